From an optimization exercise on the open Yosys and OpenROAD flow, aimed at small area and a short achievable clock period; shortcuts taken in it are not production practice.
Where RTL was checked, it was by simulation tests only, not by an equivalence proof against the original.
Order is by start time. A run may have started before the one above it ended, and the first run may already hold edits.
Some runs may be left out. An edit can pass the tests and still lose a function that they never use.
The RTL of runs 3 and 4 was laid out without a check of its function.
In run 13 the design's own scripts or RTL, not TritonCTS, make the clock network.
No driver is modelled on the clock port, so clock power and skew are understated where the tree is cut down; a real chip needs a root buffer or a tree.
Power figures rest on the tool's default switching activity, not on a simulated workload.

### flow/config.mk
export PLATFORM = sky130hd
export DESIGN_NAME = lab9
export DESIGN_NICKNAME = lab9
export VERILOG_FILES = /design/flow/design.v
export SDC_FILE = /design/flow/constraint.sdc
export NUM_CORES = 4
export LEC_CHECK = 0
export CAP_MARGIN = 20
export CORE_MARGIN = 2
export CORE_UTILIZATION = 40
export PLACE_DENSITY = 0.6
export SLEW_MARGIN = 20
### flow/constraint.sdc
create_clock -name core_clock -period 120.0 [get_ports {clk}]
set_input_delay 24.0000 -clock core_clock [delete_from_list [all_inputs] [get_ports {clk}]]
set_output_delay 24.0000 -clock core_clock [all_outputs]
set_load 0.01 [all_outputs]
### flow/design.v
module lab9(input clk,
            input reset,
            input give_valid,
            input [13:0]Intake,
            output reg [13:0]UpPrime,
            output reg [13:0]LowPrime,
            output out_valid);
wire [7:0] uproot;
wire [7:0] lowroot;
reg updone;
reg lowdone;
reg flag;
reg upflag;
reg lowflag;
reg [13:0]uptmp;
reg [13:0]lowtmp;
reg [13:0]upnumber;
reg [13:0]lownumber;
reg [7:0]cnt_i;
reg [7:0]cnt_j;
reg [3:0]upstate;
reg [3:0]lowstate;
assign out_valid = lowdone & updone;
sqrt sqrt0(.in(upnumber),.out(uproot));
sqrt sqrt1(.in(lownumber),.out(lowroot));
always@(posedge clk or posedge reset)
begin
    if(reset)
    begin
		upflag<=0;
		upnumber<=0;
		cnt_i<=2;
		upstate<=3;
    end
	 else if(give_valid)
	 begin
		upnumber<=Intake;
		upflag<=0;
		upstate<=0;
	 end
    else
    begin
		case(upstate)
			4'd0:begin
				upnumber<=upnumber+1;
				cnt_i<=2;
				upstate<=1;
			end
			4'd1:begin
				if(out_valid) upstate<=2;
				else
				begin
					if(cnt_i>uproot)
					begin
						upflag<=1;
					end
					else
					begin
						if(upnumber%cnt_i==0) upstate<=0;
						else cnt_i<=cnt_i+1;
					end
				end
			end
			4'd2:begin
				upstate<=3;
				upflag<=0;
				upnumber<=0;
				cnt_i<=2;
			end
		endcase
    end
end
always@(posedge clk or posedge reset)
begin
    if(reset)
    begin
		lowflag<=0;
		lownumber<=0;
		cnt_j<=2;
		lowstate<=3;
    end
	 else if(give_valid)
	 begin
		lownumber<=Intake;
		lowflag<=0;
		lowstate<=0;
	 end
    else
    begin
		case(lowstate)
			4'd0:begin
				lownumber<=lownumber-1;
				cnt_j<=2;
				lowstate<=1;
			end
			4'd1:begin
				if(out_valid) lowstate<=2;
				else
				begin
					if(cnt_j>lowroot)
					begin
						lowflag<=1;
					end
					else
					begin
						if(lownumber%cnt_j==0) lowstate<=0;
						else cnt_j<=cnt_j+1;
					end
				end
			end
			4'd2:begin
				lowflag<=0;
				lowstate<=3;
				lownumber<=0;
				cnt_j<=2;
			end
		endcase
    end
end
always@(posedge clk or posedge reset)
begin
    if(reset)
    begin
        updone<=0;
		  lowdone<=0;
		  UpPrime<=0;
		  LowPrime<=0;
    end
	 else if(give_valid)
	 begin
		updone<=0;
		UpPrime<=0;
		lowdone<=0;
		LowPrime<=0;
	 end
	 else if(upflag && lowflag)
	 begin
		updone<=1;
		UpPrime<=upnumber;
		lowdone<=1;
		LowPrime<=lownumber;
	 end
	 else
	 begin
		updone<=0;
		UpPrime<=0;
		lowdone<=0;
		LowPrime<=0;
	 end
end
endmodule
module sqrt(
input [13:0]in,
output reg [7:0]out);
always@(*)
begin
	if ( in >= 9409 ) out <=  97 ;
	 else if ( in >= 7921 ) out <=  89 ;
	 else if ( in >= 6889 ) out <=  83 ;
	 else if ( in >= 6241 ) out <=  79 ;
	 else if ( in >= 5329 ) out <=  73 ;
	 else if ( in >= 5041 ) out <=  71 ;
	 else if ( in >= 4489 ) out <=  67 ;
	 else if ( in >= 3721 ) out <=  61 ;
	 else if ( in >= 3481 ) out <=  59 ;
	 else if ( in >= 2809 ) out <=  53 ;
	 else if ( in >= 2209 ) out <=  47 ;
	 else if ( in >= 1849 ) out <=  43 ;
	 else if ( in >= 1681 ) out <=  41 ;
	 else if ( in >= 1369 ) out <=  37 ;
	 else if ( in >= 961 ) out <=  31 ;
	 else if ( in >= 841 ) out <=  29 ;
	 else if ( in >= 529 ) out <=  23 ;
	 else if ( in >= 361 ) out <=  19 ;
	 else if ( in >= 289 ) out <=  17 ;
	 else if ( in >= 169 ) out <=  13 ;
	 else if ( in >= 121 ) out <=  11 ;
	 else if ( in >= 49 ) out <=  7 ;
	 else if ( in >= 25 ) out <=  5 ;
	 else if ( in >= 9 ) out <=  3 ;
	 else if ( in >= 4 ) out <=  2 ;
	 else out <= 1 ;
end
endmodule 
### flow/run.sh
#!/bin/bash
# synth_recipe.tcl (not shown) runs the flow's synth.tcl, then flattens the netlist and writes it again
# the make line also repeats each setting of config.mk as NAME=value (left out here)
make -C /OpenROAD-flow-scripts/flow DESIGN_CONFIG=/design/flow/config.mk WORK_HOME=/design/flow/orfs CLKGATE_MAP_FILE= SYNTH_SCRIPT=/design/flow/synth_recipe.tcl finish
==> impl_metrics.env, run 1 <==
export IMPL_io_pins=46
export IMPL_syn_avg_cell_area_sq_um=6.84
export IMPL_slew_limit_headroom=0.261
export IMPL_place_gp_congestion=0.944
export IMPL_synth_distinct_cells=141
export IMPL_grt_start_max_net_pins=60
export IMPL_worst_hold_path_type="register to register"
export IMPL_rows=121
export IMPL_cpPeakStageDelay_ns=0.79
export IMPL_dominantRegCellSynth="dfrtp_1"
export IMPL_final_report_hold_violation_count=0
export IMPL_place_port_buffers=45
export IMPL_clk_root_buffer_cell="clkbuf_16"
export IMPL_layout_commonest_cell="nor2_1"
export IMPL_cts_buf_count=9
export IMPL_grt_pass1_wl_um=234000
export IMPL_ys_warnings_count=2
export IMPL_finalWirelength_um=144000
export IMPL_core_region_area_sq_um=109000
export IMPL_max_slew_worst_pin_slew_ns=1.10
export IMPL_drt_pass1_iterations=6
export IMPL_number_of_enable_type_register_cells_in_the_synthesized_netlist=0
export IMPL_post_route_setup_tns_ns=0
export IMPL_post_synth_instance_area_sq_um=44200
export IMPL_die_area_sq_um=113000
export IMPL_postSynth_asyncResetShare=1.00
export IMPL_grt_usage=0.244
export IMPL_antenna_violating_nets_left=0
export IMPL_post_cts_buffers=0
export IMPL_critPathMostFrequentCell="o21a_1"
export IMPL_routedWlPerCell_um=18.3
export IMPL_cts_tree="done"
export IMPL_synthToLayoutAreaGrowth_pct=5.03
export IMPL_flip_flop_and_latch_count_after_synthesis=79
export IMPL_timing_final_max_slew_violations=0
export IMPL_clock_fmax_ghz=0.0104
export IMPL_antenna_found_initial=3
export IMPL_drive_gt1_frac=0.0632
export IMPL_finalSetupViolations=0
export IMPL_routed_via_count=49800
export IMPL_outcome="timing/DRC/antenna clean"
export IMPL_rrSetupSlack_ns=23.56
export IMPL_post_cts_resized=0
export IMPL_clkSlewWorstSetupHoldPaths_ns=0.07
export IMPL_clk_insertion_delay_late_ns=0.38
export IMPL_worst_endpoint_required_ns=120.28
export IMPL_grt_ovfl_total=0
export IMPL_worstSetupStartpointType="register"
export IMPL_cts_sinks=79
export IMPL_seq_area_frac_synth=0.0449
export IMPL_grt_pass1_vias=45400
export IMPL_routed_via_density=6.33
export IMPL_num_nets_final=6896
export IMPL_cpMaxStageDelayCell="a2111oi_1"
export IMPL_dieHeight_um=336
export IMPL_timing_clock_skew_ns=0.0112
export IMPL_syn_instance_count=6459
export IMPL_critPathCaptureType="register"
export IMPL_finalCritPeriodShare=0.804
export IMPL_cts_htree_levels=3
export IMPL_crit_arrival_ns=96.72
export IMPL_fp_dieW_um=336
export IMPL_detailed_place_hpwl_um=115000
export IMPL_floorplan_initialDensity=0.405
export IMPL_cts_buffer_depth=2
export IMPL_criticalPathCategory="register to register"
export IMPL_drv_cap=0
export IMPL_detail_route_drc_violations=0
export IMPL_grt_setup_unrepaired="no"
export IMPL_mostFrequentLayoutCells="nor2_1, nand2_1, ha_1, nor3_1, a21oi_1"
export IMPL_postCtsHoldBufs=0
export IMPL_fin_crit_ns=96.44
export IMPL_worst_path_max_fanout=27
export IMPL_drt_initial_drc_count=4185
==> registers in the layout, summed over array words and instances (netlist names) <==
signal     count
upnumber      14
lownumber     14
upstate        2
LowPrime      14
cnt_j          8
upflag         1
lowdone        1
lowflag        1
lowstate       2
cnt_i          8
UpPrime       14
==> worst paths after layout <==
check | from | to | cells after the start
setup / recovery | cnt_j[7] | cnt_j[7] | 394
hold / removal | lowstate[0] | lowstate[0] | 2
setup reg to reg | cnt_j[7] | cnt_j[7] | 394
hold reg to reg | lowstate[0] | lowstate[0] | 2
max in group asynchronous | reset | UpPrime[0] | 3
min in group asynchronous | reset | UpPrime[10] | 2
==> critical path: cells and delay by family, from the launching register on <==
| kind | cells | cell delay (ns) |
|---|---|---|
| compound gates | 212 | 48.27 |
| simple gates | 122 | 33.09 |
| fa+ha+maj | 31 | 9.25 |
| buf+inv | 21 | 2.60 |
| mux | 8 | 2.49 |
| flops | 1 | 0.51 |
==> synth_stat cells (18+ instances only) <==
master       n  area, sq um
nand3_1    189          946
or3_1      102          638
nor2b_1     50          313
xor2_1     124         1090
nor4b_1     18          158
a41oi_1     23          201
clkbuf_1   134          503
a31oi_1     87          544
mux2i_1     88          881
o2111ai_1   32          280
inv_1      171          642
o21ai_1     33          165
nor3_1     453         2270
ha_1       489         6120
o211ai_1    95          713
a21o_1     117          878
nand2b_1    84          526
or2_2       87          544
a211oi_1    64          480
and3_1      79          494
or4_1       32          240
a211o_1     36          315
a21boi_0    30          225
dfrtp_1     73         1830
buf_2       51          255
mux2_2      94         1060
a31o_2      27          236
o31a_1      21          184
o22ai_1     45          282
xnor2_1    181         1590
nor4_1      63          394
and2_1     111          694
a21oi_1    400         2000
nand2_1    604         2270
and4_1      40          350
nand4_1    116          726
o31ai_1    164         1230
o211a_1     28          280
o21bai_1    32          240
o21ai_0    307         1540
o21a_1     329         2470
nor2_1     665         2500
==> final cells by class <==
class,instances,area [sq um]
fill,11400,62700
inverter,175,659
clock inverter,6,68.8
timing repair buffer,98,843
multi-input combinational,6025,40800
clock buffer,10,229
antenna,2,5.00
sequential,79,1980
tap,1476,1850
==> cell families (layout without fill, tap and decap cells) <==
| group | Yosys count | count (layout) | share of synthesized area |
|---|---|---|---|
| buffers and inverters | 388 | 289 | 0.0353 |
| xor gates and xnor gates | 306 | 306 | 0.0608 |
| other | 1 | 36 | 0.0000848 |
| adders and majority gates | 495 | 495 | 0.140 |
| muxes | 188 | 188 | 0.0459 |
| and+or+nand+nor | 2817 | 2817 | 0.323 |
| DFF | 79 | 79 | 0.0449 |
| AOI/OAI and AO/OA | 2185 | 2185 | 0.350 |
==> per-layer routing <==
| layer | vias to the layer above | track usage | part of all wire |
|---|---|---|---|
| li1 | 24700 | - | - |
| met1 | 23500 | 0.342 | 0.48 |
| met2 | 1456 | 0.406 | 0.45 |
| met3 | 178 | 0.0213 | 0.055 |
| met4 | 0 | 0.0452 | 0.016 |
| met5 | - | 0 | 0 |
==> stage by stage <==
| step | instances | area [sq um] | hold WS, ns | utilization | worst slack, ns |
|---|---|---|---|---|---|
| after detailed placement | 7853 | 46100 | 0.500 | 0.422 | 25.02 |
| final | 7871 | 46400 | 0.519 | 0.425 | 23.56 |
| after floorplan | 6492 | 44300 | 0.470 | - | 36.04 |
| after global routing | 7869 | 46400 | 0.536 | 0.425 | 14.76 |
| after global placement | 7853 | 46100 | 0.490 | 0.422 | 27.77 |
| after CTS | 7869 | 46400 | 0.515 | 0.425 | 24.66 |
Power of run 1 is left out: the tool's default activity adds up to more than one toggle a clock period on the data nets, which glitch-free logic cannot reach.
==> run 2, diff against run 1 <==
==> flow/design.v (replaced) <==
module lab9(input clk,
            input reset,
            input give_valid,
            input [13:0]Intake,
            output [13:0]UpPrime,
            output [13:0]LowPrime,
            output out_valid);
localparam INIT = 2'd0, STEP = 2'd1, TEST = 2'd2, DIV = 2'd3;
reg        busy;
reg        done;
reg        dir;         
reg [1:0]  phase;
reg [13:0] up;
reg [13:0] dn;
reg [1:0]  m3;          
reg [2:0]  k;           
reg [4:0]  idx;         
reg [6:0]  r;           
reg        qf;          
assign out_valid = done;
assign UpPrime   = up;
assign LowPrime  = dn;
reg [6:0] p;
always @(*) begin
    case (idx)
        5'd0:  p = 7'd5;
        5'd1:  p = 7'd7;
        5'd2:  p = 7'd11;
        5'd3:  p = 7'd13;
        5'd4:  p = 7'd17;
        5'd5:  p = 7'd19;
        5'd6:  p = 7'd23;
        5'd7:  p = 7'd29;
        5'd8:  p = 7'd31;
        5'd9:  p = 7'd37;
        5'd10: p = 7'd41;
        5'd11: p = 7'd43;
        5'd12: p = 7'd47;
        5'd13: p = 7'd53;
        5'd14: p = 7'd59;
        5'd15: p = 7'd61;
        5'd16: p = 7'd67;
        5'd17: p = 7'd71;
        5'd18: p = 7'd73;
        5'd19: p = 7'd79;
        5'd20: p = 7'd83;
        5'd21: p = 7'd89;
        default: p = 7'd97;
    endcase
end
wire [13:0] c = dir ? dn : up;
reg [1:0] pair;
always @(*) begin
    case (k)
        3'd0: pair = c[1:0];
        3'd1: pair = c[3:2];
        3'd2: pair = c[5:4];
        3'd3: pair = c[7:6];
        3'd4: pair = c[9:8];
        3'd5: pair = c[11:10];
        default: pair = c[13:12];
    endcase
end
wire [8:0] t   = {r, pair};
wire [9:0] s1  = {1'b0, t} - {2'b0, p, 1'b0};
wire       ge2 = ~s1[9];
wire [7:0] t1  = ge2 ? s1[7:0] : t[7:0];
wire [8:0] s2  = {1'b0, t1} - {2'b0, p};
wire       ge1 = ~s2[8];
wire [6:0] rn  = ge1 ? s2[6:0] : t1[6:0];
wire last_div  = (idx == 5'd22);
wire composite = (rn == 7'd0) & (qf | ge2);
wire c_is3  = (c == 14'd3);
wire reject = ~c[0] | ((m3 == 2'd0) & ~c_is3);
wire [1:0] m3_step = dir ? ((m3 == 2'd0) ? 2'd2 : m3 - 2'd1)
                         : ((m3 == 2'd2) ? 2'd0 : m3 + 2'd1);
wire [2:0] m3_sum  = {1'b0, m3} + {1'b0, pair};
wire [1:0] m3_pass = (m3_sum >= 3'd3) ? m3_sum[1:0] - 2'd3 : m3_sum[1:0];
reg advance;
always @(*) begin
    advance = 1'b0;
    case (phase)
        STEP:    advance = 1'b1;
        TEST:    advance = reject;
        DIV:     advance = (k == 3'd0) & composite;
        default: advance = 1'b0;
    endcase
end
wire prime_found = (phase == DIV) & (k == 3'd0) & ~composite & last_div;
always @(posedge clk or posedge reset) begin
    if (reset) begin
        busy <= 1'b0;
        done <= 1'b0;
    end else if (give_valid) begin
        busy <= 1'b1;
        done <= 1'b0;
    end else if (busy & prime_found & dir) begin
        busy <= 1'b0;
        done <= 1'b1;
    end
end
always @(posedge clk) begin
    if (give_valid) begin
        up <= Intake;
        dn <= Intake;
    end else if (busy & advance) begin
        if (dir) dn <= dn - 14'd1;
        else     up <= up + 14'd1;
    end
end
always @(posedge clk) begin
    if (give_valid) begin
        dir   <= 1'b0;
        phase <= INIT;
        k     <= 3'd6;
        m3    <= 2'd0;
    end else if (busy) begin
        case (phase)
            INIT: begin
                m3 <= m3_pass;
                k  <= k - 3'd1;
                if (k == 3'd0) phase <= STEP;
            end
            STEP: begin
                m3    <= m3_step;
                phase <= TEST;
            end
            TEST: begin
                if (reject) begin
                    m3 <= m3_step;
                end else begin
                    phase <= DIV;
                    idx   <= 5'd0;
                    qf    <= 1'b0;
                    r     <= {5'd0, c[13:12]};
                    k     <= 3'd5;
                end
            end
            DIV: begin
                if (k != 3'd0) begin
                    r  <= rn;
                    qf <= qf | ge1 | ge2;
                    k  <= k - 3'd1;
                end else if (composite) begin
                    m3    <= m3_step;
                    phase <= TEST;
                end else if (last_div) begin
                    dir   <= 1'b1;
                    phase <= INIT;
                    k     <= 3'd6;
                    m3    <= 2'd0;
                end else begin
                    idx <= idx + 5'd1;
                    qf  <= 1'b0;
                    if (idx < 5'd3) begin
                        r <= {5'd0, c[13:12]};
                        k <= 3'd5;
                    end else begin
                        r <= {3'd0, c[13:10]};
                        k <= 3'd4;
                    end
                end
            end
        endcase
    end
end
endmodule
==> run 2 against run 1 <==
- routed wire length shrank 91%
- area after synthesis shrank 89%
- first-iteration DRC count shrank 95%
- highest routed layer unchanged
- synthesized cell count shrank 92%
- non-clock buffer count shrank 50
- critical path type is now input port to register
==> impl_metrics.env, run 2 <==
export IMPL_grt_usage=0.203
export IMPL_criticalPathCategory="input port to register"
export IMPL_worst_hold_path_type="register to register"
export IMPL_ys_warnings_count=1
export IMPL_timing_final_max_slew_violations=0
export IMPL_layout_commonest_cell="nor2_1"
export IMPL_switching_share=0.371
export IMPL_hold_path_endpoint="done"
export IMPL_rows=40
export IMPL_post_route_setup_tns_ns=0
export IMPL_place_worst_setup_slack_ns=92.71
export IMPL_floorplan_initialDensity=0.412
export IMPL_drt_initial_drc_count=203
export IMPL_hold_ws_ns=0.505
export IMPL_final_report_hold_violation_count=0
export IMPL_critPathCaptureType="register"
export IMPL_drive_gt1_frac=0.116
export IMPL_vdd_ir_drop_max_v=0.0000120
export IMPL_syn_avg_cell_area_sq_um=9.26
export IMPL_clk_insertion_delay_late_ns=0.34
export IMPL_timing_rr_start="dir"
export IMPL_grt_start_max_net_pins=39
export IMPL_grt_pass1_wl_um=21400
export IMPL_grt_setup_unrepaired="no"
export IMPL_post_synth_instance_area_sq_um=4990
export IMPL_clkSlewWorstSetupHoldPaths_ns=0.05
export IMPL_finalSetupViolations=0
export IMPL_critPathMostFrequentCell="inv_1"
export IMPL_synth_distinct_cells=88
export IMPL_cts_buf_count=9
export IMPL_antenna_violating_nets_left=0
export IMPL_dominantRegCellSynth="edfxtp_1"
export IMPL_die_area_sq_um=13400
export IMPL_slew_limit_headroom=0.338
export IMPL_clk_root_buffer_cell="clkbuf_16"
export IMPL_synth_largest_area_cell="edfxtp_1"
export IMPL_post_cts_buffers=0
export IMPL_detailed_place_hpwl_um=9590
export IMPL_clock_fmax_ghz=0.0370
export IMPL_ys_top_cells_by_area="edfxtp_1, ha_1, dfxtp_1"
export IMPL_io_pins=46
export IMPL_crit_start="give_valid"
export IMPL_timing_hold_worst_path_depth=2
export IMPL_grt_pass1_vias=4246
export IMPL_antenna_found_initial=0
export IMPL_fp_dieW_um=116
export IMPL_routed_via_density=5.68
export IMPL_worstSetupStartpointType="input port"
export IMPL_worstRegToRegCells=23
export IMPL_cellInternalPower_uw=65.5
export IMPL_fin_crit_ns=27.01
export IMPL_place_gp_congestion=0.862
export IMPL_dieHeight_um=116
export IMPL_routed_via_count=4278
export IMPL_flip_flop_and_latch_count_after_synthesis=57
export IMPL_p_comb_frac=0.445
export IMPL_core_region_area_sq_um=12100
export IMPL_cts_htree_levels=3
export IMPL_worst_path_buf_inv=3
export IMPL_final_util=0.488
export IMPL_synthToLayoutAreaGrowth_pct=18.4
export IMPL_postSynth_asyncResetShare=0.0351
export IMPL_largest_registers="dn x14, up x14, r x7"
export IMPL_number_of_enable_type_register_cells_in_the_synthesized_netlist=41
export IMPL_timing_final_ws_setup_ns=92.99
export IMPL_cp_top_family="compound AO/OA/AOI/OAI gates"
export IMPL_drv_cap=0
export IMPL_synthDominantCellAreaShare=0.247
export IMPL_rrSetupSlack_ns=112.60
export IMPL_cts_tree="done"
export IMPL_mostFrequentLayoutCells="nor2_1, clkdlybuf4s50_1, nand2_1, a21oi_1, edfxtp_1"
export IMPL_crit_path_cell_chain="clkdlybuf4s50_1 > inv_1 > o211ai_1 > a21oi_1 > nand2_2 > and2_1 > a311oi_1 > inv_1 > ha_1 > a2111oi_0 > a211o_1 > a32o_1"
export IMPL_worst_path_max_fanout=16
export IMPL_power_leakage_uw=0.00219
export IMPL_synth_top_cells_by_count="nor2_1, nand2_1, a21oi_1, edfxtp_1, ha_1"
export IMPL_outcome="timing/DRC/antenna clean"
export IMPL_place_port_buffers=45
export IMPL_drt_pass1_iterations=5
export IMPL_power_switching_uw=38.7
export IMPL_max_slew_worst_pin_slew_ns=0.968
export IMPL_grt_ovfl_total=0
export IMPL_timing_clock_skew_ns=0.00693
export IMPL_post_cts_resized=0
export IMPL_power_density_nw_per_um2=17.6
export IMPL_detail_route_drc_violations=0
export IMPL_finalCritPeriodShare=0.225
export IMPL_capture_point_of_the_worst_reg_to_reg_path="p[2]"
export IMPL_cpPeakStageDelay_ns=0.68
export IMPL_cts_sinks=57
export IMPL_share_seq_of_total_power=0.271
export IMPL_num_nets_final=637
export IMPL_hold_path_startpoint="done"
export IMPL_worst_endpoint_required_ns=120.29
export IMPL_finalWirelength_um=12700
export IMPL_seq_area_frac_synth=0.313
export IMPL_cts_buffer_depth=2
export IMPL_antenna_cells_inserted=0
export IMPL_power_clock_fraction=0.284
export IMPL_cpMaxStageDelayCell="clkdlybuf4s50_1"
export IMPL_syn_instance_count=539
export IMPL_crit_arrival_ns=27.29
export IMPL_routedWlPerCell_um=16.9
export IMPL_postCtsHoldBufs=0
export IMPL_cell_with_the_most_instances_after_synthesis="nor2_1"
[run 2: logic make-up (layout without fill, tap and decap cells)]
logic type | after synthesis | in the layout | share of synthesized area
AND/OR/NAND/NOR | 173 | 173 | 0.172
AO/OA/AOI/OAI | 156 | 156 | 0.244
adder cells (fa/ha/maj) | 40 | 40 | 0.105
buffers and inverters | 53 | 99 | 0.0464
flip-flops | 57 | 57 | 0.313
multiplexers | 26 | 26 | 0.0609
XOR/XNOR | 34 | 34 | 0.0596
[run 2: how the worst max path moves through the flow]
stage / to / cells after the start
after floorplan: p[2] / 11
after global placement: p[2] / 12
after detailed placement: p[2] / 12
after CTS: p[2] / 12
after global routing: p[2] / 12
final: p[2] / 12
[run 2: worst register-to-register path, cell delays in order (launching register included)]
cell	delay [ns]
dfxtp_1	0.30
buf_4	0.31
mux2i_1	0.55
and3_1	0.29
a41oi_2	0.11
fa_1	0.53
a211oi_2	0.32
o211ai_1	0.23
nand2_2	0.22
mux2_2	0.39
ha_1	0.40
a211oi_2	0.25
nor2_1	0.11
o31a_4	0.33
or3_4	0.44
mux2i_1	0.31
o2111a_2	0.39
a2111oi_0	0.15
a311oi_1	0.62
inv_1	0.19
ha_1	0.26
a2111oi_0	0.33
a211o_1	0.16
a32o_1	0.15
[run 2: power groups by stage]
| stage | sequential (uW) | combinational [uW] | clock, uW |
|---|---|---|---|
| CTS | 28.2 | 46.5 | 29.8 |
| finish | 28.2 | 46.3 | 29.6 |
| detailed placement | 28.6 | 45.9 | 0 |
| floorplan | 27.8 | 34.9 | 0 |
| global route | 28.8 | 52.1 | 30.7 |
| global placement | 28.5 | 45.1 | 0 |
[run 2: final cells by class]
cell class / instances / area [sq um]
flip-flops and latches: 57 / 1560
multi-input cells: 429 / 3200
well taps: 168 / 210
inverters: 35 / 131
clock buffers: 10 / 229
repair buffers: 48 / 473
clock inverters: 6 / 106
fillers: 1177 / 6200
[run 2: layer usage]
metal  wire length (um)  vias to the layer above  global-route usage
li1                   -                     2109                   -
met1               5960                     2044               0.274
met2               5890                      101               0.325
met3                483                       24              0.0256
met4                363                        0              0.0944
met5                  0                        -                   0
[run 2: per-stage QoR]
step	cells	cell area, sq um	total power, uW
after detailed placement	737	5580	74.4
after floorplan	539	4990	62.6
after global placement	737	5580	73.6
after CTS	753	5910	105
after global routing	753	5910	112
final	753	5910	104
==> run 3, diff against run 2 <==
==> flow/design.v (replaced) <==
module lab9(input clk,
            input reset,
            input give_valid,
            input [13:0]Intake,
            output [13:0]UpPrime,
            output [13:0]LowPrime,
            output out_valid);
localparam INIT = 2'd0, STEP = 2'd1, TEST = 2'd2, DIV = 2'd3;
reg        busy;        
reg        done;
reg        dir;         
reg [1:0]  phase;
reg [13:0] up;
reg [13:0] dn;
reg [1:0]  m3;          
reg [2:0]  k;           
reg [4:0]  idx;         
reg [6:0]  r;           
reg        qf;          
assign out_valid = done;
assign UpPrime   = up;
assign LowPrime  = dn;
reg [6:0] p;
always @(*) begin
    case (idx)
        5'd0:  p = 7'd5;
        5'd1:  p = 7'd7;
        5'd2:  p = 7'd11;
        5'd3:  p = 7'd13;
        5'd4:  p = 7'd17;
        5'd5:  p = 7'd19;
        5'd6:  p = 7'd23;
        5'd7:  p = 7'd29;
        5'd8:  p = 7'd31;
        5'd9:  p = 7'd37;
        5'd10: p = 7'd41;
        5'd11: p = 7'd43;
        5'd12: p = 7'd47;
        5'd13: p = 7'd53;
        5'd14: p = 7'd59;
        5'd15: p = 7'd61;
        5'd16: p = 7'd67;
        5'd17: p = 7'd71;
        5'd18: p = 7'd73;
        5'd19: p = 7'd79;
        5'd20: p = 7'd83;
        5'd21: p = 7'd89;
        default: p = 7'd97;
    endcase
end
wire [13:0] c = dir ? dn : up;
reg [1:0] pair;
always @(*) begin
    case (k)
        3'd0: pair = c[1:0];
        3'd1: pair = c[3:2];
        3'd2: pair = c[5:4];
        3'd3: pair = c[7:6];
        3'd4: pair = c[9:8];
        3'd5: pair = c[11:10];
        default: pair = c[13:12];
    endcase
end
function [8:0] sub8(input [7:0] a, input [7:0] b);  
    integer i;
    reg bw;
    reg [7:0] d;
    begin
        bw = 1'b0;
        for (i = 0; i < 8; i = i + 1) begin
            d[i] = a[i] ^ b[i] ^ bw;
            bw   = (~a[i] & b[i]) | (~(a[i] ^ b[i]) & bw);
        end
        sub8 = {bw, d};
    end
endfunction
wire [8:0] t   = {r, pair};
wire [8:0] s1  = sub8(t[8:1], {1'b0, p});
wire       ge2 = ~s1[8];
wire [7:0] t1  = ge2 ? {s1[6:0], t[0]} : t[7:0];
wire [8:0] s2  = sub8(t1, {1'b0, p});
wire       ge1 = ~s2[8];
wire [6:0] rn  = ge1 ? s2[6:0] : t1[6:0];
wire k0        = (k == 3'd0);
wire last_div  = (idx == 5'd22);
wire composite = (rn == 7'd0) & (qf | ge2);
wire reject = ~c[0] | ((m3 == 2'd0) & (|c[13:2]));
wire advance = (phase == STEP) | ((phase == TEST) & reject) |
               ((phase == DIV) & k0 & composite);
wire found   = (phase == DIV) & k0 & ~composite & last_div;
wire [1:0] m3_step = dir ? ((m3 == 2'd0) ? 2'd2 : m3 - 2'd1)
                         : ((m3 == 2'd2) ? 2'd0 : m3 + 2'd1);
wire [2:0] m3_sum  = {1'b0, m3} + {1'b0, pair};
wire [1:0] m3_pass = (m3_sum >= 3'd3) ? m3_sum[1:0] - 2'd3 : m3_sum[1:0];
reg [13:0] up_inc, dn_dec;
integer j;
reg cu, cd;
always @(*) begin
    cu = 1'b1;
    cd = 1'b1;
    for (j = 0; j < 14; j = j + 1) begin
        up_inc[j] = up[j] ^ cu;
        cu        = cu & up[j];
        dn_dec[j] = dn[j] ^ cd;
        cd        = cd & ~dn[j];
    end
end
always @(posedge clk or posedge reset) begin
    if (reset) begin
        busy <= 1'b0;
        done <= 1'b0;
    end else if (give_valid) begin
        busy <= 1'b1;
        done <= 1'b0;
    end else if (busy & found & dir) begin
        busy <= 1'b0;
        done <= 1'b1;
    end
end
always @(posedge clk) begin
    if (give_valid) begin
        up <= Intake;
        dn <= Intake;
    end else if (advance) begin
        if (dir) dn <= dn_dec;
        else     up <= up_inc;
    end
end
always @(posedge clk) begin
    if (give_valid) begin
        dir   <= 1'b0;
        phase <= INIT;
        k     <= 3'd6;
        m3    <= 2'd0;
    end else begin
        case (phase)
            INIT: begin
                m3 <= m3_pass;
                k  <= k - 3'd1;
                if (k0) phase <= STEP;
            end
            STEP: begin
                m3    <= m3_step;
                phase <= TEST;
            end
            TEST: begin
                if (reject) begin
                    m3 <= m3_step;
                end else begin
                    phase <= DIV;
                    k     <= 3'd5;
                end
            end
            default: begin  
                if (!k0) begin
                    k <= k - 3'd1;
                end else if (composite) begin
                    m3    <= m3_step;
                    phase <= TEST;
                end else if (last_div) begin
                    dir   <= 1'b1;
                    phase <= INIT;
                    k     <= 3'd6;
                    m3    <= 2'd0;
                end else begin
                    k <= (idx < 5'd3) ? 3'd5 : 3'd4;
                end
            end
        endcase
    end
end
always @(posedge clk) begin
    if (phase != DIV) begin
        idx <= 5'd0;
        qf  <= 1'b0;
        r   <= {5'd0, c[13:12]};
    end else if (!k0) begin
        r  <= rn;
        qf <= qf | ge1 | ge2;
    end else begin
        idx <= idx + 5'd1;
        qf  <= 1'b0;
        r   <= (idx < 5'd3) ? {5'd0, c[13:12]} : {3'd0, c[13:10]};
    end
end
endmodule
--- a/flow/config.mk
+++ b/flow/config.mk
@@ -7,6 +7,7 @@
 export LEC_CHECK = 0
 export CAP_MARGIN = 20
 export CORE_MARGIN = 2
-export CORE_UTILIZATION = 40
-export PLACE_DENSITY = 0.6
+export CORE_UTILIZATION = 70
+export CTS_BUF_LIST = sky130_fd_sc_hd__clkbuf_4
+export PLACE_DENSITY = 0.85
 export SLEW_MARGIN = 20
==> run 3 against run 2 <==
- still clean on timing, DRC and antenna
- setup slack better by 0.62 ns
- core utilization is 34 points higher
- critical path depth decreased by 9
- global-route usage increased by 11 points
- area after synthesis fell by 14%
- critical endpoint is now up[10]
- largest cell class unchanged
==> impl_metrics.env, run 3 <==
export IMPL_route_met2_wl_um=4860
export IMPL_power_leakage_uw=0.00203
export IMPL_top_routing_layer_in_use="met4"
export IMPL_worst_path_buf_inv=2
export IMPL_cp_depth=3
export IMPL_drive_gt1_frac=0.0937
export IMPL_post_route_setup_tns_ns=0
export IMPL_power_density_nw_per_um2=16.8
export IMPL_antenna_violating_nets_left=0
export IMPL_number_of_enable_type_register_cells_in_the_synthesized_netlist=28
export IMPL_layout_commonest_cell="inv_1"
export IMPL_worst_hold_path_type="register to register"
export IMPL_cts_htree_levels=3
export IMPL_routedWlPerCell_um=17.8
export IMPL_floorplan_initialDensity=0.725
export IMPL_post_cts_buffers=0
export IMPL_clk_root_buffer_cell="clkbuf_4"
export IMPL_post_cts_resized=0
export IMPL_timing_clock_skew_ns=0.00903
export IMPL_crit_start="give_valid"
export IMPL_finalSetupViolations=0
export IMPL_seq_area_sq_um=1430
export IMPL_synthDominantCellAreaShare=0.196
export IMPL_clock_fmax_ghz=0.0379
export IMPL_multi_input_comb_area_sq_um=2590
export IMPL_place_gp_congestion=0.848
export IMPL_seq_area_frac_synth=0.333
export IMPL_grt_pass1_wl_um=15900
export IMPL_final_design_area_no_fill_sq_um=4910
export IMPL_num_nets_final=563
export IMPL_grt_usage=0.315
export IMPL_rows=28
export IMPL_syn_avg_cell_area_sq_um=9.63
export IMPL_cpMaxStageDelayCell="clkdlybuf4s50_1"
export IMPL_finalCritPeriodShare=0.220
export IMPL_place_worst_setup_slack_ns=93.22
export IMPL_antenna_cells_inserted=0
export IMPL_synth_distinct_cells=69
export IMPL_vdd_ir_drop_max_v=0.0000190
export IMPL_timing_rr_start="dir"
export IMPL_cts_sinks=57
export IMPL_cts_tree="done"
export IMPL_cts_buffer_depth=2
export IMPL_timing_hold_worst_path_depth=2
export IMPL_fp_dieW_um=82.3
export IMPL_cts_buf_count=9
export IMPL_final_util=0.829
export IMPL_critPathCapture="up[10]"
export IMPL_mostFrequentLayoutCells="inv_1, ha_1, clkdlybuf4s50_1, nor2_1, a21oi_1"
export IMPL_dominantRegCellSynth="edfxtp_1"
export IMPL_fillCellCount=381
export IMPL_cell_with_the_most_instances_after_synthesis="inv_1"
export IMPL_post_synth_instance_area_sq_um=4290
export IMPL_wl_met1_um=4260
export IMPL_worst_path_max_fanout=32
export IMPL_routed_via_density=6.27
export IMPL_postCtsHoldBufs=0
export IMPL_clk_insertion_delay_late_ns=0.41
export IMPL_finalWirelength_um=10100
export IMPL_detail_route_drc_violations=0
export IMPL_drt_pass1_iterations=5
export IMPL_drv_cap=0
export IMPL_placed_area_sq_um=4780
export IMPL_total_power_uw=82.5
export IMPL_slew_limit_headroom=0.330
export IMPL_grt_start_max_net_pins=33
export IMPL_detailroute_wirelength_met3_um=777
export IMPL_cp_top_family="buffers and inverters"
export IMPL_largest_registers="dn x14, up x14, r x7"
export IMPL_ys_warnings_count=1
export IMPL_syn_instance_count=446
export IMPL_max_slew_worst_pin_slew_ns=1.00
export IMPL_worstSetupStartpointType="input port"
export IMPL_place_port_buffers=45
export IMPL_crit_arrival_ns=26.43
export IMPL_ys_top_cells_by_area="edfxtp_1, ha_1, dfxtp_1"
export IMPL_timing_final_ws_setup_ns=93.61
export IMPL_final_report_hold_violation_count=0
export IMPL_rrSetupSlack_ns=109.48
export IMPL_detailed_place_hpwl_um=7700
export IMPL_io_pins=46
export IMPL_fin_crit_ns=26.39
export IMPL_flip_flop_and_latch_count_after_synthesis=57
export IMPL_drt_initial_drc_count=314
export IMPL_cpPeakStageDelay_ns=1.13
export IMPL_timing_final_max_slew_violations=0
export IMPL_die_area_sq_um=6780
export IMPL_core_region_area_sq_um=5920
export IMPL_antenna_found_initial=0
export IMPL_crit_path_cell_chain="clkdlybuf4s50_1 > inv_1 > o21ai_2"
export IMPL_synth_top_cells_by_count="inv_1, ha_1, nor2_1"
export IMPL_outcome="timing/DRC/antenna clean"
export IMPL_clkSlewWorstSetupHoldPaths_ns=0.10
export IMPL_dieHeight_um=82.3
export IMPL_routed_via_count=3548
export IMPL_worstRegToRegCells=27
export IMPL_critPathCaptureType="register"
export IMPL_synth_largest_area_cell="edfxtp_1"
export IMPL_postSynth_asyncResetShare=0.0351
export IMPL_grt_ovfl_total=0
export IMPL_capture_point_of_the_worst_reg_to_reg_path="up[10]"
export IMPL_synthToLayoutAreaGrowth_pct=14.4
export IMPL_grt_setup_unrepaired="no"
export IMPL_worst_endpoint_required_ns=120.04
export IMPL_grt_pass1_vias=3325
export IMPL_criticalPathCategory="input port to register"
run 3: worst min-delay path, stage by stage, from the launching register on:
cell and delay, ns:
dfrtp_1 0.36, a41oi_1 0.05, nor2_1 0.07
run 3: where the power goes:
part	switching (uW)	total [uW]	internal (uW)
Combinational	24.0	43.1	19.1
Sequential	2.53	25.2	22.7
Clock	7.23	14.2	6.93
Total	33.8	82.5	48.7
run 3: cells by family (layout without fill, tap and decap cells):
| kind of cell | count (synthesis) | in the layout | synth area share |
|---|---|---|---|
| AND/OR/NAND/NOR | 124 | 124 | 0.145 |
| AO/OA/AOI/OAI | 92 | 92 | 0.146 |
| buffers and inverters | 70 | 115 | 0.0653 |
| adder cells (fa/ha/maj) | 62 | 62 | 0.202 |
| flip-flops | 57 | 57 | 0.333 |
| multiplexers | 33 | 33 | 0.0921 |
| XOR/XNOR | 8 | 8 | 0.0163 |
run 3: worst min-delay path by stage:
stage,start,end
CTS,busy,busy
finish,done,done
global placement,busy,busy
detailed placement,busy,busy
global route,phase[0],phase[0]
floorplan,busy,busy
run 3: through the flow:
stage	cells	hold WS, ns
6_report	566	0.524
5_1_grt	566	0.546
4_1_cts	566	0.527
3_5_place_dp	550	0.501
3_3_place_gp	550	0.495
2_1_floorplan	446	0.470
run 3: final cells by class:
class                           instances  area share
Sequential cell                        57       0.291
Timing Repair Buffer                   48      0.0963
Clock inverter                          4     0.00892
Clock buffer                           12      0.0183
Inverter                               51      0.0390
Tap cell                               75      0.0191
Multi-Input combinational cell        319       0.527
run 3: metal layers:
| metal | vias to the layer above | track usage |
|---|---|---|
| met5 | - | 0 |
| met2 | 177 | 0.490 |
| met3 | 22 | 0.0565 |
| met1 | 1681 | 0.441 |
| li1 | 1668 | - |
| met4 | 0 | 0.118 |
==> run 4, diff against run 3 <==
--- a/flow/config.mk
+++ b/flow/config.mk
@@ -7,7 +7,6 @@
 export LEC_CHECK = 0
 export CAP_MARGIN = 20
 export CORE_MARGIN = 2
-export CORE_UTILIZATION = 70
-export CTS_BUF_LIST = sky130_fd_sc_hd__clkbuf_4
-export PLACE_DENSITY = 0.85
+export CORE_UTILIZATION = 40
+export PLACE_DENSITY = 0.6
 export SLEW_MARGIN = 20
==> run 4 against run 3 <==
- hold slack lost 0.0055 ns
- core utilization shrank 34 points
- power grew 6.3%
- non-clock buffer count grew 2
- sequential cell count is the same
- critical path type unchanged
- largest cell class unchanged
- largest power group unchanged
==> impl_metrics.env, run 4 <==
export IMPL_cell_with_the_most_instances_after_synthesis="inv_1"
export IMPL_crit_arrival_ns=25.73
export IMPL_final_report_hold_violation_count=0
export IMPL_flip_flop_and_latch_count_after_synthesis=57
export IMPL_finalSetupViolations=0
export IMPL_rows=37
export IMPL_post_cts_resized=0
export IMPL_final_util=0.489
export IMPL_placed_area_sq_um=4860
export IMPL_postCtsHoldBufs=0
export IMPL_syn_avg_cell_area_sq_um=9.63
export IMPL_clock_fmax_ghz=0.0389
export IMPL_cts_tree="done"
export IMPL_num_nets_final=565
export IMPL_worst_endpoint_required_ns=120.04
export IMPL_clk_root_buffer_cell="clkbuf_8"
export IMPL_drv_cap=0
export IMPL_dominantRegCellSynth="edfxtp_1"
export IMPL_worst_hold_path_type="register to register"
export IMPL_drt_pass1_iterations=4
export IMPL_detailed_place_hpwl_um=7740
export IMPL_clk_insertion_delay_late_ns=0.35
export IMPL_cts_buf_count=9
export IMPL_core_region_area_sq_um=10400
export IMPL_mostFrequentLayoutCells="inv_1, ha_1, clkdlybuf4s50_1, nor2_1, a21oi_1"
export IMPL_grt_ovfl_total=0
export IMPL_dieHeight_um=108
export IMPL_timing_final_max_slew_violations=0
export IMPL_slew_limit_headroom=0.342
export IMPL_finalWirelength_um=10100
export IMPL_floorplan_initialDensity=0.414
export IMPL_die_area_sq_um=11600
export IMPL_antenna_cells_inserted=0
export IMPL_routed_via_count=3398
export IMPL_worst_path_max_fanout=32
export IMPL_ys_top_cells_by_area="edfxtp_1, ha_1, dfxtp_1"
export IMPL_power_density_nw_per_um2=17.3
export IMPL_cts_buffer_depth=2
export IMPL_rrSetupSlack_ns=109.96
export IMPL_grt_usage=0.189
export IMPL_clkSlewWorstSetupHoldPaths_ns=0.07
export IMPL_post_route_setup_tns_ns=0
export IMPL_final_design_area_no_fill_sq_um=5070
export IMPL_max_slew_worst_pin_slew_ns=0.985
export IMPL_synthToLayoutAreaGrowth_pct=18.2
export IMPL_grt_setup_unrepaired="no"
export IMPL_worstSetupStartpointType="input port"
export IMPL_cts_htree_levels=3
export IMPL_postSynth_asyncResetShare=0.0351
export IMPL_fin_crit_ns=25.69
export IMPL_place_port_buffers=45
export IMPL_critPathCaptureType="register"
export IMPL_grt_pass1_vias=3401
export IMPL_drt_initial_drc_count=114
export IMPL_vdd_ir_drop_max_v=0.0000130
export IMPL_finalCritPeriodShare=0.214
export IMPL_layout_commonest_cell="inv_1"
export IMPL_place_gp_congestion=0.812
export IMPL_grt_start_max_net_pins=33
export IMPL_synth_largest_area_cell="edfxtp_1"
export IMPL_outcome="timing/DRC/antenna clean"
export IMPL_power_leakage_uw=0.00206
export IMPL_ys_warnings_count=1
export IMPL_detail_route_drc_violations=0
export IMPL_cts_sinks=57
export IMPL_post_synth_instance_area_sq_um=4290
export IMPL_synthDominantCellAreaShare=0.196
export IMPL_timing_clock_skew_ns=0.0116
export IMPL_drive_gt1_frac=0.0933
export IMPL_routed_via_density=5.40
export IMPL_antenna_found_initial=0
export IMPL_routedWlPerCell_um=16.1
export IMPL_criticalPathCategory="input port to register"
export IMPL_synth_distinct_cells=69
export IMPL_grt_pass1_wl_um=17100
export IMPL_largest_registers="dn x14, up x14, r x7"
export IMPL_number_of_enable_type_register_cells_in_the_synthesized_netlist=28
export IMPL_fp_dieW_um=108
export IMPL_seq_area_frac_synth=0.333
export IMPL_synth_top_cells_by_count="inv_1, ha_1, nor2_1"
export IMPL_io_pins=46
export IMPL_antenna_violating_nets_left=0
export IMPL_post_cts_buffers=0
export IMPL_syn_instance_count=446
run 4: cell types whose count changed in the layout (fill, tap and decap cells not counted), sizes merged:
cell    before  now
buf          3    5
bufinv       1    2
clkbuf      12   10
clkinv       3    4
run 4: routing by layer:
metal,vias to the layer above,share of wire,GRT usage
met5,-,0,0
met4,0,0.013,0.0531
met3,11,0.040,0.0339
met2,66,0.46,0.294
met1,1643,0.49,0.268
li1,1678,-,-
run 4: final timing paths:
check / cells after the start / endpoint / startpoint
min in group asynchronous: 2 / done / reset
min reg2reg: 2 / busy / busy
max reg2reg: 28 / dn[10] / dir
max: 5 / dn[10] / give_valid
min: 2 / busy / busy
max in group asynchronous: 2 / busy / reset
run 4: power breakdown:
group          internal (uW)  switching (uW)
Clock                   11.6            8.32
Sequential              22.7            2.58
Combinational           19.0            23.4
run 4: critical path, cell delays in order:
cell and delay, ns:
clkdlybuf4s50_1 0.46, buf_4 0.30, inv_1 0.48, o21ai_1 0.21, buf_4 0.26
run 4: logic make-up after synthesis:
kind of cell | after synthesis | synth area share
buf+inv | 70 | 0.0653
flops | 57 | 0.333
xor+xnor | 8 | 0.0163
fa+ha+maj | 62 | 0.202
mux | 33 | 0.0921
simple gates | 124 | 0.145
compound gates | 92 | 0.146
run 4: area by class of cell:
cell class / instances / area [sq um]
Clock buffer: 10 / 128
Clock inverter: 6 / 82.6
Fill cell: 1014 / 5300
Inverter: 51 / 191
Multi-Input combinational cell: 319 / 2580
Sequential cell: 57 / 1430
Tap cell: 136 / 170
Timing Repair Buffer: 50 / 488
run 4: per-stage QoR:
step,hold WS (ns),setup slack [ns],cells,power [uW]
after global placement,0.496,93.96,613,67.0
after detailed placement,0.507,93.93,613,67.8
after global routing,0.573,94.18,629,94.8
after floorplan,0.470,94.50,446,57.5
after CTS,0.524,94.31,629,88.0
final,0.518,94.31,629,87.6
==> run 5, diff against run 4 <==
--- a/flow/design.v
+++ b/flow/design.v
@@ -20,34 +20,11 @@
 assign out_valid = done;
 assign UpPrime   = up;
 assign LowPrime  = dn;
-reg [6:0] p;
-always @(*) begin
-    case (idx)
-        5'd0:  p = 7'd5;
-        5'd1:  p = 7'd7;
-        5'd2:  p = 7'd11;
-        5'd3:  p = 7'd13;
-        5'd4:  p = 7'd17;
-        5'd5:  p = 7'd19;
-        5'd6:  p = 7'd23;
-        5'd7:  p = 7'd29;
-        5'd8:  p = 7'd31;
-        5'd9:  p = 7'd37;
-        5'd10: p = 7'd41;
-        5'd11: p = 7'd43;
-        5'd12: p = 7'd47;
-        5'd13: p = 7'd53;
-        5'd14: p = 7'd59;
-        5'd15: p = 7'd61;
-        5'd16: p = 7'd67;
-        5'd17: p = 7'd71;
-        5'd18: p = 7'd73;
-        5'd19: p = 7'd79;
-        5'd20: p = 7'd83;
-        5'd21: p = 7'd89;
-        default: p = 7'd97;
-    endcase
-end
+wire [223:0] ptab = {{10{7'd30}},
+                     7'd30, 7'd38, 7'd44, 7'd48, 7'd54, 7'd56, 7'd60, 7'd66,
+                     7'd68, 7'd74, 7'd80, 7'd84, 7'd86, 7'd90, 7'd96, 7'd98,
+                     7'd104, 7'd108, 7'd110, 7'd114, 7'd116, 7'd120, 7'd122};
+wire [6:0] pn = ptab[idx * 7 +: 7];    
 wire [13:0] c = dir ? dn : up;
 reg [1:0] pair;
 always @(*) begin
@@ -61,25 +38,27 @@
         default: pair = c[13:12];
     endcase
 end
-function [8:0] sub8(input [7:0] a, input [7:0] b);  
+function [8:0] subp(input [7:0] a, input [6:0] bn);  
     integer i;
-    reg bw;
+    reg cy;
+    reg [7:0] b;
     reg [7:0] d;
     begin
-        bw = 1'b0;
+        b  = {1'b1, bn};
+        cy = 1'b1;
         for (i = 0; i < 8; i = i + 1) begin
-            d[i] = a[i] ^ b[i] ^ bw;
-            bw   = (~a[i] & b[i]) | (~(a[i] ^ b[i]) & bw);
+            d[i] = a[i] ^ b[i] ^ cy;
+            cy   = (a[i] & b[i]) | ((a[i] ^ b[i]) & cy);
         end
-        sub8 = {bw, d};
+        subp = {cy, d};
     end
 endfunction
 wire [8:0] t   = {r, pair};
-wire [8:0] s1  = sub8(t[8:1], {1'b0, p});
-wire       ge2 = ~s1[8];
+wire [8:0] s1  = subp(t[8:1], pn);
+wire       ge2 = s1[8];
 wire [7:0] t1  = ge2 ? {s1[6:0], t[0]} : t[7:0];
-wire [8:0] s2  = sub8(t1, {1'b0, p});
-wire       ge1 = ~s2[8];
+wire [8:0] s2  = subp(t1, pn);
+wire       ge1 = s2[8];
 wire [6:0] rn  = ge1 ? s2[6:0] : t1[6:0];
 wire k0        = (k == 3'd0);
 wire last_div  = (idx == 5'd22);
@@ -92,12 +71,14 @@
                          : ((m3 == 2'd2) ? 2'd0 : m3 + 2'd1);
 wire [2:0] m3_sum  = {1'b0, m3} + {1'b0, pair};
 wire [1:0] m3_pass = (m3_sum >= 3'd3) ? m3_sum[1:0] - 2'd3 : m3_sum[1:0];
+wire adv_up = advance & ~dir;
+wire adv_dn = advance & dir;
 reg [13:0] up_inc, dn_dec;
 integer j;
 reg cu, cd;
 always @(*) begin
-    cu = 1'b1;
-    cd = 1'b1;
+    cu = adv_up;
+    cd = adv_dn;
     for (j = 0; j < 14; j = j + 1) begin
         up_inc[j] = up[j] ^ cu;
         cu        = cu & up[j];
@@ -118,13 +99,8 @@
     end
 end
 always @(posedge clk) begin
-    if (give_valid) begin
-        up <= Intake;
-        dn <= Intake;
-    end else if (advance) begin
-        if (dir) dn <= dn_dec;
-        else     up <= up_inc;
-    end
+    up <= give_valid ? Intake : up_inc;
+    dn <= give_valid ? Intake : dn_dec;
 end
 always @(posedge clk) begin
     if (give_valid) begin
==> flow/flow/run.sh (new file) <==
#!/bin/bash
# Layout flow: the standard ORFS flow (standard synthesis unchanged), with
#  - port buffers of a small plain buffer cell instead of the default delay cell,
#  - clock tree synthesis without dummy load cells, using small clock buffers.
# The ORFS output goes to flow.log; each ORFS step keeps its own log under orfs/logs.
set -uo pipefail
export BUFFER_PORTS_ARGS="-buffer_cell sky130_fd_sc_hd__buf_1"
export CTS_ARGS="-sink_clustering_enable -repair_clock_nets -dont_use_dummy_load -buf_list sky130_fd_sc_hd__clkbuf_8"
bash standard.sh > flow.log 2>&1
==> flow/standard.sh (new file) <==
#!/bin/bash
# synth_recipe.tcl (not shown) runs the flow's synth.tcl, then flattens the netlist and writes it again
# the make line also repeats each setting of config.mk as NAME=value (left out here)
make -C /OpenROAD-flow-scripts/flow DESIGN_CONFIG=/design/flow/config.mk WORK_HOME=/design/flow/orfs CLKGATE_MAP_FILE= SYNTH_SCRIPT=/design/flow/synth_recipe.tcl "${@:-finish}"
--- a/flow/config.mk
+++ b/flow/config.mk
@@ -5,8 +5,9 @@
 export SDC_FILE = /design/flow/constraint.sdc
 export NUM_CORES = 4
 export LEC_CHECK = 0
+export ABC_AREA = 1
 export CAP_MARGIN = 20
 export CORE_MARGIN = 2
-export CORE_UTILIZATION = 40
-export PLACE_DENSITY = 0.6
+export CORE_UTILIZATION = 70
+export PLACE_DENSITY = 0.8
 export SLEW_MARGIN = 20
removed: flow/run.sh
==> run 5 against run 4 <==
- area after synthesis decreased by 11%
- cell area decreased by 20%
- fmax rose by 3.1%
- hold slack got worse by 0.039 ns
- synthesized cell count grew 17%
==> impl_metrics.env, run 5 <==
export IMPL_outcome="timing/DRC/antenna clean"
export IMPL_fin_crit_ns=24.92
export IMPL_cts_buffer_depth=2
export IMPL_clk_root_buffer_cell="clkbuf_8"
export IMPL_grt_pass1_vias=3303
export IMPL_worst_path_max_fanout=3
export IMPL_synth_mux_area_frac=0
export IMPL_die_area_sq_um=6040
export IMPL_share_seq_of_total_power=0.282
export IMPL_vdd_ir_drop_max_v=0.0000107
export IMPL_routedWlPerCell_um=13.3
export IMPL_power_density_nw_per_um2=18.3
export IMPL_placed_area_sq_um=3990
export IMPL_clk_insertion_delay_late_ns=0.30
export IMPL_criticalPathCategory="register to output port"
export IMPL_detailed_place_hpwl_um=6710
export IMPL_power_clock_fraction=0.124
export IMPL_rows=26
export IMPL_grt_start_max_net_pins=33
export IMPL_cell_with_the_most_instances_after_synthesis="nand2_1"
export IMPL_synth_largest_area_cell="dfxtp_1"
export IMPL_finalCritPeriodShare=0.208
export IMPL_finalSetupViolations=0
export IMPL_ys_warnings_count=1
export IMPL_cts_sinks=51
export IMPL_drt_initial_drc_count=261
export IMPL_worst_endpoint_required_ns=96.00
export IMPL_postCtsHoldBufs=0
export IMPL_cpPeakStageDelay_ns=0.44
export IMPL_syn_avg_cell_area_sq_um=7.27
export IMPL_place_port_buffers=45
export IMPL_drt_pass1_iterations=6
export IMPL_rrSetupSlack_ns=108.87
export IMPL_multi_input_comb_area_sq_um=2430
export IMPL_slew_limit_headroom=0.435
export IMPL_mostFrequentLayoutCells="nand2_1, inv_1, dfxtp_1, ha_1, buf_1"
export IMPL_final_design_area_no_fill_sq_um=4060
export IMPL_grt_setup_unrepaired="no"
export IMPL_detail_route_drc_violations=0
export IMPL_power_switching_uw=35.3
export IMPL_drv_cap=0
export IMPL_p_comb_frac=0.594
export IMPL_post_route_setup_tns_ns=0
export IMPL_fillCellCount=407
export IMPL_synthDominantCellAreaShare=0.258
export IMPL_ys_top_cells_by_area="dfxtp_1, nand2_1, ha_1"
export IMPL_antenna_found_initial=0
export IMPL_io_pins=46
export IMPL_synth_distinct_cells=43
export IMPL_routed_via_count=3440
export IMPL_flip_flop_and_latch_count_after_synthesis=51
export IMPL_cts_htree_levels=2
export IMPL_cpMaxStageDelayCell="dfxtp_1"
export IMPL_synth_top_cells_by_count="nand2_1, inv_1, dfxtp_1"
export IMPL_clock_fmax_ghz=0.0401
export IMPL_syn_instance_count=523
export IMPL_cts_buf_count=5
export IMPL_finalWirelength_um=8410
export IMPL_synthToLayoutAreaGrowth_pct=6.81
export IMPL_crit_path_cell_chain="buf_1"
export IMPL_routed_via_density=5.43
export IMPL_grt_pass1_wl_um=14500
export IMPL_cellInternalPower_uw=38.9
export IMPL_dieHeight_um=77.7
export IMPL_antenna_violating_nets_left=0
export IMPL_worstSetupStartpointType="register"
export IMPL_floorplan_initialDensity=0.735
export IMPL_timing_final_max_slew_violations=0
export IMPL_power_leakage_uw=0.00204
export IMPL_crit_arrival_ns=0.92
export IMPL_cp_top_family="flip-flops"
export IMPL_largest_registers="dn x14, up x14, r x7"
export IMPL_place_gp_congestion=0.905
export IMPL_critPathCaptureType="output port"
export IMPL_clkSlewWorstSetupHoldPaths_ns=0.10
export IMPL_synth_top_family_by_area="simple AND/OR/NAND/NOR gates"
export IMPL_postSynth_asyncResetShare=0.0392
export IMPL_seq_area_sq_um=1030
export IMPL_num_nets_final=640
export IMPL_cts_tree="done"
export IMPL_worst_hold_path_type="register to register"
export IMPL_max_slew_worst_pin_slew_ns=0.847
export IMPL_grt_usage=0.296
export IMPL_worst_path_buf_inv=1
export IMPL_antenna_cells_inserted=0
export IMPL_fp_dieW_um=77.7
export IMPL_grt_ovfl_total=0
export IMPL_yosys_area_share_simple=0.316
export IMPL_synth_compound_area_frac=0.106
export IMPL_final_report_hold_violation_count=0
export IMPL_dominantRegCellSynth="dfxtp_1"
export IMPL_synthXorXnorAreaFrac=0.00230
export IMPL_drive_gt1_frac=0.0906
export IMPL_switching_share=0.475
export IMPL_core_region_area_sq_um=5170
export IMPL_post_cts_resized=0
export IMPL_synth_adder_area_share=0.217
export IMPL_layout_commonest_cell="nand2_1"
export IMPL_seq_area_frac_synth=0.271
export IMPL_post_cts_buffers=0
export IMPL_post_synth_instance_area_sq_um=3800
export IMPL_number_of_enable_type_register_cells_in_the_synthesized_netlist=0
export IMPL_timing_clock_skew_ns=0.0160
[run 5: metal layers]
metal  part of all wire  wire length (um)  track usage  vias up
met5                  0                 0            0        -
met4              0.015               129       0.0857        0
met3              0.054               454       0.0465       15
li1                   -                 -            -     1740
met2               0.49              4110        0.516      109
met1               0.44              3720        0.375     1576
[run 5: kinds of logic after synthesis]
| family | Yosys count |
|---|---|
| AND/OR/NAND/NOR | 263 |
| buffers and inverters | 81 |
| XOR/XNOR | 1 |
| AO/OA/AOI/OAI | 69 |
| flip-flops | 51 |
| adder cells (fa/ha/maj) | 58 |
[run 5: tightest hold or removal path, delay by kind of cell (launching register included)]
family        cells  cell delay (ns)
flops             1             0.36
simple gates      2             0.10
[run 5: area by class of cell]
type	instances	area share
clock buffers	5	0.0169
well taps	70	0.0216
inverters	70	0.0647
flip-flops and latches	51	0.254
repair buffers	46	0.0434
multi-input cells	391	0.600
[run 5: power by group through the flow]
stage / clock network, uW / logic [uW] / registers [uW]
after CTS: 9.34 / 43.6 / 20.9
after floorplan: 0 / 34.1 / 21.3
after global placement: 0 / 41.3 / 21.2
after detailed placement: 0 / 43.3 / 21.3
final: 9.21 / 44.1 / 20.9
after global routing: 9.93 / 50.6 / 21.2
[run 5: worst paths after layout]
| check | end | cells after the start | from |
|---|---|---|---|
| min in group asynchronous | done | 2 | reset |
| min | busy | 2 | busy |
| max in group asynchronous | busy | 2 | reset |
| min reg2reg | busy | 2 | busy |
| max | LowPrime[8] | 1 | dn[8] |
| max reg2reg | up[13] | 51 | dir |
[run 5: through the flow]
step / std cells / hold slack [ns] / power, uW / util / setup slack (ns)
floorplan: 523 / 0.442 / 55.4 / - / 95.46
global placement: 628 / 0.454 / 62.6 / 0.772 / 94.92
detailed placement: 628 / 0.459 / 64.6 / 0.772 / 94.85
CTS: 633 / 0.483 / 73.8 / 0.785 / 95.08
global route: 633 / 0.507 / 81.8 / 0.785 / 95.00
finish: 633 / 0.479 / 74.2 / 0.785 / 95.08
==> run 6, diff against run 5 <==
--- a/flow/config.mk
+++ b/flow/config.mk
@@ -8,6 +8,6 @@
 export ABC_AREA = 1
 export CAP_MARGIN = 20
 export CORE_MARGIN = 2
-export CORE_UTILIZATION = 70
-export PLACE_DENSITY = 0.8
+export CORE_UTILIZATION = 85
+export PLACE_DENSITY = 0.92
 export SLEW_MARGIN = 20
==> run 6 against run 5 <==
- synthesized cell count is the same
- still clean
- critical path type unchanged
- first-iteration DRC count increased by 100%
- combinational power up 5.0%
- fmax shrank 0.13%
==> impl_metrics.env, run 6 <==
export IMPL_max_slew_worst_pin_slew_ns=0.945
export IMPL_layout_commonest_cell="nand2_1"
export IMPL_num_nets_final=640
export IMPL_routed_via_count=3903
export IMPL_clk_insertion_delay_late_ns=0.32
export IMPL_fp_dieW_um=70.9
export IMPL_flip_flop_and_latch_count_after_synthesis=51
export IMPL_grt_setup_unrepaired="no"
export IMPL_timing_final_ws_setup_ns=95.05
export IMPL_power_density_nw_per_um2=19.1
export IMPL_cpPeakStageDelay_ns=0.44
export IMPL_slew_limit_headroom=0.369
export IMPL_synth_top_cells_by_count="nand2_1, inv_1, dfxtp_1"
export IMPL_fin_crit_ns=24.95
export IMPL_mostFrequentLayoutCells="nand2_1, inv_1, dfxtp_1, ha_1, buf_1"
export IMPL_critPathCaptureType="output port"
export IMPL_drt_pass1_iterations=14
export IMPL_rrSetupSlack_ns=108.57
export IMPL_synthToLayoutAreaGrowth_pct=6.22
export IMPL_cell_with_the_most_instances_after_synthesis="nand2_1"
export IMPL_cts_tree="done"
export IMPL_place_port_buffers=45
export IMPL_drt_initial_drc_count=523
export IMPL_post_cts_resized=0
export IMPL_seq_area_frac_synth=0.271
export IMPL_final_report_hold_violation_count=0
export IMPL_synth_distinct_cells=43
export IMPL_number_of_enable_type_register_cells_in_the_synthesized_netlist=0
export IMPL_antenna_cells_inserted=0
export IMPL_postSynth_asyncResetShare=0.0392
export IMPL_largest_registers="dn x14, up x14, r x7"
export IMPL_antenna_found_initial=0
export IMPL_dominantRegCellSynth="dfxtp_1"
export IMPL_cp_top_family="flip-flops"
export IMPL_grt_usage=0.436
export IMPL_rows=24
export IMPL_worst_hold_path_type="register to register"
export IMPL_place_gp_congestion=0.926
export IMPL_io_pins=46
export IMPL_worst_path_max_fanout=3
export IMPL_worstRegToRegCells=51
export IMPL_cpMaxStageDelayCell="dfxtp_1"
export IMPL_place_worst_setup_slack_ns=94.83
export IMPL_syn_instance_count=523
export IMPL_timing_final_max_slew_violations=0
export IMPL_fillCellCount=159
export IMPL_grt_pass1_wl_um=17200
export IMPL_drv_cap=0
export IMPL_finalWirelength_um=10600
export IMPL_post_synth_instance_area_sq_um=3800
export IMPL_cts_buf_count=5
export IMPL_critPathCapture="LowPrime[8]"
export IMPL_outcome="timing/DRC/antenna clean"
export IMPL_finalSetupViolations=0
export IMPL_routed_via_density=6.35
export IMPL_crit_start="dn[8]"
export IMPL_power_leakage_uw=0.00204
export IMPL_cts_buffer_depth=2
export IMPL_criticalPathCategory="register to output port"
export IMPL_worst_endpoint_required_ns=96.00
export IMPL_crit_path_cell_chain="buf_1"
export IMPL_syn_avg_cell_area_sq_um=7.27
export IMPL_worst_path_buf_inv=1
export IMPL_post_route_setup_tns_ns=0
export IMPL_drive_gt1_frac=0.0906
export IMPL_detailed_place_hpwl_um=7280
export IMPL_antenna_violating_nets_left=0
export IMPL_timing_clock_skew_ns=0.00902
export IMPL_vdd_ir_drop_max_v=0.0000113
export IMPL_worstSetupStartpointType="register"
export IMPL_grt_pass1_vias=3795
export IMPL_synth_largest_area_cell="dfxtp_1"
export IMPL_clkSlewWorstSetupHoldPaths_ns=0.10
export IMPL_clk_root_buffer_cell="clkbuf_8"
export IMPL_timing_rr_start="dir"
export IMPL_floorplan_initialDensity=0.879
export IMPL_grt_start_max_net_pins=33
export IMPL_hold_ws_ns=0.538
export IMPL_ys_top_cells_by_area="dfxtp_1, nand2_1, ha_1"
export IMPL_cp_depth=1
export IMPL_crit_arrival_ns=0.95
export IMPL_cts_sinks=51
export IMPL_core_region_area_sq_um=4320
export IMPL_dieHeight_um=70.9
export IMPL_clock_fmax_ghz=0.0401
export IMPL_die_area_sq_um=5020
export IMPL_cts_htree_levels=2
export IMPL_capture_point_of_the_worst_reg_to_reg_path="up[13]"
export IMPL_routedWlPerCell_um=17.2
export IMPL_ys_warnings_count=1
export IMPL_postCtsHoldBufs=0
export IMPL_post_cts_buffers=0
export IMPL_detail_route_drc_violations=0
export IMPL_synthDominantCellAreaShare=0.258
export IMPL_finalCritPeriodShare=0.208
export IMPL_grt_ovfl_total=0
run 6: cell counts in the layout (fill, tap and decap cells not counted):
No cell type changed its count.
run 6: power by group:
group	leakage [uW]	switching [uW]	total [uW]	internal, uW
combinational	0.00158	29.9	46.3	16.4
sequential	0.000430	2.16	21.1	19.0
clock	0.0000359	5.79	9.58	3.79
run 6: layout make-up:
type	count	area (sq um)	share of cell area
Timing Repair Buffer	46	176	0.0437
Tap cell	52	65.1	0.0161
Inverter	70	263	0.0651
Multi-Input combinational cell	391	2430	0.603
Clock buffer	5	68.8	0.0170
Sequential cell	51	1030	0.255
run 6: worst min path at each step:
stage	end	slack, ns	depth (start not counted)	from
after floorplan	busy	0.44	2	busy
after global placement	busy	0.45	2	busy
after detailed placement	busy	0.48	2	busy
after CTS	busy	0.53	2	busy
after global routing	busy	0.57	2	busy
final	qf	0.54	2	qf
run 6: metal layers:
layer	up-vias	track usage	part of all wire
li1	1752	-	-
met1	1729	0.488	0.35
met2	320	0.767	0.49
met3	102	0.0883	0.10
met4	0	0.254	0.062
met5	-	0	0
run 6: stage by stage:
| stage | utilization | area, sq um | total power [uW] | cells |
|---|---|---|---|---|
| after detailed placement | 0.918 | 3970 | 65.0 | 610 |
| after global routing | 0.934 | 4040 | 81.9 | 615 |
| final | 0.934 | 4040 | 77.0 | 615 |
| after floorplan | - | 3800 | 55.4 | 523 |
| after CTS | 0.934 | 4040 | 75.2 | 615 |
| after global placement | 0.918 | 3970 | 62.0 | 610 |
run 6: cell families after synthesis:
logic type | Yosys count | synth area share
AO/OA/AOI/OAI | 69 | 0.106
XOR/XNOR | 1 | 0.00230
adder cells (fa/ha/maj) | 58 | 0.217
buffers and inverters | 81 | 0.0885
flip-flops | 51 | 0.271
AND/OR/NAND/NOR | 263 | 0.316
==> run 7, diff against run 6 <==
--- a/flow/flow/run.sh
+++ b/flow/flow/run.sh
@@ -5,5 +5,5 @@
 # The ORFS output goes to flow.log; each ORFS step keeps its own log under orfs/logs.
 set -uo pipefail
 export BUFFER_PORTS_ARGS="-buffer_cell sky130_fd_sc_hd__buf_1"
-export CTS_ARGS="-sink_clustering_enable -repair_clock_nets -dont_use_dummy_load -buf_list sky130_fd_sc_hd__clkbuf_8"
+export CTS_ARGS="-sink_clustering_enable -repair_clock_nets -dont_use_dummy_load -buf_list {sky130_fd_sc_hd__clkbuf_4 sky130_fd_sc_hd__clkbuf_8}"
 bash standard.sh > flow.log 2>&1
--- a/flow/config.mk
+++ b/flow/config.mk
@@ -8,6 +8,6 @@
 export ABC_AREA = 1
 export CAP_MARGIN = 20
 export CORE_MARGIN = 2
-export CORE_UTILIZATION = 85
-export PLACE_DENSITY = 0.92
+export CORE_UTILIZATION = 70
+export PLACE_DENSITY = 0.8
 export SLEW_MARGIN = 20
==> run 7 against run 6 <==
- still clean on timing, DRC and antenna
- clock power decreased by 3.9%
- sequential cell count unchanged
- cell count increased by 2.9%
- critical path depth unchanged
- combinational power decreased by 4.8%
- power decreased by 3.6%
- clock skew increased by 0.0070 ns
- via count decreased by 12%
- die area increased by 20%
- cell area increased by 0.56%
- largest power group unchanged
==> impl_metrics.env, run 7 <==
export IMPL_detailed_place_hpwl_um=6710
export IMPL_drv_cap=0
export IMPL_worstRegToRegCells=51
export IMPL_worst_endpoint_required_ns=96.00
export IMPL_cp_top_family="flip-flops"
export IMPL_grt_start_max_net_pins=33
export IMPL_mostFrequentLayoutCells="nand2_1, inv_1, dfxtp_1, ha_1, buf_1"
export IMPL_floorplan_initialDensity=0.735
export IMPL_ys_warnings_count=1
export IMPL_rrSetupSlack_ns=108.87
export IMPL_syn_avg_cell_area_sq_um=7.27
export IMPL_synthDominantCellAreaShare=0.258
export IMPL_hold_path_startpoint="busy"
export IMPL_syn_instance_count=523
export IMPL_die_area_sq_um=6040
export IMPL_cts_buffer_depth=2
export IMPL_post_route_setup_tns_ns=0
export IMPL_capture_point_of_the_worst_reg_to_reg_path="up[13]"
export IMPL_timing_clock_skew_ns=0.0160
export IMPL_io_pins=46
export IMPL_routedWlPerCell_um=13.3
export IMPL_criticalPathCategory="register to output port"
export IMPL_dieHeight_um=77.7
export IMPL_fp_dieW_um=77.7
export IMPL_finalWirelength_um=8410
export IMPL_grt_ovfl_total=0
export IMPL_outcome="timing/DRC/antenna clean"
export IMPL_grt_usage=0.296
export IMPL_ys_top_cells_by_area="dfxtp_1, nand2_1, ha_1"
export IMPL_largest_registers="dn x14, up x14, r x7"
export IMPL_post_cts_resized=0
export IMPL_clock_fmax_ghz=0.0401
export IMPL_timing_final_max_slew_violations=0
export IMPL_worst_path_buf_inv=1
export IMPL_switching_share=0.475
export IMPL_synth_top_cells_by_count="nand2_1, inv_1, dfxtp_1"
export IMPL_cpPeakStageDelay_ns=0.44
export IMPL_drt_pass1_iterations=6
export IMPL_cell_with_the_most_instances_after_synthesis="nand2_1"
export IMPL_grt_pass1_vias=3303
export IMPL_cts_tree="done"
export IMPL_finalSetupViolations=0
export IMPL_power_density_nw_per_um2=18.3
export IMPL_grt_pass1_wl_um=14500
export IMPL_antenna_violating_nets_left=0
export IMPL_cts_sinks=51
export IMPL_postSynth_asyncResetShare=0.0392
export IMPL_hold_path_endpoint="busy"
export IMPL_antenna_cells_inserted=0
export IMPL_cp_depth=1
export IMPL_critPathCaptureType="output port"
export IMPL_power_switching_uw=35.3
export IMPL_synthToLayoutAreaGrowth_pct=6.81
export IMPL_post_synth_instance_area_sq_um=3800
export IMPL_number_of_enable_type_register_cells_in_the_synthesized_netlist=0
export IMPL_place_gp_congestion=0.905
export IMPL_crit_path_cell_chain="buf_1"
export IMPL_synth_largest_area_cell="dfxtp_1"
export IMPL_layout_commonest_cell="nand2_1"
export IMPL_dominantRegCellSynth="dfxtp_1"
export IMPL_synth_distinct_cells=43
export IMPL_crit_arrival_ns=0.92
export IMPL_final_design_area_no_fill_sq_um=4060
export IMPL_timing_hold_worst_path_depth=2
export IMPL_max_slew_worst_pin_slew_ns=0.847
export IMPL_share_seq_of_total_power=0.282
export IMPL_cts_buf_count=5
export IMPL_postCtsHoldBufs=0
export IMPL_placed_area_sq_um=3990
export IMPL_num_nets_final=640
export IMPL_drt_initial_drc_count=261
export IMPL_grt_setup_unrepaired="no"
export IMPL_worst_path_max_fanout=3
export IMPL_rows=26
export IMPL_clkSlewWorstSetupHoldPaths_ns=0.10
export IMPL_routed_via_density=5.43
export IMPL_power_leakage_uw=0.00204
export IMPL_core_region_area_sq_um=5170
export IMPL_worstSetupStartpointType="register"
export IMPL_fin_crit_ns=24.92
export IMPL_finalCritPeriodShare=0.208
export IMPL_detail_route_drc_violations=0
export IMPL_vdd_ir_drop_max_v=0.0000107
export IMPL_routed_via_count=3440
export IMPL_cpMaxStageDelayCell="dfxtp_1"
export IMPL_slew_limit_headroom=0.435
export IMPL_antenna_found_initial=0
export IMPL_seq_area_frac_synth=0.271
export IMPL_cellInternalPower_uw=38.9
export IMPL_post_cts_buffers=0
export IMPL_clk_root_buffer_cell="clkbuf_8"
export IMPL_drive_gt1_frac=0.0906
export IMPL_p_comb_frac=0.594
export IMPL_cts_htree_levels=2
export IMPL_worst_hold_path_type="register to register"
export IMPL_timing_rr_start="dir"
export IMPL_place_port_buffers=45
export IMPL_clk_insertion_delay_late_ns=0.30
export IMPL_flip_flop_and_latch_count_after_synthesis=51
export IMPL_final_report_hold_violation_count=0
export IMPL_power_clock_fraction=0.124
-- run 7: cell counts after synthesis --
Identical to the previous run, type by type.
-- run 7: power groups by stage --
stage	combinational (uW)	clock, uW	sequential, uW
floorplan	34.1	0	21.3
global placement	41.3	0	21.2
detailed placement	43.3	0	21.3
CTS	43.6	9.34	20.9
global route	50.6	9.93	21.2
finish	44.1	9.21	20.9
-- run 7: worst min-delay path, cell delays in order (launching register included) --
cell and delay (ns):
dfrtp_1 0.36, nand2_1 0.05, nand2_1 0.05
-- run 7: cell type report --
type / count / area [sq um]
Inverter: 70 / 263
Timing Repair Buffer: 46 / 176
Sequential cell: 51 / 1030
Tap cell: 70 / 87.6
Fill cell: 407 / 1110
Multi-Input combinational cell: 391 / 2430
Clock buffer: 5 / 68.8
-- run 7: kinds of logic after synthesis --
kind of cell	count (synthesis)	synth area share
compound gates	69	0.106
xor+xnor	1	0.00230
fa+ha+maj	58	0.217
buf+inv	81	0.0885
flops	51	0.271
simple gates	263	0.316
-- run 7: layer usage --
layer | GRT usage | part of all wire | up-vias
met3 | 0.0465 | 0.054 | 15
li1 | - | - | 1740
met5 | 0 | 0 | -
met1 | 0.375 | 0.44 | 1576
met2 | 0.516 | 0.49 | 109
met4 | 0.0857 | 0.015 | 0
-- run 7: worst max path at each step --
| stage | from | endpoint | slack (ns) |
|---|---|---|---|
| floorplan | give_valid | k[1] | 95.46 |
| global placement | give_valid | m3[0] | 94.92 |
| detailed placement | give_valid | phase[1] | 94.85 |
| CTS | dn[8] | LowPrime[8] | 95.08 |
| global route | give_valid | phase[1] | 95.00 |
| finish | dn[8] | LowPrime[8] | 95.08 |
-- run 7: metrics by stage --
stage | power, uW | hold WS [ns] | util | instances | setup WS [ns]
global placement | 62.6 | 0.454 | 0.772 | 628 | 94.92
CTS | 73.8 | 0.483 | 0.785 | 633 | 95.08
detailed placement | 64.6 | 0.459 | 0.772 | 628 | 94.85
finish | 74.2 | 0.479 | 0.785 | 633 | 95.08
floorplan | 55.4 | 0.442 | - | 523 | 95.46
global route | 81.8 | 0.507 | 0.785 | 633 | 95.00
==> run 8, diff against run 7 <==
--- a/flow/flow/run.sh
+++ b/flow/flow/run.sh
@@ -5,5 +5,5 @@
 # The ORFS output goes to flow.log; each ORFS step keeps its own log under orfs/logs.
 set -uo pipefail
 export BUFFER_PORTS_ARGS="-buffer_cell sky130_fd_sc_hd__buf_1"
-export CTS_ARGS="-sink_clustering_enable -repair_clock_nets -dont_use_dummy_load -buf_list {sky130_fd_sc_hd__clkbuf_4 sky130_fd_sc_hd__clkbuf_8}"
+export CTS_ARGS="-sink_clustering_enable -repair_clock_nets -dont_use_dummy_load -buf_list sky130_fd_sc_hd__clkbuf_16 -sink_clustering_size 64 -sink_clustering_max_diameter 400"
 bash standard.sh > flow.log 2>&1
==> run 8 against run 7 <==
- still clean
- critical path depth increased by 4
- clock power increased by 43%
- combinational power about the same
- cell area increased by 1.4%
- setup slack improved by 0.021 ns
- via count increased by 0.78%
- sequential share of layout area decreased by 0.35 points
- synthesized cell count unchanged
- critical path type is now input port to register
- critical endpoint is now k[0]
==> impl_metrics.env, run 8 <==
export IMPL_outcome="timing/DRC/antenna clean"
export IMPL_synth_distinct_cells=43
export IMPL_cts_tree="done"
export IMPL_cp_top_family="buffers and inverters"
export IMPL_p_comb_frac=0.565
export IMPL_fp_dieW_um=77.7
export IMPL_seq_area_sq_um=1030
export IMPL_final_report_hold_violation_count=0
export IMPL_clock_fmax_ghz=0.0402
export IMPL_worst_endpoint_required_ns=120.21
export IMPL_rows=26
export IMPL_worstSetupStartpointType="input port"
export IMPL_layout_commonest_cell="nand2_1"
export IMPL_power_density_nw_per_um2=19.0
export IMPL_floorplan_initialDensity=0.735
export IMPL_grt_pass1_wl_um=14800
export IMPL_switching_share=0.457
export IMPL_io_pins=46
export IMPL_multi_input_comb_area_sq_um=2430
export IMPL_slew_limit_headroom=0.435
export IMPL_grt_start_max_net_pins=33
export IMPL_grt_setup_unrepaired="no"
export IMPL_cpPeakStageDelay_ns=0.51
export IMPL_routed_via_count=3467
export IMPL_finalSetupViolations=0
export IMPL_cpMaxStageDelayCell="inv_1"
export IMPL_critPathCaptureType="register"
export IMPL_dieHeight_um=77.7
export IMPL_clkSlewWorstSetupHoldPaths_ns=0.07
export IMPL_post_synth_instance_area_sq_um=3800
export IMPL_clk_root_buffer_cell="clkbuf_16"
export IMPL_postSynth_asyncResetShare=0.0392
export IMPL_grt_usage=0.301
export IMPL_criticalPathCategory="input port to register"
export IMPL_detailed_place_hpwl_um=6710
export IMPL_timing_clock_skew_ns=0.0107
export IMPL_routed_via_density=5.48
export IMPL_final_design_area_no_fill_sq_um=4120
export IMPL_antenna_found_initial=0
export IMPL_core_region_area_sq_um=5170
export IMPL_share_seq_of_total_power=0.267
export IMPL_seq_area_frac_synth=0.271
export IMPL_antenna_cells_inserted=0
export IMPL_cts_buffer_depth=2
export IMPL_cellInternalPower_uw=42.6
export IMPL_max_slew_worst_pin_slew_ns=0.846
export IMPL_crit_path_cell_chain="buf_1 > buf_4 > inv_1 > nand2_1 > nor2_1"
export IMPL_cell_with_the_most_instances_after_synthesis="nand2_1"
export IMPL_worst_path_buf_inv=3
export IMPL_drt_initial_drc_count=259
export IMPL_routedWlPerCell_um=13.5
export IMPL_dominantRegCellSynth="dfxtp_1"
export IMPL_antenna_violating_nets_left=0
export IMPL_ys_warnings_count=1
export IMPL_flip_flop_and_latch_count_after_synthesis=51
export IMPL_power_leakage_uw=0.00207
export IMPL_worst_path_max_fanout=32
export IMPL_power_switching_uw=35.8
export IMPL_post_cts_resized=0
export IMPL_placed_area_sq_um=3990
export IMPL_die_area_sq_um=6040
export IMPL_vdd_ir_drop_max_v=0.0000123
export IMPL_synth_largest_area_cell="dfxtp_1"
export IMPL_drv_cap=0
export IMPL_detail_route_drc_violations=0
export IMPL_mostFrequentLayoutCells="nand2_1, inv_1, dfxtp_1, ha_1, buf_1"
export IMPL_synthDominantCellAreaShare=0.258
export IMPL_largest_registers="dn x14, up x14, r x7"
export IMPL_synth_top_cells_by_count="nand2_1, inv_1, dfxtp_1"
export IMPL_cts_sinks=51
export IMPL_clk_insertion_delay_late_ns=0.29
export IMPL_grt_pass1_vias=3321
export IMPL_power_clock_fraction=0.168
export IMPL_post_cts_buffers=0
export IMPL_place_port_buffers=45
export IMPL_crit_arrival_ns=25.11
export IMPL_synthToLayoutAreaGrowth_pct=8.29
export IMPL_num_nets_final=640
export IMPL_syn_avg_cell_area_sq_um=7.27
export IMPL_fillCellCount=393
export IMPL_place_gp_congestion=0.905
export IMPL_cts_buf_count=5
export IMPL_fin_crit_ns=24.90
export IMPL_finalCritPeriodShare=0.207
export IMPL_timing_final_max_slew_violations=0
export IMPL_cts_htree_levels=2
export IMPL_ys_top_cells_by_area="dfxtp_1, nand2_1, ha_1"
export IMPL_drive_gt1_frac=0.0906
export IMPL_drt_pass1_iterations=5
export IMPL_finalWirelength_um=8520
export IMPL_postCtsHoldBufs=0
export IMPL_number_of_enable_type_register_cells_in_the_synthesized_netlist=0
export IMPL_worst_hold_path_type="register to register"
export IMPL_grt_ovfl_total=0
export IMPL_post_route_setup_tns_ns=0
export IMPL_syn_instance_count=523
==> run 8: cell counts after synthesis <==
No cell type changed its count.
==> run 8: final timing paths <==
check	from	end	slack (ns)	depth (start not counted)
max in group asynchronous	reset	busy	96.33	2
min reg2reg	busy	busy	0.47	2
max reg2reg	dir	up[13]	108.84	51
min in group asynchronous	reset	done	23.54	2
max	give_valid	k[0]	95.10	5
min	busy	busy	0.47	2
==> run 8: power groups by stage <==
| stage | Clock [uW] | Combinational (uW) | Sequential (uW) |
|---|---|---|---|
| 4_1_cts | 13.4 | 43.8 | 20.9 |
| 2_1_floorplan | 0 | 34.1 | 21.3 |
| 3_3_place_gp | 0 | 41.3 | 21.2 |
| 6_report | 13.2 | 44.3 | 20.9 |
| 3_5_place_dp | 0 | 43.3 | 21.3 |
| 5_1_grt | 14.1 | 50.8 | 21.2 |
==> run 8: worst reg2reg max path: cells and delay by family, from the launching register on <==
family / cells / cell delay, ns
simple gates: 17 / 1.64
compound gates: 3 / 0.50
xor+xnor: 1 / 0.15
flops: 1 / 0.87
buf+inv: 5 / 0.66
fa+ha+maj: 25 / 7.19
==> run 8: per-stage QoR <==
step | hold WS [ns] | total power (uW) | utilization | cells | setup slack, ns
after floorplan | 0.442 | 55.4 | - | 523 | 95.46
after global placement | 0.454 | 62.6 | 0.772 | 628 | 94.92
after detailed placement | 0.459 | 64.6 | 0.772 | 628 | 94.85
after CTS | 0.476 | 78.1 | 0.796 | 633 | 95.11
after global routing | 0.499 | 86.1 | 0.796 | 633 | 94.98
final | 0.473 | 78.4 | 0.796 | 633 | 95.10
==> run 8: kinds of logic (layout without fill, tap and decap cells) <==
logic type | after synthesis | count (layout) | synth area share
xor gates and xnor gates | 1 | 1 | 0.00230
adders and majority gates | 58 | 58 | 0.217
AOI/OAI and AO/OA | 69 | 69 | 0.106
buffers and inverters | 81 | 121 | 0.0885
DFF | 51 | 51 | 0.271
and+or+nand+nor | 263 | 263 | 0.316
==> run 8: routing by layer <==
layer  vias to the layer above  track usage  share of wire  routed length, um
met5                         -            0              0                  0
met3                        16       0.0407          0.051                437
met4                         0       0.0946          0.019                162
met1                      1603        0.383           0.43               3670
li1                       1744            -              -                  -
met2                       104        0.526           0.50               4260
==> run 8: final cells by class <==
cell class / count / area share
Tap cell: 70 / 0.0213
Inverter: 70 / 0.0638
Clock buffer: 5 / 0.0304
Timing Repair Buffer: 46 / 0.0428
Sequential cell: 51 / 0.250
Multi-Input combinational cell: 391 / 0.591
==> run 9, diff against run 8 <==
--- a/flow/design.v
+++ b/flow/design.v
@@ -139,7 +139,7 @@
                     k     <= 3'd6;
                     m3    <= 2'd0;
                 end else begin
-                    k <= (idx < 5'd3) ? 3'd5 : 3'd4;
+                    k <= 3'd5;
                 end
             end
         endcase
@@ -156,7 +156,7 @@
     end else begin
         idx <= idx + 5'd1;
         qf  <= 1'b0;
-        r   <= (idx < 5'd3) ? {5'd0, c[13:12]} : {3'd0, c[13:10]};
+        r   <= {5'd0, c[13:12]};
     end
 end
 endmodule
--- a/flow/flow/run.sh
+++ b/flow/flow/run.sh
@@ -5,5 +5,5 @@
 # The ORFS output goes to flow.log; each ORFS step keeps its own log under orfs/logs.
 set -uo pipefail
 export BUFFER_PORTS_ARGS="-buffer_cell sky130_fd_sc_hd__buf_1"
-export CTS_ARGS="-sink_clustering_enable -repair_clock_nets -dont_use_dummy_load -buf_list sky130_fd_sc_hd__clkbuf_16 -sink_clustering_size 64 -sink_clustering_max_diameter 400"
+export CTS_ARGS="-sink_clustering_enable -repair_clock_nets -dont_use_dummy_load -buf_list sky130_fd_sc_hd__clkbuf_8"
 bash standard.sh > flow.log 2>&1
==> run 9 against run 8 <==
- still clean on timing, DRC and antenna
- die area decreased by 1.8%
- critical path depth decreased by 4
- non-clock buffer count unchanged
- via count decreased by 3.9%
- cell area decreased by 3.2%
- hold slack improved by 0.0039 ns
- clock-buffer cell count unchanged
- setup slack improved by 0.0023 ns
- core utilization decreased by 2.0 points
- area after synthesis decreased by 1.9%
==> impl_metrics.env, run 9 <==
export IMPL_routed_via_count=3331
export IMPL_routed_via_density=5.35
export IMPL_largest_registers="dn x14, up x14, r x7"
export IMPL_mostFrequentLayoutCells="nand2_1, inv_1, dfxtp_1, ha_1, buf_1"
export IMPL_grt_ovfl_total=0
export IMPL_worst_path_max_fanout=4
export IMPL_outcome="timing/DRC/antenna clean"
export IMPL_grt_start_max_net_pins=33
export IMPL_fillCellCount=439
export IMPL_post_cts_resized=0
export IMPL_timing_final_ws_setup_ns=95.10
export IMPL_synth_top_cells_by_count="nand2_1, inv_1, dfxtp_1"
export IMPL_timing_rr_start="k[0]"
export IMPL_switching_share=0.471
export IMPL_post_synth_instance_area_sq_um=3730
export IMPL_number_of_enable_type_register_cells_in_the_synthesized_netlist=0
export IMPL_rows=26
export IMPL_cts_tree="done"
export IMPL_rrSetupSlack_ns=109.15
export IMPL_critPathCapture="LowPrime[13]"
export IMPL_grt_pass1_vias=3149
export IMPL_place_gp_congestion=0.905
export IMPL_grt_pass1_wl_um=14100
export IMPL_power_density_nw_per_um2=19.0
export IMPL_synth_distinct_cells=36
export IMPL_antenna_cells_inserted=0
export IMPL_ys_top_cells_by_area="dfxtp_1, nand2_1, ha_1"
export IMPL_drive_gt1_frac=0.0687
export IMPL_syn_avg_cell_area_sq_um=7.25
export IMPL_clock_fmax_ghz=0.0402
export IMPL_die_area_sq_um=5930
export IMPL_power_switching_uw=35.7
export IMPL_core_region_area_sq_um=5140
export IMPL_worst_path_buf_inv=1
export IMPL_place_worst_setup_slack_ns=94.83
export IMPL_dieHeight_um=77.0
export IMPL_final_report_hold_violation_count=0
export IMPL_seq_area_frac_synth=0.277
export IMPL_finalWirelength_um=8030
export IMPL_cell_with_the_most_instances_after_synthesis="nand2_1"
export IMPL_power_leakage_uw=0.00204
export IMPL_finalSetupViolations=0
export IMPL_criticalPathCategory="register to output port"
export IMPL_timing_clock_skew_ns=0.0346
export IMPL_share_seq_of_total_power=0.275
export IMPL_cts_buffer_depth=2
export IMPL_cellInternalPower_uw=40.1
export IMPL_p_comb_frac=0.603
export IMPL_cpMaxStageDelayCell="dfxtp_1"
export IMPL_clkSlewWorstSetupHoldPaths_ns=0.09
export IMPL_flip_flop_and_latch_count_after_synthesis=51
export IMPL_finalCritPeriodShare=0.207
export IMPL_worstSetupStartpointType="register"
export IMPL_worst_endpoint_required_ns=96.00
export IMPL_fin_crit_ns=24.90
export IMPL_critPathCaptureType="output port"
export IMPL_detail_route_drc_violations=0
export IMPL_antenna_found_initial=0
export IMPL_routedWlPerCell_um=12.9
export IMPL_cts_htree_levels=2
export IMPL_io_pins=46
export IMPL_synthToLayoutAreaGrowth_pct=6.95
export IMPL_total_power_uw=75.7
export IMPL_power_clock_fraction=0.121
export IMPL_cpPeakStageDelay_ns=0.42
export IMPL_grt_setup_unrepaired="no"
export IMPL_grt_usage=0.291
export IMPL_drt_pass1_iterations=5
export IMPL_detailed_place_hpwl_um=6410
export IMPL_postCtsHoldBufs=0
export IMPL_synth_largest_area_cell="dfxtp_1"
export IMPL_crit_path_cell_chain="buf_1"
export IMPL_postSynth_asyncResetShare=0.0392
export IMPL_syn_instance_count=514
export IMPL_cts_buf_count=5
export IMPL_fp_dieW_um=77.0
export IMPL_vdd_ir_drop_max_v=0.00000918
export IMPL_max_slew_worst_pin_slew_ns=0.739
export IMPL_cts_sinks=51
export IMPL_hold_ws_ns=0.477
export IMPL_post_cts_buffers=0
export IMPL_clk_root_buffer_cell="clkbuf_8"
export IMPL_place_port_buffers=45
export IMPL_cp_top_family="flip-flops"
export IMPL_capture_point_of_the_worst_reg_to_reg_path="dn[13]"
export IMPL_drt_initial_drc_count=251
export IMPL_layout_commonest_cell="nand2_1"
export IMPL_num_nets_final=631
export IMPL_synthDominantCellAreaShare=0.263
export IMPL_timing_final_max_slew_violations=0
export IMPL_clk_insertion_delay_late_ns=0.32
export IMPL_antenna_violating_nets_left=0
export IMPL_slew_limit_headroom=0.506
export IMPL_crit_start="dn[13]"
export IMPL_post_route_setup_tns_ns=0
export IMPL_drv_cap=0
export IMPL_worst_hold_path_type="register to register"
export IMPL_worstRegToRegCells=51
export IMPL_final_util=0.776
export IMPL_ys_warnings_count=1
export IMPL_dominantRegCellSynth="dfxtp_1"
export IMPL_floorplan_initialDensity=0.725
export IMPL_crit_arrival_ns=0.90
export IMPL_cp_depth=1
## run 9: cell families (layout without fill, tap and decap cells)
group,after synthesis,count (layout),synth area share
xor+xnor,1,1,0.00235
compound gates,67,67,0.0997
fa+ha+maj,59,59,0.224
simple gates,256,256,0.305
mux,1,1,0.00302
buf+inv,79,118,0.0893
flops,51,51,0.277
## run 9: layer usage
metal	global-route usage	part of all wire	vias up
li1	-	-	1711
met1	0.379	0.46	1515
met2	0.502	0.48	89
met4	0.0714	0.013	0
met5	0	0	-
met3	0.0553	0.052	16
## run 9: worst min-delay path by stage
stage / start / to / slack [ns] / cells past startpoint
4_1_cts: busy / busy / 0.48 / 2
5_1_grt: busy / busy / 0.50 / 2
2_1_floorplan: busy / busy / 0.44 / 2
6_report: busy / busy / 0.48 / 2
3_5_place_dp: busy / busy / 0.47 / 2
3_3_place_gp: busy / busy / 0.46 / 2
## run 9: per-stage QoR
step | instance area [sq um] | cells
floorplan | 3730 | 514
global placement | 3920 | 618
detailed placement | 3920 | 618
CTS | 3990 | 623
global route | 3990 | 623
finish | 3990 | 623
## run 9: area by class of cell
class,count,area [sq um],share of cell area
Clock buffer,5,68.8,0.0173
Multi-Input combinational cell,384,2360,0.593
Sequential cell,51,1030,0.259
Timing Repair Buffer,46,176,0.0442
Inverter,67,259,0.0650
Tap cell,70,87.6,0.0220
## run 9: worst reg2reg max path, delay by kind of cell (launching register included)
kind | cells | cell delay, ns
buffers and inverters | 5 | 0.49
AOI/OAI and AO/OA | 4 | 0.62
adders and majority gates | 26 | 7.43
and+or+nand+nor | 16 | 1.80
DFF | 1 | 0.44
## run 9: power by group through the flow
stage	clock network [uW]	logic (uW)	registers (uW)
after CTS	9.25	45.5	20.9
after global placement	0	43.1	21.1
final	9.18	45.7	20.9
after detailed placement	0	45.2	21.3
after floorplan	0	36.0	21.3
after global routing	9.67	52.9	21.2
==> run 10, diff against run 9 <==
--- a/flow/flow/run.sh
+++ b/flow/flow/run.sh
@@ -5,5 +5,5 @@
 # The ORFS output goes to flow.log; each ORFS step keeps its own log under orfs/logs.
 set -uo pipefail
 export BUFFER_PORTS_ARGS="-buffer_cell sky130_fd_sc_hd__buf_1"
-export CTS_ARGS="-sink_clustering_enable -repair_clock_nets -dont_use_dummy_load -buf_list sky130_fd_sc_hd__clkbuf_8"
+export CTS_ARGS="-sink_clustering_enable -repair_clock_nets -dont_use_dummy_load -buf_list {sky130_fd_sc_hd__clkbuf_4 sky130_fd_sc_hd__clkbuf_8} -root_buf sky130_fd_sc_hd__clkbuf_8 -tree_buf sky130_fd_sc_hd__clkbuf_4"
 bash standard.sh > flow.log 2>&1
==> run 10 against run 9 <==
- first-iteration DRC count unchanged
- highest routed layer unchanged
- core utilization unchanged
- via count unchanged
- setup slack unchanged
- sequential cell count unchanged
- clock skew unchanged
- largest cell class unchanged
- cell area unchanged
==> impl_metrics.env, run 10 <==
export IMPL_post_synth_instance_area_sq_um=3730
export IMPL_finalCritPeriodShare=0.207
export IMPL_routed_via_count=3331
export IMPL_floorplan_initialDensity=0.725
export IMPL_syn_instance_count=514
export IMPL_grt_setup_unrepaired="no"
export IMPL_postCtsHoldBufs=0
export IMPL_clock_fmax_ghz=0.0402
export IMPL_outcome="timing/DRC/antenna clean"
export IMPL_final_report_hold_violation_count=0
export IMPL_routed_via_density=5.35
export IMPL_dominantRegCellSynth="dfxtp_1"
export IMPL_largest_registers="dn x14, up x14, r x7"
export IMPL_number_of_enable_type_register_cells_in_the_synthesized_netlist=0
export IMPL_fin_crit_ns=24.90
export IMPL_clk_insertion_delay_late_ns=0.32
export IMPL_worst_hold_path_type="register to register"
export IMPL_cts_buffer_depth=2
export IMPL_worst_path_max_fanout=4
export IMPL_io_pins=46
export IMPL_cts_tree="done"
export IMPL_drive_gt1_frac=0.0687
export IMPL_vdd_ir_drop_max_v=0.00000918
export IMPL_fillCellCount=439
export IMPL_cell_with_the_most_instances_after_synthesis="nand2_1"
export IMPL_final_util=0.776
export IMPL_antenna_violating_nets_left=0
export IMPL_drt_pass1_iterations=5
export IMPL_grt_start_max_net_pins=33
export IMPL_die_area_sq_um=5930
export IMPL_core_region_area_sq_um=5140
export IMPL_antenna_found_initial=0
export IMPL_final_instance_count_excl_fill=623
export IMPL_ys_warnings_count=1
export IMPL_cts_buf_count=5
export IMPL_flip_flop_and_latch_count_after_synthesis=51
export IMPL_critPathCaptureType="output port"
export IMPL_grt_pass1_wl_um=14100
export IMPL_mostFrequentLayoutCells="nand2_1, inv_1, dfxtp_1, ha_1, buf_1"
export IMPL_cts_sinks=51
export IMPL_detail_route_drc_violations=0
export IMPL_syn_avg_cell_area_sq_um=7.25
export IMPL_dieHeight_um=77.0
export IMPL_ys_top_cells_by_area="dfxtp_1, nand2_1, ha_1"
export IMPL_num_nets_final=631
export IMPL_fp_dieW_um=77.0
export IMPL_worst_endpoint_required_ns=96.00
export IMPL_placed_cells=618
export IMPL_synthDominantCellAreaShare=0.263
export IMPL_grt_pass1_vias=3149
export IMPL_routedWlPerCell_um=12.9
export IMPL_timing_final_max_slew_violations=0
export IMPL_grt_usage=0.291
export IMPL_clk_root_buffer_cell="clkbuf_8"
export IMPL_postSynth_asyncResetShare=0.0392
export IMPL_finalSetupViolations=0
export IMPL_final_design_area_no_fill_sq_um=3990
export IMPL_post_cts_buffers=0
export IMPL_placed_area_sq_um=3920
export IMPL_clkSlewWorstSetupHoldPaths_ns=0.09
export IMPL_cts_htree_levels=2
export IMPL_seq_area_frac_synth=0.277
export IMPL_synth_distinct_cells=36
export IMPL_place_gp_congestion=0.905
export IMPL_grt_ovfl_total=0
export IMPL_post_route_setup_tns_ns=0
export IMPL_max_slew_worst_pin_slew_ns=0.739
export IMPL_rows=26
export IMPL_criticalPathCategory="register to output port"
export IMPL_cp_top_family="flip-flops"
export IMPL_layout_commonest_cell="nand2_1"
export IMPL_synth_top_cells_by_count="nand2_1, inv_1, dfxtp_1"
export IMPL_power_leakage_uw=0.00204
export IMPL_drt_initial_drc_count=251
export IMPL_crit_path_cell_chain="buf_1"
export IMPL_power_density_nw_per_um2=19.0
export IMPL_slew_limit_headroom=0.506
export IMPL_synthToLayoutAreaGrowth_pct=6.95
export IMPL_detailed_place_hpwl_um=6410
export IMPL_crit_arrival_ns=0.90
export IMPL_post_cts_resized=0
export IMPL_synth_largest_area_cell="dfxtp_1"
export IMPL_finalWirelength_um=8030
export IMPL_antenna_cells_inserted=0
export IMPL_place_port_buffers=45
export IMPL_drv_cap=0
export IMPL_worstSetupStartpointType="register"
export IMPL_worst_path_buf_inv=1
export IMPL_cpMaxStageDelayCell="dfxtp_1"
export IMPL_timing_clock_skew_ns=0.0346
export IMPL_cpPeakStageDelay_ns=0.42
-- run 10: layer usage --
metal | GRT usage | vias to the layer above | wire (um)
met2 | 0.502 | 89 | 3830
met1 | 0.379 | 1515 | 3680
met3 | 0.0553 | 16 | 417
li1 | - | 1711 | -
met5 | 0 | - | 0
met4 | 0.0714 | 0 | 102
-- run 10: power by group --
group,switching (uW),leakage (uW),internal [uW]
registers,1.88,0.000430,19.0
logic,28.4,0.00157,17.3
clock network,5.40,0.0000359,3.78
-- run 10: final timing paths --
path / slack (ns) / from / endpoint / cells past startpoint
worst max-delay path: 95.10 / dn[13] / LowPrime[13] / 1
min in group asynchronous: 23.52 / reset / busy / 2
worst min-delay path: 0.48 / busy / busy / 2
worst min register to register: 0.48 / busy / busy / 2
max in group asynchronous: 96.37 / reset / busy / 2
worst max register to register: 109.15 / k[0] / dn[13] / 51
-- run 10: kinds of logic after synthesis --
family          after synthesis  share of synthesized area
mux                           1                    0.00302
compound gates               67                     0.0997
flops                        51                      0.277
xor+xnor                      1                    0.00235
simple gates                256                      0.305
buf+inv                      79                     0.0893
fa+ha+maj                    59                      0.224
-- run 10: layout make-up --
| type | instances | area [sq um] | share of cell area |
|---|---|---|---|
| clock buffers | 5 | 68.8 | 0.0173 |
| inverters | 67 | 259 | 0.0650 |
| flip-flops and latches | 51 | 1030 | 0.259 |
| repair buffers | 46 | 176 | 0.0442 |
| multi-input cells | 384 | 2360 | 0.593 |
| well taps | 70 | 87.6 | 0.0220 |
-- run 10: worst register-to-register path, delay by kind of cell, from the launching register on --
family                     cells  cell delay (ns)
AOI/OAI and AO/OA              4             0.62
adders and majority gates     26             7.43
buffers and inverters          5             0.49
DFF                            1             0.44
and+or+nand+nor               16             1.80
-- run 10: metrics by stage --
stage	total power (uW)	hold WS, ns	worst slack (ns)
2_1_floorplan	57.3	0.442	95.43
3_3_place_gp	64.2	0.456	94.86
3_5_place_dp	66.5	0.468	94.83
4_1_cts	75.6	0.484	95.11
5_1_grt	83.7	0.504	94.96
6_report	75.7	0.477	95.10
==> run 11, diff against run 10 <==
==> flow/flow/run.sh (replaced) <==
#!/bin/bash
# Layout flow: the standard ORFS flow (standard synthesis unchanged), with
#  - port buffers of a small plain buffer cell instead of the default delay cell,
#  - the clock buffered by a single clkbuf_16 (flow/pre_cts.tcl) before CTS.
# The ORFS output goes to flow.log; each ORFS step keeps its own log under orfs/logs.
set -uo pipefail
export BUFFER_PORTS_ARGS="-buffer_cell sky130_fd_sc_hd__buf_1"
export PRE_CTS_TCL="$PWD/flow/pre_cts.tcl"
export CTS_ARGS="-sink_clustering_enable -repair_clock_nets -dont_use_dummy_load -buf_list sky130_fd_sc_hd__clkbuf_8"
bash standard.sh > flow.log 2>&1
==> flow/flow/pre_cts.tcl (new file) <==
# Clock buffering done here instead of by TritonCTS: one clkbuf_16 between
# the clock port and every clock pin, placed at the centre of its sinks.
set block [ord::get_db_block]
set clk_net [$block findNet clk]
set master [[ord::get_db] findMaster sky130_fd_sc_hd__clkbuf_16]
set inst [odb::dbInst_create $block $master clkbuf_root]
set new_net [odb::dbNet_create $block clk_root]
$new_net setSigType CLOCK
set n 0; set sx 0; set sy 0
foreach iterm [$clk_net getITerms] {
  set i [$iterm getInst]
  if {[$i getName] eq "clkbuf_root"} { continue }
  set loc [$i getLocation]
  incr n; set sx [expr {$sx + [lindex $loc 0]}]; set sy [expr {$sy + [lindex $loc 1]}]
  $iterm disconnect
  $iterm connect $new_net
}
[$inst findITerm A] connect $clk_net
[$inst findITerm X] connect $new_net
$inst setLocation [expr {$sx / $n}] [expr {$sy / $n}]
$inst setPlacementStatus PLACED
puts "pre_cts: clkbuf_root drives $n clock pins"
==> run 11 against run 10 <==
- still clean
- fmax decreased by 0.42%
- sequential cell count did not move
- setup slack lost 0.10 ns
- clock power grew 17%
- synthesized cell count is the same
- die area did not move
- combinational power grew 0.9%
- first-iteration DRC count down 2.0%
- cell count up 0.16%
- global-route usage fell by 0.18 points
- sequential power about the same
- largest cell class unchanged
==> impl_metrics.env, run 11 <==
export IMPL_outcome="timing/DRC/antenna clean"
export IMPL_hold_ws_ns=0.479
export IMPL_core_region_area_sq_um=5140
export IMPL_postSynth_asyncResetShare=0.0392
export IMPL_antenna_found_initial=0
export IMPL_largest_registers="dn x14, up x14, r x7"
export IMPL_final_instance_count_excl_fill=624
export IMPL_synth_largest_area_cell="dfxtp_1"
export IMPL_drt_initial_drc_count=246
export IMPL_synthDominantCellAreaShare=0.263
export IMPL_crit_path_cell_chain="buf_1"
export IMPL_share_seq_of_total_power=0.269
export IMPL_cts_sinks=51
export IMPL_grt_pass1_vias=3147
export IMPL_drt_pass1_iterations=5
export IMPL_num_nets_final=632
export IMPL_seq_area_sq_um=1030
export IMPL_antenna_cells_inserted=0
export IMPL_mostFrequentLayoutCells="nand2_1, inv_1, dfxtp_1, ha_1, buf_1"
export IMPL_worstSetupStartpointType="register"
export IMPL_yosys_area_share_simple=0.305
export IMPL_grt_setup_unrepaired="no"
export IMPL_finalWirelength_um=8130
export IMPL_detailed_place_hpwl_um=6410
export IMPL_critPathCaptureType="output port"
export IMPL_synth_top_family_by_area="simple AND/OR/NAND/NOR gates"
export IMPL_wl_met1_um=3660
export IMPL_routedWlPerCell_um=13.0
export IMPL_slew_limit_headroom=0.505
export IMPL_fp_dieW_um=77.0
export IMPL_final_report_hold_violation_count=0
export IMPL_switching_share=0.466
export IMPL_timing_final_max_slew_violations=0
export IMPL_seq_area_frac_synth=0.277
export IMPL_power_clock_fraction=0.138
export IMPL_syn_instance_count=514
export IMPL_cpMaxStageDelayCell="dfxtp_1"
export IMPL_place_gp_congestion=0.905
export IMPL_postCtsHoldBufs=0
export IMPL_post_synth_instance_area_sq_um=3730
export IMPL_dieHeight_um=77.0
export IMPL_top_routing_layer_in_use="met4"
export IMPL_p_comb_frac=0.593
export IMPL_synth_mux_area_frac=0.00302
export IMPL_routed_via_count=3344
export IMPL_synthToLayoutAreaGrowth_pct=7.62
export IMPL_detailroute_wirelength_met3_um=448
export IMPL_synth_distinct_cells=36
export IMPL_worst_hold_path_type="register to register"
export IMPL_ys_warnings_count=1
export IMPL_clk_insertion_delay_late_ns=0.42
export IMPL_finalCritPeriodShare=0.208
export IMPL_cell_with_the_most_instances_after_synthesis="nand2_1"
export IMPL_cts_tree="done"
export IMPL_number_of_enable_type_register_cells_in_the_synthesized_netlist=0
export IMPL_route_met2_wl_um=3940
export IMPL_max_slew_worst_pin_slew_ns=0.741
export IMPL_place_port_buffers=45
export IMPL_drive_gt1_frac=0.0704
export IMPL_die_area_sq_um=5930
export IMPL_rows=26
export IMPL_flip_flop_and_latch_count_after_synthesis=51
export IMPL_post_route_setup_tns_ns=0
export IMPL_cts_buf_count=5
export IMPL_antenna_violating_nets_left=0
export IMPL_crit_arrival_ns=1.00
export IMPL_fillCellCount=435
export IMPL_timing_clock_skew_ns=0.0358
export IMPL_criticalPathCategory="register to output port"
export IMPL_clock_fmax_ghz=0.0400
export IMPL_synth_compound_area_frac=0.0997
export IMPL_syn_avg_cell_area_sq_um=7.25
export IMPL_grt_pass1_wl_um=14200
export IMPL_multi_input_comb_area_sq_um=2360
export IMPL_layout_commonest_cell="nand2_1"
export IMPL_clkSlewWorstSetupHoldPaths_ns=0.09
export IMPL_post_cts_buffers=0
export IMPL_power_density_nw_per_um2=19.4
export IMPL_grt_start_max_net_pins=33
export IMPL_cpPeakStageDelay_ns=0.42
export IMPL_cellInternalPower_uw=41.5
export IMPL_worst_endpoint_required_ns=96.00
export IMPL_routed_via_density=5.36
export IMPL_worst_path_buf_inv=1
export IMPL_dominantRegCellSynth="dfxtp_1"
export IMPL_ys_top_cells_by_area="dfxtp_1, nand2_1, ha_1"
export IMPL_finalSetupViolations=0
export IMPL_cp_top_family="flip-flops"
export IMPL_vdd_ir_drop_max_v=0.00000933
export IMPL_worst_path_max_fanout=4
export IMPL_io_pins=46
export IMPL_floorplan_initialDensity=0.725
export IMPL_power_leakage_uw=0.00205
export IMPL_grt_ovfl_total=0
export IMPL_synthXorXnorAreaFrac=0.00235
export IMPL_synth_adder_area_share=0.224
export IMPL_placed_cells=618
export IMPL_post_cts_resized=0
export IMPL_detail_route_drc_violations=0
export IMPL_power_switching_uw=36.2
export IMPL_drv_cap=0
export IMPL_fin_crit_ns=25.00
export IMPL_synth_top_cells_by_count="nand2_1, inv_1, dfxtp_1"
export IMPL_grt_usage=0.290
[run 11: cell counts after synthesis]
Identical to the previous run, type by type.
[run 11: cell type report, without the clock buffers]
class / count / area share
well taps: 70 / 0.0218
inverters: 67 / 0.0645
plain buffers: 1 / 0.00624
repair buffers: 46 / 0.0440
flip-flops and latches: 51 / 0.257
multi-input cells: 384 / 0.589
[run 11: metal layers]
layer,vias to the layer above,global-route usage
met5,-,0
met4,0,0.0571
met3,9,0.0412
met2,97,0.511
met1,1521,0.380
li1,1717,-
[run 11: final timing paths]
| kind | endpoint | startpoint | depth (start not counted) | slack [ns] |
|---|---|---|---|---|
| max reg2reg | dn[13] | k[0] | 51 | 109.10 |
| min reg2reg | busy | busy | 2 | 0.48 |
| max in group asynchronous | busy | reset | 2 | 96.48 |
| max | LowPrime[13] | dn[13] | 1 | 95.00 |
| min in group asynchronous | busy | reset | 2 | 23.42 |
| min | busy | busy | 2 | 0.48 |
[run 11: power groups by stage]
stage / clock network (uW) / logic [uW] / registers [uW]
finish: 10.7 / 46.1 / 20.9
global route: 11.3 / 53.0 / 21.2
CTS: 10.8 / 45.6 / 20.9
detailed placement: 0 / 45.2 / 21.3
global placement: 0 / 43.1 / 21.1
floorplan: 0 / 36.0 / 21.3
[run 11: kinds of logic (layout without fill, tap and decap cells)]
kind of cell | after synthesis | in the layout
XOR/XNOR | 1 | 1
adder cells (fa/ha/maj) | 59 | 59
AND/OR/NAND/NOR | 256 | 256
AO/OA/AOI/OAI | 67 | 67
flip-flops | 51 | 51
multiplexers | 1 | 1
buffers and inverters | 79 | 119
[run 11: metrics by stage]
step | cell area (sq um) | total power [uW] | utilization | setup WS, ns
3_5_place_dp | 3920 | 66.5 | 0.762 | 94.83
6_report | 4010 | 77.7 | 0.781 | 95.00
3_3_place_gp | 3920 | 64.2 | 0.762 | 94.86
2_1_floorplan | 3730 | 57.3 | - | 95.43
5_1_grt | 4010 | 85.5 | 0.781 | 94.98
4_1_cts | 4010 | 77.3 | 0.781 | 95.00
==> run 12, diff against run 11 <==
--- a/flow/flow/run.sh
+++ b/flow/flow/run.sh
@@ -6,5 +6,6 @@
 set -uo pipefail
 export BUFFER_PORTS_ARGS="-buffer_cell sky130_fd_sc_hd__buf_1"
 export PRE_CTS_TCL="$PWD/flow/pre_cts.tcl"
-export CTS_ARGS="-sink_clustering_enable -repair_clock_nets -dont_use_dummy_load -buf_list sky130_fd_sc_hd__clkbuf_8"
+export CLK_LEAF_BUF=sky130_fd_sc_hd__clkbuf_8
+export CTS_ARGS="-clk_nets clk -dont_use_dummy_load -buf_list sky130_fd_sc_hd__clkbuf_8"
 bash standard.sh > flow.log 2>&1
==> flow/flow/pre_cts.tcl (replaced) <==
# Clock buffering done here instead of by TritonCTS: the clock pins are split
# into four groups (halves by x, then each half by y, at the medians), and
# each group gets one clock buffer, placed at its centre and driven directly
# by the clock port.
set buf_cell $::env(CLK_LEAF_BUF)
set block [ord::get_db_block]
set clk_net [$block findNet clk]
set master [[ord::get_db] findMaster $buf_cell]
set sinks {}
foreach iterm [$clk_net getITerms] {
  set loc [[$iterm getInst] getLocation]
  lappend sinks [list $iterm [lindex $loc 0] [lindex $loc 1]]
}
proc halves {lst idx} {
  set s [lsort -integer -index $idx $lst]
  set h [expr {[llength $s] / 2}]
  return [list [lrange $s 0 [expr {$h - 1}]] [lrange $s $h end]]
}
set groups {}
foreach half [halves $sinks 1] {
  foreach q [halves $half 2] { lappend groups $q }
}
set g 0
foreach grp $groups {
  set inst [odb::dbInst_create $block $master clkbuf_leaf_$g]
  set net [odb::dbNet_create $block clk_leaf_$g]
  $net setSigType CLOCK
  set sx 0; set sy 0
  foreach s $grp {
    set iterm [lindex $s 0]
    $iterm disconnect
    $iterm connect $net
    set sx [expr {$sx + [lindex $s 1]}]; set sy [expr {$sy + [lindex $s 2]}]
  }
  set n [llength $grp]
  [$inst findITerm A] connect $clk_net
  [$inst findITerm X] connect $net
  $inst setLocation [expr {$sx / $n}] [expr {$sy / $n}]
  $inst setPlacementStatus PLACED
  puts "pre_cts: clkbuf_leaf_$g ($buf_cell) drives $n clock pins"
  incr g
}
==> run 12 against run 11 <==
- still clean
- via count is 0.93% higher
- hold slack improved by 0.0046 ns
- clock power hardly changed
- first-iteration DRC count shrank 11%
- sequential power is essentially flat
- critical path depth stayed put
- critical path type unchanged
- largest cell class unchanged
- largest power group unchanged
- highest routed layer unchanged
==> impl_metrics.env, run 12 <==
export IMPL_vdd_ir_drop_max_v=0.0000149
export IMPL_clkSlewWorstSetupHoldPaths_ns=0.09
export IMPL_drt_pass1_iterations=5
export IMPL_post_route_setup_tns_ns=0
export IMPL_clk_insertion_delay_late_ns=0.40
export IMPL_max_slew_worst_pin_slew_ns=0.743
export IMPL_cell_with_the_most_instances_after_synthesis="nand2_1"
export IMPL_grt_usage=0.285
export IMPL_worst_path_max_fanout=4
export IMPL_hold_path_startpoint="busy"
export IMPL_criticalPathCategory="register to output port"
export IMPL_floorplan_initialDensity=0.725
export IMPL_finalSetupViolations=0
export IMPL_routed_via_count=3375
export IMPL_worst_path_buf_inv=1
export IMPL_place_gp_congestion=0.905
export IMPL_slew_limit_headroom=0.504
export IMPL_timing_final_ws_setup_ns=95.01
export IMPL_worst_hold_path_type="register to register"
export IMPL_drive_gt1_frac=0.0721
export IMPL_post_synth_instance_area_sq_um=3730
export IMPL_place_port_buffers=45
export IMPL_antenna_cells_inserted=0
export IMPL_cp_top_family="flip-flops"
export IMPL_syn_instance_count=514
export IMPL_rows=26
export IMPL_routed_via_density=5.40
export IMPL_die_area_sq_um=5930
export IMPL_synthToLayoutAreaGrowth_pct=7.68
export IMPL_grt_pass1_vias=3189
export IMPL_mostFrequentLayoutCells="nand2_1, inv_1, dfxtp_1, ha_1, buf_1"
export IMPL_largest_registers="dn x14, up x14, r x7"
export IMPL_number_of_enable_type_register_cells_in_the_synthesized_netlist=0
export IMPL_grt_start_max_net_pins=33
export IMPL_flip_flop_and_latch_count_after_synthesis=51
export IMPL_io_pins=46
export IMPL_detail_route_drc_violations=0
export IMPL_worstSetupStartpointType="register"
export IMPL_crit_start="dn[13]"
export IMPL_post_cts_resized=0
export IMPL_syn_avg_cell_area_sq_um=7.25
export IMPL_fp_dieW_um=77.0
export IMPL_routedWlPerCell_um=12.8
export IMPL_worst_endpoint_required_ns=96.00
export IMPL_finalCritPeriodShare=0.208
export IMPL_postSynth_asyncResetShare=0.0392
export IMPL_cpMaxStageDelayCell="dfxtp_1"
export IMPL_post_cts_buffers=0
export IMPL_drt_initial_drc_count=219
export IMPL_final_util=0.781
export IMPL_grt_ovfl_total=0
export IMPL_synth_largest_area_cell="dfxtp_1"
export IMPL_final_report_hold_violation_count=0
export IMPL_antenna_found_initial=0
export IMPL_synth_top_cells_by_count="nand2_1, inv_1, dfxtp_1"
export IMPL_antenna_violating_nets_left=0
export IMPL_dieHeight_um=77.0
export IMPL_timing_final_max_slew_violations=0
export IMPL_critPathCaptureType="output port"
export IMPL_power_leakage_uw=0.00205
export IMPL_crit_arrival_ns=0.99
export IMPL_grt_pass1_wl_um=14000
export IMPL_place_worst_setup_slack_ns=94.83
export IMPL_layout_commonest_cell="nand2_1"
export IMPL_postCtsHoldBufs=0
export IMPL_outcome="timing/DRC/antenna clean"
export IMPL_synthDominantCellAreaShare=0.263
export IMPL_total_power_uw=77.6
export IMPL_timing_rr_start="k[0]"
export IMPL_grt_setup_unrepaired="no"
export IMPL_dominantRegCellSynth="dfxtp_1"
export IMPL_fin_crit_ns=24.99
export IMPL_ys_warnings_count=1
export IMPL_cpPeakStageDelay_ns=0.42
export IMPL_crit_path_cell_chain="buf_1"
export IMPL_power_density_nw_per_um2=19.3
export IMPL_timing_clock_skew_ns=0.0192
export IMPL_seq_area_frac_synth=0.277
export IMPL_core_region_area_sq_um=5140
export IMPL_clock_fmax_ghz=0.0400
export IMPL_cts_tree="done"
export IMPL_finalWirelength_um=8030
export IMPL_synth_distinct_cells=36
export IMPL_drv_cap=0
export IMPL_fillCellCount=448
export IMPL_detailed_place_hpwl_um=6410
export IMPL_ys_top_cells_by_area="dfxtp_1, nand2_1, ha_1"
export IMPL_cts_buf_count=3
export IMPL_num_nets_final=633
## run 12: cell type report, without the clock buffers
cell class	count	area, sq um	area share
Multi-Input combinational cell	384	2360	0.589
Tap cell	70	87.6	0.0218
Sequential cell	51	1030	0.257
Inverter	67	259	0.0645
Timing Repair Buffer	46	176	0.0439
Buffer	4	55.1	0.0137
## run 12: power by group
part | switching [uW] | total, uW | leakage, uW | internal [uW]
Combinational | 28.7 | 46.0 | 0.00157 | 17.3
Clock | 5.58 | 10.8 | 0.0000503 | 5.21
Sequential | 1.87 | 20.9 | 0.000430 | 19.0
## run 12: routing by layer
| layer | track usage | up-vias | part of all wire |
|---|---|---|---|
| met4 | 0.0643 | 0 | 0.013 |
| met1 | 0.377 | 1536 | 0.45 |
| li1 | - | 1718 | - |
| met2 | 0.499 | 109 | 0.49 |
| met3 | 0.0365 | 12 | 0.051 |
| met5 | 0 | - | 0 |
## run 12: final timing paths
kind | to | slack, ns | cells past startpoint
max in group asynchronous | busy | 96.48 | 2
setup reg to reg | dn[13] | 109.13 | 51
hold reg to reg | busy | 0.48 | 2
min in group asynchronous | busy | 23.42 | 2
hold / removal | busy | 0.48 | 2
setup / recovery | LowPrime[13] | 95.01 | 1
## run 12: worst register-to-register path: cells and delay by family, from the launching register on
family | cells | cell delay [ns]
DFF | 1 | 0.43
adders and majority gates | 26 | 7.48
buffers and inverters | 5 | 0.49
and+or+nand+nor | 16 | 1.83
AOI/OAI and AO/OA | 4 | 0.62
## run 12: cells by family (layout without fill, tap and decap cells)
| kind of cell | count (synthesis) | count (layout) | synth area share |
|---|---|---|---|
| and+or+nand+nor | 256 | 256 | 0.305 |
| AOI/OAI and AO/OA | 67 | 67 | 0.0997 |
| muxes | 1 | 1 | 0.00302 |
| buffers and inverters | 79 | 120 | 0.0893 |
| adders and majority gates | 59 | 59 | 0.224 |
| xor gates and xnor gates | 1 | 1 | 0.00235 |
| DFF | 51 | 51 | 0.277 |
## run 12: metrics by stage
| stage | std cells | instance area (sq um) | hold slack (ns) |
|---|---|---|---|
| global route | 625 | 4020 | 0.511 |
| global placement | 618 | 3920 | 0.456 |
| finish | 625 | 4020 | 0.484 |
| CTS | 625 | 4020 | 0.490 |
| floorplan | 514 | 3730 | 0.442 |
| detailed placement | 618 | 3920 | 0.468 |
==> run 13, diff against run 12 <==
==> flow/flow/run.sh (replaced) <==
#!/bin/bash
# Layout flow: the standard ORFS flow (standard synthesis unchanged), with
#  - port buffers of a small plain buffer cell instead of the default delay cell,
#  - a clock tree of four leaf buffers built by flow/pre_cts.tcl instead of TritonCTS.
# The ORFS output goes to flow.log; each ORFS step keeps its own log under orfs/logs.
set -uo pipefail
export BUFFER_PORTS_ARGS="-buffer_cell sky130_fd_sc_hd__buf_1"
export PRE_CTS_TCL="$PWD/flow/pre_cts.tcl"
export CLK_LEAF_BUF=sky130_fd_sc_hd__clkbuf_8
export CTS_ARGS="-dont_use_dummy_load"
bash standard.sh > flow.log 2>&1
--- a/flow/flow/pre_cts.tcl
+++ b/flow/flow/pre_cts.tcl
@@ -40,3 +40,9 @@
   puts "pre_cts: clkbuf_leaf_$g ($buf_cell) drives $n clock pins"
   incr g
 }
+
+# The clock tree is complete: TritonCTS is not run on top of it.
+rename clock_tree_synthesis orfs_clock_tree_synthesis_unused
+proc clock_tree_synthesis {args} {
+  puts "pre_cts: clock tree built by flow/pre_cts.tcl; clock_tree_synthesis skipped"
+}
==> run 13 against run 12 <==
- cell area decreased by 1.0%
- hold slack about the same
- area after synthesis unchanged
- global-route usage decreased by 0.93 points
- die area unchanged
- synthesized cell count unchanged
- critical path depth increased by 3
- clock skew decreased by 0.010 ns
- fmax about the same
- via count decreased by 1.6%
- critical path type is now input port to register
==> impl_metrics.env, run 13 <==
export IMPL_outcome="timing/DRC/antenna clean"
export IMPL_io_pins=46
export IMPL_post_cts_buffers=0
export IMPL_post_cts_resized=0
export IMPL_finalSetupViolations=0
export IMPL_critPathCapture="k[2]"
export IMPL_post_synth_instance_area_sq_um=3730
export IMPL_grt_start_max_net_pins=33
export IMPL_grt_ovfl_total=0
export IMPL_fin_crit_ns=25.01
export IMPL_routed_via_density=5.34
export IMPL_criticalPathCategory="input port to register"
export IMPL_grt_setup_unrepaired="no"
export IMPL_post_route_setup_tns_ns=0
export IMPL_critPathCaptureType="register"
export IMPL_antenna_violating_nets_left=0
export IMPL_max_slew_worst_pin_slew_ns=0.732
export IMPL_largest_registers="dn x14, up x14, r x7"
export IMPL_clock_fmax_ghz=0.0400
export IMPL_grt_pass1_vias=3158
export IMPL_ys_top_cells_by_area="dfxtp_1, nand2_1, ha_1"
export IMPL_layout_commonest_cell="nand2_1"
export IMPL_postSynth_asyncResetShare=0.0392
export IMPL_syn_avg_cell_area_sq_um=7.25
export IMPL_die_area_sq_um=5930
export IMPL_grt_pass1_wl_um=13900
export IMPL_clk_insertion_delay_late_ns=0.15
export IMPL_timing_final_ws_setup_ns=94.99
export IMPL_core_region_area_sq_um=5140
export IMPL_ys_warnings_count=1
export IMPL_antenna_cells_inserted=0
export IMPL_syn_instance_count=514
export IMPL_timing_final_max_slew_violations=0
export IMPL_timing_clock_skew_ns=0.00880
export IMPL_place_worst_setup_slack_ns=94.83
export IMPL_worst_path_max_fanout=32
export IMPL_worst_endpoint_required_ns=120.00
export IMPL_place_port_buffers=45
export IMPL_cp_depth=4
export IMPL_routed_via_count=3321
export IMPL_place_gp_congestion=0.905
export IMPL_fp_dieW_um=77.0
export IMPL_worstSetupStartpointType="input port"
export IMPL_rows=26
export IMPL_crit_start="give_valid"
export IMPL_power_leakage_uw=0.00203
export IMPL_synth_distinct_cells=36
export IMPL_routedWlPerCell_um=12.7
export IMPL_mostFrequentLayoutCells="nand2_1, inv_1, dfxtp_1, ha_1, buf_1"
export IMPL_postCtsHoldBufs=0
export IMPL_drt_pass1_iterations=4
export IMPL_drv_cap=0
export IMPL_cell_with_the_most_instances_after_synthesis="nand2_1"
export IMPL_flip_flop_and_latch_count_after_synthesis=51
export IMPL_timing_rr_start="k[0]"
export IMPL_clkSlewWorstSetupHoldPaths_ns=0.08
export IMPL_vdd_ir_drop_max_v=0.0000138
export IMPL_detailed_place_hpwl_um=6410
export IMPL_dieHeight_um=77.0
export IMPL_capture_point_of_the_worst_reg_to_reg_path="dn[13]"
export IMPL_synth_top_cells_by_count="nand2_1, inv_1, dfxtp_1"
export IMPL_number_of_enable_type_register_cells_in_the_synthesized_netlist=0
export IMPL_synth_largest_area_cell="dfxtp_1"
export IMPL_dominantRegCellSynth="dfxtp_1"
export IMPL_floorplan_initialDensity=0.725
export IMPL_cp_top_family="buffers and inverters"
export IMPL_seq_area_frac_synth=0.277
export IMPL_synthToLayoutAreaGrowth_pct=6.58
export IMPL_slew_limit_headroom=0.511
export IMPL_worst_path_buf_inv=3
export IMPL_crit_arrival_ns=25.01
export IMPL_antenna_found_initial=0
export IMPL_drive_gt1_frac=0.0670
export IMPL_crit_path_cell_chain="buf_1 > buf_4 > inv_1 > o211ai_1"
export IMPL_worstRegToRegCells=51
export IMPL_drt_initial_drc_count=190
export IMPL_finalWirelength_um=7930
export IMPL_cpPeakStageDelay_ns=0.53
export IMPL_detail_route_drc_violations=0
export IMPL_rrSetupSlack_ns=109.14
export IMPL_final_report_hold_violation_count=0
export IMPL_power_density_nw_per_um2=18.7
export IMPL_grt_usage=0.276
export IMPL_num_nets_final=630
export IMPL_worst_hold_path_type="register to register"
export IMPL_finalCritPeriodShare=0.208
export IMPL_synthDominantCellAreaShare=0.263
export IMPL_cpMaxStageDelayCell="inv_1"
run 13: cell types whose count changed in the layout (fill, tap and decap cells not counted), sizes merged:
cell,delta
clkbuf,-3
run 13: how the worst min path moves through the flow:
stage	slack [ns]	startpoint	end	cells past startpoint
CTS	0.47	busy	busy	2
floorplan	0.44	busy	busy	2
detailed placement	0.47	busy	busy	2
global placement	0.46	busy	busy	2
finish	0.48	busy	busy	2
global route	0.51	busy	busy	2
run 13: cell families (layout without fill, tap and decap cells):
| family | after synthesis | in the layout | synth area share |
|---|---|---|---|
| AND/OR/NAND/NOR | 256 | 256 | 0.305 |
| buffers and inverters | 79 | 117 | 0.0893 |
| AO/OA/AOI/OAI | 67 | 67 | 0.0997 |
| adder cells (fa/ha/maj) | 59 | 59 | 0.224 |
| flip-flops | 51 | 51 | 0.277 |
| XOR/XNOR | 1 | 1 | 0.00235 |
| multiplexers | 1 | 1 | 0.00302 |
run 13: metrics by stage:
stage	instances	area [sq um]	hold WS, ns	power, uW	util
after floorplan	514	3730	0.442	57.3	-
after global placement	618	3920	0.456	64.2	0.762
after detailed placement	618	3920	0.468	66.5	0.762
after CTS	622	3970	0.470	72.3	0.773
after global routing	622	3970	0.511	81.9	0.773
final	622	3970	0.483	74.2	0.773
run 13: final cells by class:
class	instances	area [sq um]
buffer	4	55.1
fill	452	1170
inverter	67	259
multi-input combinational	384	2360
sequential	51	1030
tap	70	87.6
timing repair buffer	46	176
run 13: power by group:
group | internal [uW] | switching [uW] | leakage [uW] | total, uW
Combinational | 17.3 | 28.6 | 0.00157 | 45.9
Clock | 3.06 | 4.38 | 0.0000288 | 7.45
Sequential | 19.0 | 1.86 | 0.000430 | 20.8
Total | 39.3 | 34.9 | 0.00203 | 74.2
run 13: worst min-delay path, cell delays in order, from the launching register on:
cell and delay, ns:
dfrtp_1 0.35, nand2_1 0.05, nand2_1 0.05
run 13: routing by layer:
layer,routed length (um),GRT usage,vias to the layer above
li1,-,-,1709
met1,3630,0.379,1507
met2,3810,0.495,93
met3,383,0.0141,12
met4,101,0.0375,0
met5,0,0,-
==> run 14, diff against run 13 <==
==> flow/flow/run.sh (replaced) <==
#!/bin/bash
# Layout flow: the standard ORFS flow (standard synthesis unchanged), with
#  - port buffers of a small plain buffer cell instead of the default delay cell,
#  - clock tree synthesis without dummy load cells, using small clock buffers.
# The ORFS output goes to flow.log; each ORFS step keeps its own log under orfs/logs.
set -uo pipefail
export BUFFER_PORTS_ARGS="-buffer_cell sky130_fd_sc_hd__buf_1"
export CTS_ARGS="-sink_clustering_enable -repair_clock_nets -dont_use_dummy_load -buf_list sky130_fd_sc_hd__clkbuf_8"
bash standard.sh > flow.log 2>&1
--- a/flow/config.mk
+++ b/flow/config.mk
@@ -5,7 +5,6 @@
 export SDC_FILE = /design/flow/constraint.sdc
 export NUM_CORES = 4
 export LEC_CHECK = 0
-export ABC_AREA = 1
 export CAP_MARGIN = 20
 export CORE_MARGIN = 2
 export CORE_UTILIZATION = 70
removed: flow/flow/pre_cts.tcl
==> run 14 against run 13 <==
- area after synthesis shrank 1.8%
- clock power is 25% higher
- die area fell by 1.7%
- hold slack better by 0.0058 ns
- register-to-register slack worse by 1.5 ns
- cell area is 1.7% lower
- setup slack better by 0.057 ns
- critical path type unchanged
==> impl_metrics.env, run 14 <==
export IMPL_outcome="timing/DRC/antenna clean"
export IMPL_drt_initial_drc_count=194
export IMPL_timing_final_ws_setup_ns=95.05
export IMPL_floorplan_initialDensity=0.721
export IMPL_hold_path_startpoint="qf"
export IMPL_clock_fmax_ghz=0.0401
export IMPL_clk_root_buffer_cell="clkbuf_8"
export IMPL_grt_pass1_vias=3026
export IMPL_largest_registers="dn x14, up x14, r x7"
export IMPL_crit_path_cell_chain="buf_1 > buf_4 > inv_1 > o21ai_0 > a41oi_2 > o21a_1"
export IMPL_routed_via_density=6.04
export IMPL_worst_path_buf_inv=3
export IMPL_seq_area_frac_synth=0.282
export IMPL_ys_warnings_count=1
export IMPL_io_pins=46
export IMPL_antenna_found_initial=0
export IMPL_syn_instance_count=414
export IMPL_grt_pass1_wl_um=13900
export IMPL_hold_path_endpoint="qf"
export IMPL_post_cts_resized=0
export IMPL_dieHeight_um=76.3
export IMPL_detailed_place_hpwl_um=6270
export IMPL_max_slew_worst_pin_slew_ns=0.929
export IMPL_post_synth_instance_area_sq_um=3660
export IMPL_grt_setup_unrepaired="no"
export IMPL_post_cts_buffers=0
export IMPL_cts_htree_levels=2
export IMPL_hold_ws_ns=0.489
export IMPL_place_gp_congestion=0.917
export IMPL_synth_distinct_cells=56
export IMPL_criticalPathCategory="input port to register"
export IMPL_number_of_enable_type_register_cells_in_the_synthesized_netlist=0
export IMPL_mostFrequentLayoutCells="dfxtp_1, ha_1, buf_1, inv_1, nor2_1"
export IMPL_flip_flop_and_latch_count_after_synthesis=51
export IMPL_place_worst_setup_slack_ns=94.74
export IMPL_cell_with_the_most_instances_after_synthesis="dfxtp_1"
export IMPL_cts_buffer_depth=2
export IMPL_final_util=0.769
export IMPL_drv_cap=0
export IMPL_worst_path_max_fanout=42
export IMPL_crit_arrival_ns=25.20
export IMPL_routed_via_count=3116
export IMPL_clk_insertion_delay_late_ns=0.31
export IMPL_grt_usage=0.295
export IMPL_worst_endpoint_required_ns=120.24
export IMPL_synth_largest_area_cell="dfxtp_1"
export IMPL_cpMaxStageDelayCell="inv_1"
export IMPL_die_area_sq_um=5820
export IMPL_capture_point_of_the_worst_reg_to_reg_path="up[13]"
export IMPL_ys_top_cells_by_area="dfxtp_1, ha_1, fa_1"
export IMPL_syn_avg_cell_area_sq_um=8.84
export IMPL_finalCritPeriodShare=0.208
export IMPL_postCtsHoldBufs=0
export IMPL_num_nets_final=524
export IMPL_timing_clock_skew_ns=0.0174
export IMPL_clkSlewWorstSetupHoldPaths_ns=0.10
export IMPL_cpPeakStageDelay_ns=0.39
export IMPL_critPathCaptureType="register"
export IMPL_grt_ovfl_total=0
export IMPL_routedWlPerCell_um=15.8
export IMPL_synth_top_cells_by_count="dfxtp_1, ha_1, inv_1"
export IMPL_drive_gt1_frac=0.0561
export IMPL_detail_route_drc_violations=0
export IMPL_antenna_cells_inserted=0
export IMPL_layout_commonest_cell="dfxtp_1"
export IMPL_synthToLayoutAreaGrowth_pct=6.66
export IMPL_rrSetupSlack_ns=107.61
export IMPL_dominantRegCellSynth="dfxtp_1"
export IMPL_fp_dieW_um=76.3
export IMPL_placed_cells=511
export IMPL_worstSetupStartpointType="input port"
export IMPL_finalWirelength_um=8160
export IMPL_timing_rr_start="dir"
export IMPL_final_report_hold_violation_count=0
export IMPL_drt_pass1_iterations=5
export IMPL_cp_top_family="buffers and inverters"
export IMPL_place_port_buffers=45
export IMPL_finalSetupViolations=0
export IMPL_cts_sinks=51
export IMPL_slew_limit_headroom=0.380
export IMPL_cts_buf_count=5
export IMPL_core_region_area_sq_um=5070
export IMPL_final_instance_count_excl_fill=516
export IMPL_post_route_setup_tns_ns=0
export IMPL_antenna_violating_nets_left=0
export IMPL_postSynth_asyncResetShare=0.0392
export IMPL_synthDominantCellAreaShare=0.268
export IMPL_fin_crit_ns=24.95
export IMPL_vdd_ir_drop_max_v=0.00000793
export IMPL_cts_tree="done"
export IMPL_timing_hold_worst_path_depth=2
export IMPL_fillCellCount=396
export IMPL_grt_start_max_net_pins=43
export IMPL_rows=26
export IMPL_worst_hold_path_type="register to register"
export IMPL_worstRegToRegCells=41
export IMPL_power_leakage_uw=0.00164
export IMPL_timing_final_max_slew_violations=0
export IMPL_cp_depth=6
export IMPL_power_density_nw_per_um2=15.5
run 14: cell types whose count changed in the layout (fill, tap and decap cells not counted), sizes merged, moves of 7 or more:
cell and delta:
xnor2 +7, nand2 -149, mux2i +12, a21oi +8
nand3 -20, inv -24
run 14: where the power goes:
part	total (uW)	internal, uW	switching, uW
registers	20.8	18.6	2.18
clock network	9.34	3.78	5.56
logic	30.5	14.1	16.4
total	60.6	36.5	24.2
run 14: worst max path at each step:
stage | start | end
floorplan | give_valid | up[7]
global placement | give_valid | k[0]
detailed placement | give_valid | k[0]
CTS | give_valid | k[0]
global route | give_valid | k[0]
finish | give_valid | k[0]
run 14: area by class of cell:
cell class,instances,area [sq um],area share
Sequential cell,51,1030,0.264
Tap cell,70,87.6,0.0224
Clock buffer,5,68.8,0.0176
Inverter,43,161,0.0413
Multi-Input combinational cell,301,2380,0.609
Timing Repair Buffer,46,176,0.0452
run 14: logic make-up (layout without fill, tap and decap cells):
logic type / Yosys count / count (layout) / synth area share
AND/OR/NAND/NOR: 116 / 116 / 0.154
AO/OA/AOI/OAI: 95 / 95 / 0.168
buffers and inverters: 62 / 94 / 0.0683
adder cells (fa/ha/maj): 59 / 59 / 0.228
flip-flops: 51 / 51 / 0.282
multiplexers: 23 / 23 / 0.0800
XOR/XNOR: 8 / 8 / 0.0191
run 14: through the flow:
step | instance area (sq um) | power, uW
floorplan | 3660 | 44.6
finish | 3910 | 60.6
CTS | 3910 | 60.4
global route | 3910 | 66.1
detailed placement | 3840 | 51.1
global placement | 3840 | 49.8
run 14: worst reg2reg max path, delay by kind of cell, from the launching register on:
kind | cells | cell delay (ns)
AND/OR/NAND/NOR | 6 | 2.36
multiplexers | 2 | 0.75
adder cells (fa/ha/maj) | 25 | 6.60
flip-flops | 1 | 0.93
buffers and inverters | 1 | 0.07
AO/OA/AOI/OAI | 5 | 1.25
XOR/XNOR | 2 | 0.31
run 14: metal layers:
metal / wire, um / GRT usage / up-vias / part of all wire
met4: 191 / 0.0982 / 0 / 0.023
met3: 401 / 0.0498 / 19 / 0.049
met1: 3510 / 0.369 / 1484 / 0.43
met2: 4050 / 0.518 / 99 / 0.50
met5: 0 / 0 / - / 0
li1: - / - / 1514 / -
==> run 15, diff against run 14 <==
--- a/flow/design.v
+++ b/flow/design.v
@@ -61,16 +61,29 @@
 wire       ge1 = s2[8];
 wire [6:0] rn  = ge1 ? s2[6:0] : t1[6:0];
 wire k0        = (k == 3'd0);
+reg [2:0] k_dec;      
+always @(*) begin
+    case (k)
+        3'd7: k_dec = 3'd6;
+        3'd6: k_dec = 3'd5;
+        3'd5: k_dec = 3'd4;
+        3'd4: k_dec = 3'd3;
+        3'd3: k_dec = 3'd2;
+        3'd2: k_dec = 3'd1;
+        3'd1: k_dec = 3'd0;
+        default: k_dec = 3'd7;
+    endcase
+end
 wire last_div  = (idx == 5'd22);
 wire composite = (rn == 7'd0) & (qf | ge2);
 wire reject = ~c[0] | ((m3 == 2'd0) & (|c[13:2]));
 wire advance = (phase == STEP) | ((phase == TEST) & reject) |
                ((phase == DIV) & k0 & composite);
 wire found   = (phase == DIV) & k0 & ~composite & last_div;
-wire [1:0] m3_step = dir ? ((m3 == 2'd0) ? 2'd2 : m3 - 2'd1)
-                         : ((m3 == 2'd2) ? 2'd0 : m3 + 2'd1);
-wire [2:0] m3_sum  = {1'b0, m3} + {1'b0, pair};
-wire [1:0] m3_pass = (m3_sum >= 3'd3) ? m3_sum[1:0] - 2'd3 : m3_sum[1:0];
+wire [1:0] m3_inc  = {m3[0], ~m3[1] & ~m3[0]};
+wire [1:0] m3_dec  = {~m3[1] & ~m3[0], m3[1]};
+wire [1:0] m3_step = dir ? m3_dec : m3_inc;
+wire [1:0] m3_pass = (pair == 2'd1) ? m3_inc : (pair == 2'd2) ? m3_dec : m3;
 wire adv_up = advance & ~dir;
 wire adv_dn = advance & dir;
 reg [13:0] up_inc, dn_dec;
@@ -112,7 +125,7 @@
         case (phase)
             INIT: begin
                 m3 <= m3_pass;
-                k  <= k - 3'd1;
+                k  <= k_dec;
                 if (k0) phase <= STEP;
             end
             STEP: begin
@@ -129,7 +142,7 @@
             end
             default: begin  
                 if (!k0) begin
-                    k <= k - 3'd1;
+                    k <= k_dec;
                 end else if (composite) begin
                     m3    <= m3_step;
                     phase <= TEST;
==> run 15 against run 14 <==
- still clean on timing, DRC and antenna
- global-route usage increased by 0.79 points
- area after synthesis decreased by 1.5%
- core utilization decreased by 0.12 points
- power decreased by 17%
- synthesized cell count decreased by 1.9%
- via count decreased by 0.45%
- critical endpoint is now LowPrime[13]
- largest power group is now sequential cells
==> impl_metrics.env, run 15 <==
export IMPL_flip_flop_and_latch_count_after_synthesis=51
export IMPL_io_pins=46
export IMPL_grt_pass1_wl_um=13200
export IMPL_routedWlPerCell_um=16.1
export IMPL_layout_commonest_cell="dfxtp_1"
export IMPL_post_route_setup_tns_ns=0
export IMPL_cts_tree="done"
export IMPL_routed_via_count=3102
export IMPL_vdd_ir_drop_max_v=0.00000976
export IMPL_worst_hold_path_type="register to register"
export IMPL_power_density_nw_per_um2=12.9
export IMPL_number_of_enable_type_register_cells_in_the_synthesized_netlist=0
export IMPL_timing_final_max_slew_violations=0
export IMPL_fin_crit_ns=24.93
export IMPL_cts_buf_count=5
export IMPL_dominantRegCellSynth="dfxtp_1"
export IMPL_antenna_cells_inserted=0
export IMPL_hold_path_endpoint="busy"
export IMPL_syn_instance_count=406
export IMPL_drt_pass1_iterations=4
export IMPL_rows=26
export IMPL_largest_registers="dn x14, up x14, r x7"
export IMPL_grt_pass1_vias=2805
export IMPL_clk_root_buffer_cell="clkbuf_8"
export IMPL_syn_avg_cell_area_sq_um=8.88
export IMPL_cell_with_the_most_instances_after_synthesis="dfxtp_1"
export IMPL_p_comb_frac=0.405
export IMPL_detailed_place_hpwl_um=6400
export IMPL_worst_path_buf_inv=1
export IMPL_detail_route_drc_violations=0
export IMPL_hold_ws_ns=0.508
export IMPL_cellInternalPower_uw=31.0
export IMPL_capture_point_of_the_worst_reg_to_reg_path="up[13]"
export IMPL_synth_top_cells_by_count="dfxtp_1, inv_1, nor2_1"
export IMPL_dieHeight_um=75.8
export IMPL_antenna_violating_nets_left=0
export IMPL_timing_clock_skew_ns=0.00251
export IMPL_die_area_sq_um=5740
export IMPL_timing_rr_start="dir"
export IMPL_synthToLayoutAreaGrowth_pct=7.46
export IMPL_postSynth_asyncResetShare=0.0392
export IMPL_final_report_hold_violation_count=0
export IMPL_clk_insertion_delay_late_ns=0.30
export IMPL_worstRegToRegCells=43
export IMPL_place_port_buffers=45
export IMPL_total_power_uw=50.1
export IMPL_switching_share=0.381
export IMPL_crit_arrival_ns=0.93
export IMPL_worstSetupStartpointType="register"
export IMPL_num_nets_final=509
export IMPL_clock_fmax_ghz=0.0401
export IMPL_seq_area_sq_um=1030
export IMPL_postCtsHoldBufs=0
export IMPL_cp_top_family="flip-flops"
export IMPL_post_synth_instance_area_sq_um=3600
export IMPL_finalSetupViolations=0
export IMPL_mostFrequentLayoutCells="dfxtp_1, buf_1, inv_1, nor2_1, ha_1"
export IMPL_power_leakage_uw=0.00163
export IMPL_routed_via_density=6.06
export IMPL_floorplan_initialDensity=0.715
export IMPL_grt_ovfl_total=0
export IMPL_core_region_area_sq_um=5040
export IMPL_drt_initial_drc_count=178
export IMPL_max_slew_worst_pin_slew_ns=0.822
export IMPL_seq_area_frac_synth=0.286
export IMPL_post_cts_resized=0
export IMPL_finalWirelength_um=8270
export IMPL_cts_sinks=51
export IMPL_worst_endpoint_required_ns=96.00
export IMPL_rrSetupSlack_ns=107.58
export IMPL_critPathCaptureType="output port"
export IMPL_clkSlewWorstSetupHoldPaths_ns=0.08
export IMPL_cts_buffer_depth=2
export IMPL_fillCellCount=395
export IMPL_synth_largest_area_cell="dfxtp_1"
export IMPL_grt_start_max_net_pins=40
export IMPL_crit_path_cell_chain="buf_1"
export IMPL_finalCritPeriodShare=0.208
export IMPL_ys_warnings_count=1
export IMPL_cpMaxStageDelayCell="dfxtp_1"
export IMPL_ys_top_cells_by_area="dfxtp_1, ha_1, fa_1"
export IMPL_multi_input_comb_area_sq_um=2360
export IMPL_grt_usage=0.303
export IMPL_drive_gt1_frac=0.0769
export IMPL_outcome="timing/DRC/antenna clean"
export IMPL_worst_path_max_fanout=4
export IMPL_hold_path_startpoint="busy"
export IMPL_criticalPathCategory="register to output port"
export IMPL_post_cts_buffers=0
export IMPL_drv_cap=0
export IMPL_fp_dieW_um=75.8
export IMPL_slew_limit_headroom=0.452
export IMPL_synth_distinct_cells=58
export IMPL_antenna_found_initial=0
export IMPL_synthDominantCellAreaShare=0.272
export IMPL_power_switching_uw=19.1
export IMPL_cts_htree_levels=2
export IMPL_share_seq_of_total_power=0.415
export IMPL_power_clock_fraction=0.180
export IMPL_timing_hold_worst_path_depth=1
export IMPL_place_gp_congestion=0.919
export IMPL_cpPeakStageDelay_ns=0.42
export IMPL_grt_setup_unrepaired="no"
-- run 15: layer usage --
| metal | GRT usage | routed length [um] | vias to the layer above |
|---|---|---|---|
| li1 | - | - | 1514 |
| met1 | 0.404 | 3580 | 1466 |
| met2 | 0.509 | 4060 | 107 |
| met3 | 0.0463 | 499 | 15 |
| met4 | 0.0897 | 123 | 0 |
| met5 | 0 | 0 | - |
-- run 15: worst max-delay path by stage --
stage               startpoint      endpoint  slack (ns)  cells past startpoint
floorplan           give_valid        dn[10]       95.21                      4
global placement    give_valid        dn[13]       94.89                      5
detailed placement  give_valid        up[13]       94.85                      5
CTS                      up[9]    UpPrime[9]       95.07                      1
global route        give_valid        up[13]       95.03                      5
finish                  dn[13]  LowPrime[13]       95.07                      1
-- run 15: worst register-to-register path: cells and delay by family, from the launching register on --
| kind | cells | cell delay [ns] |
|---|---|---|
| compound gates | 7 | 1.71 |
| xor+xnor | 1 | 0.21 |
| fa+ha+maj | 25 | 7.11 |
| buf+inv | 2 | 0.15 |
| flops | 1 | 0.86 |
| mux | 1 | 0.61 |
| simple gates | 7 | 1.67 |
-- run 15: cell families (layout without fill, tap and decap cells) --
kind of cell	after synthesis	count (layout)	share of synthesized area
mux	26	26	0.0948
fa+ha+maj	48	48	0.192
compound gates	97	97	0.191
flops	51	51	0.286
xor+xnor	7	7	0.0170
buf+inv	55	91	0.0604
simple gates	122	122	0.159
-- run 15: metrics by stage --
stage,util,area (sq um),worst slack (ns),instances
6_report,0.768,3870,95.07,512
5_1_grt,0.768,3870,95.03,512
4_1_cts,0.768,3870,95.07,512
3_5_place_dp,0.755,3800,94.85,507
3_3_place_gp,0.755,3800,94.89,507
2_1_floorplan,-,3600,95.21,406
-- run 15: final cells by class --
cell class	count	area share
multi-input cells	300	0.608
flip-flops and latches	51	0.266
repair buffers	47	0.0475
inverters	39	0.0378
clock buffers	5	0.0178
well taps	70	0.0226
-- run 15: power by group through the flow --
| stage | sequential (uW) | clock (uW) | combinational (uW) |
|---|---|---|---|
| after floorplan | 20.5 | 0 | 15.5 |
| after global placement | 21.0 | 0 | 19.5 |
| after detailed placement | 21.1 | 0 | 20.1 |
| after CTS | 20.7 | 9.17 | 20.1 |
| after global routing | 21.0 | 9.79 | 22.6 |
| final | 20.8 | 9.00 | 20.3 |
==> run 16, diff against run 15 <==
--- a/flow/config.mk
+++ b/flow/config.mk
@@ -5,6 +5,7 @@
 export SDC_FILE = /design/flow/constraint.sdc
 export NUM_CORES = 4
 export LEC_CHECK = 0
+export ABC_AREA = 1
 export CAP_MARGIN = 20
 export CORE_MARGIN = 2
 export CORE_UTILIZATION = 70
==> run 16 against run 15 <==
- still clean on timing, DRC and antenna
- sequential power about the same
- area after synthesis down 4.9%
- core utilization up 1.6 points
- critical path depth up 4
- cell area down 4.4%
- register-to-register slack better by 1.7 ns
- sequential cell count unchanged
- global-route usage down 1.7 points
- clock power down 2%
- clock-buffer cell count unchanged
- cell count up 17%
- critical path type is now input port to register
- largest cell class unchanged
- highest routed layer unchanged
==> impl_metrics.env, run 16 <==
export IMPL_grt_ovfl_total=0
export IMPL_groute_layer_met1_usage=0.323
export IMPL_fp_dieW_um=74.0
export IMPL_yosys_area_share_simple=0.301
export IMPL_synth_adder_area_share=0.201
export IMPL_detail_route_drc_violations=0
export IMPL_power_density_nw_per_um2=16.2
export IMPL_place_port_buffers=45
export IMPL_timing_final_ws_setup_ns=94.99
export IMPL_die_area_sq_um=5470
export IMPL_synthDominantCellAreaShare=0.286
export IMPL_cpMaxStageDelayCell="clkinv_1"
export IMPL_multi_input_comb_area_sq_um=2100
export IMPL_cts_sinks=51
export IMPL_cell_with_the_most_instances_after_synthesis="nand2_1"
export IMPL_largest_registers="dn x14, up x14, r x7"
export IMPL_timing_hold_worst_path_depth=2
export IMPL_slew_limit_headroom=0.530
export IMPL_drive_gt1_frac=0.0414
export IMPL_cp_depth=5
export IMPL_cts_buffer_depth=2
export IMPL_busiest_layer="met2"
export IMPL_seq_area_sq_um=1030
export IMPL_final_design_area_no_fill_sq_um=3700
export IMPL_grt_start_max_net_pins=35
export IMPL_hold_ws_ns=0.491
export IMPL_power_leakage_uw=0.00183
export IMPL_worst_endpoint_required_ns=120.19
export IMPL_drv_cap=0
export IMPL_placed_area_sq_um=3640
export IMPL_timing_final_max_slew_violations=0
export IMPL_post_cts_resized=0
export IMPL_cpPeakStageDelay_ns=0.54
export IMPL_postSynth_asyncResetShare=0.0392
export IMPL_synth_largest_area_cell="dfxtp_1"
export IMPL_cts_htree_levels=2
export IMPL_num_nets_final=599
export IMPL_ys_top_cells_by_area="dfxtp_1, nand2_1, ha_1"
export IMPL_antenna_cells_inserted=0
export IMPL_worst_path_max_fanout=34
export IMPL_post_cts_buffers=0
export IMPL_worstSetupStartpointType="input port"
export IMPL_fillCellCount=379
export IMPL_finalCritPeriodShare=0.208
export IMPL_antenna_violating_nets_left=0
export IMPL_synth_mux_area_frac=0
export IMPL_final_report_hold_violation_count=0
export IMPL_synth_top_cells_by_count="nand2_1, inv_1, dfxtp_1"
export IMPL_rows=25
export IMPL_finalWirelength_um=7200
export IMPL_detailed_place_hpwl_um=5750
export IMPL_post_synth_instance_area_sq_um=3430
export IMPL_fin_crit_ns=25.01
export IMPL_crit_start="give_valid"
export IMPL_place_worst_setup_slack_ns=94.68
export IMPL_routedWlPerCell_um=12.0
export IMPL_antenna_found_initial=0
export IMPL_syn_instance_count=491
export IMPL_crit_path_cell_chain="buf_1 > buf_4 > clkinv_1 > nand2_1 > nor2_1"
export IMPL_outcome="timing/DRC/antenna clean"
export IMPL_ys_warnings_count=1
export IMPL_worst_hold_path_type="register to register"
export IMPL_postCtsHoldBufs=0
export IMPL_synth_distinct_cells=34
export IMPL_routed_via_count=3188
export IMPL_place_gp_congestion=0.888
export IMPL_grt_pass1_vias=2985
export IMPL_grt_setup_unrepaired="no"
export IMPL_floorplan_initialDensity=0.726
export IMPL_routed_via_density=5.32
export IMPL_layout_commonest_cell="nand2_1"
export IMPL_synthToLayoutAreaGrowth_pct=8.07
export IMPL_clk_insertion_delay_late_ns=0.30
export IMPL_worst_path_buf_inv=3
export IMPL_cp_top_family="buffers and inverters"
export IMPL_flip_flop_and_latch_count_after_synthesis=51
export IMPL_timing_rr_start="dir"
export IMPL_io_pins=46
export IMPL_syn_avg_cell_area_sq_um=6.98
export IMPL_critPathCaptureType="register"
export IMPL_cts_tree="done"
export IMPL_met2_usage=0.529
export IMPL_grt_pass1_wl_um=12300
export IMPL_number_of_enable_type_register_cells_in_the_synthesized_netlist=0
export IMPL_cts_buf_count=5
export IMPL_drt_initial_drc_count=130
export IMPL_dieHeight_um=74.0
export IMPL_synthXorXnorAreaFrac=0.00255
export IMPL_crit_arrival_ns=25.20
export IMPL_globalRouteMet3Util=0.0556
export IMPL_clock_fmax_ghz=0.0400
export IMPL_clkSlewWorstSetupHoldPaths_ns=0.08
export IMPL_synth_top_family_by_area="simple AND/OR/NAND/NOR gates"
export IMPL_timing_clock_skew_ns=0.00746
export IMPL_drt_pass1_iterations=5
export IMPL_vdd_ir_drop_max_v=0.00000981
export IMPL_hold_path_startpoint="busy"
export IMPL_worstRegToRegCells=48
export IMPL_max_slew_worst_pin_slew_ns=0.704
export IMPL_clk_root_buffer_cell="clkbuf_8"
export IMPL_seq_area_frac_synth=0.301
export IMPL_mostFrequentLayoutCells="nand2_1, inv_1, dfxtp_1, nor2_1, buf_1"
export IMPL_grt_usage=0.286
export IMPL_dominantRegCellSynth="dfxtp_1"
export IMPL_core_region_area_sq_um=4720
export IMPL_criticalPathCategory="input port to register"
export IMPL_synth_compound_area_frac=0.109
export IMPL_post_route_setup_tns_ns=0
export IMPL_finalSetupViolations=0
==> run 16: changes by cell type after synthesis, moves of 9 or more <==
cell,before,now
inv_1,39,61
mux2_2,11,0
mux2i_1,9,0
nand2_1,32,149
nand3_1,2,21
nor2_1,39,48
o21ai_0,28,41
==> run 16: final timing paths <==
check | end | slack [ns]
max in group asynchronous | done | 96.39
worst max register to register | up[13] | 109.23
worst min-delay path | busy | 0.49
worst max-delay path | m3[1] | 94.99
min in group asynchronous | busy | 23.51
worst min register to register | busy | 0.49
==> run 16: stage by stage <==
step	utilization	cells	total power (uW)
finish	0.784	599	60.2
global route	0.784	599	66.1
CTS	0.784	599	60.1
detailed placement	0.770	594	51.0
global placement	0.770	594	49.9
floorplan	-	491	44.3
==> run 16: kinds of logic after synthesis <==
group | after synthesis
DFF | 51
and+or+nand+nor | 246
buffers and inverters | 74
xor gates and xnor gates | 1
adders and majority gates | 48
AOI/OAI and AO/OA | 71
==> run 16: report_power, final <==
part | leakage [uW] | switching, uW | internal (uW)
clock network | 0.0000359 | 5.07 | 3.77
registers | 0.000430 | 1.69 | 18.9
logic | 0.00137 | 19.5 | 11.3
total | 0.00183 | 26.2 | 33.9
==> run 16: final cells by class <==
cell class | instances | share of cell area
Multi-Input combinational cell | 366 | 0.568
Sequential cell | 51 | 0.278
Inverter | 64 | 0.0648
Timing Repair Buffer | 46 | 0.0476
Tap cell | 67 | 0.0226
Clock buffer | 5 | 0.0186
==> run 16: tightest hold or removal path: cells and delay by family, from the launching register on <==
| family | cells | cell delay (ns) |
|---|---|---|
| DFF | 1 | 0.36 |
| and+or+nand+nor | 2 | 0.10 |
==> run 16: metal layers <==
layer | up-vias | wire, um | share of wire
met5 | - | 0 | 0
li1 | 1648 | - | -
met3 | 23 | 315 | 0.044
met2 | 85 | 3650 | 0.51
met4 | 0 | 206 | 0.029
met1 | 1432 | 3030 | 0.42
==> run 17, diff against run 16 <==
--- a/flow/design.v
+++ b/flow/design.v
@@ -76,7 +76,7 @@
 end
 wire last_div  = (idx == 5'd22);
 wire composite = (rn == 7'd0) & (qf | ge2);
-wire reject = ~c[0] | ((m3 == 2'd0) & (|c[13:2]));
+wire reject = (|c[13:2]) & (~c[0] | (m3 == 2'd0));
 wire advance = (phase == STEP) | ((phase == TEST) & reject) |
                ((phase == DIV) & k0 & composite);
 wire found   = (phase == DIV) & k0 & ~composite & last_div;
==> run 17 against run 16 <==
- still clean
- global-route usage about the same
- clock power increased by 1%
- combinational power fell by 55%
- via count fell by 0.41%
- fmax down 0.11%
- highest routed layer unchanged
==> impl_metrics.env, run 17 <==
export IMPL_grt_ovfl_total=0
export IMPL_cts_buffer_depth=2
export IMPL_cpMaxStageDelayCell="clkinv_1"
export IMPL_crit_path_cell_chain="buf_1 > buf_4 > clkinv_1 > nand2_1 > nor2_1"
export IMPL_worst_endpoint_required_ns=120.19
export IMPL_ys_warnings_count=1
export IMPL_grt_usage=0.286
export IMPL_clk_root_buffer_cell="clkbuf_8"
export IMPL_grt_start_max_net_pins=35
export IMPL_hold_path_endpoint="busy"
export IMPL_worst_hold_path_type="register to register"
export IMPL_mostFrequentLayoutCells="nand2_1, inv_1, dfxtp_1, buf_1, nor2_1"
export IMPL_max_slew_worst_pin_slew_ns=0.731
export IMPL_vdd_ir_drop_max_v=0.00000816
export IMPL_synthToLayoutAreaGrowth_pct=7.42
export IMPL_post_synth_instance_area_sq_um=3540
export IMPL_final_report_hold_violation_count=0
export IMPL_drv_cap=0
export IMPL_synth_largest_area_cell="dfxtp_1"
export IMPL_routedWlPerCell_um=12.3
export IMPL_power_switching_uw=14.9
export IMPL_cp_top_family="buffers and inverters"
export IMPL_layout_commonest_cell="nand2_1"
export IMPL_cpPeakStageDelay_ns=0.56
export IMPL_syn_instance_count=491
export IMPL_cts_htree_levels=2
export IMPL_hold_path_startpoint="busy"
export IMPL_placed_cells=594
export IMPL_power_clock_fraction=0.213
export IMPL_timing_clock_skew_ns=0.0150
export IMPL_timing_final_max_slew_violations=0
export IMPL_drt_pass1_iterations=5
export IMPL_place_gp_congestion=0.916
export IMPL_drive_gt1_frac=0.0714
export IMPL_cts_tree="done"
export IMPL_routed_via_count=3175
export IMPL_cellInternalPower_uw=27.1
export IMPL_post_cts_resized=0
export IMPL_num_nets_final=599
export IMPL_worstRegToRegCells=49
export IMPL_dominantRegCellSynth="dfxtp_1"
export IMPL_largest_registers="dn x14, up x14, r x7"
export IMPL_grt_setup_unrepaired="no"
export IMPL_rows=25
export IMPL_synth_top_cells_by_count="nand2_1, inv_1, dfxtp_1"
export IMPL_floorplan_initialDensity=0.740
export IMPL_antenna_violating_nets_left=0
export IMPL_fp_dieW_um=75.1
export IMPL_criticalPathCategory="input port to register"
export IMPL_postCtsHoldBufs=0
export IMPL_seq_area_sq_um=1030
export IMPL_antenna_found_initial=0
export IMPL_core_region_area_sq_um=4790
export IMPL_finalWirelength_um=7370
export IMPL_die_area_sq_um=5640
export IMPL_cell_with_the_most_instances_after_synthesis="nand2_1"
export IMPL_clock_fmax_ghz=0.0399
export IMPL_rrSetupSlack_ns=109.12
export IMPL_fillCellCount=389
export IMPL_timing_hold_worst_path_depth=2
export IMPL_final_instance_count_excl_fill=599
export IMPL_seq_area_frac_synth=0.291
export IMPL_worstSetupStartpointType="input port"
export IMPL_capture_point_of_the_worst_reg_to_reg_path="dn[13]"
export IMPL_place_port_buffers=45
export IMPL_ys_top_cells_by_area="dfxtp_1, nand2_1, ha_1"
export IMPL_crit_arrival_ns=25.22
export IMPL_syn_avg_cell_area_sq_um=7.21
export IMPL_worst_path_buf_inv=3
export IMPL_finalSetupViolations=0
export IMPL_routed_via_density=5.30
export IMPL_critPathCaptureType="register"
export IMPL_share_seq_of_total_power=0.457
export IMPL_drt_initial_drc_count=184
export IMPL_clkSlewWorstSetupHoldPaths_ns=0.08
export IMPL_multi_input_comb_area_sq_um=2200
export IMPL_post_route_setup_tns_ns=0
export IMPL_outcome="timing/DRC/antenna clean"
export IMPL_number_of_enable_type_register_cells_in_the_synthesized_netlist=0
export IMPL_slew_limit_headroom=0.512
export IMPL_clk_insertion_delay_late_ns=0.30
export IMPL_postSynth_asyncResetShare=0.0392
export IMPL_timing_rr_start="dir"
export IMPL_grt_pass1_vias=2958
export IMPL_power_density_nw_per_um2=11.0
export IMPL_detail_route_drc_violations=0
export IMPL_flip_flop_and_latch_count_after_synthesis=51
export IMPL_synth_distinct_cells=42
export IMPL_io_pins=46
export IMPL_worst_path_max_fanout=34
export IMPL_fin_crit_ns=25.03
export IMPL_antenna_cells_inserted=0
export IMPL_detailed_place_hpwl_um=5800
export IMPL_finalCritPeriodShare=0.209
export IMPL_cts_sinks=51
export IMPL_grt_pass1_wl_um=12700
export IMPL_cts_buf_count=5
export IMPL_power_leakage_uw=0.00190
export IMPL_dieHeight_um=75.1
export IMPL_post_cts_buffers=0
export IMPL_synthDominantCellAreaShare=0.277
export IMPL_p_comb_frac=0.330
export IMPL_switching_share=0.355
## run 17: worst reg2reg max path, delay by kind of cell (launching register included)
kind | cells | cell delay (ns)
compound gates | 4 | 0.65
fa+ha+maj | 25 | 7.19
buf+inv | 4 | 0.53
flops | 1 | 0.80
simple gates | 16 | 1.66
## run 17: through the flow
| step | worst slack (ns) | util | power [uW] | hold WS (ns) | instance area (sq um) |
|---|---|---|---|---|---|
| floorplan | 95.13 | - | 29.9 | 0.443 | 3540 |
| global placement | 94.74 | 0.780 | 32.6 | 0.489 | 3730 |
| detailed placement | 94.66 | 0.780 | 33.3 | 0.501 | 3730 |
| CTS | 94.98 | 0.795 | 42.1 | 0.521 | 3800 |
| global route | 94.84 | 0.795 | 45.2 | 0.548 | 3800 |
| finish | 94.97 | 0.795 | 42.0 | 0.521 | 3800 |
## run 17: per-layer routing
metal / up-vias / part of all wire / global-route usage
li1: 1644 / - / -
met5: - / 0 / 0
met1: 1437 / 0.45 / 0.353
met3: 10 / 0.042 / 0.0469
met2: 84 / 0.49 / 0.514
met4: 0 / 0.012 / 0.0794
## run 17: layout make-up
cell class | count | share of cell area
Multi-Input combinational cell | 365 | 0.578
Sequential cell | 51 | 0.271
Inverter | 65 | 0.0642
Timing Repair Buffer | 46 | 0.0464
Tap cell | 67 | 0.0220
Clock buffer | 5 | 0.0181
## run 17: how the worst max path moves through the flow
stage	startpoint	endpoint	slack, ns	cells past startpoint
3_3_place_gp	give_valid	phase[1]	94.74	5
6_report	give_valid	k[0]	94.97	5
5_1_grt	give_valid	up[10]	94.84	5
3_5_place_dp	give_valid	phase[0]	94.66	5
4_1_cts	give_valid	k[0]	94.98	5
2_1_floorplan	give_valid	up[10]	95.13	5
## run 17: cells by family (layout without fill, tap and decap cells)
group | Yosys count | after routing | synth area share
fa+ha+maj | 48 | 48 | 0.195
buf+inv | 75 | 116 | 0.0877
xor+xnor | 1 | 1 | 0.00247
compound gates | 69 | 69 | 0.109
simple gates | 247 | 247 | 0.315
flops | 51 | 51 | 0.291
## run 17: power by group through the flow
stage,combinational (uW),sequential [uW],clock [uW]
global route,16.0,19.3,9.84
detailed placement,13.7,19.6,0
finish,13.8,19.2,8.95
CTS,13.8,19.2,9.10
global placement,13.1,19.5,0
floorplan,10.1,19.8,0
==> run 18, diff against run 17 <==
--- a/flow/design.v
+++ b/flow/design.v
@@ -5,7 +5,7 @@
             output [13:0]UpPrime,
             output [13:0]LowPrime,
             output out_valid);
-localparam INIT = 2'd0, STEP = 2'd1, TEST = 2'd2, DIV = 2'd3;
+localparam INIT = 2'd0, TEST = 2'd2, DIV = 2'd3;
 reg        busy;        
 reg        done;
 reg        dir;         
@@ -77,13 +77,16 @@
 wire last_div  = (idx == 5'd22);
 wire composite = (rn == 7'd0) & (qf | ge2);
 wire reject = (|c[13:2]) & (~c[0] | (m3 == 2'd0));
-wire advance = (phase == STEP) | ((phase == TEST) & reject) |
+wire advance = ((phase == INIT) & k0) | ((phase != INIT) & (phase != DIV) & reject) |
                ((phase == DIV) & k0 & composite);
 wire found   = (phase == DIV) & k0 & ~composite & last_div;
 wire [1:0] m3_inc  = {m3[0], ~m3[1] & ~m3[0]};
 wire [1:0] m3_dec  = {~m3[1] & ~m3[0], m3[1]};
 wire [1:0] m3_step = dir ? m3_dec : m3_inc;
 wire [1:0] m3_pass = (pair == 2'd1) ? m3_inc : (pair == 2'd2) ? m3_dec : m3;
+wire [1:0] m3_pass_inc = {m3_pass[0], ~m3_pass[1] & ~m3_pass[0]};
+wire [1:0] m3_pass_dec = {~m3_pass[1] & ~m3_pass[0], m3_pass[1]};
+wire [1:0] m3_last = dir ? m3_pass_dec : m3_pass_inc;
 wire adv_up = advance & ~dir;
 wire adv_dn = advance & dir;
 reg [13:0] up_inc, dn_dec;
@@ -124,15 +127,15 @@
     end else begin
         case (phase)
             INIT: begin
-                m3 <= m3_pass;
-                k  <= k_dec;
-                if (k0) phase <= STEP;
+                k <= k_dec;
+                if (k0) begin
+                    m3    <= m3_last;
+                    phase <= TEST;
+                end else begin
+                    m3 <= m3_pass;
+                end
             end
-            STEP: begin
-                m3    <= m3_step;
-                phase <= TEST;
-            end
-            TEST: begin
+            default: begin  
                 if (reject) begin
                     m3 <= m3_step;
                 end else begin
@@ -140,7 +143,7 @@
                     k     <= 3'd5;
                 end
             end
-            default: begin  
+            DIV: begin
                 if (!k0) begin
                     k <= k_dec;
                 end else if (composite) begin
==> run 18 against run 17 <==
- register-to-register slack better by 0.59 ns
- setup slack better by 0.17 ns
- largest cell class unchanged
- still clean on timing, DRC and antenna
- routed wire length hardly changed
- fmax increased by 0.70%
- synthesized cell count is 0.81% higher
- clock skew rose by 0.0035 ns
- sequential share of layout area is 0.30 points higher
==> impl_metrics.env, run 18 <==
export IMPL_synth_distinct_cells=39
export IMPL_detail_route_drc_violations=0
export IMPL_grt_ovfl_total=0
export IMPL_floorplan_initialDensity=0.737
export IMPL_place_gp_congestion=0.911
export IMPL_die_area_sq_um=5620
export IMPL_final_util=0.786
export IMPL_power_clock_fraction=0.130
export IMPL_synthDominantCellAreaShare=0.278
export IMPL_cpPeakStageDelay_ns=0.38
export IMPL_clk_root_buffer_cell="clkbuf_8"
export IMPL_cpMaxStageDelayCell="dfxtp_1"
export IMPL_p_comb_frac=0.570
export IMPL_routed_via_count=3224
export IMPL_timing_clock_skew_ns=0.0184
export IMPL_synth_top_cells_by_count="nand2_1, inv_1, dfxtp_1"
export IMPL_syn_avg_cell_area_sq_um=7.13
export IMPL_timing_hold_worst_path_depth=2
export IMPL_post_synth_instance_area_sq_um=3530
export IMPL_cellInternalPower_uw=37.3
export IMPL_power_switching_uw=32.9
export IMPL_drt_pass1_iterations=4
export IMPL_drive_gt1_frac=0.0846
export IMPL_synth_largest_area_cell="dfxtp_1"
export IMPL_finalWirelength_um=7380
export IMPL_num_nets_final=595
export IMPL_fillCellCount=377
export IMPL_postSynth_asyncResetShare=0.0392
export IMPL_post_cts_buffers=0
export IMPL_worst_endpoint_required_ns=96.00
export IMPL_power_leakage_uw=0.00187
export IMPL_drt_initial_drc_count=197
export IMPL_worst_hold_path_type="register to register"
export IMPL_worstSetupStartpointType="register"
export IMPL_fp_dieW_um=75.0
export IMPL_cts_sinks=51
export IMPL_antenna_found_initial=0
export IMPL_post_cts_resized=0
export IMPL_cts_buffer_depth=2
export IMPL_routedWlPerCell_um=12.3
export IMPL_ys_top_cells_by_area="dfxtp_1, nand2_1, ha_1"
export IMPL_outcome="timing/DRC/antenna clean"
export IMPL_largest_registers="dn x14, up x14, r x7"
export IMPL_critPathCaptureType="output port"
export IMPL_ys_warnings_count=1
export IMPL_cts_buf_count=5
export IMPL_worst_path_max_fanout=3
export IMPL_flip_flop_and_latch_count_after_synthesis=51
export IMPL_worstRegToRegCells=50
export IMPL_detailed_place_hpwl_um=5750
export IMPL_grt_usage=0.281
export IMPL_clk_insertion_delay_late_ns=0.30
export IMPL_antenna_violating_nets_left=0
export IMPL_fin_crit_ns=24.86
export IMPL_rows=25
export IMPL_finalSetupViolations=0
export IMPL_switching_share=0.468
export IMPL_drv_cap=0
export IMPL_routed_via_density=5.38
export IMPL_cp_depth=1
export IMPL_postCtsHoldBufs=0
export IMPL_cts_tree="done"
export IMPL_layout_commonest_cell="nand2_1"
export IMPL_syn_instance_count=495
export IMPL_slew_limit_headroom=0.578
export IMPL_share_seq_of_total_power=0.300
export IMPL_number_of_enable_type_register_cells_in_the_synthesized_netlist=0
export IMPL_seq_area_frac_synth=0.292
export IMPL_max_slew_worst_pin_slew_ns=0.632
export IMPL_mostFrequentLayoutCells="nand2_1, inv_1, dfxtp_1, buf_1, o21ai_0"
export IMPL_vdd_ir_drop_max_v=0.0000108
export IMPL_cell_with_the_most_instances_after_synthesis="nand2_1"
export IMPL_crit_path_cell_chain="buf_1"
export IMPL_clkSlewWorstSetupHoldPaths_ns=0.10
export IMPL_post_route_setup_tns_ns=0
export IMPL_grt_setup_unrepaired="no"
export IMPL_synthToLayoutAreaGrowth_pct=6.60
export IMPL_place_port_buffers=45
export IMPL_crit_arrival_ns=0.86
export IMPL_grt_pass1_vias=2905
export IMPL_core_region_area_sq_um=4790
export IMPL_clock_fmax_ghz=0.0402
export IMPL_dieHeight_um=75.0
export IMPL_grt_start_max_net_pins=34
export IMPL_timing_final_max_slew_violations=0
export IMPL_dominantRegCellSynth="dfxtp_1"
export IMPL_grt_pass1_wl_um=12200
export IMPL_cts_htree_levels=2
export IMPL_final_report_hold_violation_count=0
export IMPL_power_density_nw_per_um2=18.7
export IMPL_criticalPathCategory="register to output port"
export IMPL_finalCritPeriodShare=0.207
export IMPL_cp_top_family="flip-flops"
export IMPL_io_pins=46
export IMPL_worst_path_buf_inv=1
export IMPL_antenna_cells_inserted=0
run 18: logic make-up (layout without fill, tap and decap cells):
logic type               after synthesis  in the layout  synth area share
buffers and inverters                 80            117            0.0993
AND/OR/NAND/NOR                      241            241             0.306
XOR/XNOR                               1              1           0.00248
adder cells (fa/ha/maj)               44             44             0.182
flip-flops                            51             51             0.292
AO/OA/AOI/OAI                         78             78             0.118
run 18: cell type report:
| class | instances | area (sq um) | area share |
|---|---|---|---|
| clock buffer | 5 | 68.8 | 0.0183 |
| inverter | 65 | 246 | 0.0655 |
| multi-input combinational | 364 | 2150 | 0.571 |
| sequential | 51 | 1030 | 0.274 |
| tap | 67 | 83.8 | 0.0223 |
| timing repair buffer | 47 | 184 | 0.0489 |
run 18: worst paths after layout:
path | startpoint | to | slack, ns
hold / removal | phase[0] | phase[0] | 0.51
max in group asynchronous | reset | busy | 96.38
min in group asynchronous | reset | done | 23.51
setup reg to reg | idx[1] | dn[13] | 109.71
hold reg to reg | phase[0] | phase[0] | 0.51
setup / recovery | up[4] | UpPrime[4] | 95.14
run 18: power by group through the flow:
stage	clock network, uW	registers [uW]	logic, uW
after floorplan	0	21.6	31.8
after global placement	0	21.3	38.4
after detailed placement	0	21.4	39.4
after CTS	9.20	21.0	39.7
after global routing	9.80	21.3	45.5
final	9.10	21.0	40.0
run 18: metrics by stage:
step                      hold slack (ns)  instances  worst slack [ns]  total power (uW)  area (sq um)
after floorplan                     0.457        495             95.45              53.4          3530
after global placement              0.473        594             94.88              59.7          3690
after detailed placement            0.486        594             94.87              60.8          3690
after CTS                           0.500        599             95.12              69.9          3760
after global routing                0.541        599             94.99              76.6          3760
final                               0.510        599             95.14              70.1          3760
run 18: metal layers:
metal / GRT usage / wire (um) / share of wire / up-vias
met2: 0.541 / 3860 / 0.52 / 87
li1: - / - / - / 1653
met4: 0.0714 / 76 / 0.010 / 0
met1: 0.318 / 3130 / 0.42 / 1478
met5: 0 / 0 / 0 / -
met3: 0.0482 / 314 / 0.043 / 6
run 18: worst register-to-register path, delay by kind of cell, from the launching register on:
family	cells	cell delay, ns
adder cells (fa/ha/maj)	26	7.33
AND/OR/NAND/NOR	13	1.17
AO/OA/AOI/OAI	6	0.82
flip-flops	1	0.46
buffers and inverters	5	0.46
==> run 19, diff against run 18 <==
--- a/flow/design.v
+++ b/flow/design.v
@@ -5,7 +5,7 @@
             output [13:0]UpPrime,
             output [13:0]LowPrime,
             output out_valid);
-localparam INIT = 2'd0, TEST = 2'd2, DIV = 2'd3;
+localparam INIT = 2'd0, TEST = 2'd1, DIV = 2'd3;
 reg        busy;        
 reg        done;
 reg        dir;         
@@ -77,9 +77,11 @@
 wire last_div  = (idx == 5'd22);
 wire composite = (rn == 7'd0) & (qf | ge2);
 wire reject = (|c[13:2]) & (~c[0] | (m3 == 2'd0));
-wire advance = ((phase == INIT) & k0) | ((phase != INIT) & (phase != DIV) & reject) |
-               ((phase == DIV) & k0 & composite);
-wire found   = (phase == DIV) & k0 & ~composite & last_div;
+wire in_init = ~phase[1] & ~phase[0];
+wire in_test = ~phase[1] & phase[0];
+wire in_div  = phase[1];
+wire advance = (in_init & k0) | (in_test & reject) | (in_div & k0 & composite);
+wire found   = in_div & k0 & ~composite & last_div;
 wire [1:0] m3_inc  = {m3[0], ~m3[1] & ~m3[0]};
 wire [1:0] m3_dec  = {~m3[1] & ~m3[0], m3[1]};
 wire [1:0] m3_step = dir ? m3_dec : m3_inc;
@@ -125,8 +127,8 @@
         k     <= 3'd6;
         m3    <= 2'd0;
     end else begin
-        case (phase)
-            INIT: begin
+        case (1'b1)
+            in_init: begin
                 k <= k_dec;
                 if (k0) begin
                     m3    <= m3_last;
@@ -135,7 +137,7 @@
                     m3 <= m3_pass;
                 end
             end
-            default: begin  
+            in_test: begin
                 if (reject) begin
                     m3 <= m3_step;
                 end else begin
@@ -143,7 +145,7 @@
                     k     <= 3'd5;
                 end
             end
-            DIV: begin
+            default: begin  
                 if (!k0) begin
                     k <= k_dec;
                 end else if (composite) begin
@@ -162,7 +164,7 @@
     end
 end
 always @(posedge clk) begin
-    if (phase != DIV) begin
+    if (!in_div) begin
         idx <= 5'd0;
         qf  <= 1'b0;
         r   <= {5'd0, c[13:12]};
==> run 19 against run 18 <==
- routed wire length decreased by 2.5%
- synthesized cell count down 5.1%
- register-to-register slack worse by 0.71 ns
- highest routed layer unchanged
- core utilization fell by 1.5 points
==> impl_metrics.env, run 19 <==
export IMPL_outcome="timing/DRC/antenna clean"
export IMPL_largest_registers="dn x14, up x14, r x7"
export IMPL_drt_pass1_iterations=5
export IMPL_finalSetupViolations=0
export IMPL_criticalPathCategory="register to output port"
export IMPL_seq_area_sq_um=1030
export IMPL_syn_instance_count=470
export IMPL_grt_start_max_net_pins=37
export IMPL_final_design_area_no_fill_sq_um=3590
export IMPL_grt_pass1_vias=2907
export IMPL_synth_distinct_cells=38
export IMPL_synth_largest_area_cell="dfxtp_1"
export IMPL_synthToLayoutAreaGrowth_pct=7.25
export IMPL_drive_gt1_frac=0.0765
export IMPL_cts_buffer_depth=2
export IMPL_die_area_sq_um=5350
export IMPL_drv_cap=0
export IMPL_grt_ovfl_total=0
export IMPL_crit_start="up[9]"
export IMPL_max_slew_worst_pin_slew_ns=0.728
export IMPL_postSynth_asyncResetShare=0.0392
export IMPL_final_report_hold_violation_count=0
export IMPL_final_instance_count_excl_fill=564
export IMPL_clkSlewWorstSetupHoldPaths_ns=0.09
export IMPL_cpMaxStageDelayCell="dfxtp_1"
export IMPL_ys_top_cells_by_area="dfxtp_1, nand2_1, ha_1"
export IMPL_antenna_violating_nets_left=0
export IMPL_detailed_place_hpwl_um=5560
export IMPL_worst_path_max_fanout=3
export IMPL_routed_via_count=3095
export IMPL_dominantRegCellSynth="dfxtp_1"
export IMPL_timing_final_max_slew_violations=0
export IMPL_slew_limit_headroom=0.514
export IMPL_core_region_area_sq_um=4660
export IMPL_post_route_setup_tns_ns=0
export IMPL_drt_initial_drc_count=190
export IMPL_syn_avg_cell_area_sq_um=7.12
export IMPL_mostFrequentLayoutCells="nand2_1, dfxtp_1, inv_1, buf_1, o21ai_0"
export IMPL_antenna_cells_inserted=0
export IMPL_clk_insertion_delay_late_ns=0.31
export IMPL_fp_dieW_um=73.2
export IMPL_place_worst_setup_slack_ns=95.10
export IMPL_fin_crit_ns=24.88
export IMPL_dieHeight_um=73.2
export IMPL_timing_final_ws_setup_ns=95.12
export IMPL_placed_area_sq_um=3520
export IMPL_crit_arrival_ns=0.88
export IMPL_hold_path_startpoint="busy"
export IMPL_grt_pass1_wl_um=12200
export IMPL_rows=25
export IMPL_cell_with_the_most_instances_after_synthesis="nand2_1"
export IMPL_placed_cells=559
export IMPL_critPathCaptureType="output port"
export IMPL_post_cts_resized=0
export IMPL_seq_area_frac_synth=0.308
export IMPL_post_cts_buffers=0
export IMPL_finalWirelength_um=7190
export IMPL_detail_route_drc_violations=0
export IMPL_cts_htree_levels=2
export IMPL_grt_setup_unrepaired="no"
export IMPL_number_of_enable_type_register_cells_in_the_synthesized_netlist=0
export IMPL_place_port_buffers=45
export IMPL_flip_flop_and_latch_count_after_synthesis=51
export IMPL_multi_input_comb_area_sq_um=2050
export IMPL_cpPeakStageDelay_ns=0.41
export IMPL_floorplan_initialDensity=0.718
export IMPL_worst_path_buf_inv=1
export IMPL_cts_buf_count=5
export IMPL_timing_clock_skew_ns=0.0114
export IMPL_crit_path_cell_chain="buf_1"
export IMPL_layout_commonest_cell="nand2_1"
export IMPL_antenna_found_initial=0
export IMPL_post_synth_instance_area_sq_um=3350
export IMPL_worst_hold_path_type="register to register"
export IMPL_timing_rr_start="dir"
export IMPL_io_pins=46
export IMPL_clk_root_buffer_cell="clkbuf_8"
export IMPL_grt_usage=0.287
export IMPL_place_gp_congestion=0.909
export IMPL_worst_endpoint_required_ns=96.00
export IMPL_cts_sinks=51
export IMPL_cp_top_family="flip-flops"
export IMPL_finalCritPeriodShare=0.207
export IMPL_num_nets_final=571
export IMPL_routedWlPerCell_um=12.8
export IMPL_synthDominantCellAreaShare=0.293
export IMPL_postCtsHoldBufs=0
export IMPL_routed_via_density=5.49
export IMPL_ys_warnings_count=1
export IMPL_worstSetupStartpointType="register"
export IMPL_clock_fmax_ghz=0.0402
export IMPL_fillCellCount=378
export IMPL_synth_top_cells_by_count="nand2_1, dfxtp_1, inv_1"
export IMPL_cts_tree="done"
## run 19: path summary, 6_finish.rpt
path	slack (ns)	depth (start not counted)	to
worst max-delay path	95.12	1	UpPrime[9]
worst min-delay path	0.48	2	busy
worst max register to register	109.00	50	dn[13]
worst min register to register	0.48	2	busy
max in group asynchronous	96.39	2	busy
min in group asynchronous	23.50	2	done
## run 19: metal layers
metal	track usage	routed length (um)	up-vias
met2	0.522	3620	90
li1	-	-	1589
met1	0.334	3070	1396
met5	0	0	-
met4	0.111	194	0
met3	0.0456	307	20
## run 19: cell families (layout without fill, tap and decap cells)
kind of cell,count (synthesis),in the layout,share of synthesized area
adders and majority gates,42,42,0.184
AOI/OAI and AO/OA,74,74,0.122
buffers and inverters,64,104,0.0803
xor gates and xnor gates,1,1,0.00262
DFF,51,51,0.308
and+or+nand+nor,238,238,0.303
## run 19: per-stage QoR
stage	hold slack, ns	utilization
final	0.484	0.770
after detailed placement	0.463	0.756
after CTS	0.484	0.770
after global routing	0.504	0.770
after global placement	0.456	0.756
after floorplan	0.443	-
## run 19: layout make-up
type                            instances  area share
Tap cell                               54      0.0188
Multi-Input combinational cell        355       0.570
Timing Repair Buffer                   46      0.0491
Sequential cell                        51       0.287
Inverter                               53      0.0554
Clock buffer                            5      0.0192
Power of run 19 is not shown: the default activity estimate is doubtful for this run.

separate check: timing with driven ports:
The results above use ideal ports. As a check the final layouts listed here were re-extracted and re-timed, cells and wires unchanged. Step 1 sets driving cells, clkbuf_16 on the clock port and buf_2 on the other inputs (assumed; they add their load-dependent delay and slew). Step 2 adds t to the input delays and takes it off the output delays; t is the mean of the earliest and latest rising clock arrival at the registers after step 1. Input paths then give back, and output paths get back, about the clock's delay inside the block. Slacks: ideal ports / drivers / drivers and shift; pairs: ideal ports / drivers.
| run | t, ns | slack for setup (ns) | worst hold slack (ns) | worst slew at a driven data input, ns | pins driven straight from the clock port |
|---|---|---|---|---|---|
| run 1 | 0.429 | 23.562 / 23.562 / 23.562 | 0.519 / 0.519 / 0.519 | 0.05 | 1 |
| run 2 | 0.378 | 92.992 / 93.005 / 92.628 | 0.505 / 0.505 / 0.505 | 0.03 | 1 |
| run 3 | 0.434 | 93.612 / 93.604 / 93.170 | 0.524 / 0.524 / 0.524 | 0.04 | 1 |
| run 4 | 0.376 | 94.314 / 94.313 / 93.937 | 0.518 / 0.518 / 0.518 | 0.04 | 1 |
| run 5 | 0.327 | 95.080 / 95.049 / 94.850 | 0.479 / 0.479 / 0.479 | 0.04 | 1 |
| run 6 | 0.344 | 95.048 / 95.015 / 94.773 | 0.538 / 0.538 / 0.538 | 0.07 | 1 |
| run 7 | 0.327 | 95.080 / 95.049 / 94.850 | 0.479 / 0.479 / 0.479 | 0.04 | 1 |
| run 8 | 0.316 | 95.101 / 95.077 / 94.800 | 0.473 / 0.473 / 0.473 | 0.04 | 1 |
| run 9 | 0.329 | 95.103 / 95.073 / 94.824 | 0.477 / 0.477 / 0.477 | 0.03 | 1 |
| run 10 | 0.329 | 95.103 / 95.073 / 94.824 | 0.477 / 0.477 / 0.477 | 0.03 | 1 |
| run 11 | 0.439 | 94.998 / 94.966 / 94.821 | 0.479 / 0.479 / 0.479 | 0.03 | 1 |
| run 12 | 0.416 | 95.014 / 94.984 / 94.824 | 0.484 / 0.484 / 0.484 | 0.03 | 1 |
| run 13 | 0.200 | 94.992 / 95.029 / 94.829 | 0.483 / 0.483 / 0.483 | 0.03 | 4 |
| run 14 | 0.331 | 95.049 / 95.054 / 94.728 | 0.489 / 0.489 / 0.489 | 0.03 | 1 |
| run 15 | 0.326 | 95.067 / 95.039 / 94.821 | 0.508 / 0.508 / 0.508 | 0.03 | 1 |
| run 16 | 0.325 | 94.994 / 94.999 / 94.675 | 0.491 / 0.491 / 0.491 | 0.03 | 1 |
| run 17 | 0.324 | 94.966 / 94.970 / 94.646 | 0.521 / 0.521 / 0.521 | 0.03 | 1 |
| run 18 | 0.326 | 95.139 / 95.108 / 94.826 | 0.510 / 0.510 / 0.510 | 0.03 | 1 |
| run 19 | 0.329 | 95.123 / 95.094 / 95.089 | 0.484 / 0.484 / 0.484 | 0.03 | 1 |
After both steps setup and hold are still met in every run listed. For run 3, which loses most, drivers alone change the setup slack by -0.008 ns; drivers and shift together by -0.442 ns.
